What follows belongs to an exercise in optimizing a design on an open flow for small area; a production flow would make more cautious choices. RTL that was checked went through simulation tests only; none was proved equivalent to the original. The runs stand in the order in which they began. Some may have run side by side, so a run need not build on the results above it, and the first need not be the original design. Some runs may be left out. An edit can pass the tests and still lose a function that they never use. Function not checked in runs 3 and 14: the RTL went through the layout flow alone. No driver is modelled on the clock port, so clocking that relies on it looks cheaper here than on a real chip.

<file path="flow/config.mk">
export PLATFORM = sky130hd
export DESIGN_NAME = top
export DESIGN_NICKNAME = top
export VERILOG_FILES = /design/flow/design.v
export SDC_FILE = /design/flow/constraint.sdc
export NUM_CORES = 4
export LEC_CHECK = 0
export CAP_MARGIN = 20
export CORE_MARGIN = 2
export CORE_UTILIZATION = 40
export SLEW_MARGIN = 20
</file>
<file path="flow/constraint.sdc">
create_clock -name core_clock -period 10.0 [get_ports {clk}]
set_input_delay 2.0000 -clock core_clock [delete_from_list [all_inputs] [get_ports {clk}]]
set_output_delay 2.0000 -clock core_clock [all_outputs]
set_load 0.01 [all_outputs]
</file>
<file path="flow/design.v">
`timescale 1ns / 1ps
   module tick_gen #(  
    parameter INPUT_FREQUENCY =100_000_000, parameter Tick_Hz=1000)
   (
           input clk,
           input reset,
          output reg tick
    ); 
    parameter TICK_COUNT=INPUT_FREQUENCY/Tick_Hz;  
    reg [$clog2(TICK_COUNT)-1:0] r_tick_counter;  
    always@(posedge clk, posedge reset) begin
        if(reset) begin
            tick<=0;
            r_tick_counter<=0;
        end else begin
            if(r_tick_counter==TICK_COUNT-1) begin
                r_tick_counter<=0;
                tick <=1'b1;
            end else begin
                r_tick_counter<=r_tick_counter +1;
                tick<=1'b0;
            end
        end
    end
    endmodule
`timescale 1ns / 1ps
module data_sender(
    input clk,
    input reset,
    input start_trigger,
    input [7:0] send_data,  
    input tx_busy,
    input tx_done,
    output reg tx_start,
    output reg [7:0] tx_data
    );
    reg [6:0] r_send_byte_cnt;
    always@(posedge clk, posedge reset) begin
        if(reset) begin
            tx_start<=1'b0;
            r_send_byte_cnt<=7'd0;
        end else begin
            if(start_trigger && !tx_busy) begin
                tx_start<=1;
                if(r_send_byte_cnt>7'd9) begin  
                    r_send_byte_cnt <=7'd0;
                    tx_data<=send_data;
                end else begin
                    tx_data <= send_data+r_send_byte_cnt;
                    r_send_byte_cnt<=r_send_byte_cnt+1;
                end
            end else begin
                tx_start<=1'b0;
            end
        end
    end
endmodule
`timescale 1ns / 1ps
module uart_tx#(parameter BPS=9600)
(   input clk,
    input reset,
    input [7:0] tx_data,
    input tx_start,
    output reg tx,
    output reg tx_done,
    output reg tx_busy
    );
parameter S_IDLE=2'b00;
parameter S_START=2'b01;
parameter S_DATA_8BITS = 2'b10;
parameter S_STOP_BIT=2'b11;
parameter DIVIDER_CNT = 100_000_000 / BPS;
reg [1:0] r_state;  
reg [3:0] r_bit_cnt;  
reg [7:0] r_data_reg;  
reg [15:0] r_baud_cnt;  
reg r_baud_tick;  
always@(posedge clk, posedge reset) begin
    if(reset) begin
        r_baud_cnt <=0;
        r_baud_tick<=0;
    end else begin
        if(r_baud_cnt>=DIVIDER_CNT-1) begin
            r_baud_cnt<=0;
            r_baud_tick<=1;
        end else begin
            r_baud_cnt<=r_baud_cnt+1;
            r_baud_tick<=0;
        end 
    end 
end
always@(posedge clk, posedge reset) begin
    if(reset) begin
       r_state <=S_IDLE;
       r_bit_cnt <=0;
       r_data_reg<=0;
       tx_done<=0;
       tx_busy<=0;
        tx<=1;  
    end else begin
      case(r_state)
        S_IDLE: begin
            tx_done<=0;
        if(tx_start) begin    
            r_state<=S_START;
            r_data_reg<=tx_data;
            tx_busy<=1'b1;
            r_bit_cnt<=0;
            end
        end
        S_START: begin
          if(r_baud_tick) begin
            tx<=1'b0;  
            r_state <= S_DATA_8BITS;
          end
        end
        S_DATA_8BITS: begin
            if(r_baud_tick) begin
                tx<=r_data_reg[r_bit_cnt];
                if(r_bit_cnt==4'd7) begin
                    r_state <=S_STOP_BIT;
                end else begin
                    r_bit_cnt<=r_bit_cnt+1;
                end
            end
        end
        S_STOP_BIT: begin
            if(r_baud_tick) begin
                tx <= 1'b1;  
                tx_done<=1;  
                tx_busy<=0;
                r_state<=S_IDLE;
            end 
        end
        default: r_state<=S_IDLE;
      endcase
    end 
end
endmodule
`timescale 1ns / 1ps
module uart_rx #(parameter BPS=9600)
(
    input clk,
    input reset,
    input rx,
    output reg [7:0] data_out,
    output reg rx_done
);
    parameter S_IDLE=2'b00;
    parameter S_START_BIT=2'b01;
    parameter S_DATA_8BITS=2'b10;
    parameter S_STOP_BIT=2'b11;
    parameter integer DIVIDER_CNT=100_100_000/(BPS*16);
    reg [1:0] r_state;  
    reg [3:0] r_bit_cnt;  
    reg [7:0] r_data_reg;  
    reg [15:0] r_baud_cnt;  
    reg r_baud_tick;  
    reg [3:0]  r_baud_tick_cnt;  
always@(posedge clk, posedge reset) begin
    if(reset) begin
        r_baud_cnt <=0;
        r_baud_tick<=0;
    end else begin
        if(r_baud_cnt>=DIVIDER_CNT-1) begin
            r_baud_cnt<=0;
            r_baud_tick<=1;
        end else begin
            r_baud_cnt<=r_baud_cnt+1;
            r_baud_tick<=0;
        end 
    end 
end
    always@(posedge clk, posedge reset) begin
    if(reset) begin
       r_state <=S_IDLE;
       r_bit_cnt <=4'd0;
       r_data_reg<=8'b0;
        data_out<=8'b0;
        rx_done<=1'b0;
        r_baud_tick_cnt<=4'd0;
    end else begin
      case(r_state)
        S_IDLE: begin
            rx_done<=1'b0;
        if(!rx) begin     
            r_state<=S_START_BIT;
            r_baud_tick_cnt<=4'd0;
            end
        end
        S_START_BIT: begin
          if(r_baud_tick) begin
            r_baud_tick_cnt<=r_baud_tick_cnt+1;
           if(r_baud_tick_cnt>=4'd7) begin
                 r_state <= S_DATA_8BITS;
                 r_bit_cnt<=4'd0;
                 r_baud_tick_cnt<=4'd0;
           end
          end
        end
        S_DATA_8BITS: begin
            if(r_baud_tick) begin
                r_baud_tick_cnt<=r_baud_tick_cnt+1;
                if(r_baud_tick_cnt>=4'd15) begin
                    r_data_reg[r_bit_cnt]<=rx;
                    r_baud_tick_cnt<=4'd0;
                    if(r_bit_cnt>= 4'd7) begin
                        r_state<=S_STOP_BIT;
                    end else begin
                        r_bit_cnt<=r_bit_cnt+1;
                    end
                end
            end
        end
        S_STOP_BIT: begin
            if(r_baud_tick) begin
            r_baud_tick_cnt<=r_baud_tick_cnt+1;
           if(r_baud_tick_cnt>=4'd15) begin
                 r_state <= S_IDLE;
                data_out<=r_data_reg;
                rx_done<=1'b1;
           end
          end
        end
        default: r_state<=S_IDLE;
      endcase
    end 
end
endmodule
`timescale 1ns / 1ps
module uart_controller(
    input clk,
    input reset,
    input [7:0] send_data,
    input rx,
    output tx,
    output [7:0] rx_data,
    output rx_done
    );
    wire w_tick_1Hz;
    wire w_tx_busy,w_tx_done,w_tx_start;
    wire [7:0] w_tx_data;
   tick_gen #(.INPUT_FREQUENCY(100_000_000), .Tick_Hz(50_000))
  u_tick_gen (
           .clk(clk),
           .reset(reset),
           .tick(w_tick_1Hz)
    ); 
 data_sender u_data_sender(
     .clk(clk),
     .reset(reset),
     .start_trigger(w_tick_1Hz),
     .send_data(send_data), 
     .tx_busy(w_tx_busy),
     .tx_done(w_tx_done),
     .tx_start(w_tx_start),
     .tx_data(w_tx_data)
    );
 uart_tx #(.BPS(1_000_000))
   u_uart_tx (    
    .clk(clk),
     .reset(reset),
     .tx_data(w_tx_data),
     .tx_start(w_tx_start),
      .tx(tx),
      .tx_done(w_tx_done),
      .tx_busy(w_tx_busy)
    );
     uart_rx #(.BPS(1_000_000)) 
     u_uart_rx(
      .clk(clk),
      .reset(reset),
      .rx(rx),
      .data_out(rx_data),
      .rx_done(rx_done)
);
endmodule
`timescale 1ns / 1ps
module controll_tower(
    input clk,
    input reset,
    input [2:0] btn,
    input [7:0] sw,
    input [7:0] rx_data,  
    input rx_done,  
    output reg [15:0] led,
    output [13:0] seg_data
    );
parameter UP_COUNTER=3'b01;  
parameter DOWN_COUNTER=3'b10; 
parameter SLIDE_SW_READ=3'b11;
reg r_prev_btnL;
reg [2:0] r_mode;
reg [19:0] r_counter;  
reg [13:0] r_ms10_counter;  
reg [7:0] cmd_buffer [0:7];
reg [2:0] write_ptr;
reg [15:0] r_led_manual;  
always @(posedge clk, posedge reset) begin
    if(reset) begin
        r_mode <= 0;
        write_ptr <= 0;
        r_led_manual <= 16'h0000;
    end else begin
        if(btn[0] && !r_prev_btnL) begin
            r_mode <= (r_mode == SLIDE_SW_READ) ? UP_COUNTER : r_mode + 1;
        end
        if(rx_done) begin
            if(rx_data == 8'h0A) begin  
                if(cmd_buffer[0]=="L" && cmd_buffer[1]=="E" && cmd_buffer[2]=="D" && cmd_buffer[3]=="O" && cmd_buffer[4]=="N") begin
                    r_led_manual <= 16'h0001;  
                end
                else if(cmd_buffer[0]=="L" && cmd_buffer[1]=="E" && cmd_buffer[2]=="D" && cmd_buffer[3]=="O" && cmd_buffer[4]=="F" && cmd_buffer[5]=="F") begin
                    r_led_manual <= 16'h0000;  
                end
                else if(cmd_buffer[0]=="U" && cmd_buffer[1]=="P") r_mode <= UP_COUNTER;
                else if(cmd_buffer[0]=="D" && cmd_buffer[1]=="N") r_mode <= DOWN_COUNTER;
                write_ptr <= 0;
            end else begin
                cmd_buffer[write_ptr] <= rx_data;
                write_ptr <= write_ptr + 1;  
            end
        end
    end
end
always @(posedge clk) begin
    r_prev_btnL <= btn[0];
end
always @(posedge clk, posedge reset)begin
    if(reset) begin
        r_counter<=0;
        r_ms10_counter<=0;
        led[13:0]<=14'd0;
    end else if(r_mode==UP_COUNTER) begin
            if(r_counter==20'd100-1) begin  
                r_counter <=0;
                if(r_ms10_counter>=9999)  
                r_ms10_counter<=0;
               else r_ms10_counter <= r_ms10_counter +1;
                led[13:0] <=r_ms10_counter;
            end else begin
                r_counter <= r_counter+1;
            end
    end else if(r_mode==DOWN_COUNTER) begin 
        if(r_counter==20'd100-1) begin
            r_counter<=0;
            if(r_ms10_counter==0)
                r_ms10_counter<=9999;
                else begin
                r_ms10_counter <= r_ms10_counter-1;
                end
            led[13:0] <= r_ms10_counter;
        end else begin
            r_counter<=r_counter+1;
        end
    end else begin  
            r_counter <=0;
        r_ms10_counter <=0;
    end
end
always @(*) begin
    case(r_mode)
        UP_COUNTER : begin
            led[15:14]=UP_COUNTER;
        end
        DOWN_COUNTER: begin
             led[15:14]=DOWN_COUNTER;
        end
        SLIDE_SW_READ : begin
            led[15:14]=SLIDE_SW_READ;
        end
        default : 
             led[15:14]=3'b000;
    endcase
end
assign seg_data = (r_mode==UP_COUNTER) ? r_ms10_counter:
                    (r_mode==DOWN_COUNTER) ? r_ms10_counter : sw;
endmodule
`timescale 1ns / 1ps
module top(
    input clk,
    input reset,
    input [2:0] btn,
    input [7:0] sw,
    input RsRx,  
    output RsTx, 
    output [15:0] led,
    output uartTx,  
    output uartRx
    );
wire [7:0] w_rx_data;
wire w_rx_done;
wire [13:0] w_seg_data;
 uart_controller u_uart_controller(
    .clk(clk),
    .reset(reset),
    .send_data(sw), 
    .rx(RsRx),
    .tx(RsTx),
    .rx_data(w_rx_data),
    .rx_done(w_rx_done)
    );
 controll_tower u_controll_tower(
     .clk(clk),
     .reset(reset),
     .btn(btn),
     .sw(sw),
     .rx_data(w_rx_data),  
     .rx_done(w_rx_done),  
     .led(led),
    .seg_data(w_seg_data)
    );
assign uartTx=RsTx;  
assign uartRx=RsRx;
endmodule
</file>
<file path="flow/run.sh">
#!/bin/bash
# synth_recipe.tcl (not shown) runs the flow's synth.tcl, then flattens the netlist and writes it again
# the make line also repeats each setting of config.mk as NAME=value (left out here)
make -C /OpenROAD-flow-scripts/flow DESIGN_CONFIG=/design/flow/config.mk WORK_HOME=/design/flow/orfs CLKGATE_MAP_FILE= SYNTH_SCRIPT=/design/flow/synth_recipe.tcl finish
</file>
==> flow_summary.json, run 1 <==
{
  "status": "timing/DRC/antenna clean",
  "synth_top_family_by_area": "simple AND/OR/NAND/NOR gates",
  "synth_edf_count": 24,
  "critPathKind": "in -> out",
  "regMostFlops": "u_controll_tower.r_counter",
  "grt_pass1_vias": 5842,
  "dr.pass1.iters": 5,
  "r2r-start": "u_controll_tower.r_ms10_counter[0]",
  "synth_xor_area_frac": 0.03516,
  "finalWirelength_um": 15940,
  "yosysSeqAreaShare": 0.5185,
  "critPathMaxFanout": 5,
  "cp-start-kind": "input pin",
  "endpoint_kind": "primary output",
  "dieArea_mm2": 0.02299,
  "rsz0062_at_grt": "false",
  "cts_root_buf": "clkbuf_16",
  "synth-main-ff-cell": "dfrtp_1",
  "worst-path-buf-inv": 2,
  "worstHoldStart": "u_uart_controller.u_uart_tx.r_baud_cnt[0]",
  "drive_gt1_frac": 0.1083,
  "final_cell_count_no_fill": 1157,
  "largest_register_ffs": 20,
  "port_buffers": 30,
  "num_vias": 5994,
  "fin_skew_ns": 0.01244,
  "syn_avg_cell_area_um2": 10.59,
  "synth_area_leaders": "dfrtp_1 43%, edfxtp_1 8.3%, ha_1 5.9%, mux2_2 4.8%, nor2_1 3.6%",
  "dpl.cell_count": 1124,
  "synth_top_area_cell": "dfrtp_1",
  "fin_ws_ns": 4.866,
  "grt.total_usage": 0.1512,
  "antenna_cells": 0,
  "slew-limit-headroom": 0.4732,
  "period_share": 0.5134,
  "min_period_ns": 5.134,
  "globalRouteOverflowTotal": 0,
  "viasPerCell": 5.181,
  "io_pins": 33,
  "grt_pass1_wl_um": 27900,
  "layout_commonest_cell": "dfrtp_1",
  "htreeDepth": 4,
  "synth_area_mm2": 0.008718,
  "clkTransAtPathRegs_ns": 0.07,
  "postRouteAntennaNets": 0,
  "die_height_um": 151.6,
  "drt_iter0_markers": 295,
  "design.core.area_mm2": 0.02162,
  "place_ws_ns": 4.855,
  "finalSetupViolCount": 0,
  "initial_utilization": 0.4032,
  "grt_max_degree": 82,
  "routabilityCongestion": 0.8237,
  "cp_slowest_stage_delay_ns": 0.57,
  "synth-simple-area-share": 0.1790,
  "final_cell_mix": "150 x dfrtp_1, 84 x nor2_1, 54 x nand2_1",
  "synth-compound-area-share": 0.1127,
  "cts_tree": "yes",
  "slowest_stage": "clkdlybuf4s50_1",
  "rows": 54,
  "worstPathArrival_ns": 3.13,
  "drv_cap": 0,
  "yosys_warnings": 6,
  "cts_setup_buffers": 0,
  "ys_types": 73,
  "clock_latency_ns": 0.43,
  "synthAdderAreaFrac": 0.06114,
  "numCtsBuffers": 17,
  "cts_sinks": 176,
  "synthCells": 823,
  "area_delta_synth_final_pct": 14.38,
  "final_core_util": 0.4612,
  "clockBufferDepth": 2,
  "tightestPinTransition_ns": 0.7837,
  "ff2ff_setup_slack_ns": 7.21,
  "synthDominantCellAreaShare": 0.4305,
  "nets": 920,
  "drc_errors": 0,
  "timing.fmax_mhz": 194.8,
  "wl_per_cell_um": 13.78,
  "cp.required_ns": 8.00,
  "min_path_type": "reg -> reg",
  "finalMaxSlewViolations": 0,
  "crit_chain": "clkdlybuf4s50_1 > clkdlybuf4s50_1",
  "crit_family": "buffers and inverters",
  "die-width_um": 151.6,
  "synthArstFlopShare": 0.8580,
  "muxShareOfSynthArea": 0.05640,
  "ys_ff_latch": 176,
  "cp-startpoint": "RsRx",
  "dp_hpwl_um": 10760,
  "cts_hold_buffers": 0,
  "hold_viol": 0,
  "cpMostUsedCell": "clkdlybuf4s50_1",
  "cts_resized": 0,
  "antenna_found_initial": 0,
  "setup_tns_ns": 0
}
cell families (layout without fill, tap and decap cells):
family	after synthesis	in the layout
AO/OA/AOI/OAI	147	147
XOR/XNOR	35	35
adder cells (fa/ha/maj)	42	42
buffers and inverters	75	109
flip-flops	176	176
multiplexers	42	42
other	1	21
AND/OR/NAND/NOR	305	305
cell usage after synthesis (all sizes together) (5+ instances only):
cell and count:
nand3 32, buf 15, clkbuf 18, and3 8, xnor2 16, a22o 5
ha 41, nor3 32, nand2 54, o22ai 6, or2 6, and2 5
nor4 16, o21ai 51, xor2 19, nor2 86, o31ai 5, edfxtp 24
nor2b 8, o2bb2ai 7, inv 42, nand2b 9, a221oi 6, nand4 14
or3 8, dfrtp 150, a21oi 21, or4 9, mux2 37, a211oi 5
worst register-to-register path, delay by kind of cell, from the launching register on:
family | cells | cell delay [ns]
flip-flops | 1 | 0.53
adder cells (fa/ha/maj) | 1 | 0.24
AND/OR/NAND/NOR | 2 | 0.85
AO/OA/AOI/OAI | 3 | 1.05
worst paths after layout:
kind	to	cells after the start
min in group asynchronous	u_uart_controller.u_uart_tx.r_baud_tick	2
max reg2reg	u_controll_tower.r_ms10_counter[3]	6
min	u_uart_controller.u_uart_tx.r_baud_cnt[0]	1
max in group asynchronous	u_uart_controller.u_uart_rx.data_out[5]	3
min reg2reg	u_uart_controller.u_uart_tx.r_baud_cnt[0]	1
max	uartRx	2
metrics by stage:
stage	area, µm²	hold slack, ns
floorplan	8793	0.4251
global placement	9309	0.4452
detailed placement	9316	0.4495
CTS	9953	0.4594
global route	9972	0.4930
finish	9972	0.4543
area by class of cell:
type	count	area, µm²
Clock buffer	17	425.4
Tap cell	280	350.3
Clock inverter	15	211.5
Timing Repair Buffer	35	349.1
Multi-Input combinational cell	592	3953
Inverter	42	162.7
Fill cell	2030	11650
Sequential cell	176	4521
routing by layer:
layer / share of wire / vias to the layer above / GRT usage
li1: - / 3023 / -
met1: 0.49 / 2877 / 0.2014
met2: 0.46 / 72 / 0.2464
met3: 0.028 / 22 / 0.03054
met4: 0.017 / 0 / 0.05370
met5: 0 / - / 0
Power of run 1 is not shown: the default activity estimate is doubtful for this run.
==> inputs of run 2 (changes only) <==
==> flow/design.v (replaced) <==
`timescale 1ns / 1ps
module top(
    input clk,
    input reset,
    input [2:0] btn,
    input [7:0] sw,
    input RsRx,
    output RsTx,
    output [15:0] led,
    output uartTx,
    output uartRx
    );
reg [6:0] l;
reg [4:0] g;
reg       first_done;    
reg [1:0] m3;            
wire l_end = (l == 7'd99);
always @(posedge clk, posedge reset) begin
    if (reset) begin
        l <= 7'd99;
        g <= 5'd5;
        first_done <= 1'b0;
        m3 <= 2'd0;
    end else begin
        l <= l_end ? 7'd0 : l + 7'd1;
        if (l_end) g <= (g == 5'd19) ? 5'd0 : g + 5'd1;
        first_done <= first_done | g[4];
        m3 <= (m3 == 2'd2) ? 2'd0 : m3 + 2'd1;
    end
end
reg [3:0] k;           
reg [7:0] d;           
wire load = first_done & l_end & (g == 5'd5);
always @(posedge clk, posedge reset) begin
    if (reset) k <= 4'd0;
    else if (load) k <= (k == 4'd10) ? 4'd0 : k + 4'd1;
end
always @(posedge clk) begin
    if (load) d <= sw + ((k == 4'd10) ? 4'd0 : k);
end
wire tx_low = first_done & ((g == 5'd7) | (g[3] & ~g[4] & ~d[g[2:0]]));
assign RsTx = ~tx_low;
assign uartTx = RsTx;
assign uartRx = RsRx;
reg [3:0] p;
reg [3:0] t;
reg m_a, m_b, m_nl;    
wire rx_tick = l[0] & (m3 == 2'd0);
wire rx_idle = p[3] & ~p[2] & p[0];
wire rx_done = (p == 4'd9);
reg [2:0] ptr;
wire ptr0 = (ptr == 3'd0);
wire [2:0] i = p[2:0];
wire [7:0] c_u = 8'h55, c_d = 8'h44, c_p = 8'h50, c_n = 8'h4E, c_nl = 8'h0A;
wire e_a  = ptr0 ? c_u[i] : c_p[i];
wire e_b  = ptr0 ? c_d[i] : c_n[i];
wire e_nl = c_nl[i];
wire sample = ~rx_idle & rx_tick & (t == 4'd15) & ~p[3];
always @(posedge clk, posedge reset) begin
    if (reset) p <= 4'd11;
    else if (rx_idle) p <= {1'b1, ~RsRx, 2'b11};
    else if (rx_tick && t == 4'd15) p <= p + 4'd1;
end
always @(posedge clk) begin
    if (rx_idle) t <= 4'd8;
    else if (rx_tick) t <= t + 4'd1;
end
always @(posedge clk) begin
    if (rx_idle) begin
        m_a <= 1'b1; m_b <= 1'b1; m_nl <= 1'b1;
    end else if (sample) begin
        m_a <= m_a & (RsRx == e_a);
        m_b <= m_b & (RsRx == e_b);
        m_nl <= m_nl & (RsRx == e_nl);
    end
end
reg b0u, b0d, b1p, b1n;
always @(posedge clk, posedge reset) begin
    if (reset) ptr <= 3'd0;
    else if (rx_done) ptr <= m_nl ? 3'd0 : ptr + 3'd1;
end
always @(posedge clk) begin
    if (rx_done && !m_nl && ptr == 3'd0) begin b0u <= m_a; b0d <= m_b; end
    if (rx_done && !m_nl && ptr == 3'd1) begin b1p <= m_a; b1n <= m_b; end
end
wire cmd_up = rx_done & m_nl & b0u & b1p;
wire cmd_dn = rx_done & m_nl & b0d & b1n;
reg prev_btn;
always @(posedge clk) prev_btn <= btn[0];
wire btn_edge = btn[0] & ~prev_btn;
reg [1:0] mode;
always @(posedge clk, posedge reset) begin
    if (reset) mode <= 2'd0;
    else if (cmd_up) mode <= 2'd1;
    else if (cmd_dn) mode <= 2'd2;
    else if (btn_edge) mode <= (mode == 2'd3) ? 2'd1 : mode + 2'd1;
end
reg [6:0] q;
reg zf, dn;
reg [13:0] cnt_led;
wire counting = mode[0] ^ mode[1];
wire step = counting & (q == 7'd99);
always @(posedge clk, posedge reset) begin
    if (reset) begin
        q <= 7'd0;
        zf <= 1'b1;
        cnt_led <= 14'd0;
    end else if (!counting) begin
        q <= 7'd0;
        zf <= 1'b1;
    end else if (step) begin
        q <= 7'd0;
        zf <= 1'b0;
        cnt_led <= zf ? 14'd0 :
                   dn ? ((cnt_led == 14'd0) ? 14'd9999 : cnt_led - 14'd1) :
                        ((cnt_led == 14'd9999) ? 14'd0 : cnt_led + 14'd1);
    end else begin
        q <= q + 7'd1;
    end
end
always @(posedge clk) if (step) dn <= mode[1];
assign led = {mode, cnt_led};
endmodule
==> flow_summary.json, run 2 <==
{
  "status": "timing/DRC/antenna clean",
  "clock_latency_ns": 0.34,
  "die-width_um": 106.9,
  "period_share": 0.5212,
  "drive_gt1_frac": 0.1000,
  "initial_utilization": 0.4119,
  "num_vias": 3236,
  "routabilityCongestion": 0.8740,
  "clkTransAtPathRegs_ns": 0.07,
  "die_height_um": 106.9,
  "htreeDepth": 3,
  "synthCells": 429,
  "slew-limit-headroom": 0.4665,
  "nFillCells": 982,
  "endpoint_kind": "primary output",
  "rows": 37,
  "finalWirelength_um": 8273,
  "postRouteAntennaNets": 0,
  "finalMaxSlewViolations": 0,
  "synth_area_mm2": 0.004233,
  "drc_errors": 0,
  "critPathMaxFanout": 6,
  "final_cell_mix": "40 x dfrtp_1, 32 x nand2_1, 31 x nor2_1",
  "crit_chain": "clkdlybuf4s50_1 > clkdlybuf4s50_1",
  "io_pins": 33,
  "regMostFlops": "cnt_led",
  "cp_num_cells": 2,
  "synthDominantCellAreaShare": 0.2365,
  "yosysMostFrequentCell": "dfrtp_1",
  "setup_tns_ns": 0,
  "r2r-start": "l[0]",
  "ff2ff_setup_slack_ns": 7.09,
  "viasPerCell": 5.522,
  "worstPathArrival_ns": 3.21,
  "largest_register_ffs": 14,
  "nets": 479,
  "wl_per_cell_um": 14.12,
  "drt_iter0_markers": 190,
  "port_buffers": 30,
  "synth-main-ff-cell": "dfrtp_1",
  "cts_hold_buffers": 0,
  "dr.pass1.iters": 4,
  "globalRouteOverflowTotal": 0,
  "cp-start-kind": "input pin",
  "worst-path-buf-inv": 2,
  "worstReg2RegEnd": "k[3]",
  "cts_setup_buffers": 0,
  "area_delta_synth_final_pct": 12.65,
  "crit_family": "buffers and inverters",
  "grt_pass1_wl_um": 14500,
  "cp.required_ns": 8.00,
  "layout_commonest_cell": "dfrtp_1",
  "min_path_type": "reg -> reg",
  "grt_pass1_vias": 3098,
  "antenna_found_initial": 0,
  "multi_input_area_mm2": 0.002187,
  "cp-endpoint": "uartRx",
  "synth_top_area_cell": "dfrtp_1",
  "ys_ff_latch": 71,
  "drv_cap": 0,
  "cts_tree": "yes",
  "reg_top3": "cnt_led x14, d x8",
  "dp_hpwl_um": 5738,
  "min_period_ns": 5.212,
  "synth_edf_count": 13,
  "antenna_cells": 0,
  "reg2regPathDepth": 8,
  "grt_max_degree": 51,
  "cp_slowest_stage_delay_ns": 0.62,
  "cts_sinks": 71,
  "regArea_mm2": 0.001814,
  "yosys_warnings": 1,
  "design.core.area_mm2": 0.01028,
  "grt.total_usage": 0.1585,
  "yosysSeqAreaShare": 0.4286,
  "dieArea_mm2": 0.01142,
  "finalSetupViolCount": 0,
  "synth_commonest_cells": "40 x dfrtp_1, 32 x nand2_1, 31 x nor2_1",
  "syn_avg_cell_area_um2": 9.867,
  "synthArstFlopShare": 0.7042,
  "slowest_stage": "clkdlybuf4s50_1",
  "numCtsBuffers": 9,
  "timing.fmax_mhz": 191.9,
  "cp-startpoint": "RsRx",
  "ys_types": 74,
  "synth_area_leaders": "dfrtp_1 24%, edfxtp_1 9.2%, dfstp_2 6.2%, ha_1 5.6%, xnor2_1 3.9%",
  "critPathKind": "in -> out",
  "cts_resized": 0,
  "rsz0062_at_grt": "false",
  "cpMostUsedCell": "clkdlybuf4s50_1",
  "clockBufferDepth": 2,
  "cts_root_buf": "clkbuf_8",
  "tightestPinTransition_ns": 0.8003,
  "fin_skew_ns": 0.01472,
  "hold_viol": 0
}
[run 2: logic make-up after synthesis]
group	Yosys count	share of synthesized area
AO/OA/AOI/OAI	92	0.1555
AND/OR/NAND/NOR	161	0.2252
multiplexers	8	0.02542
flip-flops	71	0.4286
adder cells (fa/ha/maj)	20	0.06089
XOR/XNOR	24	0.04966
buffers and inverters	53	0.05468
[run 2: worst min path at each step]
stage,from,end,slack (ns),depth (start not counted)
floorplan,q[0],q[0],0.43,1
global placement,q[0],q[0],0.44,1
detailed placement,m3[0],m3[0],0.46,1
CTS,q[0],q[0],0.47,1
global route,q[0],q[0],0.48,1
finish,q[0],q[0],0.46,1
[run 2: stage by stage]
| step | std cells | hold WS, ns | setup WS, ns | area, µm² | util |
|---|---|---|---|---|---|
| 2_1_floorplan | 429 | 0.4251 | 5.881 | 4233 | - |
| 3_3_place_gp | 570 | 0.4415 | 4.798 | 4581 | 0.4457 |
| 3_5_place_dp | 570 | 0.4577 | 4.801 | 4581 | 0.4457 |
| 4_1_cts | 586 | 0.4680 | 4.789 | 4768 | 0.4640 |
| 5_1_grt | 586 | 0.4827 | 4.757 | 4768 | 0.4640 |
| 6_report | 586 | 0.4607 | 4.788 | 4768 | 0.4640 |
[run 2: area by class of cell]
class | instances | area share
well taps | 136 | 0.03569
inverters | 27 | 0.02125
multi-input cells | 305 | 0.4587
clock buffers | 14 | 0.03647
flip-flops and latches | 71 | 0.3805
repair buffers | 31 | 0.06455
clock inverters | 2 | 0.002886
[run 2: layer usage]
layer | wire, µm | vias to the layer above | track usage
met1 | 3943 | 1543 | 0.2048
met3 | 305 | 21 | 0.04559
li1 | - | 1589 | -
met5 | 0 | - | 0
met2 | 3864 | 83 | 0.2525
met4 | 159 | 0 | 0.05937
Power of run 2 is not shown: the default activity estimate is doubtful for this run.
==> inputs of run 3 (changes only) <==
--- a/flow/design.v
+++ b/flow/design.v
@@ -13,39 +13,48 @@
 reg [6:0] l;
 reg [4:0] g;
 reg       first_done;    
-reg [1:0] m3;            
-wire l_end = (l == 7'd99);
+reg [2:0] j6;            
+wire l_end = (l == 7'd14);
 always @(posedge clk, posedge reset) begin
     if (reset) begin
-        l <= 7'd99;
+        l <= 7'd14;
         g <= 5'd5;
         first_done <= 1'b0;
-        m3 <= 2'd0;
+        j6 <= 3'd0;
     end else begin
-        l <= l_end ? 7'd0 : l + 7'd1;
+        l <= {l[5:0], ~(l[6] ^ l[5] ^ l_end)};
         if (l_end) g <= (g == 5'd19) ? 5'd0 : g + 5'd1;
         first_done <= first_done | g[4];
-        m3 <= (m3 == 2'd2) ? 2'd0 : m3 + 2'd1;
+        j6 <= {j6[1:0], ~j6[2]};
     end
 end
 reg [3:0] k;           
 reg [7:0] d;           
+reg       cy;          
 wire load = first_done & l_end & (g == 5'd5);
+wire k_inc = first_done & l_end & (g == 5'd15);    
+wire [3:0] addend = {k[3] & ~k[1], k[2], k[1] & ~k[3], k[0]};
 always @(posedge clk, posedge reset) begin
     if (reset) k <= 4'd0;
-    else if (load) k <= (k == 4'd10) ? 4'd0 : k + 4'd1;
+    else if (k_inc) k <= (k == 4'd10) ? 4'd0 : k + 4'd1;
 end
 always @(posedge clk) begin
-    if (load) d <= sw + ((k == 4'd10) ? 4'd0 : k);
+    if (load) d <= sw;
 end
-wire tx_low = first_done & ((g == 5'd7) | (g[3] & ~g[4] & ~d[g[2:0]]));
+wire a_bit = ~g[2] & addend[g[1:0]];
+wire d_bit = d[g[2:0]];
+wire s_bit = d_bit ^ a_bit ^ cy;
+always @(posedge clk) begin
+    if (l_end) cy <= g[3] & ((d_bit & a_bit) | (d_bit & cy) | (a_bit & cy));
+end
+wire tx_low = first_done & ((g == 5'd7) | (g[3] & ~g[4] & ~s_bit));
 assign RsTx = ~tx_low;
 assign uartTx = RsTx;
 assign uartRx = RsRx;
 reg [3:0] p;
 reg [3:0] t;
 reg m_a, m_b, m_nl;    
-wire rx_tick = l[0] & (m3 == 2'd0);
+wire rx_tick = ~j6[2] & ~j6[0];
 wire rx_idle = p[3] & ~p[2] & p[0];
 wire rx_done = (p == 4'd9);
 reg [2:0] ptr;
@@ -99,23 +108,27 @@
 reg zf, dn;
 reg [13:0] cnt_led;
 wire counting = mode[0] ^ mode[1];
-wire step = counting & (q == 7'd99);
+wire step = counting & (q == 7'd75);
+wire [14:0] c;
+assign c[0] = step & ~zf;
+genvar gi;
+generate for (gi = 0; gi < 14; gi = gi + 1) begin : g_ch
+    assign c[gi+1] = c[gi] & (cnt_led[gi] ^ dn);
+end endgenerate
+wire up_wrap = ~dn & (&{cnt_led[13], cnt_led[10:8], cnt_led[3:0]});
+wire clr = step & (zf | up_wrap);
+wire dn_wrap = c[14];
+localparam [13:0] K9999 = 14'd9999;
 always @(posedge clk, posedge reset) begin
     if (reset) begin
         q <= 7'd0;
         zf <= 1'b1;
         cnt_led <= 14'd0;
-    end else if (!counting) begin
-        q <= 7'd0;
-        zf <= 1'b1;
-    end else if (step) begin
-        q <= 7'd0;
-        zf <= 1'b0;
-        cnt_led <= zf ? 14'd0 :
-                   dn ? ((cnt_led == 14'd0) ? 14'd9999 : cnt_led - 14'd1) :
-                        ((cnt_led == 14'd9999) ? 14'd0 : cnt_led + 14'd1);
     end else begin
-        q <= q + 7'd1;
+        cnt_led <= (cnt_led ^ c[13:0]) & {14{~clr}} & (K9999 | {14{~dn_wrap}});
+        q <= (counting & ~step) ? {q[5:0], ~(q[6] ^ q[5])} : 7'd0;
+        if (!counting) zf <= 1'b1;
+        else if (step) zf <= 1'b0;
     end
 end
 always @(posedge clk) if (step) dn <= mode[1];
==> flow/flow/run.sh (new file) <==
#!/bin/bash
# Standard layout with smaller port buffers and a clock tree without dummy loads.
export BUFFER_PORTS_ARGS="-buffer_cell sky130_fd_sc_hd__buf_1"
export CTS_ARGS="-sink_clustering_enable -repair_clock_nets -dont_use_dummy_load -buf_list sky130_fd_sc_hd__clkbuf_4"
bash standard.sh > standard.log 2>&1
==> flow/standard.sh (new file) <==
#!/bin/bash
# synth_recipe.tcl (not shown) runs the flow's synth.tcl, then flattens the netlist and writes it again
# the make line also repeats each setting of config.mk as NAME=value (left out here)
make -C /OpenROAD-flow-scripts/flow DESIGN_CONFIG=/design/flow/config.mk WORK_HOME=/design/flow/orfs CLKGATE_MAP_FILE= SYNTH_SCRIPT=/design/flow/synth_recipe.tcl "${@:-finish}"
removed: flow/run.sh
==> flow_summary.json, run 3 <==
{
  "cts_tree": "yes",
  "layout_commonest_cell": "dfrtp_1",
  "cts_resized": 0,
  "status": "timing/DRC/antenna clean",
  "endpoint_kind": "primary output",
  "drt_iter0_markers": 73,
  "worstPathArrival_ns": 2.79,
  "die_height_um": 97.72,
  "hold_viol": 0,
  "synthCells": 318,
  "ff2ff_setup_slack_ns": 7.38,
  "finalSetupViolCount": 0,
  "worstHoldEndpoint": "l[3]",
  "ys_ff_latch": 73,
  "wl_per_cell_um": 13.17,
  "largest_register_ffs": 14,
  "regMostFlops": "cnt_led",
  "critPathKind": "reg -> out",
  "drc_errors": 0,
  "hold_depth": 0,
  "synth_commonest_cells": "42 x dfrtp_1, 34 x nor2_1, 17 x nand2_1",
  "io_pins": 33,
  "cts_root_buf": "clkbuf_4",
  "routabilityCongestion": 0.7489,
  "finalMaxSlewViolations": 0,
  "initial_utilization": 0.4068,
  "cts_sinks": 73,
  "area_delta_synth_final_pct": 6.944,
  "viasPerCell": 5.164,
  "place_ws_ns": 5.566,
  "finalWirelength_um": 5927,
  "htreeDepth": 3,
  "yosysMostFrequentCell": "dfrtp_1",
  "port_buffers": 30,
  "grt_pass1_vias": 2241,
  "synth_edf_count": 14,
  "design.core.area_mm2": 0.008636,
  "die-width_um": 97.72,
  "final_core_util": 0.4351,
  "synthArstFlopShare": 0.6986,
  "worstReg2RegEnd": "cnt_led[6]",
  "fin_ws_ns": 5.207,
  "dr.pass1.iters": 4,
  "grt_pass1_wl_um": 10080,
  "worstHoldStart": "l[2]",
  "tightestPinTransition_ns": 0.8777,
  "drv_cap": 0,
  "drive_gt1_frac": 0.09357,
  "timing.fmax_mhz": 208.6,
  "numCtsBuffers": 9,
  "yosysSeqAreaShare": 0.5317,
  "nets": 371,
  "period_share": 0.4793,
  "cp_slowest_stage_delay_ns": 0.67,
  "min_path_type": "reg -> reg",
  "grt.total_usage": 0.1314,
  "final_cell_mix": "42 x dfrtp_1, 34 x nor2_1, 30 x buf_1",
  "slowest_stage": "dfstp_2",
  "postRouteAntennaNets": 0,
  "synth_area_mm2": 0.003513,
  "synthDominantCellAreaShare": 0.2991,
  "min_period_ns": 4.793,
  "antenna_cells": 0,
  "rows": 34,
  "fin_skew_ns": 0.02896,
  "dieArea_mm2": 0.009549,
  "regArea_mm2": 0.001868,
  "cts_hold_buffers": 0,
  "setup_tns_ns": 0,
  "clock_latency_ns": 0.41,
  "multi_input_area_mm2": 0.001513,
  "globalRouteOverflowTotal": 0,
  "synth_area_leaders": "dfrtp_1 30%, edfxtp_1 12%, dfstp_2 6.7%, dfxtp_1 4.6%, ha_1 4.3%",
  "nFillCells": 836,
  "syn_avg_cell_area_um2": 11.05,
  "synth-main-ff-cell": "dfrtp_1",
  "grt_max_degree": 52,
  "critPathMaxFanout": 10,
  "crit_chain": "mux4_2 > mux2_2 > fa_1 > mux2i_1 > nand3_1 > buf_1",
  "yosys_warnings": 1,
  "dp_hpwl_um": 4104,
  "cp-start-kind": "register",
  "rsz0062_at_grt": "false",
  "cts_setup_buffers": 0,
  "reg2regPathDepth": 5,
  "synth_top_area_cell": "dfrtp_1",
  "antenna_found_initial": 0,
  "clkTransAtPathRegs_ns": 0.12,
  "num_vias": 2324,
  "clockBufferDepth": 2,
  "ys_types": 64,
  "reg_top3": "cnt_led x14, d x8",
  "r2r-start": "dn",
  "slew-limit-headroom": 0.4142,
  "cp.required_ns": 8.00
}
## run 3: cell type report
class | count | share of cell area
clock buffer | 9 | 0.01798
multi-input combinational | 214 | 0.4026
sequential | 73 | 0.4972
timing repair buffer | 30 | 0.02997
inverter | 16 | 0.01632
tap | 108 | 0.03596
## run 3: logic make-up after synthesis
kind of cell,synth area share
buf+inv,0.03774
fa+ha+maj,0.04843
compound gates,0.09687
mux,0.03525
xor+xnor,0.05734
simple gates,0.1927
flops,0.5317
## run 3: per-layer routing
layer / vias to the layer above / wire [µm] / track usage
met5: - / 0 / 0
met4: 0 / 145 / 0.07692
met3: 12 / 171 / 0.02590
met2: 32 / 2656 / 0.2000
met1: 1109 / 2955 / 0.1753
li1: 1171 / - / -
## run 3: worst max path at each step
stage	from	endpoint	slack, ns
6_report	g[0]	RsTx	5.21
5_1_grt	g[0]	uartTx	5.06
4_1_cts	g[0]	RsTx	5.14
3_5_place_dp	RsRx	uartRx	5.57
3_3_place_gp	RsRx	uartRx	5.57
2_1_floorplan	g[0]	uartTx	5.48
## run 3: critical path: cells and delay by family, from the launching register on
family        cells  cell delay (ns)
fa+ha+maj         1             0.48
buf+inv           1             0.14
simple gates      1             0.12
flops             1             0.67
mux               3             0.99
## run 3: stage by stage
stage,hold WS [ns],cell area (µm²),instances
3_3_place_gp,0.3352,3689,441
6_report,0.3388,3757,450
2_1_floorplan,0.3312,3513,318
3_5_place_dp,0.3387,3689,441
4_1_cts,0.3389,3756,450
5_1_grt,0.3316,3757,450
Power of run 3 is not shown: the default activity estimate is doubtful for this run.
==> inputs of run 4 (changes only) <==
--- a/flow/design.v
+++ b/flow/design.v
@@ -120,16 +120,13 @@
 wire dn_wrap = c[14];
 localparam [13:0] K9999 = 14'd9999;
 always @(posedge clk, posedge reset) begin
-    if (reset) begin
-        q <= 7'd0;
-        zf <= 1'b1;
-        cnt_led <= 14'd0;
-    end else begin
-        cnt_led <= (cnt_led ^ c[13:0]) & {14{~clr}} & (K9999 | {14{~dn_wrap}});
-        q <= (counting & ~step) ? {q[5:0], ~(q[6] ^ q[5])} : 7'd0;
-        if (!counting) zf <= 1'b1;
-        else if (step) zf <= 1'b0;
-    end
+    if (reset) cnt_led <= 14'd0;
+    else cnt_led <= (cnt_led ^ c[13:0]) & {14{~clr}} & (K9999 | {14{~dn_wrap}});
+end
+always @(posedge clk) begin
+    q <= (counting & ~step) ? {q[5:0], ~(q[6] ^ q[5])} : 7'd0;
+    if (!counting) zf <= 1'b1;
+    else if (step) zf <= 1'b0;
 end
 always @(posedge clk) if (step) dn <= mode[1];
 assign led = {mode, cnt_led};
==> flow/flow/run.sh (replaced) <==
#!/bin/bash
# Standard layout with buf_1 port buffers and a clock tree without dummy loads.
export BUFFER_PORTS_ARGS="-buffer_cell sky130_fd_sc_hd__buf_1"
export CTS_ARGS="-sink_clustering_enable -repair_clock_nets -dont_use_dummy_load -buf_list {sky130_fd_sc_hd__clkbuf_2 sky130_fd_sc_hd__clkbuf_4 sky130_fd_sc_hd__clkbuf_8}"
bash standard.sh > standard.log 2>&1
==> flow_summary.json, run 4 <==
{
  "min_period_ns": 4.676,
  "viasPerCell": 5.188,
  "reg_top3": "cnt_led x14, d x8",
  "ff2ff_setup_slack_ns": 7.29,
  "slew-limit-headroom": 0.4400,
  "r2r-start": "mode[1]",
  "routabilityCongestion": 0.7953,
  "dp_hpwl_um": 4097,
  "cts_hold_buffers": 0,
  "initial_utilization": 0.4161,
  "critPathMaxFanout": 11,
  "regMostFlops": "cnt_led",
  "numCtsBuffers": 9,
  "synthArstFlopShare": 0.5890,
  "ys_ff_latch": 73,
  "fin_skew_ns": 0.02003,
  "multi_input_area_mm2": 0.001499,
  "clockBufferDepth": 2,
  "top_layer": "met4",
  "largest_register_ffs": 14,
  "final_cell_mix": "35 x dfrtp_1, 31 x nor2_1, 30 x buf_1",
  "cp-endpoint": "RsTx",
  "finalWirelength_um": 5897,
  "met3_length_um": 200,
  "cts_resized": 0,
  "ys_types": 56,
  "grt_pass1_vias": 2262,
  "drive_gt1_frac": 0.08960,
  "synth_commonest_cells": "35 x dfrtp_1, 31 x nor2_1, 21 x nand2_1",
  "antenna_cells": 0,
  "synthDominantCellAreaShare": 0.2549,
  "wl_per_cell_um": 13.08,
  "grt_pass1_wl_um": 10450,
  "postRouteAntennaNets": 0,
  "fin_ws_ns": 5.324,
  "area_delta_synth_final_pct": 9.578,
  "finalMaxSlewViolations": 0,
  "timing.fmax_mhz": 213.9,
  "synth-main-ff-cell": "dfrtp_1",
  "syn_avg_cell_area_um2": 10.84,
  "antenna_found_initial": 0,
  "worst_hold_slack_ns": 0.3561,
  "synth_area_leaders": "dfrtp_1 25%, edfxtp_1 12%, dfxtp_1 9.3%, dfstp_2 6.1%, ha_1 4.4%",
  "place_ws_ns": 5.546,
  "port_buffers": 30,
  "cp.required_ns": 8.00,
  "cp-start-kind": "register",
  "synth_area_mm2": 0.003436,
  "grt.total_usage": 0.1378,
  "worstReg2RegEnd": "cnt_led[7]",
  "yosysSeqAreaShare": 0.5317,
  "routed-wl-met2_um": 2652,
  "clock_latency_ns": 0.34,
  "dieArea_mm2": 0.009347,
  "drt-met1-wl_um": 2951,
  "tightestPinTransition_ns": 0.8392,
  "reg2regPathDepth": 7,
  "layout_commonest_cell": "dfrtp_1",
  "rows": 33,
  "hold_viol": 0,
  "cts_root_buf": "clkbuf_8",
  "rsz0062_at_grt": "false",
  "yosysMostFrequentCell": "dfrtp_1",
  "period_share": 0.4676,
  "synth_edf_count": 14,
  "worstPathArrival_ns": 2.68,
  "io_pins": 33,
  "critPathKind": "reg -> out",
  "hold_depth": 0,
  "min_path_type": "reg -> reg",
  "synth_top_area_cell": "dfrtp_1",
  "globalRouteOverflowTotal": 0,
  "num_vias": 2340,
  "design.core.area_mm2": 0.008258,
  "nets": 375,
  "cts_sinks": 73,
  "dr.pass1.iters": 4,
  "grt_max_degree": 44,
  "setup_tns_ns": 0,
  "status": "timing/DRC/antenna clean",
  "finalSetupViolCount": 0,
  "clkTransAtPathRegs_ns": 0.06,
  "endpoint_kind": "primary output",
  "htreeDepth": 3,
  "drt_iter0_markers": 108,
  "drc_errors": 0,
  "yosys_warnings": 1,
  "cp-startpoint": "g[0]",
  "drv_cap": 0,
  "cts_setup_buffers": 0,
  "die-width_um": 96.68,
  "nFillCells": 805,
  "regArea_mm2": 0.001827,
  "synthCells": 317,
  "die_height_um": 96.68,
  "cts_tree": "yes"
}
## run 4: cell count changes after synthesis, sizes merged, moves of 4 or more
cell / delta
dfxtp: +8
dfrtp: -7
a31oi: -4
mux2: +4
nand2: +4
xnor2: +4
## run 4: area by class of cell
type                       count  area share
clock buffer                   9     0.03290
inverter                      15     0.01496
timing repair buffer          32     0.03390
tap                          105     0.03490
multi-input combinational    217      0.3981
sequential                    73      0.4852
## run 4: per-layer routing
| metal | vias up | global-route usage |
|---|---|---|
| met5 | - | 0 |
| met3 | 6 | 0.03324 |
| met1 | 1117 | 0.1819 |
| met2 | 37 | 0.2105 |
| li1 | 1180 | - |
| met4 | 0 | 0.07259 |
## run 4: metrics by stage
stage | util | area, µm² | cells
floorplan | - | 3436 | 317
global placement | 0.4409 | 3641 | 442
detailed placement | 0.4409 | 3641 | 442
CTS | 0.4559 | 3765 | 451
global route | 0.4559 | 3765 | 451
finish | 0.4559 | 3765 | 451
## run 4: how the worst min path moves through the flow
stage,slack (ns),endpoint,start
after floorplan,0.33,j6[2],j6[1]
after global placement,0.33,j6[2],j6[1]
after detailed placement,0.35,j6[2],j6[1]
after CTS,0.36,l[3],l[2]
after global routing,0.36,l[3],l[2]
final,0.36,l[3],l[2]
## run 4: cells by family after synthesis
kind of cell    Yosys count  synth area share
simple gates            119            0.1901
flops                    73            0.5317
compound gates           50           0.09251
buf+inv                  27           0.03204
xor+xnor                 25           0.06373
fa+ha+maj                13           0.04953
mux                      10           0.04042
## run 4: worst max-delay path, cell delays in order (launching register included)
cell     delay, ns
dfstp_2       0.66
mux4_2        0.53
mux2_2        0.29
fa_1          0.46
o21ai_0       0.15
nand3_1       0.11
buf_1         0.14
Power of run 4 is not shown: the default activity estimate is doubtful for this run.
==> inputs of run 5 (changes only) <==
==> flow/flow/run.sh (replaced) <==
#!/bin/bash
export BUFFER_PORTS_ARGS="-buffer_cell sky130_fd_sc_hd__buf_1"
export CTS_ARGS="-sink_clustering_enable -repair_clock_nets -dont_use_dummy_load -buf_list sky130_fd_sc_hd__clkbuf_8 -sink_clustering_size 30 -sink_clustering_max_diameter 200"
bash standard.sh > standard.log 2>&1
==> flow_summary.json, run 5 <==
{
  "status": "timing/DRC/antenna clean",
  "reg2regPathDepth": 7,
  "reg_top3": "cnt_led x14, d x8",
  "nets": 375,
  "die_height_um": 96.68,
  "dp_hpwl_um": 4097,
  "cts_setup_buffers": 0,
  "viasPerCell": 5.188,
  "critPathKind": "reg -> out",
  "slew-limit-headroom": 0.4400,
  "worstHoldStart": "l[2]",
  "layout_commonest_cell": "dfrtp_1",
  "port_buffers": 30,
  "ff2ff_setup_slack_ns": 7.29,
  "design.core.area_mm2": 0.008258,
  "hold_depth": 0,
  "worst-path-buf-inv": 1,
  "globalRouteOverflowTotal": 0,
  "synth_area_leaders": "dfrtp_1 25%, edfxtp_1 12%, dfxtp_1 9.3%, dfstp_2 6.1%, ha_1 4.4%",
  "numCtsBuffers": 9,
  "cts_tree": "yes",
  "cts_root_buf": "clkbuf_8",
  "yosysMostFrequentCell": "dfrtp_1",
  "ys_ff_latch": 73,
  "htreeDepth": 3,
  "clkTransAtPathRegs_ns": 0.06,
  "synthDominantCellAreaShare": 0.2549,
  "yosys_warnings": 1,
  "drv_cap": 0,
  "drt_iter0_markers": 108,
  "cts_sinks": 73,
  "io_pins": 33,
  "slowest_stage": "dfstp_2",
  "grt_max_degree": 44,
  "r2r-start": "mode[1]",
  "crit_chain": "mux4_2 > mux2_2 > fa_1 > o21ai_0 > nand3_1 > buf_1",
  "min_period_ns": 4.676,
  "area_delta_synth_final_pct": 9.578,
  "tightestPinTransition_ns": 0.8392,
  "antenna_cells": 0,
  "finalWirelength_um": 5897,
  "clock_latency_ns": 0.34,
  "largest_register_ffs": 14,
  "antenna_found_initial": 0,
  "timing.fmax_mhz": 213.9,
  "final_cell_mix": "35 x dfrtp_1, 31 x nor2_1, 30 x buf_1",
  "endpoint_kind": "primary output",
  "cts_hold_buffers": 0,
  "synthArstFlopShare": 0.5890,
  "rows": 33,
  "nFillCells": 805,
  "synth-main-ff-cell": "dfrtp_1",
  "critPathMaxFanout": 11,
  "drc_errors": 0,
  "dr.pass1.iters": 4,
  "num_vias": 2340,
  "die-width_um": 96.68,
  "setup_tns_ns": 0,
  "wl_per_cell_um": 13.08,
  "cp_slowest_stage_delay_ns": 0.66,
  "period_share": 0.4676,
  "grt_pass1_vias": 2262,
  "ys_types": 56,
  "syn_avg_cell_area_um2": 10.84,
  "worstPathArrival_ns": 2.68,
  "dieArea_mm2": 0.009347,
  "synth_edf_count": 14,
  "finalMaxSlewViolations": 0,
  "drive_gt1_frac": 0.08960,
  "synth_area_mm2": 0.003436,
  "rsz0062_at_grt": "false",
  "clockBufferDepth": 2,
  "min_path_type": "reg -> reg",
  "synth_top_area_cell": "dfrtp_1",
  "grt_pass1_wl_um": 10450,
  "synth_commonest_cells": "35 x dfrtp_1, 31 x nor2_1, 21 x nand2_1",
  "crit_family": "multiplexers",
  "hold_viol": 0,
  "yosysSeqAreaShare": 0.5317,
  "synthCells": 317,
  "grt.total_usage": 0.1378,
  "fin_skew_ns": 0.02003,
  "cp.required_ns": 8.00,
  "initial_utilization": 0.4161,
  "cts_resized": 0,
  "worstReg2RegEnd": "cnt_led[7]",
  "worstHoldEndpoint": "l[3]",
  "postRouteAntennaNets": 0,
  "routabilityCongestion": 0.7953,
  "cp-start-kind": "register",
  "regMostFlops": "cnt_led",
  "finalSetupViolCount": 0
}
-- run 5: worst max path at each step --
stage	start	endpoint	slack (ns)	depth (start not counted)
2_1_floorplan	g[0]	uartTx	5.46	7
3_3_place_gp	RsRx	uartRx	5.57	2
3_5_place_dp	RsRx	uartRx	5.55	2
4_1_cts	g[0]	RsTx	5.26	6
5_1_grt	g[0]	RsTx	5.12	6
6_report	g[0]	RsTx	5.32	6
-- run 5: worst register-to-register path: stages, from the launching register on --
cell	delay, ns
dfrtp_1	0.38
inv_1	0.05
ha_1	0.39
nor2_1	0.21
o2111ai_1	0.43
or2_0	0.47
or4_1	0.53
a41oi_2	0.19
-- run 5: cells by family after synthesis --
family,Yosys count,synth area share
muxes,10,0.04042
xor gates and xnor gates,25,0.06373
and+or+nand+nor,119,0.1901
AOI/OAI and AO/OA,50,0.09251
buffers and inverters,27,0.03204
adders and majority gates,13,0.04953
DFF,73,0.5317
-- run 5: stage by stage --
| step | worst slack (ns) | instances | utilization | area (µm²) | hold WS, ns |
|---|---|---|---|---|---|
| after floorplan | 5.456 | 317 | - | 3436 | 0.3312 |
| after global placement | 5.566 | 442 | 0.4409 | 3641 | 0.3348 |
| after detailed placement | 5.546 | 442 | 0.4409 | 3641 | 0.3464 |
| after CTS | 5.258 | 451 | 0.4559 | 3765 | 0.3573 |
| after global routing | 5.121 | 451 | 0.4559 | 3765 | 0.3566 |
| final | 5.324 | 451 | 0.4559 | 3765 | 0.3561 |
-- run 5: metal layers --
metal / up-vias / wire [µm] / global-route usage
met5: - / 0 / 0
li1: 1180 / - / -
met1: 1117 / 2951 / 0.1819
met4: 0 / 92 / 0.07259
met3: 6 / 200 / 0.03324
met2: 37 / 2652 / 0.2105
-- run 5: layout make-up --
| type | instances | area [µm²] | share of cell area |
|---|---|---|---|
| Tap cell | 105 | 131.4 | 0.03490 |
| Inverter | 15 | 56.30 | 0.01496 |
| Sequential cell | 73 | 1827 | 0.4852 |
| Clock buffer | 9 | 123.9 | 0.03290 |
| Multi-Input combinational cell | 217 | 1499 | 0.3981 |
| Timing Repair Buffer | 32 | 127.6 | 0.03390 |
Power of run 5 is not shown: the default activity estimate is doubtful for this run.
==> inputs of run 6 (changes only) <==
==> flow/flow/run.sh (replaced) <==
#!/bin/bash
export BUFFER_PORTS_ARGS="-buffer_cell sky130_fd_sc_hd__buf_1"
export CTS_ARGS="-sink_clustering_enable -repair_clock_nets -dont_use_dummy_load -buf_list sky130_fd_sc_hd__clkbuf_16 -sink_clustering_size 80 -sink_clustering_max_diameter 500"
bash standard.sh > standard.log 2>&1
==> flow_summary.json, run 6 <==
{
  "finalMaxSlewViolations": 0,
  "dieArea_mm2": 0.009347,
  "fin_skew_ns": 0.01516,
  "worst-path-buf-inv": 1,
  "min_period_ns": 4.665,
  "synthCells": 317,
  "syn_avg_cell_area_um2": 10.84,
  "dr.pass1.iters": 4,
  "area_delta_synth_final_pct": 12.53,
  "synth_commonest_cells": "35 x dfrtp_1, 31 x nor2_1, 21 x nand2_1",
  "timing.fmax_mhz": 214.4,
  "ff2ff_setup_slack_ns": 7.28,
  "yosysSeqAreaShare": 0.5317,
  "worstHoldStart": "l[2]",
  "htreeDepth": 3,
  "synth_area_mm2": 0.003436,
  "ys_types": 56,
  "antenna_cells": 0,
  "reg_top3": "cnt_led x14, d x8",
  "cts_sinks": 73,
  "rsz0062_at_grt": "false",
  "min_path_type": "reg -> reg",
  "critPathKind": "reg -> out",
  "cts_setup_buffers": 0,
  "setup_tns_ns": 0,
  "synthArstFlopShare": 0.5890,
  "synth_area_leaders": "dfrtp_1 25%, edfxtp_1 12%, dfxtp_1 9.3%, dfstp_2 6.1%, ha_1 4.4%",
  "slowest_stage": "dfstp_2",
  "synth-main-ff-cell": "dfrtp_1",
  "cts_root_buf": "clkbuf_16",
  "synthDominantCellAreaShare": 0.2549,
  "clock_latency_ns": 0.32,
  "dpl.cell_count": 442,
  "num_vias": 2321,
  "clkTransAtPathRegs_ns": 0.05,
  "slew-limit-headroom": 0.4362,
  "critPathMaxFanout": 11,
  "cp-start-kind": "register",
  "cts_hold_buffers": 0,
  "routabilityCongestion": 0.7953,
  "grt_pass1_vias": 2264,
  "rows": 33,
  "design.core.area_mm2": 0.008258,
  "crit_family": "multiplexers",
  "numCtsBuffers": 9,
  "drive_gt1_frac": 0.08960,
  "drc_errors": 0,
  "finalWirelength_um": 5829,
  "worstPathArrival_ns": 2.67,
  "drt_iter0_markers": 113,
  "yosys_warnings": 1,
  "drv_cap": 0,
  "ys_ff_latch": 73,
  "viasPerCell": 5.146,
  "crit_chain": "mux4_2 > mux2_2 > fa_1 > o21ai_0 > nand3_1 > buf_1",
  "grt.total_usage": 0.1349,
  "initial_utilization": 0.4161,
  "io_pins": 33,
  "period_share": 0.4665,
  "wl_per_cell_um": 12.92,
  "hold_viol": 0,
  "die_height_um": 96.68,
  "status": "timing/DRC/antenna clean",
  "clockBufferDepth": 2,
  "worstHoldEndpoint": "l[3]",
  "final_cell_mix": "35 x dfrtp_1, 31 x nor2_1, 30 x buf_1",
  "postRouteAntennaNets": 0,
  "endpoint_kind": "primary output",
  "regMostFlops": "cnt_led",
  "synth_top_area_cell": "dfrtp_1",
  "cp.required_ns": 8.00,
  "final_core_util": 0.4682,
  "antenna_found_initial": 0,
  "grt_max_degree": 44,
  "largest_register_ffs": 14,
  "dp_hpwl_um": 4097,
  "nets": 375,
  "nFillCells": 792,
  "final_cell_count_no_fill": 451,
  "cts_resized": 0,
  "port_buffers": 30,
  "globalRouteOverflowTotal": 0,
  "layout_commonest_cell": "dfrtp_1",
  "r2r-start": "mode[1]",
  "cts_tree": "yes",
  "die-width_um": 96.68,
  "grt_pass1_wl_um": 10380,
  "tightestPinTransition_ns": 0.8448,
  "hold_depth": 0,
  "worst_hold_slack_ns": 0.3550,
  "worstReg2RegEnd": "cnt_led[7]",
  "finalSetupViolCount": 0,
  "cp_slowest_stage_delay_ns": 0.66,
  "yosysMostFrequentCell": "dfrtp_1",
  "synth_edf_count": 14,
  "reg2regPathDepth": 7
}
run 6: cell counts after synthesis:
Identical to the previous run, type by type.
run 6: how the worst max path moves through the flow:
stage,startpoint,to,slack [ns],cells after the start
finish,g[0],RsTx,5.33,6
global route,g[0],RsTx,5.15,6
CTS,g[0],RsTx,5.28,6
detailed placement,RsRx,uartRx,5.55,2
global placement,RsRx,uartRx,5.57,2
floorplan,g[0],uartTx,5.46,7
run 6: logic make-up (layout without fill, tap and decap cells):
group / Yosys count / after routing / synth area share
flip-flops: 73 / 73 / 0.5317
AO/OA/AOI/OAI: 50 / 50 / 0.09251
adder cells (fa/ha/maj): 13 / 13 / 0.04953
buffers and inverters: 27 / 56 / 0.03204
AND/OR/NAND/NOR: 119 / 119 / 0.1901
XOR/XNOR: 25 / 25 / 0.06373
multiplexers: 10 / 10 / 0.04042
run 6: final cells by class:
type	instances	area [µm²]	share of cell area
clock buffers	9	225.2	0.05825
well taps	105	131.4	0.03398
inverters	15	56.30	0.01456
flip-flops and latches	73	1827	0.4725
multi-input cells	217	1499	0.3877
repair buffers	32	127.6	0.03301
run 6: layer usage:
layer	wire [µm]	global-route usage	up-vias
met5	0	0	-
met4	50	0.05525	0
met3	172	0.03179	6
met2	2661	0.2115	29
met1	2945	0.1805	1102
li1	-	-	1184
run 6: metrics by stage:
step | setup WS [ns] | instance area (µm²)
3_3_place_gp | 5.566 | 3641
3_5_place_dp | 5.546 | 3641
4_1_cts | 5.285 | 3866
5_1_grt | 5.151 | 3866
2_1_floorplan | 5.456 | 3436
6_report | 5.335 | 3866
Power of run 6 is not shown: the default activity estimate is doubtful for this run.
==> inputs of run 7 (changes only) <==
==> flow/flow/run.sh (replaced) <==
#!/bin/bash
# Standard layout with buf_1 port buffers and a clock tree of clkbuf_4 without dummy loads.
export BUFFER_PORTS_ARGS="-buffer_cell sky130_fd_sc_hd__buf_1"
export CTS_ARGS="-sink_clustering_enable -repair_clock_nets -dont_use_dummy_load -buf_list sky130_fd_sc_hd__clkbuf_4 -sink_clustering_size 10"
bash standard.sh > standard.log 2>&1
--- a/flow/config.mk
+++ b/flow/config.mk
@@ -7,5 +7,6 @@
 export LEC_CHECK = 0
 export CAP_MARGIN = 20
 export CORE_MARGIN = 2
-export CORE_UTILIZATION = 40
+export CORE_UTILIZATION = 70
+export PLACE_DENSITY = 0.8
 export SLEW_MARGIN = 20
==> flow_summary.json, run 7 <==
{
  "htreeDepth": 3,
  "synth_commonest_cells": "35 x dfrtp_1, 31 x nor2_1, 21 x nand2_1",
  "synth_edf_count": 14,
  "wl_per_cell_um": 13.40,
  "reg2regPathDepth": 7,
  "die_height_um": 74.06,
  "viasPerCell": 5.731,
  "drt_iter0_markers": 95,
  "timing.fmax_mhz": 210.5,
  "rsz0062_at_grt": "false",
  "area_delta_synth_final_pct": 6.555,
  "yosysSeqAreaShare": 0.5317,
  "synth-compound-area-share": 0.09250,
  "drv_cap": 0,
  "cts_setup_buffers": 0,
  "yosys_warnings": 1,
  "globalRouteOverflowTotal": 0,
  "synth_area_mm2": 0.003436,
  "critPathMaxFanout": 11,
  "cts_sinks": 73,
  "regMostFlops": "cnt_led",
  "endpoint_kind": "primary output",
  "r2r-start": "mode[1]",
  "cts_root_buf": "clkbuf_4",
  "cp-start-kind": "register",
  "synth_area_leaders": "dfrtp_1 25%, edfxtp_1 12%, dfxtp_1 9.3%, dfstp_2 6.1%, ha_1 4.4%",
  "min_period_ns": 4.750,
  "final_cell_mix": "35 x dfrtp_1, 31 x nor2_1, 30 x buf_1",
  "status": "timing/DRC/antenna clean",
  "cts_hold_buffers": 0,
  "initial_utilization": 0.7274,
  "worstPathArrival_ns": 2.75,
  "synth_xor_area_frac": 0.06373,
  "antenna_cells": 0,
  "design.core.area_mm2": 0.004723,
  "grt_max_degree": 44,
  "clockBufferDepth": 2,
  "synth-main-ff-cell": "dfrtp_1",
  "routabilityCongestion": 0.8691,
  "muxShareOfSynthArea": 0.04042,
  "critPathKind": "reg -> out",
  "synthArstFlopShare": 0.5890,
  "largest_register_ffs": 14,
  "layout_commonest_cell": "dfrtp_1",
  "ff2ff_setup_slack_ns": 7.23,
  "finalWirelength_um": 5536,
  "synthAdderAreaFrac": 0.04953,
  "tightestPinTransition_ns": 0.8084,
  "cp-endpoint": "RsTx",
  "finalSetupViolCount": 0,
  "worstReg2RegEnd": "cnt_led[7]",
  "syn_avg_cell_area_um2": 10.84,
  "synth_top_family_by_area": "simple AND/OR/NAND/NOR gates",
  "clkTransAtPathRegs_ns": 0.08,
  "io_pins": 33,
  "rows": 25,
  "cp.required_ns": 8.00,
  "synth_top_area_cell": "dfrtp_1",
  "period_share": 0.4750,
  "ys_types": 56,
  "worst_hold_slack_ns": 0.3680,
  "antenna_found_initial": 0,
  "grt.total_usage": 0.2319,
  "dieArea_mm2": 0.005485,
  "setup_tns_ns": 0,
  "synthDominantCellAreaShare": 0.2549,
  "drc_errors": 0,
  "cts_tree": "yes",
  "postRouteAntennaNets": 0,
  "cp-startpoint": "g[0]",
  "num_vias": 2367,
  "port_buffers": 30,
  "ys_ff_latch": 73,
  "synth-simple-area-share": 0.1901,
  "die-width_um": 74.06,
  "cts_resized": 0,
  "fin_skew_ns": 0.03398,
  "dr.pass1.iters": 4,
  "clock_latency_ns": 0.40,
  "grt_pass1_vias": 2212,
  "nFillCells": 324,
  "dp_hpwl_um": 3908,
  "slew-limit-headroom": 0.4606,
  "yosysMostFrequentCell": "dfrtp_1",
  "numCtsBuffers": 9,
  "synthCells": 317,
  "min_path_type": "reg -> reg",
  "finalMaxSlewViolations": 0,
  "grt_pass1_wl_um": 9632,
  "reg_top3": "cnt_led x14, d x8",
  "nets": 375,
  "hold_viol": 0,
  "drive_gt1_frac": 0.08960
}
run 7: cell counts after synthesis:
No cell type changed its count.
run 7: cells by family (layout without fill, tap and decap cells):
family          after synthesis  count (layout)
buf+inv                      27              56
simple gates                119             119
mux                          10              10
compound gates               50              50
xor+xnor                     25              25
fa+ha+maj                    13              13
flops                        73              73
run 7: cell type report:
class	instances	area [µm²]	share of cell area
clock buffers	9	67.56	0.01846
inverters	15	56.30	0.01538
multi-input cells	217	1499	0.4094
flip-flops and latches	73	1827	0.4990
well taps	67	83.83	0.02290
repair buffers	32	127.6	0.03486
run 7: worst min-delay path by stage:
stage / start / endpoint / cells past startpoint
global placement: j6[1] / j6[2] / 0
global route: l[2] / l[3] / 0
finish: l[2] / l[3] / 0
detailed placement: j6[1] / j6[2] / 0
CTS: l[2] / l[3] / 0
floorplan: j6[1] / j6[2] / 0
run 7: metrics by stage:
| step | setup WS (ns) | area (µm²) | std cells | util |
|---|---|---|---|---|
| 6_report | 5.250 | 3661 | 413 | 0.7751 |
| 3_5_place_dp | 5.564 | 3593 | 404 | 0.7608 |
| 4_1_cts | 5.215 | 3661 | 413 | 0.7751 |
| 5_1_grt | 5.131 | 3661 | 413 | 0.7751 |
| 3_3_place_gp | 5.566 | 3593 | 404 | 0.7608 |
| 2_1_floorplan | 5.456 | 3436 | 317 | - |
run 7: critical path, stage by stage (launching register included):
cell and delay [ns]:
dfstp_2 0.66, mux4_2 0.53, mux2_2 0.29, fa_1 0.46, o21ai_0 0.17, nand3_1 0.12, buf_1 0.15
run 7: per-layer routing:
| layer | wire [µm] | GRT usage | up-vias |
|---|---|---|---|
| li1 | - | - | 1182 |
| met1 | 2554 | 0.2985 | 1136 |
| met2 | 2725 | 0.3730 | 43 |
| met3 | 192 | 0.05420 | 6 |
| met4 | 64 | 0.1131 | 0 |
| met5 | 0 | 0 | - |
Power of run 7 is not shown: the default activity estimate is doubtful for this run.
==> inputs of run 8 (changes only) <==
--- a/flow/config.mk
+++ b/flow/config.mk
@@ -7,6 +7,6 @@
 export LEC_CHECK = 0
 export CAP_MARGIN = 20
 export CORE_MARGIN = 2
-export CORE_UTILIZATION = 70
-export PLACE_DENSITY = 0.8
+export CORE_UTILIZATION = 60
+export PLACE_DENSITY = 0.7
 export SLEW_MARGIN = 20
==> flow_summary.json, run 8 <==
{
  "status": "timing/DRC/antenna clean",
  "period_share": 0.4705,
  "place_ws_ns": 5.582,
  "htreeDepth": 3,
  "hold_depth": 0,
  "cts_sinks": 73,
  "drc_errors": 0,
  "worstHoldStart": "l[2]",
  "cts_hold_buffers": 0,
  "cp_slowest_stage_delay_ns": 0.66,
  "dr.pass1.iters": 4,
  "synthDominantCellAreaShare": 0.2549,
  "synth-simple-area-share": 0.1901,
  "drv_cap": 0,
  "viasPerCell": 5.517,
  "synth-main-ff-cell": "dfrtp_1",
  "worst-path-buf-inv": 1,
  "reg2regPathDepth": 7,
  "die_height_um": 79.67,
  "yosys_warnings": 1,
  "synthAdderAreaFrac": 0.04953,
  "grt_pass1_vias": 2159,
  "cts_tree": "yes",
  "finalMaxSlewViolations": 0,
  "synth_area_leaders": "dfrtp_1 25%, edfxtp_1 12%, dfxtp_1 9.3%, dfstp_2 6.1%, ha_1 4.4%",
  "numCtsBuffers": 9,
  "grt_max_degree": 44,
  "worstReg2RegEnd": "cnt_led[7]",
  "port_buffers": 30,
  "syn_avg_cell_area_um2": 10.84,
  "area_delta_synth_final_pct": 6.737,
  "globalRouteOverflowTotal": 0,
  "cts_resized": 0,
  "ys_types": 56,
  "fin_skew_ns": 0.02946,
  "rsz0062_at_grt": "false",
  "finalSetupViolCount": 0,
  "finalWirelength_um": 5595,
  "dpl.cell_count": 409,
  "synth_top_area_cell": "dfrtp_1",
  "r2r-start": "mode[1]",
  "final_cell_count_no_fill": 418,
  "drt_iter0_markers": 69,
  "worstPathArrival_ns": 2.71,
  "nFillCells": 438,
  "wl_per_cell_um": 13.39,
  "nets": 375,
  "clock_latency_ns": 0.39,
  "crit_chain": "mux4_2 > mux2_2 > fa_1 > o21ai_0 > nand3_1 > buf_1",
  "endpoint_kind": "primary output",
  "fin_ws_ns": 5.295,
  "antenna_found_initial": 0,
  "timing.fmax_mhz": 212.5,
  "grt.total_usage": 0.1957,
  "critPathMaxFanout": 11,
  "antenna_cells": 0,
  "layout_commonest_cell": "dfrtp_1",
  "synth-compound-area-share": 0.09250,
  "ff2ff_setup_slack_ns": 7.24,
  "synthArstFlopShare": 0.5890,
  "synthCells": 317,
  "grt_pass1_wl_um": 9604,
  "design.core.area_mm2": 0.005507,
  "yosysSeqAreaShare": 0.5317,
  "synth_top_family_by_area": "simple AND/OR/NAND/NOR gates",
  "ys_ff_latch": 73,
  "initial_utilization": 0.6239,
  "num_vias": 2306,
  "drive_gt1_frac": 0.08960,
  "regMostFlops": "cnt_led",
  "slew-limit-headroom": 0.4420,
  "largest_register_ffs": 14,
  "synth_area_mm2": 0.003436,
  "critPathKind": "reg -> out",
  "dieArea_mm2": 0.006347,
  "clkTransAtPathRegs_ns": 0.09,
  "synth_xor_area_frac": 0.06373,
  "setup_tns_ns": 0,
  "cts_setup_buffers": 0,
  "cp-start-kind": "register",
  "min_period_ns": 4.705,
  "die-width_um": 79.67,
  "min_path_type": "reg -> reg",
  "hold_viol": 0,
  "synth_commonest_cells": "35 x dfrtp_1, 31 x nor2_1, 21 x nand2_1",
  "postRouteAntennaNets": 0,
  "clockBufferDepth": 2,
  "reg_top3": "cnt_led x14, d x8",
  "synth_edf_count": 14,
  "tightestPinTransition_ns": 0.8362,
  "worstHoldEndpoint": "l[3]",
  "io_pins": 33,
  "cp.required_ns": 8.00,
  "rows": 27,
  "crit_family": "multiplexers",
  "routabilityCongestion": 0.8097,
  "yosysMostFrequentCell": "dfrtp_1",
  "dp_hpwl_um": 3942,
  "slowest_stage": "dfstp_2",
  "cts_root_buf": "clkbuf_4",
  "final_cell_mix": "35 x dfrtp_1, 31 x nor2_1, 30 x buf_1",
  "muxShareOfSynthArea": 0.04042
}
## run 8: cell counts after synthesis
No cell type changed its count.
## run 8: cells by family after synthesis
logic type,count (synthesis)
flip-flops,73
AO/OA/AOI/OAI,50
multiplexers,10
XOR/XNOR,25
adder cells (fa/ha/maj),13
AND/OR/NAND/NOR,119
buffers and inverters,27
## run 8: metrics by stage
stage          area [µm²]  utilization  hold WS (ns)
2_1_floorplan        3436            -        0.3312
3_3_place_gp         3600       0.6537        0.3334
3_5_place_dp         3600       0.6537        0.3418
4_1_cts              3667       0.6660        0.3576
5_1_grt              3667       0.6660        0.3714
6_report             3667       0.6660        0.3527
## run 8: worst max-delay path by stage
| stage | startpoint | endpoint | cells past startpoint |
|---|---|---|---|
| 5_1_grt | g[0] | RsTx | 6 |
| 3_5_place_dp | RsRx | uartRx | 2 |
| 2_1_floorplan | g[0] | uartTx | 7 |
| 6_report | g[0] | RsTx | 6 |
| 4_1_cts | g[0] | RsTx | 6 |
| 3_3_place_gp | RsRx | uartRx | 2 |
## run 8: per-layer routing
metal | track usage | up-vias | part of all wire
met1 | 0.2623 | 1077 | 0.48
met4 | 0.09828 | 0 | 0.010
met2 | 0.3050 | 37 | 0.47
met5 | 0 | - | 0
li1 | - | 1186 | -
met3 | 0.03733 | 6 | 0.041
## run 8: layout make-up
type | instances | area [µm²] | area share
multi-input combinational | 217 | 1499 | 0.4087
clock buffer | 9 | 67.56 | 0.01842
tap | 72 | 90.09 | 0.02456
sequential | 73 | 1827 | 0.4981
timing repair buffer | 32 | 127.6 | 0.03480
inverter | 15 | 56.30 | 0.01535
Power of run 8 is not shown: the default activity estimate is doubtful for this run.
==> inputs of run 9 (changes only) <==
==> flow/flow/run.sh (replaced) <==
#!/bin/bash
# Standard ORFS layout (standard.sh) with these changes:
#  - synthesis maps logic with an area-oriented ABC script (flow/abc_area.script,
#    used through ABC_AREA=1 from a local copy of the ORFS scripts folder);
#    registers and the rest of synthesis are unchanged;
#  - port buffers are sky130_fd_sc_hd__buf_1;
#  - the clock tree is built from clkbuf_8 without dummy loads, then each clock
#    buffer is downsized while flip-flop clock slews stay under 110 ps (flow/post_cts.tcl).
set -euo pipefail
rm -rf orfs_scripts
cp -r "$FLOW_HOME/scripts" orfs_scripts
cp flow/abc_area.script orfs_scripts/abc_area.script
export SCRIPTS_DIR="$PWD/orfs_scripts"
export BUFFER_PORTS_ARGS="-buffer_cell sky130_fd_sc_hd__buf_1"
export CTS_ARGS="-sink_clustering_enable -repair_clock_nets -dont_use_dummy_load -buf_list sky130_fd_sc_hd__clkbuf_8"
export POST_CTS_TCL="$PWD/flow/post_cts.tcl"
bash standard.sh > standard.log 2>&1
==> flow/flow/abc_area.script (new file) <==
strash
balance
rewrite
refactor
balance
rewrite
rewrite -z
balance
refactor -z
rewrite -z
balance
dch -f
amap
strash
dch -f
amap
strash
dch -f
amap
topo
==> flow/flow/post_cts.tcl (new file) <==
# Downsize clock-tree buffers (leaves first, then the root) to the smallest
# clkbuf that keeps every flip-flop clock pin's slew under the limit below,
# measured with placement parasitics.
set clk_slew_limit 0.11
set clk_sizes {sky130_fd_sc_hd__clkbuf_2 sky130_fd_sc_hd__clkbuf_4 sky130_fd_sc_hd__clkbuf_8 sky130_fd_sc_hd__clkbuf_16}

proc worst_ff_clk_slew {} {
  set worst 0
  foreach p [get_pins -hierarchical */CLK] {
    set s [get_property $p slew_max]
    if {$s > $worst} { set worst $s }
  }
  return $worst
}

proc clk_buf_rank { name } {
  set i [lsearch -exact $::clk_sizes $name]
  return $i
}

estimate_parasitics -placement
puts "post_cts: worst flip-flop clock slew before downsizing [worst_ff_clk_slew]"
set bufs {}
foreach inst [get_cells clkbuf_*] {
  set n [get_property $inst name]
  if {[string match clkbuf_0_* $n]} { set bufs [concat $bufs [list $n]] } else { set bufs [concat [list $n] $bufs] }
}
foreach n $bufs {
  set orig [get_property [get_cells $n] ref_name]
  set r [clk_buf_rank $orig]
  if {$r < 0} continue
  for {set k 0} {$k < $r} {incr k} {
    set c [lindex $clk_sizes $k]
    replace_cell $n $c
    estimate_parasitics -placement
    if {[worst_ff_clk_slew] <= $clk_slew_limit} {
      puts "post_cts: $n $orig -> $c"
      break
    }
    replace_cell $n $orig
    estimate_parasitics -placement
  }
}
puts "post_cts: worst flip-flop clock slew after downsizing [worst_ff_clk_slew]"
detailed_placement
estimate_parasitics -placement
--- a/flow/config.mk
+++ b/flow/config.mk
@@ -5,8 +5,8 @@
 export SDC_FILE = /design/flow/constraint.sdc
 export NUM_CORES = 4
 export LEC_CHECK = 0
+export ABC_AREA = 1
 export CAP_MARGIN = 20
 export CORE_MARGIN = 2
-export CORE_UTILIZATION = 60
-export PLACE_DENSITY = 0.7
+export CORE_UTILIZATION = 50
 export SLEW_MARGIN = 20
==> flow_summary.json, run 9 <==
{
  "synthArstFlopShare": 0.5890,
  "status": "did not finish",
  "error": "Error: cts.tcl, 90 can't read \"::clk_sizes\": no such variable",
  "syn_avg_cell_area_um2": 9.722,
  "synth_area_leaders": "dfrtp_1 27%, edfxtp_1 13%, dfxtp_1 10%, nor2_1 7.0%, dfstp_2 6.5%",
  "die-width_um": 84.23,
  "yosysMostFrequentCell": "nor2_1",
  "yosysSeqAreaShare": 0.5677,
  "dp_hpwl_um": 3997,
  "ys_ff_latch": 73,
  "synth_commonest_cells": "60 x nor2_1, 55 x clkinv_1, 35 x dfrtp_1",
  "ys_types": 36,
  "failing_step": "clock tree synthesis (4_1_cts)",
  "routabilityCongestion": 0.8239,
  "io_pins": 33,
  "initial_utilization": 0.5127,
  "cts_sinks": 73,
  "rows": 29,
  "port_buffers": 30,
  "synthDominantCellAreaShare": 0.2722,
  "synth_edf_count": 14,
  "synth-main-ff-cell": "dfrtp_1",
  "yosys_warnings": 1,
  "synth_top_area_cell": "dfrtp_1",
  "synth_area_mm2": 0.003218,
  "synthCells": 331,
  "die_height_um": 84.23
}
==> run 9: changes by cell type after synthesis, moves of 7 or more <==
cell	change
clkbuf_1	-8
xnor2_1	-17
nand4_1	-7
and2_1	-8
nor2_1	+29
a211oi_1	+8
o22ai_1	+10
xor2_1	-8
clkinv_1	+55
inv_1	-15
==> run 9: how the worst min path moves through the flow <==
stage / to / slack, ns / from / depth (start not counted)
floorplan: j6[2] / 0.33 / j6[1] / 0
detailed placement: j6[2] / 0.35 / j6[1] / 0
global placement: j6[2] / 0.34 / j6[1] / 0
==> run 9: kinds of logic after synthesis <==
kind of cell               share of synthesized area
and+or+nand+nor                               0.1470
DFF                                           0.5677
AOI/OAI and AO/OA                             0.1637
buffers and inverters                        0.06882
adders and majority gates                    0.05288
==> run 9: metrics by stage <==
step | setup WS, ns | cell area [µm²] | std cells | hold WS, ns
3_3_place_gp | 5.587 | 3427 | 438 | 0.3359
2_1_floorplan | 5.881 | 3218 | 331 | 0.3312
3_5_place_dp | 5.586 | 3427 | 438 | 0.3471
==> inputs of run 10 (changes only) <==
--- a/flow/flow/post_cts.tcl
+++ b/flow/flow/post_cts.tcl
@@ -1,8 +1,8 @@
 # Downsize clock-tree buffers (leaves first, then the root) to the smallest
 # clkbuf that keeps every flip-flop clock pin's slew under the limit below,
 # measured with placement parasitics.
-set clk_slew_limit 0.11
-set clk_sizes {sky130_fd_sc_hd__clkbuf_2 sky130_fd_sc_hd__clkbuf_4 sky130_fd_sc_hd__clkbuf_8 sky130_fd_sc_hd__clkbuf_16}
+set ::clk_slew_limit 0.11
+set ::clk_sizes {sky130_fd_sc_hd__clkbuf_2 sky130_fd_sc_hd__clkbuf_4 sky130_fd_sc_hd__clkbuf_8 sky130_fd_sc_hd__clkbuf_16}
 
 proc worst_ff_clk_slew {} {
   set worst 0
@@ -30,10 +30,10 @@
   set r [clk_buf_rank $orig]
   if {$r < 0} continue
   for {set k 0} {$k < $r} {incr k} {
-    set c [lindex $clk_sizes $k]
+    set c [lindex $::clk_sizes $k]
     replace_cell $n $c
     estimate_parasitics -placement
-    if {[worst_ff_clk_slew] <= $clk_slew_limit} {
+    if {[worst_ff_clk_slew] <= $::clk_slew_limit} {
       puts "post_cts: $n $orig -> $c"
       break
     }
==> flow_summary.json, run 10 <==
{
  "status": "timing/DRC/antenna clean",
  "setup_tns_ns": 0,
  "die-width_um": 84.23,
  "grt_pass1_vias": 2129,
  "cts_sinks": 73,
  "timing.fmax_mhz": 218.9,
  "synth_edf_count": 14,
  "synth-main-ff-cell": "dfrtp_1",
  "min_period_ns": 4.569,
  "drt-met1-wl_um": 2708,
  "antenna_cells": 0,
  "final_core_util": 0.5583,
  "finalWirelength_um": 5456,
  "min_path_type": "reg -> reg",
  "ys_ff_latch": 73,
  "rows": 29,
  "clkTransAtPathRegs_ns": 0.08,
  "worst-path-buf-inv": 2,
  "num_vias": 2334,
  "nFillCells": 577,
  "reg_top3": "cnt_led x14, d x8",
  "drv_cap": 0,
  "top_layer": "met4",
  "crit_family": "flip-flops",
  "worstPathArrival_ns": 2.57,
  "met3_length_um": 195,
  "grt.total_usage": 0.1666,
  "io_pins": 33,
  "drc_errors": 0,
  "viasPerCell": 5.221,
  "die_height_um": 84.23,
  "cts_tree": "yes",
  "antenna_found_initial": 0,
  "rsz0062_at_grt": "false",
  "synthDominantCellAreaShare": 0.2722,
  "cp-start-kind": "register",
  "wl_per_cell_um": 12.21,
  "final_cell_count_no_fill": 447,
  "routabilityCongestion": 0.8239,
  "synth_commonest_cells": "60 x nor2_1, 55 x clkinv_1, 35 x dfrtp_1",
  "yosys_warnings": 1,
  "yosysSeqAreaShare": 0.5677,
  "cp_slowest_stage_delay_ns": 0.63,
  "drt_iter0_markers": 77,
  "hold_viol": 0,
  "dpl.cell_count": 438,
  "finalSetupViolCount": 0,
  "finalMaxSlewViolations": 0,
  "crit_chain": "clkinv_1 > a221oi_1 > o31ai_1 > fa_1 > o22ai_1 > nand3_1 > buf_1",
  "postRouteAntennaNets": 0,
  "critPathKind": "reg -> out",
  "nets": 399,
  "regMostFlops": "cnt_led",
  "synth_area_mm2": 0.003218,
  "largest_register_ffs": 14,
  "final_cell_mix": "60 x nor2_1, 55 x clkinv_1, 35 x dfrtp_1",
  "dr.pass1.iters": 4,
  "endpoint_kind": "primary output",
  "routed-wl-met2_um": 2507,
  "area_delta_synth_final_pct": 8.904,
  "synth_area_leaders": "dfrtp_1 27%, edfxtp_1 13%, dfxtp_1 10%, nor2_1 7.0%, dfstp_2 6.5%",
  "drive_gt1_frac": 0.05135,
  "globalRouteOverflowTotal": 0,
  "grt_pass1_wl_um": 9377,
  "period_share": 0.4569,
  "syn_avg_cell_area_um2": 9.722,
  "synthCells": 331,
  "synth_top_area_cell": "dfrtp_1",
  "dieArea_mm2": 0.007094,
  "critPathMaxFanout": 9,
  "layout_commonest_cell": "nor2_1",
  "cp.required_ns": 8.00,
  "initial_utilization": 0.5127,
  "design.core.area_mm2": 0.006277,
  "yosysMostFrequentCell": "nor2_1",
  "ys_types": 36,
  "dp_hpwl_um": 3997,
  "tightestPinTransition_ns": 0.7670,
  "synthArstFlopShare": 0.5890,
  "slew-limit-headroom": 0.4832,
  "slowest_stage": "dfstp_2",
  "grt_max_degree": 34,
  "fin_skew_ns": 0.03251,
  "clock_latency_ns": 0.46,
  "port_buffers": 30
}
run 10: cell counts after synthesis:
No cell type changed its count.
run 10: final timing paths:
check                       from          end  slack [ns]  depth (start not counted)
max reg2reg                 q[0]  cnt_led[12]        5.68                         15
min reg2reg                 l[1]         l[2]        0.36                          0
max                         g[0]         RsTx        5.43                          7
min in group asynchronous  reset   cnt_led[7]        1.44                          2
min                         l[1]         l[2]        0.36                          0
max in group asynchronous  reset         l[1]        7.77                          3
run 10: cell type report:
class | instances | area, µm² | share of cell area
inverter | 55 | 206.4 | 0.05891
sequential | 73 | 1827 | 0.5212
multi-input combinational | 201 | 1170 | 0.3338
clock buffer | 9 | 77.57 | 0.02213
timing repair buffer | 32 | 127.6 | 0.03642
tap | 77 | 96.34 | 0.02749
run 10: logic make-up (layout without fill, tap and decap cells):
logic type	count (synthesis)	count (layout)	share of synthesized area
and+or+nand+nor	108	108	0.1470
AOI/OAI and AO/OA	80	80	0.1637
DFF	73	73	0.5677
buffers and inverters	57	96	0.06882
adders and majority gates	13	13	0.05288
run 10: metal layers:
| layer | global-route usage | vias up |
|---|---|---|
| met5 | 0 | - |
| met4 | 0.08651 | 0 |
| met3 | 0.05113 | 4 |
| met2 | 0.2496 | 41 |
| met1 | 0.2187 | 1060 |
| li1 | - | 1229 |
run 10: through the flow:
stage / hold slack (ns) / cell area (µm²) / worst slack [ns]
6_report: 0.3599 / 3505 / 5.431
5_1_grt: 0.3599 / 3505 / 5.114
3_5_place_dp: 0.3471 / 3427 / 5.586
3_3_place_gp: 0.3359 / 3427 / 5.587
2_1_floorplan: 0.3312 / 3218 / 5.881
Power of run 10 is not shown: the default activity estimate is doubtful for this run.
==> inputs of run 11 (changes only) <==
--- a/flow/design.v
+++ b/flow/design.v
@@ -23,7 +23,7 @@
         j6 <= 3'd0;
     end else begin
         l <= {l[5:0], ~(l[6] ^ l[5] ^ l_end)};
-        if (l_end) g <= (g == 5'd19) ? 5'd0 : g + 5'd1;
+        g <= (l_end & (g == 5'd19)) ? 5'd0 : g + {4'd0, l_end};
         first_done <= first_done | g[4];
         j6 <= {j6[1:0], ~j6[2]};
     end
@@ -64,11 +64,11 @@
 wire e_a  = ptr0 ? c_u[i] : c_p[i];
 wire e_b  = ptr0 ? c_d[i] : c_n[i];
 wire e_nl = c_nl[i];
-wire sample = ~rx_idle & rx_tick & (t == 4'd15) & ~p[3];
+wire sample = rx_tick & (&t) & ~p[3];
 always @(posedge clk, posedge reset) begin
     if (reset) p <= 4'd11;
     else if (rx_idle) p <= {1'b1, ~RsRx, 2'b11};
-    else if (rx_tick && t == 4'd15) p <= p + 4'd1;
+    else if (rx_tick) p <= p + {3'd0, &t};
 end
 always @(posedge clk) begin
     if (rx_idle) t <= 4'd8;
@@ -86,7 +86,7 @@
 reg b0u, b0d, b1p, b1n;
 always @(posedge clk, posedge reset) begin
     if (reset) ptr <= 3'd0;
-    else if (rx_done) ptr <= m_nl ? 3'd0 : ptr + 3'd1;
+    else ptr <= (rx_done & m_nl) ? 3'd0 : ptr + {2'd0, rx_done};
 end
 always @(posedge clk) begin
     if (rx_done && !m_nl && ptr == 3'd0) begin b0u <= m_a; b0d <= m_b; end
==> flow_summary.json, run 11 <==
{
  "die_height_um": 82.92,
  "nets": 374,
  "dpl.cell_count": 415,
  "clkTransAtPathRegs_ns": 0.09,
  "worst_hold_slack_ns": 0.3632,
  "design.core.area_mm2": 0.005956,
  "crit_chain": "clkinv_1 > nand2_1 > nor2_1 > o41ai_1 > fa_1 > o32a_1 > buf_1",
  "wl_per_cell_um": 12.72,
  "synthCells": 310,
  "reg2regPathDepth": 15,
  "drt_iter0_markers": 89,
  "area_delta_synth_final_pct": 8.919,
  "status": "timing/DRC/antenna clean",
  "synth_area_leaders": "dfrtp_1 28%, edfxtp_1 13%, dfxtp_1 10%, dfstp_2 6.7%, nor2_1 5.9%",
  "grt_pass1_vias": 2177,
  "crit_family": "compound AO/OA/AOI/OAI gates",
  "cp-start-kind": "register",
  "final_core_util": 0.5695,
  "met2_usage": 0.2757,
  "synthDominantCellAreaShare": 0.2812,
  "drc_errors": 0,
  "cp_slowest_stage_delay_ns": 0.51,
  "reg_top3": "cnt_led x14, d x8",
  "regMostFlops": "cnt_led",
  "yosysSeqAreaShare": 0.5866,
  "endpoint_kind": "primary output",
  "hold_depth": 0,
  "dr.pass1.iters": 4,
  "grt-busiest-layer": "met2",
  "dp_hpwl_um": 3892,
  "critPathMaxFanout": 8,
  "use_met3": 0.05268,
  "worst-path-buf-inv": 2,
  "ff2ff_setup_slack_ns": 5.46,
  "io_pins": 33,
  "cts_tree": "yes",
  "synth_edf_count": 14,
  "cts_sinks": 73,
  "synth_commonest_cells": "49 x nor2_1, 40 x clkinv_1, 35 x dfrtp_1",
  "ys_ff_latch": 73,
  "drive_gt1_frac": 0.05444,
  "synth_top_area_cell": "dfrtp_1",
  "routabilityCongestion": 0.7661,
  "layout_commonest_cell": "nor2_1",
  "hold_viol": 0,
  "r2r-start": "dn",
  "synth-main-ff-cell": "dfrtp_1",
  "finalSetupViolCount": 0,
  "setup_tns_ns": 0,
  "synthArstFlopShare": 0.5890,
  "globalRouteOverflowTotal": 0,
  "antenna_found_initial": 0,
  "antenna_cells": 0,
  "drv_cap": 0,
  "syn_avg_cell_area_um2": 10.05,
  "yosys_warnings": 1,
  "slew-limit-headroom": 0.3248,
  "met1_usage": 0.2170,
  "yosysMostFrequentCell": "nor2_1",
  "grt.total_usage": 0.1722,
  "tightestPinTransition_ns": 0.9873,
  "dieArea_mm2": 0.006876,
  "grt_pass1_wl_um": 9542,
  "final_cell_count_no_fill": 424,
  "worstHoldEndpoint": "j6[2]",
  "nFillCells": 544,
  "die-width_um": 82.92,
  "port_buffers": 30,
  "ys_types": 37,
  "timing.fmax_mhz": 207.9,
  "finalMaxSlewViolations": 0,
  "min_period_ns": 4.811,
  "initial_utilization": 0.5229,
  "period_share": 0.4811,
  "finalWirelength_um": 5392,
  "critPathKind": "reg -> out",
  "fin_skew_ns": 0.02608,
  "final_cell_mix": "49 x nor2_1, 40 x clkinv_1, 35 x dfrtp_1",
  "synth_area_mm2": 0.003114,
  "clock_latency_ns": 0.50,
  "rsz0062_at_grt": "false",
  "num_vias": 2285,
  "slowest_stage": "dfrtp_1",
  "postRouteAntennaNets": 0,
  "worstReg2RegEnd": "cnt_led[6]",
  "cp.required_ns": 8.00,
  "worstPathArrival_ns": 2.81,
  "viasPerCell": 5.389,
  "min_path_type": "reg -> reg",
  "rows": 28,
  "worstHoldStart": "j6[1]",
  "grt_max_degree": 44,
  "largest_register_ffs": 14
}
[run 11: cells by family after synthesis]
family	Yosys count	synth area share
simple gates	116	0.1728
flops	73	0.5866
compound gates	70	0.1491
buf+inv	42	0.05303
fa+ha+maj	9	0.03857
[run 11: metrics by stage]
stage,setup WS (ns),area [µm²]
2_1_floorplan,5.871,3114
3_3_place_gp,5.539,3321
3_5_place_dp,5.498,3321
5_1_grt,4.946,3392
6_report,5.189,3392
[run 11: worst max path at each step]
stage / start / slack [ns] / to / depth (start not counted)
after detailed placement: dn / 5.50 / cnt_led[6] / 15
after global placement: dn / 5.54 / cnt_led[12] / 15
after floorplan: g[1] / 5.87 / uartTx / 7
final: g[1] / 5.19 / uartTx / 7
after global routing: dn / 4.95 / cnt_led[6] / 15
[run 11: metal layers]
metal  up-vias  share of wire
li1       1174              -
met1      1063           0.47
met2        38           0.47
met3        10          0.036
met4         0          0.020
met5         -              0
[run 11: layout make-up]
| type | instances | area [µm²] | area share |
|---|---|---|---|
| inverters | 40 | 150.1 | 0.04426 |
| well taps | 75 | 93.84 | 0.02767 |
| flip-flops and latches | 73 | 1827 | 0.5385 |
| repair buffers | 32 | 127.6 | 0.03762 |
| multi-input cells | 195 | 1122 | 0.3309 |
| clock buffers | 9 | 71.32 | 0.02103 |
Power of run 11 is not shown: the default activity estimate is doubtful for this run.
==> inputs of run 12 (changes only) <==
--- a/flow/design.v
+++ b/flow/design.v
@@ -12,30 +12,31 @@
     );
 reg [6:0] l;
 reg [4:0] g;
-reg       first_done;    
 reg [2:0] j6;            
 wire l_end = (l == 7'd14);
+wire g19 = g[4] & g[1] & g[0];
+wire g5  = ~g[3] & g[2] & ~g[1] & g[0];
+wire g7  = ~g[3] & g[2] & g[1] & g[0];
+wire g15 = g[3] & g[2] & g[1] & g[0];
 always @(posedge clk, posedge reset) begin
     if (reset) begin
         l <= 7'd14;
         g <= 5'd5;
-        first_done <= 1'b0;
         j6 <= 3'd0;
     end else begin
         l <= {l[5:0], ~(l[6] ^ l[5] ^ l_end)};
-        g <= (l_end & (g == 5'd19)) ? 5'd0 : g + {4'd0, l_end};
-        first_done <= first_done | g[4];
+        g <= (l_end & g19) ? 5'd0 : g + {4'd0, l_end};
         j6 <= {j6[1:0], ~j6[2]};
     end
 end
-reg [3:0] k;           
+reg [3:0] k;
 reg [7:0] d;           
 reg       cy;          
-wire load = first_done & l_end & (g == 5'd5);
-wire k_inc = first_done & l_end & (g == 5'd15);    
+wire load = l_end & g5;
+wire k_inc = l_end & g15;    
 wire [3:0] addend = {k[3] & ~k[1], k[2], k[1] & ~k[3], k[0]};
 always @(posedge clk, posedge reset) begin
-    if (reset) k <= 4'd0;
+    if (reset) k <= 4'd15;
     else if (k_inc) k <= (k == 4'd10) ? 4'd0 : k + 4'd1;
 end
 always @(posedge clk) begin
@@ -47,7 +48,7 @@
 always @(posedge clk) begin
     if (l_end) cy <= g[3] & ((d_bit & a_bit) | (d_bit & cy) | (a_bit & cy));
 end
-wire tx_low = first_done & ((g == 5'd7) | (g[3] & ~g[4] & ~s_bit));
+wire tx_low = ~(k[3] & k[2]) & (g7 | (g[3] & ~s_bit));    
 assign RsTx = ~tx_low;
 assign uartTx = RsTx;
 assign uartRx = RsRx;
@@ -56,7 +57,7 @@
 reg m_a, m_b, m_nl;    
 wire rx_tick = ~j6[2] & ~j6[0];
 wire rx_idle = p[3] & ~p[2] & p[0];
-wire rx_done = (p == 4'd9);
+wire rx_done = p[3] & ~p[1] & p[0];    
 reg [2:0] ptr;
 wire ptr0 = (ptr == 3'd0);
 wire [2:0] i = p[2:0];
==> flow_summary.json, run 12 <==
{
  "status": "timing/DRC/antenna clean",
  "synth_area_mm2": 0.003074,
  "design.core.area_mm2": 0.005921,
  "dp_hpwl_um": 3675,
  "finalWirelength_um": 5314,
  "met3_length_um": 168,
  "synthArstFlopShare": 0.5833,
  "min_period_ns": 4.869,
  "drc_errors": 0,
  "placed_cell_area_mm2": 0.003273,
  "regMostFlops": "cnt_led",
  "period_share": 0.4869,
  "globalRouteOverflowTotal": 0,
  "synth_commonest_cells": "47 x nor2_1, 41 x clkinv_1, 30 x dfrtp_1",
  "grt_pass1_wl_um": 9142,
  "grt.total_usage": 0.1809,
  "nets": 363,
  "fin_ws_ns": 5.131,
  "num_vias": 2232,
  "ys_ff_latch": 72,
  "clock_latency_ns": 0.47,
  "slew-limit-headroom": 0.3998,
  "timing.fmax_mhz": 205.4,
  "fin_skew_ns": 0.02688,
  "final_cell_mix": "47 x nor2_1, 41 x clkinv_1, 30 x dfrtp_1, 30 x buf_1, 18 x a211oi_1",
  "cp-start-kind": "register",
  "ys_types": 35,
  "dr.pass1.iters": 4,
  "dieArea_mm2": 0.006791,
  "finish.instance_area_mm2": 0.003344,
  "postRouteAntennaNets": 0,
  "drv_cap": 0,
  "cts_sinks": 72,
  "port_buffers": 30,
  "initial_utilization": 0.5192,
  "yosys_warnings": 1,
  "drt-met1-wl_um": 2663,
  "viasPerCell": 5.404,
  "antenna_cells": 0,
  "yosysMostFrequentCell": "nor2_1",
  "cp.required_ns": 10.34,
  "finalMaxSlewViolations": 0,
  "synthCells": 300,
  "critPathMaxFanout": 6,
  "yosysSeqAreaShare": 0.5877,
  "top_layer": "met4",
  "io_pins": 33,
  "drive_gt1_frac": 0.06509,
  "worstPathArrival_ns": 5.20,
  "finalSetupViolCount": 0,
  "die-width_um": 82.41,
  "area_delta_synth_final_pct": 8.791,
  "reg_top3": "cnt_led x14, d x8",
  "synth-main-ff-cell": "dfrtp_1",
  "hold_viol": 0,
  "rsz0062_at_grt": "false",
  "largest_register_ffs": 14,
  "routed-wl-met2_um": 2393,
  "grt_max_degree": 43,
  "syn_avg_cell_area_um2": 10.25,
  "rows": 28,
  "final_core_util": 0.5649,
  "endpoint_kind": "register",
  "cts_tree": "yes",
  "synth_top_area_cell": "dfrtp_1",
  "min_path_type": "reg -> reg",
  "synth_area_leaders": "dfrtp_1 24%, edfxtp_1 14%, dfxtp_1 10%, dfstp_2 10%, nor2_1 5.7%",
  "tightestPinTransition_ns": 0.8776,
  "layout_commonest_cell": "nor2_1",
  "place_ws_ns": 5.123,
  "critPathKind": "reg -> reg",
  "clkTransAtPathRegs_ns": 0.11,
  "drt_iter0_markers": 70,
  "die_height_um": 82.41,
  "grt_pass1_vias": 2066,
  "synthDominantCellAreaShare": 0.2442,
  "antenna_found_initial": 0,
  "synth_edf_count": 14,
  "wl_per_cell_um": 12.87,
  "routabilityCongestion": 0.7952,
  "setup_tns_ns": 0
}
[run 12: metal layers]
| metal | vias up | track usage |
|---|---|---|
| met3 | 10 | 0.03587 |
| met2 | 31 | 0.2742 |
| li1 | 1156 | - |
| met1 | 1035 | 0.2434 |
| met4 | 0 | 0.1000 |
| met5 | - | 0 |
[run 12: layout make-up]
type / count / area [µm²]
Tap cell: 75 / 93.84
Multi-Input combinational cell: 185 / 1099
Inverter: 41 / 153.9
Timing Repair Buffer: 31 / 120.1
Clock buffer: 9 / 71.32
Sequential cell: 72 / 1807
Fill cell: 529 / 2576
[run 12: critical path, stage by stage, from the launching register on]
cell	delay (ns)
dfrtp_1	0.37
clkinv_1	0.08
ha_1	0.34
nor2_1	0.19
o21ai_0	0.11
a211oi_1	0.39
o21ai_0	0.26
a211oi_1	0.35
clkinv_1	0.14
a211oi_1	0.27
clkinv_1	0.16
a2111oi_0	0.72
o221ai_1	0.36
nor2_1	0.30
clkinv_1	0.13
nor2_1	0.21
a21o_1	0.27
a221oi_1	0.08
[run 12: path summary, 6_finish.rpt]
path	start	end	slack, ns	depth (start not counted)
min reg2reg	l[1]	l[2]	0.35	0
min	l[1]	l[2]	0.35	0
min in group asynchronous	reset	g[4]	1.62	3
max	mode[1]	cnt_led[11]	5.13	17
max reg2reg	mode[1]	cnt_led[11]	5.13	17
max in group asynchronous	reset	k[2]	7.99	3
[run 12: logic make-up after synthesis]
family,after synthesis,synth area share
compound gates,76,0.1652
simple gates,100,0.1530
buf+inv,43,0.05494
fa+ha+maj,9,0.03907
flops,72,0.5877
[run 12: through the flow]
stage,std cells,hold slack [ns]
final,413,0.3481
after global routing,413,0.3397
after detailed placement,404,0.3449
after global placement,404,0.3385
after floorplan,300,0.3312
Power of run 12 is not shown: the default activity estimate is doubtful for this run.
==> inputs of run 13 (changes only) <==
--- a/flow/config.mk
+++ b/flow/config.mk
@@ -8,5 +8,6 @@
 export ABC_AREA = 1
 export CAP_MARGIN = 20
 export CORE_MARGIN = 2
-export CORE_UTILIZATION = 50
+export CORE_UTILIZATION = 70
+export PLACE_DENSITY = 0.8
 export SLEW_MARGIN = 20
==> flow_summary.json, run 13 <==
{
  "status": "timing/DRC/antenna clean",
  "port_buffers": 30,
  "reg_top3": "cnt_led x14, d x8",
  "regMostFlops": "cnt_led",
  "globalRouteOverflowTotal": 0,
  "period_share": 0.4825,
  "finalSetupViolCount": 0,
  "synth-main-ff-cell": "dfrtp_1",
  "die_height_um": 70.27,
  "critPathKind": "reg -> reg",
  "endpoint_kind": "register",
  "ys_ff_latch": 72,
  "setup_tns_ns": 0,
  "final_cell_count_no_fill": 390,
  "fin_skew_ns": 0.03202,
  "viasPerCell": 5.903,
  "synth_commonest_cells": "47 x nor2_1, 41 x clkinv_1, 30 x dfrtp_1",
  "yosysMostFrequentCell": "nor2_1",
  "cp.required_ns": 10.31,
  "synthDominantCellAreaShare": 0.2442,
  "min_path_type": "reg -> reg",
  "layout_commonest_cell": "nor2_1",
  "min_period_ns": 4.825,
  "drive_gt1_frac": 0.06509,
  "synth_edf_count": 14,
  "worstHoldStart": "j6[1]",
  "dpl.cell_count": 381,
  "finish.instance_area_mm2": 0.003316,
  "drt_iter0_markers": 160,
  "synth_top_area_cell": "dfrtp_1",
  "cp-start-kind": "register",
  "dr.pass1.iters": 4,
  "placed_cell_area_mm2": 0.003244,
  "area_delta_synth_final_pct": 7.855,
  "rsz0062_at_grt": "false",
  "reg2regPathDepth": 17,
  "die-width_um": 70.27,
  "design.core.area_mm2": 0.004294,
  "io_pins": 33,
  "grt.total_usage": 0.2404,
  "dp_hpwl_um": 3733,
  "hold_depth": 0,
  "rows": 24,
  "drv_cap": 0,
  "synthCells": 300,
  "antenna_cells": 0,
  "postRouteAntennaNets": 0,
  "routabilityCongestion": 0.8178,
  "num_vias": 2302,
  "antenna_found_initial": 0,
  "slew-limit-headroom": 0.4790,
  "worstPathArrival_ns": 5.14,
  "dieArea_mm2": 0.004938,
  "grt_pass1_wl_um": 9287,
  "cp-startpoint": "mode[1]",
  "synthArstFlopShare": 0.5833,
  "cts_tree": "yes",
  "synth_area_leaders": "dfrtp_1 24%, edfxtp_1 14%, dfxtp_1 10%, dfstp_2 10%, nor2_1 5.7%",
  "finalWirelength_um": 5223,
  "syn_avg_cell_area_um2": 10.25,
  "nFillCells": 307,
  "drc_errors": 0,
  "grt_max_degree": 43,
  "wl_per_cell_um": 13.39,
  "yosysSeqAreaShare": 0.5877,
  "tightestPinTransition_ns": 0.7618,
  "synth_area_mm2": 0.003074,
  "critPathMaxFanout": 6,
  "r2r-start": "mode[1]",
  "finalMaxSlewViolations": 0,
  "largest_register_ffs": 14,
  "hold_viol": 0,
  "grt_pass1_vias": 2201,
  "clkTransAtPathRegs_ns": 0.10,
  "nets": 363,
  "initial_utilization": 0.7159,
  "yosys_warnings": 1,
  "cts_sinks": 72,
  "timing.fmax_mhz": 207.3,
  "final_cell_mix": "47 x nor2_1, 41 x clkinv_1, 30 x dfrtp_1, 30 x buf_1, 18 x a211oi_1",
  "clock_latency_ns": 0.46,
  "ys_types": 35
}
[run 13: cell counts after synthesis]
Identical to the previous run, type by type.
[run 13: routing by layer]
layer	share of wire	GRT usage
met3	0.037	0.04473
met5	0	0
met1	0.47	0.3198
met2	0.48	0.3732
met4	0.022	0.1346
[run 13: worst paths after layout]
path | endpoint | slack [ns]
min | j6[2] | 0.33
max reg2reg | cnt_led[5] | 5.18
min reg2reg | j6[2] | 0.33
max | cnt_led[5] | 5.18
min in group asynchronous | cnt_led[1] | 1.62
max in group asynchronous | p[0] | 7.98
[run 13: layout make-up]
class / instances / area, µm² / area share
repair buffers: 31 / 120.1 / 0.03623
clock buffers: 9 / 71.32 / 0.02151
well taps: 52 / 65.06 / 0.01962
multi-input cells: 185 / 1099 / 0.3313
inverters: 41 / 153.9 / 0.04642
flip-flops and latches: 72 / 1807 / 0.5449
[run 13: metrics by stage]
step	setup WS, ns	hold slack [ns]	utilization
2_1_floorplan	5.836	0.3312	-
3_3_place_gp	5.304	0.3443	0.7555
3_5_place_dp	5.267	0.3465	0.7555
5_1_grt	4.648	0.3382	0.7721
6_report	5.175	0.3268	0.7721
[run 13: critical path, cell delays in order (launching register included)]
cell and delay (ns):
dfrtp_1 0.39, clkinv_1 0.10, ha_1 0.33, nor2_1 0.17, o21ai_0 0.12, a211oi_1 0.41, o21ai_0 0.27, a211oi_1 0.41
clkinv_1 0.16, a211oi_1 0.29, clkinv_1 0.18, a2111oi_0 0.61, o221ai_1 0.33, nor2_1 0.26, clkinv_1 0.11, nor2_1 0.20
a21o_1 0.27, a221oi_1 0.07
[run 13: cell families (layout without fill, tap and decap cells)]
family          Yosys count  in the layout  synth area share
buf+inv                  43             81           0.05494
simple gates            100            100            0.1530
fa+ha+maj                 9              9           0.03907
flops                    72             72            0.5877
compound gates           76             76            0.1652
Power of run 13 is not shown: the default activity estimate is doubtful for this run.
==> inputs of run 14 (changes only) <==
--- a/flow/design.v
+++ b/flow/design.v
@@ -13,18 +13,18 @@
 reg [6:0] l;
 reg [4:0] g;
 reg [2:0] j6;            
-wire l_end = (l == 7'd14);
+wire l_end = (l == 7'd28);
 wire g19 = g[4] & g[1] & g[0];
 wire g5  = ~g[3] & g[2] & ~g[1] & g[0];
 wire g7  = ~g[3] & g[2] & g[1] & g[0];
 wire g15 = g[3] & g[2] & g[1] & g[0];
 always @(posedge clk, posedge reset) begin
     if (reset) begin
-        l <= 7'd14;
+        l <= 7'd28;
         g <= 5'd5;
         j6 <= 3'd0;
     end else begin
-        l <= {l[5:0], ~(l[6] ^ l[5] ^ l_end)};
+        l <= {l[5:0], ~(l[6] ^ l[0] ^ l_end)};
         g <= (l_end & g19) ? 5'd0 : g + {4'd0, l_end};
         j6 <= {j6[1:0], ~j6[2]};
     end
==> flow/flow/abc_area.script (replaced) <==
strash
balance
resub -K 6
rewrite
resub -K 6 -N 2
refactor
resub -K 8
balance
resub -K 8 -N 2
rewrite
resub -K 10
rewrite -z
resub -K 10 -N 2
balance
resub -K 12
refactor -z
resub -K 12 -N 2
rewrite -z
balance
balance
resub -K 6
rewrite
resub -K 6 -N 2
refactor
resub -K 8
balance
resub -K 8 -N 2
rewrite
resub -K 10
rewrite -z
resub -K 10 -N 2
balance
resub -K 12
refactor -z
resub -K 12 -N 2
rewrite -z
balance
dch -f
amap
strash
dch -f
amap
strash
dch -f
amap
topo
--- a/flow/config.mk
+++ b/flow/config.mk
@@ -8,6 +8,5 @@
 export ABC_AREA = 1
 export CAP_MARGIN = 20
 export CORE_MARGIN = 2
-export CORE_UTILIZATION = 70
-export PLACE_DENSITY = 0.8
+export CORE_UTILIZATION = 50
 export SLEW_MARGIN = 20
==> flow_summary.json, run 14 <==
{
  "ys_ff_latch": 72,
  "crit_chain": "clkinv_1 > ha_1 > nor2_1 > clkinv_1 > nor3_1 > o221ai_1 > nor2_1 > clkinv_1 > a211oi_1 > clkinv_1 > a211oi_1 > clkinv_1 > nor2_1 > o221ai_1 > nor2_1 > o221ai_1 > o21ai_0 > a221oi_1",
  "synth_area_mm2": 0.003082,
  "drv_cap": 0,
  "period_share": 0.4802,
  "ff2ff_setup_slack_ns": 5.20,
  "tightestPinTransition_ns": 0.8378,
  "slew-limit-headroom": 0.4372,
  "cp_slowest_stage_delay_ns": 0.67,
  "yosysMostFrequentCell": "clkinv_1",
  "synthArstFlopShare": 0.5833,
  "reg2regPathDepth": 18,
  "dr.pass1.iters": 4,
  "wl_per_cell_um": 12.55,
  "min_period_ns": 4.802,
  "worstPathArrival_ns": 4.96,
  "initial_utilization": 0.5174,
  "die_height_um": 82.51,
  "die-width_um": 82.51,
  "synth_commonest_cells": "47 x clkinv_1, 41 x nor2_1, 30 x dfrtp_1",
  "regMostFlops": "cnt_led",
  "worstHoldStart": "l[2]",
  "synthDominantCellAreaShare": 0.2436,
  "grt.total_usage": 0.1721,
  "antenna_found_initial": 0,
  "yosys_warnings": 1,
  "cp_num_cells": 18,
  "synthCells": 301,
  "drc_errors": 0,
  "nFillCells": 533,
  "crit_family": "compound AO/OA/AOI/OAI gates",
  "cts_tree": "yes",
  "cp.required_ns": 10.16,
  "routabilityCongestion": 0.7425,
  "status": "timing/DRC/antenna clean",
  "timing.fmax_mhz": 208.2,
  "postRouteAntennaNets": 0,
  "finalSetupViolCount": 0,
  "fin_skew_ns": 0.02958,
  "drt_iter0_markers": 101,
  "clkTransAtPathRegs_ns": 0.09,
  "dieArea_mm2": 0.006807,
  "grt_pass1_vias": 2086,
  "regArea_mm2": 0.001807,
  "setup_tns_ns": 0,
  "rsz0062_at_grt": "false",
  "worstReg2RegEnd": "cnt_led[5]",
  "final_cell_mix": "47 x clkinv_1, 41 x nor2_1, 30 x dfrtp_1, 30 x buf_1, 17 x a211oi_1",
  "cts_sinks": 72,
  "cp-start-kind": "register",
  "largest_register_ffs": 14,
  "finalWirelength_um": 5210,
  "ys_types": 31,
  "min_path_type": "reg -> reg",
  "num_vias": 2228,
  "endpoint_kind": "register",
  "io_pins": 33,
  "yosysSeqAreaShare": 0.5863,
  "port_buffers": 30,
  "slowest_stage": "o21ai_0",
  "drive_gt1_frac": 0.06765,
  "viasPerCell": 5.369,
  "r2r-start": "mode[1]",
  "design.core.area_mm2": 0.005956,
  "cpMostUsedCell": "clkinv_1",
  "antenna_cells": 0,
  "hold_depth": 0,
  "area_delta_synth_final_pct": 9.501,
  "reg_top3": "cnt_led x14, d x8",
  "synth_area_leaders": "dfrtp_1 24%, edfxtp_1 14%, dfxtp_1 10%, dfstp_2 10%, clkinv_1 5.7%",
  "dp_hpwl_um": 3635,
  "worst-path-buf-inv": 5,
  "critPathKind": "reg -> reg",
  "grt_max_degree": 43,
  "hold_viol": 0,
  "syn_avg_cell_area_um2": 10.24,
  "critPathMaxFanout": 6,
  "layout_commonest_cell": "clkinv_1",
  "clock_latency_ns": 0.34,
  "synth_edf_count": 14,
  "finalMaxSlewViolations": 0,
  "grt_pass1_wl_um": 8914,
  "worstHoldEndpoint": "l[3]",
  "rows": 28,
  "synth_top_area_cell": "dfrtp_1",
  "synth-main-ff-cell": "dfrtp_1",
  "multi_input_area_mm2": 0.001084,
  "nets": 365,
  "globalRouteOverflowTotal": 0
}
-- run 14: cell types whose count changed after synthesis, moves of 2 or more --
cell / previous run / this run
a22oi_1: 4 / 6
o22ai_1: 6 / 9
o21ai_0: 17 / 15
a221oi_1: 7 / 5
nor3_1: 6 / 8
o221ai_1: 4 / 6
clkinv_1: 41 / 47
nor2_1: 47 / 41
-- run 14: metal layers --
layer / wire length, µm / part of all wire / up-vias / GRT usage
li1: - / - / 1161 / -
met1: 2603 / 0.50 / 1017 / 0.2270
met2: 2339 / 0.45 / 40 / 0.2637
met3: 170 / 0.033 / 10 / 0.04565
met4: 97 / 0.019 / 0 / 0.08361
met5: 0 / 0 / - / 0
-- run 14: logic make-up after synthesis --
kind of cell	after synthesis	share of synthesized area
adders and majority gates	9	0.03898
DFF	72	0.5863
AOI/OAI and AO/OA	77	0.1685
buffers and inverters	49	0.06212
and+or+nand+nor	94	0.1441
-- run 14: worst max-delay path by stage --
stage / from / end
global route: mode[1] / cnt_led[5]
detailed placement: mode[1] / cnt_led[5]
global placement: mode[1] / cnt_led[5]
finish: mode[1] / cnt_led[5]
floorplan: RsRx / uartRx
-- run 14: worst reg2reg max path, stage by stage (launching register included) --
cell and delay, ns:
dfrtp_1 0.38, clkinv_1 0.10, ha_1 0.36, nor2_1 0.16, clkinv_1 0.10, nor3_1 0.29
o221ai_1 0.23, nor2_1 0.22, clkinv_1 0.12, a211oi_1 0.34, clkinv_1 0.15, a211oi_1 0.28
clkinv_1 0.17, nor2_1 0.24, o221ai_1 0.20, nor2_1 0.28, o221ai_1 0.24, o21ai_0 0.67
a221oi_1 0.10
-- run 14: area by class of cell --
class	count	area share
sequential	72	0.5354
multi-input combinational	180	0.3211
inverter	47	0.05228
timing repair buffer	32	0.03782
tap	75	0.02781
clock buffer	9	0.02558
-- run 14: through the flow --
stage / instance area, µm² / hold WS (ns) / cells / utilization / setup WS [ns]
global route: 3374 / 0.3825 / 415 / 0.5666 / 4.642
detailed placement: 3288 / 0.3380 / 406 / 0.5521 / 5.205
floorplan: 3082 / 0.3312 / 301 / - / 5.881
finish: 3374 / 0.3724 / 415 / 0.5666 / 5.198
global placement: 3288 / 0.3368 / 406 / 0.5521 / 5.363
Power of run 14 is not shown: the default activity estimate is doubtful for this run.
==> inputs of run 15 (changes only) <==
--- a/flow/design.v
+++ b/flow/design.v
@@ -13,18 +13,18 @@
 reg [6:0] l;
 reg [4:0] g;
 reg [2:0] j6;            
-wire l_end = (l == 7'd28);
+wire l_end = (l == 7'd14);
 wire g19 = g[4] & g[1] & g[0];
 wire g5  = ~g[3] & g[2] & ~g[1] & g[0];
 wire g7  = ~g[3] & g[2] & g[1] & g[0];
 wire g15 = g[3] & g[2] & g[1] & g[0];
 always @(posedge clk, posedge reset) begin
     if (reset) begin
-        l <= 7'd28;
+        l <= 7'd14;
         g <= 5'd5;
         j6 <= 3'd0;
     end else begin
-        l <= {l[5:0], ~(l[6] ^ l[0] ^ l_end)};
+        l <= {l[5:0], ~(l[6] ^ l[5] ^ l_end)};
         g <= (l_end & g19) ? 5'd0 : g + {4'd0, l_end};
         j6 <= {j6[1:0], ~j6[2]};
     end
==> flow_summary.json, run 15 <==
{
  "dieArea_mm2": 0.006810,
  "cp_slowest_stage_delay_ns": 0.67,
  "worst-path-buf-inv": 5,
  "port_buffers": 30,
  "yosysSeqAreaShare": 0.5860,
  "die_height_um": 82.53,
  "nets": 364,
  "grt.total_usage": 0.1662,
  "synth_top_area_cell": "dfrtp_1",
  "critPathMaxFanout": 6,
  "worstReg2RegEnd": "cnt_led[5]",
  "hold_depth": 0,
  "synth-main-ff-cell": "dfrtp_1",
  "finalWirelength_um": 5286,
  "synthDominantCellAreaShare": 0.2435,
  "synthCells": 301,
  "num_vias": 2224,
  "cpMostUsedCell": "clkinv_1",
  "viasPerCell": 5.372,
  "cp-start-kind": "register",
  "globalRouteOverflowTotal": 0,
  "rows": 28,
  "fin_skew_ns": 0.02645,
  "ys_types": 36,
  "synth_area_mm2": 0.003083,
  "antenna_cells": 0,
  "area_delta_synth_final_pct": 9.172,
  "grt_max_degree": 25,
  "multi_input_area_mm2": 0.001096,
  "reg_top3": "cnt_led x14, d x8",
  "ff2ff_setup_slack_ns": 5.21,
  "postRouteAntennaNets": 0,
  "synth_commonest_cells": "46 x nor2_1, 44 x clkinv_1, 30 x dfrtp_1",
  "final_cell_mix": "46 x nor2_1, 44 x clkinv_1, 30 x dfrtp_1, 30 x buf_1, 16 x dfxtp_1",
  "nFillCells": 569,
  "min_path_type": "reg -> reg",
  "grt_pass1_vias": 1989,
  "regMostFlops": "cnt_led",
  "status": "timing/DRC/antenna clean",
  "routabilityCongestion": 0.7915,
  "endpoint_kind": "register",
  "initial_utilization": 0.5176,
  "clock_latency_ns": 0.47,
  "min_period_ns": 4.794,
  "rsz0062_at_grt": "false",
  "slew-limit-headroom": 0.4395,
  "synthArstFlopShare": 0.5833,
  "yosys_warnings": 1,
  "reg2regPathDepth": 18,
  "finalSetupViolCount": 0,
  "timing.fmax_mhz": 208.6,
  "dr.pass1.iters": 6,
  "finalMaxSlewViolations": 0,
  "crit_family": "compound AO/OA/AOI/OAI gates",
  "die-width_um": 82.53,
  "grt_pass1_wl_um": 8659,
  "worstPathArrival_ns": 5.08,
  "worstHoldEndpoint": "l[1]",
  "ys_ff_latch": 72,
  "tightestPinTransition_ns": 0.8343,
  "cp.required_ns": 10.29,
  "crit_chain": "clkinv_1 > ha_1 > nor2_1 > clkinv_1 > nor3_1 > o221ai_1 > nor2_1 > clkinv_1 > a211oi_1 > clkinv_1 > a211oi_1 > clkinv_1 > nor2_1 > o221ai_1 > nor2_1 > o221ai_1 > o21ai_0 > a221oi_1",
  "worstHoldStart": "l[0]",
  "critPathKind": "reg -> reg",
  "hold_viol": 0,
  "drive_gt1_frac": 0.06490,
  "design.core.area_mm2": 0.005956,
  "io_pins": 33,
  "largest_register_ffs": 14,
  "period_share": 0.4794,
  "dp_hpwl_um": 3768,
  "cts_sinks": 72,
  "drv_cap": 0,
  "clkTransAtPathRegs_ns": 0.09,
  "slowest_stage": "o21ai_0",
  "yosysMostFrequentCell": "nor2_1",
  "synth_area_leaders": "dfrtp_1 24%, edfxtp_1 14%, dfxtp_1 10%, dfstp_2 10%, nor2_1 5.6%",
  "layout_commonest_cell": "nor2_1",
  "setup_tns_ns": 0,
  "synth_edf_count": 14,
  "regArea_mm2": 0.001807,
  "antenna_found_initial": 0,
  "wl_per_cell_um": 12.77,
  "drt_iter0_markers": 95,
  "syn_avg_cell_area_um2": 10.24,
  "cts_tree": "yes",
  "r2r-start": "mode[1]",
  "drc_errors": 0
}
## run 15: cell count changes after synthesis, sizes merged, moves of 2 or more
cell and change:
nor2 +5, clkinv -3, nand2 +3, nor4 -3
a211oi -2, nand3 -2
## run 15: worst max path at each step
stage                     slack, ns  startpoint    endpoint  cells after the start
after global routing           4.48     mode[1]  cnt_led[5]                     18
after global placement         5.29     mode[1]  cnt_led[5]                     18
after floorplan                5.88        RsRx      uartRx                      1
after detailed placement       5.23     mode[1]  cnt_led[5]                     18
final                          5.21     mode[1]  cnt_led[5]                     18
## run 15: final cells by class
class,count,area share
clock buffer,9,0.02491
inverter,44,0.04907
multi-input combinational,183,0.3257
sequential,72,0.5368
tap,75,0.02788
timing repair buffer,31,0.03569
## run 15: metal layers
| layer | global-route usage | share of wire |
|---|---|---|
| met1 | 0.2297 | 0.50 |
| met2 | 0.2468 | 0.45 |
| met3 | 0.03478 | 0.040 |
| met4 | 0.08525 | 0.011 |
| met5 | 0 | 0 |
## run 15: metrics by stage
stage               std cells  setup slack, ns  cell area (µm²)  hold slack, ns    util
floorplan                 301            5.881             3083          0.3312       -
global placement          405            5.289             3282          0.3356  0.5511
detailed placement        405            5.227             3282          0.3466  0.5511
global route              414            4.480             3366          0.3718  0.5651
finish                    414            5.206             3366          0.3645  0.5651
## run 15: cell families after synthesis
family / Yosys count / synth area share
adder cells (fa/ha/maj): 9 / 0.03896
buffers and inverters: 46 / 0.05844
flip-flops: 72 / 0.5860
AND/OR/NAND/NOR: 98 / 0.1473
AO/OA/AOI/OAI: 76 / 0.1692
Power of run 15 is not shown: the default activity estimate is doubtful for this run.
==> inputs of run 16 (changes only) <==
--- a/flow/flow/run.sh
+++ b/flow/flow/run.sh
@@ -5,7 +5,8 @@
 #    registers and the rest of synthesis are unchanged;
 #  - port buffers are sky130_fd_sc_hd__buf_1;
 #  - the clock tree is built from clkbuf_8 without dummy loads, then each clock
-#    buffer is downsized while flip-flop clock slews stay under 110 ps (flow/post_cts.tcl).
+#    buffer is downsized, greedily, while flip-flop clock slews stay under 110 ps
+#    (flow/post_cts.tcl).
 set -euo pipefail
 rm -rf orfs_scripts
 cp -r "$FLOW_HOME/scripts" orfs_scripts
==> flow/flow/abc_area.script (replaced) <==
strash
balance
rewrite
refactor
balance
rewrite
rewrite -z
balance
refactor -z
rewrite -z
balance
dch -f
amap
strash
dch -f
amap
strash
dch -f
amap
topo
==> flow/flow/post_cts.tcl (replaced) <==
# Downsize clock-tree buffers to save area while every flip-flop clock pin's
# slew (placement parasitics) stays under ::clk_slew_limit. Greedy: repeatedly
# apply the single one-step downsizing that leaves the smallest worst slew.
set ::clk_slew_limit 0.11
set ::clk_sizes {sky130_fd_sc_hd__clkbuf_1 sky130_fd_sc_hd__clkbuf_2 sky130_fd_sc_hd__clkbuf_4 sky130_fd_sc_hd__clkbuf_8 sky130_fd_sc_hd__clkbuf_16}

proc worst_ff_clk_slew {} {
  set worst 0
  foreach p [get_pins -hierarchical */CLK] {
    set s [get_property $p slew_max]
    if {$s > $worst} { set worst $s }
  }
  return $worst
}

estimate_parasitics -placement
puts "post_cts: worst flip-flop clock slew before downsizing [worst_ff_clk_slew]"
set names {}
foreach inst [get_cells clkbuf_*] { lappend names [get_property $inst name] }
while {1} {
  set best ""
  set best_s 1e9
  set best_c ""
  foreach n $names {
    set orig [get_property [get_cells $n] ref_name]
    set r [lsearch -exact $::clk_sizes $orig]
    if {$r <= 0} continue
    set c [lindex $::clk_sizes [expr {$r - 1}]]
    replace_cell $n $c
    estimate_parasitics -placement
    set s [worst_ff_clk_slew]
    replace_cell $n $orig
    if {$s <= $::clk_slew_limit && $s < $best_s} {
      set best $n
      set best_s $s
      set best_c $c
    }
  }
  if {$best == ""} break
  puts "post_cts: $best [get_property [get_cells $best] ref_name] -> $best_c (worst slew $best_s)"
  replace_cell $best $best_c
}
estimate_parasitics -placement
puts "post_cts: worst flip-flop clock slew after downsizing [worst_ff_clk_slew]"
detailed_placement
estimate_parasitics -placement
==> flow_summary.json, run 16 <==
{
  "status": "timing/DRC/antenna clean",
  "drt_iter0_markers": 65,
  "routabilityCongestion": 0.7952,
  "slew-limit-headroom": 0.3998,
  "worst-path-buf-inv": 2,
  "regArea_mm2": 0.001807,
  "finalWirelength_um": 5318,
  "syn_avg_cell_area_um2": 10.25,
  "drc_errors": 0,
  "crit_family": "compound AO/OA/AOI/OAI gates",
  "endpoint_kind": "primary output",
  "cts_tree": "yes",
  "dieArea_mm2": 0.006791,
  "worstPathArrival_ns": 2.97,
  "cp.required_ns": 8.00,
  "synthArstFlopShare": 0.5833,
  "period_share": 0.4975,
  "hold_viol": 0,
  "die_height_um": 82.41,
  "grt_pass1_vias": 2067,
  "yosysSeqAreaShare": 0.5877,
  "area_delta_synth_final_pct": 8.954,
  "timing.fmax_mhz": 201.0,
  "dp_hpwl_um": 3675,
  "synth_area_leaders": "dfrtp_1 24%, edfxtp_1 14%, dfxtp_1 10%, dfstp_2 10%, nor2_1 5.7%",
  "antenna_cells": 0,
  "drive_gt1_frac": 0.06213,
  "postRouteAntennaNets": 0,
  "grt.total_usage": 0.1807,
  "globalRouteOverflowTotal": 0,
  "regMostFlops": "cnt_led",
  "synthDominantCellAreaShare": 0.2442,
  "synth_commonest_cells": "47 x nor2_1, 41 x clkinv_1, 30 x dfrtp_1",
  "multi_input_area_mm2": 0.001099,
  "min_path_type": "reg -> reg",
  "fin_skew_ns": 0.03397,
  "use_met3": 0.03587,
  "design.core.area_mm2": 0.005921,
  "layout_commonest_cell": "nor2_1",
  "met2_usage": 0.2750,
  "grt-busiest-layer": "met2",
  "cp_slowest_stage_delay_ns": 0.63,
  "critPathKind": "reg -> out",
  "slowest_stage": "dfstp_2",
  "clkTransAtPathRegs_ns": 0.10,
  "wl_per_cell_um": 12.88,
  "final_cell_mix": "47 x nor2_1, 41 x clkinv_1, 30 x dfrtp_1, 30 x buf_1, 18 x a211oi_1",
  "antenna_found_initial": 0,
  "met1_usage": 0.2420,
  "port_buffers": 30,
  "dr.pass1.iters": 4,
  "final_core_util": 0.5657,
  "initial_utilization": 0.5192,
  "die-width_um": 82.41,
  "nFillCells": 526,
  "min_period_ns": 4.975,
  "grt_pass1_wl_um": 9142,
  "reg_top3": "cnt_led x14, d x8",
  "setup_tns_ns": 0,
  "largest_register_ffs": 14,
  "synth-main-ff-cell": "dfrtp_1",
  "num_vias": 2224,
  "viasPerCell": 5.385,
  "cp-start-kind": "register",
  "rows": 28,
  "rsz0062_at_grt": "false",
  "finalSetupViolCount": 0,
  "critPathMaxFanout": 10,
  "io_pins": 33,
  "cts_sinks": 72,
  "ys_ff_latch": 72,
  "crit_chain": "clkinv_1 > o22ai_1 > a22oi_1 > o22a_1 > fa_1 > o32ai_1 > o21ai_0 > buf_1",
  "clock_latency_ns": 0.71,
  "yosys_warnings": 1,
  "synthCells": 300,
  "tightestPinTransition_ns": 0.8776,
  "ys_types": 35,
  "synth_edf_count": 14,
  "finalMaxSlewViolations": 0,
  "synth_area_mm2": 0.003074,
  "grt_max_degree": 43,
  "drv_cap": 0,
  "nets": 363,
  "synth_top_area_cell": "dfrtp_1",
  "yosysMostFrequentCell": "nor2_1"
}
-- run 16: final cells by class --
cell class	instances	share of cell area
Multi-Input combinational cell	185	0.3280
Inverter	41	0.04595
Clock buffer	9	0.02279
Timing Repair Buffer	31	0.03586
Sequential cell	72	0.5394
Tap cell	75	0.02802
-- run 16: final timing paths --
path,startpoint,end,slack (ns),depth (start not counted)
setup / recovery,g[0],uartTx,5.03,8
hold / removal,l[2],l[3],0.33,0
setup reg to reg,mode[1],cnt_led[11],5.13,17
hold reg to reg,l[2],l[3],0.33,0
max in group asynchronous,reset,g[0],8.22,3
min in group asynchronous,reset,cnt_led[0],1.37,3
-- run 16: kinds of logic (layout without fill, tap and decap cells) --
group | Yosys count | after routing | share of synthesized area
AOI/OAI and AO/OA | 76 | 76 | 0.1652
adders and majority gates | 9 | 9 | 0.03907
buffers and inverters | 43 | 81 | 0.05494
DFF | 72 | 72 | 0.5877
and+or+nand+nor | 100 | 100 | 0.1530
-- run 16: through the flow --
step	worst slack (ns)	hold WS, ns	area [µm²]	std cells
3_5_place_dp	5.123	0.3449	3273	404
3_3_place_gp	5.150	0.3385	3273	404
5_1_grt	4.428	0.3361	3349	413
6_report	5.025	0.3341	3349	413
2_1_floorplan	5.836	0.3312	3074	300
-- run 16: metal layers --
layer	vias to the layer above	wire, µm
li1	1156	-
met1	1025	2667
met2	33	2385
met3	10	175
met4	0	89
met5	-	0
Power of run 16 is not shown: the default activity estimate is doubtful for this run.
==> inputs of run 17 (changes only) <==
--- a/flow/flow/run.sh
+++ b/flow/flow/run.sh
@@ -5,8 +5,7 @@
 #    registers and the rest of synthesis are unchanged;
 #  - port buffers are sky130_fd_sc_hd__buf_1;
 #  - the clock tree is built from clkbuf_8 without dummy loads, then each clock
-#    buffer is downsized, greedily, while flip-flop clock slews stay under 110 ps
-#    (flow/post_cts.tcl).
+#    buffer is downsized while flip-flop clock slews stay under 110 ps (flow/post_cts.tcl).
 set -euo pipefail
 rm -rf orfs_scripts
 cp -r "$FLOW_HOME/scripts" orfs_scripts
==> flow/flow/abc_area.script (replaced) <==
strash
balance
rewrite
refactor
balance
rewrite
rewrite -z
balance
refactor -z
rewrite -z
balance
dch -f
amap -F 8 -A 30
strash
dch -f
amap -F 8 -A 30
strash
dch -f
amap -F 8 -A 30
topo
==> flow/flow/post_cts.tcl (replaced) <==
# Downsize clock-tree buffers (leaves first, then the root) to the smallest
# clkbuf that keeps every flip-flop clock pin's slew under the limit below,
# measured with placement parasitics.
set ::clk_slew_limit 0.11
set ::clk_sizes {sky130_fd_sc_hd__clkbuf_2 sky130_fd_sc_hd__clkbuf_4 sky130_fd_sc_hd__clkbuf_8 sky130_fd_sc_hd__clkbuf_16}

proc worst_ff_clk_slew {} {
  set worst 0
  foreach p [get_pins -hierarchical */CLK] {
    set s [get_property $p slew_max]
    if {$s > $worst} { set worst $s }
  }
  return $worst
}

proc clk_buf_rank { name } {
  set i [lsearch -exact $::clk_sizes $name]
  return $i
}

estimate_parasitics -placement
puts "post_cts: worst flip-flop clock slew before downsizing [worst_ff_clk_slew]"
set bufs {}
foreach inst [get_cells clkbuf_*] {
  set n [get_property $inst name]
  if {[string match clkbuf_0_* $n]} { set bufs [concat $bufs [list $n]] } else { set bufs [concat [list $n] $bufs] }
}
foreach n $bufs {
  set orig [get_property [get_cells $n] ref_name]
  set r [clk_buf_rank $orig]
  if {$r < 0} continue
  for {set k 0} {$k < $r} {incr k} {
    set c [lindex $::clk_sizes $k]
    replace_cell $n $c
    estimate_parasitics -placement
    if {[worst_ff_clk_slew] <= $::clk_slew_limit} {
      puts "post_cts: $n $orig -> $c"
      break
    }
    replace_cell $n $orig
    estimate_parasitics -placement
  }
}
puts "post_cts: worst flip-flop clock slew after downsizing [worst_ff_clk_slew]"
detailed_placement
estimate_parasitics -placement
==> flow_summary.json, run 17 <==
{
  "status": "timing/DRC/antenna clean",
  "ys_ff_latch": 72,
  "design.core.area_mm2": 0.005921,
  "port_buffers": 30,
  "dieArea_mm2": 0.006749,
  "grt_max_degree": 43,
  "cts_sinks": 72,
  "worstHoldEndpoint": "l[2]",
  "min_path_type": "reg -> reg",
  "globalRouteOverflowTotal": 0,
  "hold_viol": 0,
  "cts_tree": "yes",
  "fin_skew_ns": 0.03360,
  "setup_tns_ns": 0,
  "final_cell_mix": "45 x clkinv_1, 41 x nor2_1, 30 x dfrtp_1, 30 x buf_1, 19 x o21ai_0",
  "synth-main-ff-cell": "dfrtp_1",
  "min_period_ns": 4.586,
  "worstReg2RegEnd": "cnt_led[5]",
  "nFillCells": 564,
  "yosysSeqAreaShare": 0.5916,
  "synthCells": 295,
  "num_vias": 2280,
  "layout_commonest_cell": "clkinv_1",
  "cp.required_ns": 8.00,
  "synth_area_mm2": 0.003054,
  "r2r-start": "q[6]",
  "die_height_um": 82.16,
  "multi_input_area_mm2": 0.001064,
  "grt_pass1_wl_um": 9370,
  "finalSetupViolCount": 0,
  "rsz0062_at_grt": "false",
  "yosysMostFrequentCell": "clkinv_1",
  "synthArstFlopShare": 0.5833,
  "worstPathArrival_ns": 2.59,
  "io_pins": 33,
  "drt_iter0_markers": 148,
  "dr.pass1.iters": 4,
  "wl_per_cell_um": 13.29,
  "synth_top_area_cell": "dfrtp_1",
  "synthDominantCellAreaShare": 0.2458,
  "tightestPinTransition_ns": 1.067,
  "ys_types": 32,
  "finalWirelength_um": 5437,
  "placed_cell_area_mm2": 0.003261,
  "regArea_mm2": 0.001807,
  "timing.fmax_mhz": 218.1,
  "synth_commonest_cells": "45 x clkinv_1, 41 x nor2_1, 30 x dfrtp_1",
  "clkTransAtPathRegs_ns": 0.11,
  "drc_errors": 0,
  "antenna_found_initial": 0,
  "reg_top3": "cnt_led x14, d x8",
  "clock_latency_ns": 0.34,
  "synth_area_leaders": "dfrtp_1 25%, edfxtp_1 14%, dfxtp_1 10%, dfstp_2 10%, clkinv_1 5.5%",
  "antenna_cells": 0,
  "finish.instance_area_mm2": 0.003341,
  "grt.total_usage": 0.1845,
  "cp-start-kind": "register",
  "postRouteAntennaNets": 0,
  "slew-limit-headroom": 0.2832,
  "area_delta_synth_final_pct": 9.381,
  "nets": 359,
  "yosys_warnings": 1,
  "routabilityCongestion": 0.7690,
  "endpoint_kind": "primary output",
  "viasPerCell": 5.575,
  "ff2ff_setup_slack_ns": 5.97,
  "initial_utilization": 0.5158,
  "grt_pass1_vias": 2103,
  "dp_hpwl_um": 3835,
  "die-width_um": 82.16,
  "final_cell_count_no_fill": 409,
  "dpl.cell_count": 400,
  "rows": 28,
  "drv_cap": 0,
  "regMostFlops": "cnt_led",
  "critPathMaxFanout": 7,
  "reg2regPathDepth": 19,
  "finalMaxSlewViolations": 0,
  "largest_register_ffs": 14,
  "period_share": 0.4586,
  "critPathKind": "reg -> out",
  "synth_edf_count": 14,
  "syn_avg_cell_area_um2": 10.35,
  "worstHoldStart": "l[1]",
  "hold_depth": 0,
  "drive_gt1_frac": 0.06886
}
-- run 17: cell count changes in the layout (fill, tap and decap cells not counted), sizes merged, moves of 3 or more --
cell | before | now
a211oi | 18 | 9
nor2 | 47 | 41
a221oi | 7 | 12
a21oi | 11 | 15
and3 | 2 | 6
clkinv | 41 | 45
a22oi | 4 | 1
nor2b | 12 | 9
nor3 | 6 | 9
or2 | 4 | 1
-- run 17: worst max-delay path by stage --
stage                     start     end  slack (ns)
after floorplan            g[0]  uartTx        5.87
after global placement     RsRx  uartRx        5.66
after detailed placement   RsRx  uartRx        5.66
after global routing       g[0]    RsTx        5.22
final                      g[0]  uartTx        5.41
-- run 17: critical path: stages (launching register included) --
cell      delay [ns]
dfstp_2         0.62
clkinv_1        0.20
o22ai_1         0.21
a32oi_1         0.08
o22a_1          0.23
fa_1            0.47
o32ai_1         0.14
o21ai_0         0.16
buf_1           0.15
-- run 17: logic make-up (layout without fill, tap and decap cells) --
logic type / Yosys count / in the layout / share of synthesized area
and+or+nand+nor: 90 / 90 / 0.1397
AOI/OAI and AO/OA: 77 / 77 / 0.1692
DFF: 72 / 72 / 0.5916
buffers and inverters: 47 / 86 / 0.06022
adders and majority gates: 9 / 9 / 0.03933
-- run 17: cell type report --
type                    count  area share
flip-flops and latches     72      0.5408
multi-input cells         176      0.3184
inverters                  45     0.05056
repair buffers             32     0.03820
well taps                  75     0.02809
clock buffers               9     0.02397
-- run 17: per-stage QoR --
| step | worst slack, ns | hold WS, ns | utilization |
|---|---|---|---|
| 2_1_floorplan | 5.871 | 0.3312 | - |
| 3_3_place_gp | 5.664 | 0.3353 | 0.5507 |
| 5_1_grt | 5.216 | 0.3380 | 0.5642 |
| 3_5_place_dp | 5.662 | 0.3443 | 0.5507 |
| 6_report | 5.414 | 0.3510 | 0.5642 |
-- run 17: per-layer routing --
metal,share of wire,track usage
met5,0,0
met3,0.023,0.04565
met4,0.016,0.06500
met2,0.48,0.2943
met1,0.48,0.2464
Power of run 17 is not shown: the default activity estimate is doubtful for this run.
==> inputs of run 18 (changes only) <==
--- a/flow/flow/run.sh
+++ b/flow/flow/run.sh
@@ -4,8 +4,9 @@
 #    used through ABC_AREA=1 from a local copy of the ORFS scripts folder);
 #    registers and the rest of synthesis are unchanged;
 #  - port buffers are sky130_fd_sc_hd__buf_1;
-#  - the clock tree is built from clkbuf_8 without dummy loads, then each clock
-#    buffer is downsized while flip-flop clock slews stay under 110 ps (flow/post_cts.tcl).
+#  - the clock tree is built from clkbuf_8 without dummy loads, then its buffers
+#    are resized to the smallest that keep flip-flop clock slews under 110 ps
+#    (flow/post_cts.tcl).
 set -euo pipefail
 rm -rf orfs_scripts
 cp -r "$FLOW_HOME/scripts" orfs_scripts
==> flow/flow/post_cts.tcl (replaced) <==
set ::clk_slew_limit 0.11
set ::clk_sizes {sky130_fd_sc_hd__clkbuf_1 sky130_fd_sc_hd__clkbuf_2 sky130_fd_sc_hd__clkbuf_4 sky130_fd_sc_hd__clkbuf_8 sky130_fd_sc_hd__clkbuf_16}

proc ff_clk_pins_of { inst } {
  set res {}
  foreach p [get_pins -of_objects [get_nets -of_objects [get_pins $inst/X]]] {
    if {[string match */CLK [get_full_name $p]]} { lappend res $p }
  }
  return $res
}
proc worst_slew_of { pins } {
  set worst 0
  foreach p $pins {
    set s [get_property $p slew_max]
    if {$s > $worst} { set worst $s }
  }
  return $worst
}
proc clk_area { names } {
  set a 0
  foreach n $names { set a [expr {$a + [get_property [get_lib_cells [get_property [get_cells $n] ref_name]] area]}] }
  return $a
}

set all_ff_clk [get_pins -hierarchical */CLK]
set root ""
set leaves {}
foreach inst [get_cells clkbuf_*] {
  set n [get_property $inst name]
  set drv [get_pins -of_objects [get_nets -of_objects [get_pins $n/A]] -filter "direction == output"]
  if {[llength $drv] == 0} { set root $n } else { lappend leaves $n }
}
set leaf_pins [dict create]
foreach n $leaves { dict set leaf_pins $n [ff_clk_pins_of $n] }
set orig [dict create]
foreach n [concat [list $root] $leaves] { dict set orig $n [get_property [get_cells $n] ref_name] }
estimate_parasitics -placement
puts "post_cts: root $root, [llength $leaves] leaves, worst slew before [worst_slew_of $all_ff_clk]"

set best_area 1e9
set best_sizes {}
foreach rs {sky130_fd_sc_hd__clkbuf_1 sky130_fd_sc_hd__clkbuf_2 sky130_fd_sc_hd__clkbuf_4 sky130_fd_sc_hd__clkbuf_8} {
  replace_cell $root $rs
  foreach n $leaves { replace_cell $n sky130_fd_sc_hd__clkbuf_8 }
  set sizes [dict create $root $rs]
  foreach n $leaves {
    set chosen sky130_fd_sc_hd__clkbuf_8
    foreach c {sky130_fd_sc_hd__clkbuf_1 sky130_fd_sc_hd__clkbuf_2 sky130_fd_sc_hd__clkbuf_4} {
      replace_cell $n $c
      estimate_parasitics -placement
      if {[worst_slew_of [dict get $leaf_pins $n]] <= $::clk_slew_limit} { set chosen $c; break }
    }
    replace_cell $n $chosen
    dict set sizes $n $chosen
  }
  estimate_parasitics -placement
  set w [worst_slew_of $all_ff_clk]
  set a [clk_area [concat [list $root] $leaves]]
  puts "post_cts: root $rs -> area $a worst $w"
  if {$w <= $::clk_slew_limit && $a < $best_area} { set best_area $a; set best_sizes $sizes }
}
if {$best_sizes == {}} { set best_sizes $orig }
dict for {n c} $best_sizes { replace_cell $n $c }
estimate_parasitics -placement
# upsize until every pin is under the limit (leaf loads shift the root's slew)
while {[worst_slew_of $all_ff_clk] > $::clk_slew_limit} {
  set worst_n ""; set worst_s 0
  foreach n $leaves {
    set s [worst_slew_of [dict get $leaf_pins $n]]
    if {$s > $worst_s} { set worst_s $s; set worst_n $n }
  }
  set r [lsearch -exact $::clk_sizes [get_property [get_cells $worst_n] ref_name]]
  if {$r >= [llength $::clk_sizes] - 1} break
  replace_cell $worst_n [lindex $::clk_sizes [expr {$r + 1}]]
  estimate_parasitics -placement
}
foreach n [concat [list $root] $leaves] { puts "post_cts: $n [get_property [get_cells $n] ref_name]" }
puts "post_cts: clock buffer area [clk_area [concat [list $root] $leaves]], worst flip-flop clock slew [worst_slew_of $all_ff_clk]"
detailed_placement
estimate_parasitics -placement
==> flow_summary.json, run 18 <==
{
  "status": "timing/DRC/antenna clean",
  "min_period_ns": 4.671,
  "worst_hold_slack_ns": 0.3603,
  "routabilityCongestion": 0.7690,
  "area_delta_synth_final_pct": 9.299,
  "slowest_stage": "dfstp_2",
  "finalWirelength_um": 5456,
  "finalSetupViolCount": 0,
  "die-width_um": 82.16,
  "dr.pass1.iters": 4,
  "endpoint_kind": "primary output",
  "ys_ff_latch": 72,
  "nets": 359,
  "cts_tree": "yes",
  "ff2ff_setup_slack_ns": 5.97,
  "antenna_found_initial": 0,
  "wl_per_cell_um": 13.34,
  "finalMaxSlewViolations": 0,
  "drt-met1-wl_um": 2651,
  "dp_hpwl_um": 3835,
  "syn_avg_cell_area_um2": 10.35,
  "synth_area_mm2": 0.003054,
  "drive_gt1_frac": 0.06886,
  "worstHoldStart": "j6[1]",
  "multi_input_area_mm2": 0.001064,
  "die_height_um": 82.16,
  "timing.fmax_mhz": 214.1,
  "synthArstFlopShare": 0.5833,
  "layout_commonest_cell": "clkinv_1",
  "port_buffers": 30,
  "globalRouteOverflowTotal": 0,
  "design.core.area_mm2": 0.005921,
  "slew-limit-headroom": 0.2836,
  "worstHoldEndpoint": "j6[2]",
  "yosysSeqAreaShare": 0.5916,
  "top_layer": "met4",
  "finish.instance_area_mm2": 0.003338,
  "viasPerCell": 5.567,
  "critPathMaxFanout": 7,
  "cts_sinks": 72,
  "final_cell_mix": "45 x clkinv_1, 41 x nor2_1, 30 x dfrtp_1, 30 x buf_1, 19 x o21ai_0",
  "synth_edf_count": 14,
  "critPathKind": "reg -> out",
  "drc_errors": 0,
  "antenna_cells": 0,
  "grt_max_degree": 43,
  "ys_types": 32,
  "postRouteAntennaNets": 0,
  "hold_viol": 0,
  "yosysMostFrequentCell": "clkinv_1",
  "worstPathArrival_ns": 2.67,
  "worstReg2RegEnd": "cnt_led[5]",
  "tightestPinTransition_ns": 1.066,
  "setup_tns_ns": 0,
  "grt_pass1_wl_um": 9356,
  "rows": 28,
  "r2r-start": "q[6]",
  "grt_pass1_vias": 2101,
  "period_share": 0.4671,
  "hold_depth": 0,
  "num_vias": 2277,
  "io_pins": 33,
  "synth-main-ff-cell": "dfrtp_1",
  "synthDominantCellAreaShare": 0.2458,
  "reg_top3": "cnt_led x14, d x8",
  "initial_utilization": 0.5158,
  "synthCells": 295,
  "reg2regPathDepth": 19,
  "dieArea_mm2": 0.006749,
  "drv_cap": 0,
  "crit_chain": "clkinv_1 > nor2_1 > a311oi_1 > nor2_1 > fa_1 > o32ai_1 > o21ai_0 > buf_1",
  "synth_top_area_cell": "dfrtp_1",
  "yosys_warnings": 1,
  "fin_skew_ns": 0.03102,
  "grt.total_usage": 0.1842,
  "min_path_type": "reg -> reg",
  "synth_commonest_cells": "45 x clkinv_1, 41 x nor2_1, 30 x dfrtp_1",
  "rsz0062_at_grt": "false",
  "placed_cell_area_mm2": 0.003261,
  "nFillCells": 566,
  "cp.required_ns": 8.00,
  "cp-start-kind": "register",
  "largest_register_ffs": 14,
  "routed-wl-met2_um": 2606,
  "regMostFlops": "cnt_led",
  "cpMostUsedCell": "nor2_1",
  "regArea_mm2": 0.001807,
  "drt_iter0_markers": 132,
  "met3_length_um": 118,
  "clkTransAtPathRegs_ns": 0.09,
  "clock_latency_ns": 0.47,
  "cp_slowest_stage_delay_ns": 0.60,
  "synth_area_leaders": "dfrtp_1 25%, edfxtp_1 14%, dfxtp_1 10%, dfstp_2 10%, clkinv_1 5.5%"
}
## run 18: cell counts after synthesis
Identical to the previous run, type by type.
## run 18: final cells by class
type,count,area share
Clock buffer,9,0.02324
Multi-Input combinational cell,176,0.3186
Timing Repair Buffer,32,0.03823
Tap cell,75,0.02811
Sequential cell,72,0.5412
Inverter,45,0.05060
## run 18: worst max-delay path by stage
| stage | from | cells after the start | slack [ns] | to |
|---|---|---|---|---|
| final | g[0] | 8 | 5.33 | uartTx |
| after global routing | g[0] | 8 | 5.12 | RsTx |
| after detailed placement | RsRx | 2 | 5.66 | uartRx |
| after global placement | RsRx | 2 | 5.66 | uartRx |
| after floorplan | g[0] | 8 | 5.87 | uartTx |
## run 18: metrics by stage
step | setup WS [ns] | utilization | cells
final | 5.329 | 0.5638 | 409
after global routing | 5.122 | 0.5638 | 409
after detailed placement | 5.662 | 0.5507 | 400
after global placement | 5.664 | 0.5507 | 400
after floorplan | 5.871 | - | 295
## run 18: kinds of logic after synthesis
logic type,share of synthesized area
AO/OA/AOI/OAI,0.1692
adder cells (fa/ha/maj),0.03933
buffers and inverters,0.06022
flip-flops,0.5916
AND/OR/NAND/NOR,0.1397
## run 18: worst max-delay path, delay by kind of cell, from the launching register on
family / cells / cell delay, ns
AND/OR/NAND/NOR: 2 / 0.42
flip-flops: 1 / 0.60
AO/OA/AOI/OAI: 3 / 0.44
adder cells (fa/ha/maj): 1 / 0.43
buffers and inverters: 2 / 0.35
## run 18: routing by layer
metal,global-route usage,up-vias
li1,-,1155
met1,0.2450,1085
met2,0.2951,30
met3,0.04565,7
met4,0.06500,0
met5,0,-
Power of run 18 is not shown: the default activity estimate is doubtful for this run.
==> inputs of run 19 (changes only) <==
--- a/flow/config.mk
+++ b/flow/config.mk
@@ -8,5 +8,6 @@
 export ABC_AREA = 1
 export CAP_MARGIN = 20
 export CORE_MARGIN = 2
-export CORE_UTILIZATION = 50
+export CORE_UTILIZATION = 65
+export PLACE_DENSITY = 0.75
 export SLEW_MARGIN = 20
==> flow_summary.json, run 19 <==
{
  "grt.total_usage": 0.2230,
  "timing.fmax_mhz": 211.3,
  "die_height_um": 72.55,
  "cp-startpoint": "g[0]",
  "finalWirelength_um": 5281,
  "drt_iter0_markers": 149,
  "final_core_util": 0.7430,
  "grt-busiest-layer": "met2",
  "synthAdderAreaFrac": 0.03933,
  "muxShareOfSynthArea": 0,
  "grt_pass1_vias": 2024,
  "antenna_cells": 0,
  "drive_gt1_frac": 0.07186,
  "synthArstFlopShare": 0.5833,
  "postRouteAntennaNets": 0,
  "min_path_type": "reg -> reg",
  "endpoint_kind": "primary output",
  "synth-main-ff-cell": "dfrtp_1",
  "synth_commonest_cells": "45 x clkinv_1, 41 x nor2_1, 30 x dfrtp_1",
  "period_share": 0.4733,
  "critPathKind": "reg -> out",
  "globalRouteOverflowTotal": 0,
  "layout_commonest_cell": "clkinv_1",
  "ys_types": 32,
  "min_period_ns": 4.733,
  "wl_per_cell_um": 13.68,
  "regMostFlops": "cnt_led",
  "tightestPinTransition_ns": 0.7751,
  "cp-start-kind": "register",
  "synth_xor_area_frac": 0,
  "grt_max_degree": 43,
  "use_met3": 0.04167,
  "finalMaxSlewViolations": 0,
  "multi_input_area_mm2": 0.001069,
  "reg2regPathDepth": 19,
  "die-width_um": 72.55,
  "critPathMaxFanout": 7,
  "ff2ff_setup_slack_ns": 6.02,
  "regArea_mm2": 0.001807,
  "routabilityCongestion": 0.7937,
  "finalSetupViolCount": 0,
  "reg_top3": "cnt_led x14, d x8",
  "antenna_found_initial": 0,
  "syn_avg_cell_area_um2": 10.35,
  "synthCells": 295,
  "synth-compound-area-share": 0.1692,
  "r2r-start": "q[6]",
  "num_vias": 2264,
  "met2_usage": 0.3414,
  "rsz0062_at_grt": "false",
  "synth_edf_count": 14,
  "worstHoldStart": "j6[1]",
  "final_cell_mix": "45 x clkinv_1, 41 x nor2_1, 30 x dfrtp_1, 30 x buf_1, 19 x o21ai_0",
  "dp_hpwl_um": 3644,
  "status": "timing/DRC/antenna clean",
  "setup_tns_ns": 0,
  "drv_cap": 0,
  "synth_area_leaders": "dfrtp_1 25%, edfxtp_1 14%, dfxtp_1 10%, dfstp_2 10%, clkinv_1 5.5%",
  "hold_viol": 0,
  "largest_register_ffs": 14,
  "initial_utilization": 0.6872,
  "cts_sinks": 72,
  "fin_skew_ns": 0.02316,
  "port_buffers": 30,
  "cp-endpoint": "uartTx",
  "cts_tree": "yes",
  "ys_ff_latch": 72,
  "synth-simple-area-share": 0.1397,
  "dr.pass1.iters": 4,
  "synth_area_mm2": 0.003054,
  "yosysSeqAreaShare": 0.5916,
  "grt_pass1_wl_um": 8880,
  "yosys_warnings": 1,
  "synthDominantCellAreaShare": 0.2458,
  "dieArea_mm2": 0.005263,
  "synth_top_family_by_area": "compound AO/OA/AOI/OAI gates",
  "design.core.area_mm2": 0.004444,
  "synth_top_area_cell": "dfrtp_1",
  "nets": 359,
  "slew-limit-headroom": 0.4785,
  "rows": 24,
  "cp.required_ns": 8.00,
  "worstPathArrival_ns": 2.73,
  "viasPerCell": 5.865,
  "clkTransAtPathRegs_ns": 0.10,
  "yosysMostFrequentCell": "clkinv_1",
  "dpl.cell_count": 377,
  "nFillCells": 339,
  "area_delta_synth_final_pct": 8.112,
  "clock_latency_ns": 0.49,
  "worstReg2RegEnd": "cnt_led[11]",
  "worst_hold_slack_ns": 0.3522,
  "final_cell_count_no_fill": 386,
  "drc_errors": 0,
  "io_pins": 33,
  "met1_usage": 0.3019
}
## run 19: cell types whose count changed in the layout (fill, tap and decap cells not counted)
cell and delta:
clkbuf_4 +2, nor3_1 -1, nor3_2 +1, clkbuf_8 -2
## run 19: worst min path at each step
stage | end | slack, ns | cells past startpoint
final | j6[2] | 0.35 | 0
after global routing | l[1] | 0.36 | 0
after detailed placement | j6[2] | 0.35 | 0
after global placement | j6[2] | 0.34 | 0
after floorplan | j6[2] | 0.33 | 0
## run 19: cells by family (layout without fill, tap and decap cells)
group | count (synthesis) | count (layout)
DFF | 72 | 72
and+or+nand+nor | 90 | 90
AOI/OAI and AO/OA | 77 | 77
adders and majority gates | 9 | 9
buffers and inverters | 47 | 86
## run 19: critical path, cell delays in order, from the launching register on
cell and delay (ns):
dfstp_2 0.61, clkinv_1 0.20, o22ai_1 0.21, a32oi_1 0.08, o22a_1 0.24, fa_1 0.47, o32ai_1 0.13, o21ai_0 0.16
buf_1 0.15
## run 19: routing by layer
metal,vias up,wire length (µm)
met5,-,0
met4,0,121
met3,11,156
met2,36,2536
met1,1063,2466
li1,1154,-
## run 19: final cells by class
type / instances / share of cell area
sequential: 72 / 0.5472
clock buffer: 9 / 0.01970
tap: 52 / 0.01970
inverter: 45 / 0.05116
multi-input combinational: 176 / 0.3236
timing repair buffer: 32 / 0.03865
## run 19: per-stage QoR
step / instance area, µm² / setup WS, ns
global placement: 3232 / 5.670
finish: 3302 / 5.267
global route: 3302 / 5.019
detailed placement: 3232 / 5.666
floorplan: 3054 / 5.871
Power of run 19 is not shown: the default activity estimate is doubtful for this run.
==> inputs of run 20 (changes only) <==
--- a/flow/design.v
+++ b/flow/design.v
@@ -87,11 +87,11 @@
 reg b0u, b0d, b1p, b1n;
 always @(posedge clk, posedge reset) begin
     if (reset) ptr <= 3'd0;
-    else ptr <= (rx_done & m_nl) ? 3'd0 : ptr + {2'd0, rx_done};
+    else if (rx_done) ptr <= m_nl ? 3'd0 : {ptr[1:0], ptr[2] ^ ptr[1] ^ (ptr[1:0] == 2'd0)};
 end
 always @(posedge clk) begin
     if (rx_done && !m_nl && ptr == 3'd0) begin b0u <= m_a; b0d <= m_b; end
-    if (rx_done && !m_nl && ptr == 3'd1) begin b1p <= m_a; b1n <= m_b; end
+    if (rx_done && !m_nl && ptr == 3'd1) begin b1p <= m_a; b1n <= m_b; end    
 end
 wire cmd_up = rx_done & m_nl & b0u & b1p;
 wire cmd_dn = rx_done & m_nl & b0d & b1n;
--- a/flow/config.mk
+++ b/flow/config.mk
@@ -8,6 +8,5 @@
 export ABC_AREA = 1
 export CAP_MARGIN = 20
 export CORE_MARGIN = 2
-export CORE_UTILIZATION = 65
-export PLACE_DENSITY = 0.75
+export CORE_UTILIZATION = 50
 export SLEW_MARGIN = 20
==> flow_summary.json, run 20 <==
{
  "status": "timing/DRC/antenna clean",
  "critPathMaxFanout": 8,
  "synth_top_area_cell": "dfrtp_1",
  "synth_edf_count": 14,
  "wl_per_cell_um": 12.75,
  "rows": 28,
  "min_period_ns": 4.748,
  "globalRouteOverflowTotal": 0,
  "cp-start-kind": "register",
  "tightestPinTransition_ns": 0.9219,
  "grt_pass1_vias": 2048,
  "fin_skew_ns": 0.03496,
  "area_delta_synth_final_pct": 9.330,
  "antenna_found_initial": 0,
  "endpoint_kind": "primary output",
  "synth-main-ff-cell": "dfrtp_1",
  "critPathKind": "reg -> out",
  "finalMaxSlewViolations": 0,
  "postRouteAntennaNets": 0,
  "period_share": 0.4748,
  "nFillCells": 536,
  "grt_pass1_wl_um": 8942,
  "final_core_util": 0.5655,
  "worst-path-buf-inv": 2,
  "finish.instance_area_mm2": 0.003328,
  "port_buffers": 30,
  "dp_hpwl_um": 3724,
  "viasPerCell": 5.363,
  "worst_hold_slack_ns": 0.3530,
  "drv_cap": 0,
  "die_height_um": 82.03,
  "syn_avg_cell_area_um2": 10.25,
  "timing.fmax_mhz": 210.6,
  "synth_area_leaders": "dfrtp_1 25%, edfxtp_1 14%, dfxtp_1 11%, dfstp_2 10%, nor2_1 5.5%",
  "regMostFlops": "cnt_led",
  "synth_area_mm2": 0.003044,
  "largest_register_ffs": 14,
  "cp.required_ns": 8.00,
  "dieArea_mm2": 0.006728,
  "cts_tree": "yes",
  "routabilityCongestion": 0.8067,
  "clock_latency_ns": 0.47,
  "synthArstFlopShare": 0.5833,
  "worstPathArrival_ns": 2.75,
  "initial_utilization": 0.5172,
  "design.core.area_mm2": 0.005886,
  "die-width_um": 82.03,
  "clkTransAtPathRegs_ns": 0.09,
  "layout_commonest_cell": "nor2_1",
  "cts_sinks": 72,
  "yosysSeqAreaShare": 0.5935,
  "yosys_warnings": 1,
  "io_pins": 33,
  "grt_max_degree": 43,
  "drt_iter0_markers": 69,
  "crit_family": "compound AO/OA/AOI/OAI gates",
  "yosysMostFrequentCell": "nor2_1",
  "finalSetupViolCount": 0,
  "hold_viol": 0,
  "synthDominantCellAreaShare": 0.2466,
  "ys_ff_latch": 72,
  "drc_errors": 0,
  "rsz0062_at_grt": "false",
  "finalWirelength_um": 5240,
  "placed_cell_area_mm2": 0.003251,
  "synthCells": 297,
  "nets": 359,
  "slew-limit-headroom": 0.3797,
  "synth_commonest_cells": "45 x nor2_1, 41 x clkinv_1, 30 x dfrtp_1",
  "final_cell_mix": "45 x nor2_1, 41 x clkinv_1, 30 x dfrtp_1, 30 x buf_1, 19 x a21oi_1",
  "grt.total_usage": 0.1754,
  "ys_types": 36,
  "slowest_stage": "dfstp_2",
  "reg_top3": "cnt_led x14, d x8",
  "antenna_cells": 0,
  "cp_slowest_stage_delay_ns": 0.61,
  "num_vias": 2204,
  "dr.pass1.iters": 4,
  "setup_tns_ns": 0,
  "drive_gt1_frac": 0.06845,
  "min_path_type": "reg -> reg",
  "crit_chain": "clkinv_1 > o22ai_1 > a32oi_1 > o22a_1 > fa_1 > o32ai_1 > o21ai_0 > buf_1"
}
==> run 20: cell count changes in the layout (fill, tap and decap cells not counted), moves of 3 or more <==
cell,previous run,this run
nand2_1,7,12
o22ai_1,5,9
clkinv_1,45,41
a21oi_1,15,19
o221ai_1,6,3
a221oi_1,12,7
nor2_1,41,45
and3_1,6,2
==> run 20: routing by layer <==
layer / vias up / routed length [µm] / global-route usage
li1: 1148 / - / -
met1: 1011 / 2609 / 0.2343
met2: 34 / 2374 / 0.2707
met3: 11 / 171 / 0.04066
met4: 0 / 85 / 0.08167
met5: - / 0 / 0
==> run 20: worst paths after layout <==
check	end	cells after the start	from	slack (ns)
min in group asynchronous	ptr[1]	3	reset	1.63
max	RsTx	8	g[0]	5.25
min reg2reg	j6[2]	0	j6[1]	0.35
max in group asynchronous	cnt_led[3]	3	reset	7.97
max reg2reg	cnt_led[5]	16	q[6]	5.63
min	j6[2]	0	j6[1]	0.35
==> run 20: layout make-up <==
cell class                 instances  area [µm²]  share of cell area
clock buffer                       9       77.57             0.02331
inverter                          41       153.9             0.04624
multi-input combinational        182        1069              0.3211
sequential                        72        1807              0.5429
tap                               75       93.84             0.02820
timing repair buffer              32       127.6             0.03835
==> run 20: cells by family (layout without fill, tap and decap cells) <==
logic type               after synthesis  count (layout)  share of synthesized area
flip-flops                            72              72                     0.5935
adder cells (fa/ha/maj)                7               7                    0.03124
buffers and inverters                 43              82                    0.05549
AO/OA/AOI/OAI                         81              81                     0.1747
AND/OR/NAND/NOR                       94              94                     0.1451
==> run 20: metrics by stage <==
step	worst slack [ns]	instances
final	5.252	411
after detailed placement	5.566	402
after global placement	5.577	402
after global routing	4.958	411
after floorplan	5.851	297
==> run 20: worst reg2reg max path, cell delays in order, from the launching register on <==
cell	delay (ns)
dfxtp_1	0.34
clkinv_1	0.08
nor4_1	0.37
nor2b_1	0.38
clkinv_1	0.14
nor3_1	0.26
clkinv_1	0.14
a21oi_1	0.17
o221ai_1	0.20
nor2_1	0.20
o21ai_0	0.14
nor2_1	0.22
o221a_1	0.25
o221ai_1	0.21
a2111o_1	0.37
o21ai_0	0.63
a221oi_1	0.11
Power of run 20 is not shown: the default activity estimate is doubtful for this run.
==> inputs of run 21 (changes only) <==
--- a/flow/config.mk
+++ b/flow/config.mk
@@ -8,5 +8,6 @@
 export ABC_AREA = 1
 export CAP_MARGIN = 20
 export CORE_MARGIN = 2
-export CORE_UTILIZATION = 50
+export CORE_UTILIZATION = 65
+export PLACE_DENSITY = 0.75
 export SLEW_MARGIN = 20
==> flow_summary.json, run 21 <==
{
  "status": "timing/DRC/antenna clean",
  "drv_cap": 0,
  "synth_area_mm2": 0.003044,
  "final_cell_mix": "45 x nor2_1, 41 x clkinv_1, 30 x dfrtp_1, 30 x buf_1, 19 x a21oi_1",
  "cp_num_cells": 8,
  "antenna_found_initial": 0,
  "port_buffers": 30,
  "regMostFlops": "cnt_led",
  "nets": 359,
  "die-width_um": 72.44,
  "timing.fmax_mhz": 212.4,
  "initial_utilization": 0.6850,
  "crit_family": "compound AO/OA/AOI/OAI gates",
  "rows": 24,
  "cp.required_ns": 8.00,
  "cp-start-kind": "register",
  "final_core_util": 0.7424,
  "synth_top_area_cell": "dfrtp_1",
  "worstPathArrival_ns": 2.71,
  "nFillCells": 345,
  "cp-endpoint": "RsTx",
  "io_pins": 33,
  "globalRouteOverflowTotal": 0,
  "finalMaxSlewViolations": 0,
  "fin_skew_ns": 0.02719,
  "cp_slowest_stage_delay_ns": 0.60,
  "reg2regPathDepth": 16,
  "synthArstFlopShare": 0.5833,
  "design.core.area_mm2": 0.004444,
  "final_cell_count_no_fill": 388,
  "worst_hold_slack_ns": 0.3720,
  "postRouteAntennaNets": 0,
  "num_vias": 2224,
  "synth_edf_count": 14,
  "finalWirelength_um": 5021,
  "clkTransAtPathRegs_ns": 0.10,
  "drive_gt1_frac": 0.06845,
  "die_height_um": 72.44,
  "finalSetupViolCount": 0,
  "rsz0062_at_grt": "false",
  "slowest_stage": "dfstp_2",
  "synth-main-ff-cell": "dfrtp_1",
  "clock_latency_ns": 0.47,
  "worst-path-buf-inv": 2,
  "largest_register_ffs": 14,
  "ys_ff_latch": 72,
  "drc_errors": 0,
  "crit_chain": "clkinv_1 > o22ai_1 > a32oi_1 > o22a_1 > fa_1 > o32ai_1 > o21ai_0 > buf_1",
  "syn_avg_cell_area_um2": 10.25,
  "wl_per_cell_um": 12.94,
  "min_path_type": "reg -> reg",
  "dieArea_mm2": 0.005247,
  "period_share": 0.4708,
  "worstReg2RegEnd": "cnt_led[5]",
  "cts_sinks": 72,
  "cp-startpoint": "g[0]",
  "reg_top3": "cnt_led x14, d x8",
  "grt_max_degree": 43,
  "tightestPinTransition_ns": 0.8424,
  "min_period_ns": 4.708,
  "synthCells": 297,
  "area_delta_synth_final_pct": 8.385,
  "routabilityCongestion": 0.8919,
  "layout_commonest_cell": "nor2_1",
  "grt_pass1_wl_um": 8638,
  "ff2ff_setup_slack_ns": 5.65,
  "r2r-start": "q[6]",
  "yosysSeqAreaShare": 0.5935,
  "synth_commonest_cells": "45 x nor2_1, 41 x clkinv_1, 30 x dfrtp_1",
  "antenna_cells": 0,
  "synthDominantCellAreaShare": 0.2466,
  "grt.total_usage": 0.2165,
  "setup_tns_ns": 0,
  "yosysMostFrequentCell": "nor2_1",
  "slew-limit-headroom": 0.4332,
  "critPathMaxFanout": 8,
  "ys_types": 36,
  "drt_iter0_markers": 152,
  "grt_pass1_vias": 1976,
  "dr.pass1.iters": 5,
  "endpoint_kind": "primary output",
  "hold_viol": 0,
  "critPathKind": "reg -> out",
  "yosys_warnings": 1,
  "cts_tree": "yes",
  "dpl.cell_count": 379,
  "dp_hpwl_um": 3572,
  "synth_area_leaders": "dfrtp_1 25%, edfxtp_1 14%, dfxtp_1 11%, dfstp_2 10%, nor2_1 5.5%",
  "viasPerCell": 5.732
}
-- run 21: worst min path at each step --
stage | startpoint | to | depth (start not counted)
finish | j6[1] | j6[2] | 0
global route | l[2] | l[3] | 0
detailed placement | j6[1] | j6[2] | 0
global placement | j6[1] | j6[2] | 0
floorplan | j6[1] | j6[2] | 0
-- run 21: area by class of cell --
type	count	area, µm²	share of cell area
multi-input cells	182	1069	0.3239
inverters	41	153.9	0.04664
repair buffers	32	127.6	0.03868
flip-flops and latches	72	1807	0.5476
well taps	52	65.06	0.01972
clock buffers	9	77.57	0.02351
-- run 21: routing by layer --
metal	track usage	up-vias	part of all wire
li1	-	1147	-
met4	0.1173	0	0.019
met5	0	-	0
met2	0.3180	39	0.45
met3	0.04167	11	0.027
met1	0.3067	1027	0.50
-- run 21: logic make-up (layout without fill, tap and decap cells) --
kind of cell / count (synthesis) / in the layout / share of synthesized area
flops: 72 / 72 / 0.5935
fa+ha+maj: 7 / 7 / 0.03124
buf+inv: 43 / 82 / 0.05549
compound gates: 81 / 81 / 0.1747
simple gates: 94 / 94 / 0.1451
-- run 21: metrics by stage --
step / area (µm²) / setup WS [ns]
floorplan: 3044 / 5.851
global placement: 3222 / 5.581
detailed placement: 3222 / 5.575
global route: 3299 / 4.872
finish: 3299 / 5.292
-- run 21: worst register-to-register path: stages (launching register included) --
cell      delay [ns]
dfxtp_1         0.35
clkinv_1        0.08
nor4_1          0.36
nor2b_1         0.39
clkinv_1        0.15
nor3_1          0.23
clkinv_1        0.12
a21oi_1         0.17
o221ai_1        0.19
nor2_1          0.22
o21ai_0         0.15
nor2_1          0.22
o221a_1         0.26
o221ai_1        0.21
a2111o_1        0.37
o21ai_0         0.59
a221oi_1        0.11
Power of run 21 is not shown: the default activity estimate is doubtful for this run.
==> inputs of run 22 (changes only) <==
--- a/flow/config.mk
+++ b/flow/config.mk
@@ -6,8 +6,8 @@
 export NUM_CORES = 4
 export LEC_CHECK = 0
 export ABC_AREA = 1
-export CAP_MARGIN = 20
+export CAP_MARGIN = 0
 export CORE_MARGIN = 2
 export CORE_UTILIZATION = 65
 export PLACE_DENSITY = 0.75
-export SLEW_MARGIN = 20
+export SLEW_MARGIN = 0
==> flow_summary.json, run 22 <==
{
  "status": "timing/DRC/antenna clean",
  "wl_per_cell_um": 12.94,
  "multi_input_area_mm2": 0.001069,
  "grt.total_usage": 0.2165,
  "regMostFlops": "cnt_led",
  "period_share": 0.4708,
  "drc_errors": 0,
  "ys_types": 36,
  "initial_utilization": 0.6850,
  "dp_hpwl_um": 3572,
  "fin_skew_ns": 0.02719,
  "design.core.area_mm2": 0.004444,
  "grt_pass1_vias": 1976,
  "synth-main-ff-cell": "dfrtp_1",
  "dieArea_mm2": 0.005247,
  "drv_cap": 0,
  "cp_slowest_stage_delay_ns": 0.60,
  "synthArstFlopShare": 0.5833,
  "tightestPinTransition_ns": 0.8424,
  "r2r-start": "q[6]",
  "io_pins": 33,
  "clkTransAtPathRegs_ns": 0.10,
  "cp.required_ns": 8.00,
  "synth_commonest_cells": "45 x nor2_1, 41 x clkinv_1, 30 x dfrtp_1",
  "routabilityCongestion": 0.8919,
  "drive_gt1_frac": 0.06845,
  "ys_ff_latch": 72,
  "clock_latency_ns": 0.47,
  "die_height_um": 72.44,
  "rows": 24,
  "layout_commonest_cell": "nor2_1",
  "finalWirelength_um": 5021,
  "setup_tns_ns": 0,
  "syn_avg_cell_area_um2": 10.25,
  "crit_chain": "clkinv_1 > o22ai_1 > a32oi_1 > o22a_1 > fa_1 > o32ai_1 > o21ai_0 > buf_1",
  "slowest_stage": "dfstp_2",
  "area_delta_synth_final_pct": 8.385,
  "yosys_warnings": 1,
  "crit_family": "compound AO/OA/AOI/OAI gates",
  "yosysMostFrequentCell": "nor2_1",
  "worstHoldStart": "j6[1]",
  "antenna_found_initial": 0,
  "final_cell_mix": "45 x nor2_1, 41 x clkinv_1, 30 x dfrtp_1, 30 x buf_1, 19 x a21oi_1",
  "nFillCells": 345,
  "die-width_um": 72.44,
  "finalMaxSlewViolations": 0,
  "synthDominantCellAreaShare": 0.2466,
  "cts_sinks": 72,
  "endpoint_kind": "primary output",
  "worst-path-buf-inv": 2,
  "nets": 359,
  "final_core_util": 0.7424,
  "largest_register_ffs": 14,
  "viasPerCell": 5.732,
  "drt_iter0_markers": 152,
  "port_buffers": 30,
  "timing.fmax_mhz": 212.4,
  "grt_pass1_wl_um": 8638,
  "postRouteAntennaNets": 0,
  "synth_edf_count": 14,
  "critPathKind": "reg -> out",
  "finalSetupViolCount": 0,
  "synthCells": 297,
  "cp-start-kind": "register",
  "reg_top3": "cnt_led x14, d x8",
  "hold_viol": 0,
  "antenna_cells": 0,
  "synth_area_mm2": 0.003044,
  "globalRouteOverflowTotal": 0,
  "critPathMaxFanout": 8,
  "num_vias": 2224,
  "grt_max_degree": 43,
  "slew-limit-headroom": 0.4332,
  "cp-startpoint": "g[0]",
  "rsz0062_at_grt": "false",
  "cts_tree": "yes",
  "worstPathArrival_ns": 2.71,
  "synth_area_leaders": "dfrtp_1 25%, edfxtp_1 14%, dfxtp_1 11%, dfstp_2 10%, nor2_1 5.5%",
  "dr.pass1.iters": 5,
  "min_period_ns": 4.708,
  "regArea_mm2": 0.001807,
  "yosysSeqAreaShare": 0.5935,
  "synth_top_area_cell": "dfrtp_1",
  "min_path_type": "reg -> reg"
}
[run 22: cell counts after synthesis]
Identical to the previous run, type by type.
[run 22: layout make-up]
class | count | share of cell area
repair buffers | 32 | 0.03868
well taps | 52 | 0.01972
clock buffers | 9 | 0.02351
flip-flops and latches | 72 | 0.5476
inverters | 41 | 0.04664
multi-input cells | 182 | 0.3239
[run 22: cells by family (layout without fill, tap and decap cells)]
family,Yosys count,after routing,share of synthesized area
buf+inv,43,82,0.05549
simple gates,94,94,0.1451
flops,72,72,0.5935
compound gates,81,81,0.1747
fa+ha+maj,7,7,0.03124
[run 22: worst paths after layout]
check,endpoint,slack [ns],depth (start not counted)
worst min register to register,j6[2],0.37,0
min in group asynchronous,cnt_led[10],1.61,3
worst max register to register,cnt_led[5],5.65,16
worst max-delay path,RsTx,5.29,8
worst min-delay path,j6[2],0.37,0
max in group asynchronous,l[3],8.00,3
[run 22: routing by layer]
metal | GRT usage | share of wire | vias up
li1 | - | - | 1147
met1 | 0.3067 | 0.50 | 1027
met2 | 0.3180 | 0.45 | 39
met3 | 0.04167 | 0.027 | 11
met4 | 0.1173 | 0.019 | 0
met5 | 0 | 0 | -
[run 22: stage by stage]
step	setup WS, ns	cell area (µm²)	hold slack (ns)	std cells
5_1_grt	4.872	3299	0.3940	388
6_report	5.292	3299	0.3720	388
2_1_floorplan	5.851	3044	0.3312	297
3_3_place_gp	5.581	3222	0.3400	379
3_5_place_dp	5.575	3222	0.3434	379
Power of run 22 is not shown: the default activity estimate is doubtful for this run.
==> inputs of run 23 (changes only) <==
--- a/flow/config.mk
+++ b/flow/config.mk
@@ -6,8 +6,9 @@
 export NUM_CORES = 4
 export LEC_CHECK = 0
 export ABC_AREA = 1
-export CAP_MARGIN = 0
+export CAP_MARGIN = 20
 export CORE_MARGIN = 2
 export CORE_UTILIZATION = 65
+export GPL_TIMING_DRIVEN = 0
 export PLACE_DENSITY = 0.75
-export SLEW_MARGIN = 0
+export SLEW_MARGIN = 20
==> flow_summary.json, run 23 <==
{
  "drv_cap": 0,
  "reg_top3": "cnt_led x14, d x8",
  "antenna_found_initial": 0,
  "synth_edf_count": 14,
  "finalSetupViolCount": 0,
  "rsz0062_at_grt": "false",
  "cp-start-kind": "register",
  "grt_pass1_vias": 2171,
  "ys_types": 36,
  "min_period_ns": 4.883,
  "design.core.area_mm2": 0.004444,
  "drt-met1-wl_um": 2600,
  "worstReg2RegEnd": "cnt_led[5]",
  "synthDominantCellAreaShare": 0.2466,
  "dp_hpwl_um": 3725,
  "layout_commonest_cell": "nor2_1",
  "antenna_cells": 0,
  "ys_ff_latch": 72,
  "dieArea_mm2": 0.005247,
  "min_path_type": "reg -> reg",
  "synth_top_family_by_area": "compound AO/OA/AOI/OAI gates",
  "cp_slowest_stage_delay_ns": 0.61,
  "yosys_warnings": 1,
  "drc_errors": 0,
  "routabilityCongestion": 0.9111,
  "period_share": 0.4883,
  "yosysSeqAreaShare": 0.5935,
  "status": "timing/DRC/antenna clean",
  "area_delta_synth_final_pct": 8.796,
  "synthCells": 297,
  "synth_commonest_cells": "45 x nor2_1, 41 x clkinv_1, 30 x dfrtp_1",
  "rows": 24,
  "setup_tns_ns": 0,
  "synthAdderAreaFrac": 0.03124,
  "tightestPinTransition_ns": 1.005,
  "top_layer": "met4",
  "wl_per_cell_um": 13.90,
  "port_buffers": 30,
  "drive_gt1_frac": 0.07715,
  "drt_iter0_markers": 136,
  "synth_area_leaders": "dfrtp_1 25%, edfxtp_1 14%, dfxtp_1 11%, dfstp_2 10%, nor2_1 5.5%",
  "timing.fmax_mhz": 204.8,
  "synthArstFlopShare": 0.5833,
  "fin_skew_ns": 0.03086,
  "die-width_um": 72.44,
  "critPathMaxFanout": 8,
  "muxShareOfSynthArea": 0,
  "grt.total_usage": 0.2400,
  "num_vias": 2273,
  "final_cell_mix": "45 x nor2_1, 40 x clkinv_1, 30 x dfrtp_1, 30 x buf_1, 19 x a21oi_1",
  "final_core_util": 0.7452,
  "viasPerCell": 5.843,
  "slowest_stage": "dfstp_2",
  "synth-compound-area-share": 0.1747,
  "cts_tree": "yes",
  "hold_depth": 0,
  "synth_xor_area_frac": 0,
  "critPathKind": "reg -> out",
  "globalRouteOverflowTotal": 0,
  "ff2ff_setup_slack_ns": 5.56,
  "slew-limit-headroom": 0.3238,
  "cp.required_ns": 8.00,
  "worst-path-buf-inv": 3,
  "cts_sinks": 72,
  "regArea_mm2": 0.001807,
  "synth_top_area_cell": "dfrtp_1",
  "hold_viol": 0,
  "routed-wl-met2_um": 2583,
  "grt_pass1_wl_um": 9556,
  "r2r-start": "q[6]",
  "multi_input_area_mm2": 0.001075,
  "regMostFlops": "cnt_led",
  "io_pins": 33,
  "nFillCells": 343,
  "worstHoldEndpoint": "j6[2]",
  "worstHoldStart": "j6[1]",
  "grt_max_degree": 43,
  "crit_family": "compound AO/OA/AOI/OAI gates",
  "syn_avg_cell_area_um2": 10.25,
  "endpoint_kind": "primary output",
  "yosysMostFrequentCell": "nor2_1",
  "worstPathArrival_ns": 2.88,
  "reg2regPathDepth": 16,
  "dr.pass1.iters": 4,
  "synth-simple-area-share": 0.1451,
  "nets": 360,
  "synth-main-ff-cell": "dfrtp_1",
  "clkTransAtPathRegs_ns": 0.09,
  "initial_utilization": 0.6850,
  "crit_chain": "clkinv_1 > o22ai_1 > a32oi_1 > o22a_1 > fa_1 > o32ai_1 > o21ai_0 > buf_4 > buf_1",
  "finalWirelength_um": 5406,
  "die_height_um": 72.44,
  "met3_length_um": 166,
  "largest_register_ffs": 14,
  "clock_latency_ns": 0.48,
  "finalMaxSlewViolations": 0,
  "postRouteAntennaNets": 0,
  "synth_area_mm2": 0.003044
}
-- run 23: cell count changes in the layout (fill, tap and decap cells not counted), sizes merged --
cell  previous run  this run
buf             32        33
-- run 23: worst register-to-register path: stages, from the launching register on --
cell	delay, ns
dfxtp_1	0.37
clkinv_1	0.10
nor4_1	0.40
nor2b_1	0.39
clkinv_1	0.15
nor3_1	0.23
clkinv_1	0.13
a21oi_1	0.17
o221ai_1	0.20
nor2_1	0.21
o21ai_0	0.14
nor2_1	0.22
o221a_1	0.26
o221ai_1	0.22
a2111o_1	0.37
o21ai_0	0.59
a221oi_1	0.11
-- run 23: metal layers --
metal  vias up  global-route usage
met5         -                   0
li1       1153                   -
met2        41              0.3741
met3         6             0.05833
met1      1073              0.3179
met4         0              0.1173
-- run 23: cells by family (layout without fill, tap and decap cells) --
group | after synthesis | count (layout)
buffers and inverters | 43 | 83
AND/OR/NAND/NOR | 94 | 94
flip-flops | 72 | 72
AO/OA/AOI/OAI | 81 | 81
adder cells (fa/ha/maj) | 7 | 7
-- run 23: how the worst max path moves through the flow --
| stage | startpoint | end | cells after the start | slack (ns) |
|---|---|---|---|---|
| floorplan | g[0] | uartTx | 8 | 5.85 |
| global placement | RsRx | uartRx | 3 | 5.48 |
| detailed placement | RsRx | uartRx | 3 | 5.46 |
| global route | g[0] | uartTx | 9 | 4.84 |
| finish | g[0] | uartTx | 9 | 5.12 |
-- run 23: cell type report --
class	instances	area share
multi-input cells	182	0.3245
plain buffers	2	0.004533
repair buffers	31	0.03551
inverters	41	0.04685
flip-flops and latches	72	0.5455
well taps	52	0.01964
clock buffers	9	0.02342
-- run 23: metrics by stage --
step                      instances  hold WS (ns)  cell area [µm²]  worst slack, ns
final                           389        0.3551             3312            5.117
after global routing            389        0.3651             3312            4.838
after detailed placement        380        0.3428             3234            5.463
after global placement          379        0.3347             3222            5.476
after floorplan                 297        0.3312             3044            5.851
Power of run 23 is not shown: the default activity estimate is doubtful for this run.
==> inputs of run 24 (changes only) <==
==> flow/run.sh (new file) <==
#!/bin/bash
# synth_recipe.tcl (not shown) runs the flow's synth.tcl, then flattens the netlist and writes it again
# the make line also repeats each setting of config.mk as NAME=value (left out here)
make -C /OpenROAD-flow-scripts/flow DESIGN_CONFIG=/design/flow/config.mk WORK_HOME=/design/flow/orfs CLKGATE_MAP_FILE= SYNTH_SCRIPT=/design/flow/synth_recipe.tcl finish
--- a/flow/config.mk
+++ b/flow/config.mk
@@ -5,10 +5,9 @@
 export SDC_FILE = /design/flow/constraint.sdc
 export NUM_CORES = 4
 export LEC_CHECK = 0
-export ABC_AREA = 1
 export CAP_MARGIN = 20
 export CORE_MARGIN = 2
 export CORE_UTILIZATION = 65
-export GPL_TIMING_DRIVEN = 0
+export CTS_BUF_LIST = sky130_fd_sc_hd__clkbuf_8
 export PLACE_DENSITY = 0.75
 export SLEW_MARGIN = 20
removed: flow/flow/run.sh
removed: flow/flow/abc_area.script
removed: flow/flow/post_cts.tcl
removed: flow/standard.sh
==> flow_summary.json, run 24 <==
{
  "drv_cap": 0,
  "area_delta_synth_final_pct": 16.80,
  "layout_commonest_cell": "nor2_1",
  "synth_area_leaders": "dfrtp_1 23%, edfxtp_1 13%, dfxtp_1 9.6%, dfstp_2 9.5%, xor2_1 4.5%",
  "timing.fmax_mhz": 193.3,
  "tightestPinTransition_ns": 1.089,
  "finalMaxSlewViolations": 0,
  "ys_types": 60,
  "drt_iter0_markers": 173,
  "rows": 26,
  "regArea_mm2": 0.001807,
  "critPathMaxFanout": 5,
  "endpoint_kind": "primary output",
  "hold_viol": 0,
  "nets": 352,
  "wl_per_cell_um": 13.85,
  "viasPerCell": 5.594,
  "dieArea_mm2": 0.005709,
  "nFillCells": 365,
  "design.core.area_mm2": 0.005010,
  "globalRouteOverflowTotal": 0,
  "worst_hold_slack_ns": 0.3474,
  "clockBufferDepth": 2,
  "die-width_um": 75.56,
  "cp-start-kind": "input pin",
  "synth_edf_count": 14,
  "synth_top_area_cell": "dfrtp_1",
  "initial_utilization": 0.6643,
  "rsz0062_at_grt": "false",
  "final_core_util": 0.7760,
  "setup_tns_ns": 0,
  "clkTransAtPathRegs_ns": 0.08,
  "ys_ff_latch": 72,
  "synthArstFlopShare": 0.5833,
  "cts_resized": 0,
  "cp-startpoint": "RsRx",
  "crit_family": "buffers and inverters",
  "drive_gt1_frac": 0.1458,
  "status": "timing/DRC/antenna clean",
  "cts_sinks": 72,
  "slew-limit-headroom": 0.2728,
  "multi_input_area_mm2": 0.001435,
  "finalWirelength_um": 5622,
  "num_vias": 2271,
  "grt_pass1_vias": 2106,
  "postRouteAntennaNets": 0,
  "synth-main-ff-cell": "dfrtp_1",
  "period_share": 0.5174,
  "antenna_found_initial": 0,
  "cts_tree": "yes",
  "cp.required_ns": 8.00,
  "clock_latency_ns": 0.35,
  "worstHoldStart": "j6[1]",
  "synthCells": 302,
  "cp_slowest_stage_delay_ns": 0.59,
  "yosysMostFrequentCell": "nor2_1",
  "synthDominantCellAreaShare": 0.2256,
  "min_period_ns": 5.174,
  "regMostFlops": "cnt_led",
  "syn_avg_cell_area_um2": 11.02,
  "dp_hpwl_um": 3846,
  "drc_errors": 0,
  "antenna_cells": 0,
  "io_pins": 33,
  "synth_commonest_cells": "32 x nor2_1, 30 x dfrtp_1, 22 x nand2_1",
  "dr.pass1.iters": 4,
  "worst-path-buf-inv": 2,
  "yosysSeqAreaShare": 0.5429,
  "cpMostUsedCell": "clkdlybuf4s50_1",
  "r2r-start": "mode[1]",
  "cts_setup_buffers": 0,
  "largest_register_ffs": 14,
  "cts_hold_buffers": 0,
  "yosys_warnings": 1,
  "grt_max_degree": 43,
  "critPathKind": "in -> out",
  "min_path_type": "reg -> reg",
  "die_height_um": 75.56,
  "final_cell_mix": "32 x nor2_1, 30 x dfrtp_1, 30 x clkdlybuf4s50_1",
  "routabilityCongestion": 0.8048,
  "grt_pass1_wl_um": 9087,
  "worstPathArrival_ns": 3.17,
  "finalSetupViolCount": 0,
  "reg_top3": "cnt_led x14, d x8",
  "numCtsBuffers": 9,
  "grt.total_usage": 0.2155,
  "synth_area_mm2": 0.003328,
  "crit_chain": "clkdlybuf4s50_1 > clkdlybuf4s50_1",
  "slowest_stage": "clkdlybuf4s50_1",
  "fin_skew_ns": 0.008858,
  "port_buffers": 30,
  "htreeDepth": 3,
  "cts_root_buf": "clkbuf_8"
}
[run 24: metal layers]
metal  vias up  track usage  part of all wire
met5         -            0                 0
met4         0       0.1072             0.022
met3        12      0.05026             0.026
met2        32       0.3575              0.49
met1      1101       0.2657              0.46
li1       1126            -                 -
[run 24: worst paths after layout]
kind                       slack (ns)  depth (start not counted)         end
max                              4.83                          2      uartRx
min                              0.35                          0       j6[2]
max reg2reg                      7.15                          7  cnt_led[5]
min reg2reg                      0.35                          0       j6[2]
max in group asynchronous        7.53                          3        p[3]
min in group asynchronous        2.10                          3     mode[0]
[run 24: stage by stage]
step	instances	setup slack [ns]	area, µm²
floorplan	302	5.392	3328
global placement	390	4.838	3662
detailed placement	390	4.829	3662
CTS	406	4.829	3882
global route	406	4.813	3887
finish	406	4.826	3887
[run 24: cell families after synthesis]
group | share of synthesized area
adders and majority gates | 0.02857
muxes | 0.02895
DFF | 0.5429
xor gates and xnor gates | 0.07105
and+or+nand+nor | 0.1974
AOI/OAI and AO/OA | 0.1038
buffers and inverters | 0.02744
[run 24: layout make-up]
type / count / area share
Clock buffer: 10 / 0.03540
Tap cell: 70 / 0.02253
Inverter: 8 / 0.007724
Clock inverter: 6 / 0.02124
Timing Repair Buffer: 31 / 0.07918
Sequential cell: 72 / 0.4648
Multi-Input combinational cell: 209 / 0.3692
Power of run 24 is not shown: the default activity estimate is doubtful for this run.
==> inputs of run 25 (changes only) <==
==> flow/flow/run.sh (new file) <==
#!/bin/bash
# Standard ORFS layout (standard.sh) with these changes:
#  - synthesis maps logic with an area-oriented ABC script (flow/abc_area.script,
#    used through ABC_AREA=1 from a local copy of the ORFS scripts folder);
#    registers and the rest of synthesis are unchanged;
#  - port buffers are sky130_fd_sc_hd__buf_1;
#  - the clock tree is built from clkbuf_8 without dummy loads, then its buffers
#    are resized to the smallest that keep flip-flop clock slews under 110 ps
#    (flow/post_cts.tcl).
set -euo pipefail
rm -rf orfs_scripts
cp -r "$FLOW_HOME/scripts" orfs_scripts
cp flow/abc_area.script orfs_scripts/abc_area.script
export SCRIPTS_DIR="$PWD/orfs_scripts"
export BUFFER_PORTS_ARGS="-buffer_cell sky130_fd_sc_hd__buf_1"
export CTS_ARGS="-sink_clustering_enable -repair_clock_nets -dont_use_dummy_load -buf_list sky130_fd_sc_hd__clkbuf_8"
export POST_CTS_TCL="$PWD/flow/post_cts.tcl"
bash standard.sh > standard.log 2>&1
==> flow/flow/abc_area.script (new file) <==
strash
balance
rewrite
refactor
balance
rewrite
rewrite -z
balance
refactor -z
rewrite -z
balance
dch -f
amap -F 8 -A 30
strash
dch -f
amap -F 8 -A 30
strash
dch -f
amap -F 8 -A 30
topo
==> flow/flow/post_cts.tcl: back to that of run 18 <==
==> flow/standard.sh (new file) <==
#!/bin/bash
# synth_recipe.tcl (not shown) runs the flow's synth.tcl, then flattens the netlist and writes it again
# the make line also repeats each setting of config.mk as NAME=value (left out here)
make -C /OpenROAD-flow-scripts/flow DESIGN_CONFIG=/design/flow/config.mk WORK_HOME=/design/flow/orfs CLKGATE_MAP_FILE= SYNTH_SCRIPT=/design/flow/synth_recipe.tcl "${@:-finish}"
==> flow/config.mk (replaced) <==
export PLATFORM = sky130hd
export DESIGN_NAME = top
export DESIGN_NICKNAME = top
export VERILOG_FILES = /design/flow/design.v
export SDC_FILE = /design/flow/constraint.sdc
export NUM_CORES = 4
export LEC_CHECK = 0
export ABC_AREA = 1
export CAP_MARGIN = 20
export CORE_MARGIN = 2
export CORE_UTILIZATION = 75
export PLACE_DENSITY = 0.85
export SLEW_MARGIN = 20
removed: flow/run.sh
==> flow_summary.json, run 25 <==
{
  "finalMaxSlewViolations": 0,
  "cts_tree": "yes",
  "reg2regPathDepth": 16,
  "setup_tns_ns": 0,
  "ys_ff_latch": 72,
  "yosys_warnings": 1,
  "critPathKind": "reg -> out",
  "wl_per_cell_um": 15.29,
  "worst_hold_slack_ns": 0.3635,
  "synth_top_area_cell": "dfrtp_1",
  "hold_depth": 0,
  "nFillCells": 237,
  "grt_max_degree": 43,
  "tightestPinTransition_ns": 0.7599,
  "synthDominantCellAreaShare": 0.2466,
  "dieArea_mm2": 0.004585,
  "slew-limit-headroom": 0.4880,
  "antenna_found_initial": 0,
  "routabilityCongestion": 0.8272,
  "cp-start-kind": "register",
  "syn_avg_cell_area_um2": 10.25,
  "initial_utilization": 0.7721,
  "synthArstFlopShare": 0.5833,
  "finalSetupViolCount": 0,
  "design.core.area_mm2": 0.003943,
  "die_height_um": 67.71,
  "status": "timing/DRC/antenna clean",
  "rows": 23,
  "regMostFlops": "cnt_led",
  "reg_top3": "cnt_led x14, d x8",
  "ys_types": 36,
  "io_pins": 33,
  "drc_errors": 0,
  "layout_commonest_cell": "nor2_1",
  "fin_ws_ns": 5.244,
  "grt_pass1_vias": 2253,
  "synth_edf_count": 14,
  "synth_area_leaders": "dfrtp_1 25%, edfxtp_1 14%, dfxtp_1 11%, dfstp_2 10%, nor2_1 5.5%",
  "worstPathArrival_ns": 2.76,
  "final_core_util": 0.8347,
  "synth_area_mm2": 0.003044,
  "yosysSeqAreaShare": 0.5935,
  "nets": 359,
  "synth-main-ff-cell": "dfrtp_1",
  "rsz0062_at_grt": "false",
  "viasPerCell": 6.140,
  "finalWirelength_um": 5903,
  "clock_latency_ns": 0.47,
  "cts_sinks": 72,
  "drv_cap": 0,
  "synthCells": 297,
  "postRouteAntennaNets": 0,
  "yosysMostFrequentCell": "nor2_1",
  "timing.fmax_mhz": 210.3,
  "dp_hpwl_um": 3945,
  "drive_gt1_frac": 0.07143,
  "place_ws_ns": 5.548,
  "globalRouteOverflowTotal": 0,
  "grt_pass1_wl_um": 9563,
  "hold_viol": 0,
  "cp.required_ns": 8.00,
  "critPathMaxFanout": 8,
  "dr.pass1.iters": 5,
  "largest_register_ffs": 14,
  "port_buffers": 30,
  "num_vias": 2370,
  "min_period_ns": 4.756,
  "grt.total_usage": 0.2872,
  "endpoint_kind": "primary output",
  "clkTransAtPathRegs_ns": 0.11,
  "min_path_type": "reg -> reg",
  "area_delta_synth_final_pct": 8.097,
  "final_cell_mix": "45 x nor2_1, 41 x clkinv_1, 30 x dfrtp_1, 30 x buf_1, 19 x a21oi_1",
  "die-width_um": 67.71,
  "synth_commonest_cells": "45 x nor2_1, 41 x clkinv_1, 30 x dfrtp_1",
  "fin_skew_ns": 0.01694,
  "antenna_cells": 0,
  "drt_iter0_markers": 251,
  "period_share": 0.4756
}
[run 25: cell count changes after synthesis, sizes merged, moves of 7 or more]
cell,previous run,this run
clkinv,0,41
xnor2,10,0
clkbuf,9,0
inv,8,0
nand2,22,12
a211oi,3,11
nand3b,9,0
a21oi,6,19
and2,7,0
xor2,17,0
nor2,32,45
a221oi,0,7
[run 25: final cells by class]
cell class	count	area, µm²	area share
clock buffers	9	65.06	0.01977
inverters	41	153.9	0.04677
multi-input cells	182	1075	0.3266
flip-flops and latches	72	1807	0.5490
well taps	50	62.56	0.01901
repair buffers	32	127.6	0.03878
[run 25: cell families after synthesis]
kind of cell,count (synthesis),synth area share
compound gates,81,0.1747
fa+ha+maj,7,0.03124
buf+inv,43,0.05549
flops,72,0.5935
simple gates,94,0.1451
[run 25: worst max-delay path, stage by stage (launching register included)]
cell and delay [ns]:
dfstp_2 0.61, clkinv_1 0.22, o22ai_1 0.22, a32oi_1 0.08, o22a_1 0.24, fa_1 0.48
o32ai_1 0.14, o21ai_0 0.15, buf_1 0.15
[run 25: layer usage]
metal	part of all wire	vias up	wire, µm	GRT usage
met5	0	-	0	0
li1	-	1151	-	-
met3	0.038	10	224	0.06500
met1	0.43	1140	2544	0.3455
met2	0.51	69	3038	0.4694
met4	0.016	0	95	0.1760
[run 25: final timing paths]
| check | endpoint | start | slack [ns] |
|---|---|---|---|
| worst max-delay path | uartTx | g[0] | 5.24 |
| worst min-delay path | l[3] | l[2] | 0.36 |
| worst max register to register | cnt_led[5] | q[6] | 5.40 |
| worst min register to register | l[3] | l[2] | 0.36 |
| max in group asynchronous | p[3] | reset | 8.01 |
| min in group asynchronous | cnt_led[0] | reset | 1.62 |
[run 25: per-stage QoR]
stage / std cells / instance area (µm²)
floorplan: 297 / 3044
global placement: 377 / 3219
detailed placement: 377 / 3219
global route: 386 / 3291
finish: 386 / 3291
Power of run 25 is not shown: the default activity estimate is doubtful for this run.
==> inputs of run 26 (changes only) <==
--- a/flow/config.mk
+++ b/flow/config.mk
@@ -8,6 +8,6 @@
 export ABC_AREA = 1
 export CAP_MARGIN = 20
 export CORE_MARGIN = 2
-export CORE_UTILIZATION = 75
-export PLACE_DENSITY = 0.85
+export CORE_UTILIZATION = 55
+export PLACE_DENSITY = 0.65
 export SLEW_MARGIN = 20
==> flow_summary.json, run 26 <==
{
  "status": "timing/DRC/antenna clean",
  "initial_utilization": 0.5597,
  "yosys_warnings": 1,
  "min_path_type": "reg -> reg",
  "met1_usage": 0.2327,
  "grt_max_degree": 43,
  "synth_edf_count": 14,
  "final_cell_mix": "45 x nor2_1, 41 x clkinv_1, 30 x dfrtp_1, 30 x buf_1, 19 x a21oi_1",
  "num_vias": 2225,
  "synthCells": 297,
  "placed_cell_area_mm2": 0.003247,
  "cp_slowest_stage_delay_ns": 0.61,
  "port_buffers": 30,
  "largest_register_ffs": 14,
  "tightestPinTransition_ns": 0.8931,
  "regMostFlops": "cnt_led",
  "grt-busiest-layer": "met2",
  "globalRouteOverflowTotal": 0,
  "yosysMostFrequentCell": "nor2_1",
  "dr.pass1.iters": 4,
  "die_height_um": 78.40,
  "postRouteAntennaNets": 0,
  "reg_top3": "cnt_led x14, d x8",
  "worst-path-buf-inv": 2,
  "nFillCells": 478,
  "grt_pass1_wl_um": 8535,
  "io_pins": 33,
  "synth_area_leaders": "dfrtp_1 25%, edfxtp_1 14%, dfxtp_1 11%, dfstp_2 10%, nor2_1 5.5%",
  "timing.fmax_mhz": 204.1,
  "ys_types": 36,
  "period_share": 0.4900,
  "slew-limit-headroom": 0.3991,
  "antenna_found_initial": 0,
  "critPathKind": "reg -> out",
  "final_core_util": 0.6110,
  "finalWirelength_um": 4994,
  "multi_input_area_mm2": 0.001069,
  "synthDominantCellAreaShare": 0.2466,
  "synth-main-ff-cell": "dfrtp_1",
  "worst_hold_slack_ns": 0.3599,
  "wl_per_cell_um": 12.24,
  "clkTransAtPathRegs_ns": 0.10,
  "use_met3": 0.04253,
  "die-width_um": 78.40,
  "drt_iter0_markers": 89,
  "routabilityCongestion": 0.8378,
  "dp_hpwl_um": 3526,
  "worstPathArrival_ns": 2.90,
  "syn_avg_cell_area_um2": 10.25,
  "ys_ff_latch": 72,
  "crit_chain": "clkinv_1 > o22ai_1 > a32oi_1 > o22a_1 > fa_1 > o32ai_1 > o21ai_0 > buf_1",
  "synth_top_area_cell": "dfrtp_1",
  "area_delta_synth_final_pct": 9.166,
  "drive_gt1_frac": 0.06548,
  "yosysSeqAreaShare": 0.5935,
  "met2_usage": 0.2802,
  "fin_skew_ns": 0.03546,
  "drc_errors": 0,
  "slowest_stage": "dfstp_2",
  "antenna_cells": 0,
  "design.core.area_mm2": 0.005439,
  "min_period_ns": 4.900,
  "critPathMaxFanout": 8,
  "dieArea_mm2": 0.006146,
  "finalMaxSlewViolations": 0,
  "clock_latency_ns": 0.68,
  "finalSetupViolCount": 0,
  "endpoint_kind": "primary output",
  "hold_viol": 0,
  "regArea_mm2": 0.001807,
  "layout_commonest_cell": "nor2_1",
  "grt.total_usage": 0.1791,
  "cts_tree": "yes",
  "grt_pass1_vias": 1945,
  "synthArstFlopShare": 0.5833,
  "cp-start-kind": "register",
  "setup_tns_ns": 0,
  "nets": 359,
  "crit_family": "compound AO/OA/AOI/OAI gates",
  "viasPerCell": 5.453,
  "finish.instance_area_mm2": 0.003323,
  "rows": 27,
  "cp.required_ns": 8.00,
  "synth_area_mm2": 0.003044,
  "synth_commonest_cells": "45 x nor2_1, 41 x clkinv_1, 30 x dfrtp_1",
  "rsz0062_at_grt": "false",
  "cts_sinks": 72,
  "drv_cap": 0
}
==> run 26: logic make-up (layout without fill, tap and decap cells) <==
group	Yosys count	count (layout)	share of synthesized area
fa+ha+maj	7	7	0.03124
buf+inv	43	82	0.05549
flops	72	72	0.5935
compound gates	81	81	0.1747
simple gates	94	94	0.1451
==> run 26: per-stage QoR <==
stage               std cells  setup slack [ns]
floorplan                 297             5.851
global placement          399             5.576
detailed placement        399             5.569
global route              408             4.818
finish                    408             5.100
==> run 26: layout make-up <==
cell class                      instances  area share
Clock buffer                            9     0.02297
Inverter                               41     0.04631
Multi-Input combinational cell        182      0.3215
Sequential cell                        72      0.5437
Tap cell                               72     0.02711
Timing Repair Buffer                   32     0.03840
==> run 26: layer usage <==
metal / wire [µm] / vias up
met5: 0 / -
met4: 112 / 0
met3: 166 / 10
met2: 2260 / 36
met1: 2454 / 1027
li1: - / 1152
==> run 26: worst paths after layout <==
| check | slack, ns | cells past startpoint | endpoint | from |
|---|---|---|---|---|
| worst max register to register | 5.74 | 16 | cnt_led[4] | q[6] |
| min in group asynchronous | 1.41 | 3 | cnt_led[13] | reset |
| worst max-delay path | 5.10 | 8 | RsTx | g[0] |
| max in group asynchronous | 8.18 | 3 | g[0] | reset |
| worst min register to register | 0.36 | 0 | l[1] | l[0] |
| worst min-delay path | 0.36 | 0 | l[1] | l[0] |
Power of run 26 is not shown: the default activity estimate is doubtful for this run.

## re-timing with driven ports
In the flow no input, the clock included, has a driving cell. The finished layouts below were timed again as built, in two steps.
Step 1: set_driving_cell puts a clkbuf_16 on clk and a buf_2 on each other input, an assumption about the parent block.
Step 2, shift: input delay + t, output delay - t, t = (earliest + latest rising clock arrival at the registers) / 2. This alone moves slack from input paths to output paths.
Three values: ideal, step 1, step 2; two values: the first two.
run | t, ns | setup slack, ns | worst hold slack (ns)
run 1 | 0.465 | 4.866 / 4.843 / 4.843 | 0.454 / 0.454 / 0.454
run 2 | 0.366 | 4.788 / 4.764 / 4.764 | 0.461 / 0.461 / 0.461
run 3 | 0.426 | 5.207 / 5.180 / 5.556 | 0.339 / 0.339 / 0.339
run 4 | 0.363 | 5.324 / 5.291 / 5.529 | 0.356 / 0.356 / 0.356
run 5 | 0.363 | 5.324 / 5.291 / 5.529 | 0.356 / 0.356 / 0.356
run 6 | 0.350 | 5.335 / 5.300 / 5.529 | 0.355 / 0.355 / 0.355
run 7 | 0.412 | 5.250 / 5.224 / 5.549 | 0.368 / 0.368 / 0.368
run 8 | 0.402 | 5.295 / 5.268 / 5.556 | 0.353 / 0.353 / 0.353
run 10 | 0.468 | 5.431 / 5.405 / 5.567 | 0.360 / 0.360 / 0.360
run 11 | 0.508 | 5.189 / 5.164 / 5.460 | 0.363 / 0.363 / 0.363
run 12 | 0.483 | 5.131 / 5.131 / 5.131 | 0.348 / 0.348 / 0.348
run 13 | 0.467 | 5.175 / 5.172 / 5.175 | 0.327 / 0.327 / 0.327
run 14 | 0.350 | 5.198 / 5.198 / 5.198 | 0.372 / 0.372 / 0.372
run 15 | 0.479 | 5.206 / 5.206 / 5.206 | 0.364 / 0.364 / 0.364
run 16 | 0.720 | 5.025 / 4.996 / 5.132 | 0.334 / 0.334 / 0.334
run 17 | 0.350 | 5.414 / 5.388 / 5.626 | 0.351 / 0.351 / 0.351
run 18 | 0.476 | 5.329 / 5.305 / 5.629 | 0.360 / 0.360 / 0.360
run 19 | 0.500 | 5.267 / 5.241 / 5.649 | 0.352 / 0.352 / 0.352
run 20 | 0.475 | 5.252 / 5.229 / 5.547 | 0.353 / 0.353 / 0.353
run 21 | 0.483 | 5.292 / 5.267 / 5.545 | 0.372 / 0.372 / 0.372
run 22 | 0.483 | 5.292 / 5.267 / 5.545 | 0.372 / 0.372 / 0.372
run 23 | 0.487 | 5.117 / 5.093 / 5.435 | 0.355 / 0.355 / 0.355
run 24 | 0.370 | 4.826 / 4.800 / 4.800 | 0.347 / 0.347 / 0.347
run 25 | 0.484 | 5.244 / 5.218 / 5.397 | 0.364 / 0.364 / 0.364
run 26 | 0.686 | 5.100 / 5.071 / 5.550 | 0.360 / 0.360 / 0.360
After both steps every run listed still meets setup and hold. The setup slack of run 24, which loses most, moves by -0.026 ns with the drivers and by -0.026 ns with both steps.
